What follows belongs to an exercise in optimizing a design on an open flow for small area; a production flow would make more cautious choices.
At most, simulation tests tie the RTL to the original design; equivalence was not proved.
The runs stand in the order in which they began. Some may have run side by side, so a run need not build on the results above it, and the first need not be the original design.
The series may have gaps, and a smaller design here may also do less where the tests do not look.
The RTL of runs 6 to 10 was laid out without a check of its function.
The clock cells of runs 8 to 19 come from the design's own scripts or RTL, not from TritonCTS.
The clock input has no modelled driver; a real chip could not lean on it and would need a root buffer or a full tree.

==> flow/design.v <==
module perceptron (
	input wire rst_n,
	input wire clk,
	input wire signed [fp_width-1:0] IN1,
	input wire signed [fp_width-1:0] IN2,
	input wire signed [fp_width-1:0] weight1_new,
	input wire signed [fp_width-1:0] weight2_new,
	input wire weight1_ld,
	input wire weight2_ld,
	output reg signed [fp_width-1:0] weight1,
	output reg signed [fp_width-1:0] weight2,
	output wire [fp_width-1:0] result
);
    parameter fp_integer_width = 4;
    parameter fp_fract_width = 12;
    localparam fp_width = fp_integer_width + fp_fract_width;
	wire signed [fp_width*2-1:0] weighted_in1;
	wire signed [fp_width*2-1:0] weighted_in2;
	wire signed [fp_width-1:0] weighted_sum;
	always @(posedge clk, negedge rst_n) begin
		if (!rst_n) begin
			weight1 <= 0;
			weight2 <= 0;
		end else begin
			if (weight1_ld) begin
				weight1 <= weight1_new;
			end 
			if (weight2_ld) begin
				weight2 <= weight2_new;
			end
		end
	end
	assign weighted_in1 = (IN1 * weight1 ) >> fp_fract_width;
	assign weighted_in2 = (IN2 * weight2 ) >> fp_fract_width;
	assign weighted_sum = (weighted_in1[fp_width-1:0]) + (weighted_in2[fp_width-1:0]);
    assign result = weighted_sum;
endmodule
module comm_controller (
    input wire rst_n,
    input wire clk,
	input wire [7:0] rx_byte,
	input wire byte_ready,
	input wire uart_busy,
	input wire [15:0] weight1,
	input wire [15:0] weight2,
	input wire [15:0] result,
	output reg [7:0]  uart_byte,
	output wire [15:0] weight1_new,
	output wire [15:0] weight2_new,
	output wire [15:0] data_in1,
	output wire [15:0] data_in2,
    output wire [4:0] controller_state,
	output reg uart_send,
	output reg uart_clear,
	output reg weight_write,
	output reg input_write
);
    parameter clock_frequency	= 12000000;
    parameter uart_baud_rate	= 9600;
    localparam integer 
        OP_READ 				= 5,
        OP_WRITE_WEIGHTS		= 50,
        OP_WRITE_INPUTS			= 51,
        OP_READ_RESPONSE		= 100,
        OP_WRITE_RESPONSE_OK 	= 101,
        OP_WRITE_RESPONSE_ERR	= 102;
    localparam integer
        WAIT_COMM_st	= 0,
        INIT_RECV_st	= 1,
        INIT_SEND_st	= 2,
        WAIT_BYTE_st	= 3,
        REG_BYTE_st		= 4,
        SEND_OK_W_st	= 5,
        SEND_OK_IN_st	= 6,
        KEEP_OK_st		= 7,
        SEND_BYTE_st	= 8,
        NEXT_VALUE_st	= 9,
        WAIT_UART_st	= 10;
    reg [4:0] state, next_state;
    reg [4:0] byte_cnt, byte_cnt_val;
    reg byte_cnt_ld;
    reg byte_cnt_en;
    reg [7:0] operation;
    reg operation_ld;
    reg [7:0] data_buffer[3:0];
    reg data_buffer_ld;
    wire [7:0] curr_data[6:0];
    assign controller_state = state; 
    assign curr_data[6] = OP_READ_RESPONSE;
    assign curr_data[5] = weight1[15:8];
    assign curr_data[4] = weight1[7:0];
    assign curr_data[3] = weight2[15:8];
    assign curr_data[2] = weight2[7:0];
    assign curr_data[1] = result[15:8];
    assign curr_data[0] = result[7:0];
    assign weight1_new = {data_buffer[3], data_buffer[2]};
    assign weight2_new = {data_buffer[1], data_buffer[0]};
    assign data_in1 = {data_buffer[3], data_buffer[2]};
    assign data_in2 = {data_buffer[1], data_buffer[0]};
    always @(posedge clk, negedge rst_n) begin
        if (!rst_n) begin
            state <= WAIT_COMM_st;
        end else begin
            state <= next_state;
        end
    end
    always @(posedge clk, negedge rst_n) begin
        if (!rst_n) begin
            byte_cnt <= 0;
        end else if (byte_cnt_ld) begin
            byte_cnt <= byte_cnt_val;
        end else if (byte_cnt_en) begin
            byte_cnt <= byte_cnt - 1;
        end
    end
    always @(posedge clk, negedge rst_n) begin
        if (!rst_n) begin
            operation <= 0;
        end else if (operation_ld) begin
            operation <= rx_byte;
        end
    end
    always @(posedge clk, negedge rst_n) begin
        if (!rst_n) begin
            data_buffer[0] <= 0;
            data_buffer[1] <= 0;
            data_buffer[2] <= 0;
            data_buffer[3] <= 0;
        end else if (data_buffer_ld) begin
            data_buffer[byte_cnt] <= rx_byte;
        end
    end
    always @(*) begin
        next_state = state;
        case (state)
            WAIT_COMM_st:
                if (byte_ready) begin
                    if (rx_byte == OP_WRITE_WEIGHTS || rx_byte == OP_WRITE_INPUTS) begin
                        next_state = INIT_RECV_st;
                    end else if (rx_byte == OP_READ) begin
                        next_state = INIT_SEND_st;
                    end
                end
            INIT_RECV_st:
                next_state = WAIT_BYTE_st;
            INIT_SEND_st:
                next_state = SEND_BYTE_st;
            WAIT_BYTE_st:
                if (byte_ready) begin
                    next_state = REG_BYTE_st;
                end
            REG_BYTE_st:
                if (byte_cnt > 0) begin
                    next_state = WAIT_BYTE_st;
                end else if (byte_cnt == 0) begin
                    if (operation == OP_WRITE_INPUTS) begin
                        next_state = SEND_OK_IN_st;
                    end else begin
                        next_state = SEND_OK_W_st;
                    end
                end
            SEND_OK_W_st:
                next_state = KEEP_OK_st;
            SEND_OK_IN_st:
                next_state = KEEP_OK_st;
            KEEP_OK_st:
                next_state = WAIT_COMM_st;
            SEND_BYTE_st:
                next_state = NEXT_VALUE_st;
            NEXT_VALUE_st:
                if (byte_cnt > 0) begin
                    next_state = WAIT_UART_st;
                end else if (byte_cnt == 0) begin
                    next_state = WAIT_COMM_st;
                end
            WAIT_UART_st:
                if (!uart_busy) begin
                    next_state = SEND_BYTE_st;
                end
        endcase
    end
    always @(*) begin
        byte_cnt_val = 0;
        byte_cnt_ld = 0;
        byte_cnt_en = 0;
        data_buffer_ld = 0;
        operation_ld = 0;
        uart_byte = 0;
        uart_send = 0;
        uart_clear = 0;
        weight_write = 0;
        input_write = 0;
        case (state)
            INIT_RECV_st: begin
                uart_clear = 1;
                operation_ld = 1;
                byte_cnt_val = 3;
                byte_cnt_ld = 1;
            end
            INIT_SEND_st: begin
                uart_clear = 1;
                operation_ld = 1;
                byte_cnt_val = 6;
                byte_cnt_ld = 1;
            end
            REG_BYTE_st: begin
                uart_clear = 1;
                byte_cnt_en = 1;
                data_buffer_ld = 1;
            end
            SEND_OK_W_st: begin
                weight_write = 1;
                uart_byte = OP_WRITE_RESPONSE_OK;
                uart_send = 1;
            end
            SEND_OK_IN_st: begin
                input_write = 1;
                uart_byte = OP_WRITE_RESPONSE_OK;
                uart_send = 1;
            end
            KEEP_OK_st: begin
                uart_byte = OP_WRITE_RESPONSE_OK;
                uart_send = 1;
            end
            SEND_BYTE_st: begin
                uart_byte = curr_data[byte_cnt]; 
                uart_send = 1;
            end
            NEXT_VALUE_st: begin
                byte_cnt_en = 1;
                uart_byte = curr_data[byte_cnt]; 
                uart_send = 1;
            end
        endcase
end
endmodule
module uart_rx (
    input wire rst_n,
    input wire clk,
    input wire rx,
    input wire clear,
    output reg [7:0] data,   
    output reg busy,
    output reg error,
    output reg new_value
);
parameter  clock_frequency        = 12000000;
parameter  baud_rate              = 9600;
localparam clock_cycles_per_pulse = clock_frequency / baud_rate;
localparam integer 
    WAIT_START_st   = 3'd0,
    INIT_SYNC_START_st  = 3'd1,
    WAIT_SYNC_START_st  = 3'd2,
    INIT_SYNC_st      = 3'd3,
    WAIT_SYNC_st    = 3'd4,
    FETCH_BIT_st    = 3'd5,
    ERROR_st        = 3'd6,
    SUCCESS_st      = 3'd7;
reg [3:0] state, next_state;
reg data_ld;
reg rx_1, rx_synced;
reg [7:0] data_int, data_int_val;
reg data_int_ld;
reg error_set;
reg new_value_set;
reg [3:0] bit_cnt;
reg bit_cnt_ld, bit_cnt_en;
reg [15:0] sync_cnt, sync_cnt_val;
reg sync_cnt_ld, sync_cnt_en;
always @(posedge clk, negedge rst_n) begin
    if (!rst_n) begin
        state <= WAIT_START_st;
    end else begin
        state <= next_state;
    end
end
always @(posedge clk, negedge rst_n) begin
    if (!rst_n) begin
        rx_1 <= 1;
        rx_synced <= 1;
    end else begin
        rx_1 <= rx;
        rx_synced <= rx_1;
    end
end
always @(posedge clk, negedge rst_n) begin
    if (!rst_n) begin
        data <= 0;
        data_int <= 0;
    end else begin
        if (data_ld) begin
            data <= data_int;
        end
        if (data_int_ld) begin
            data_int[bit_cnt] <= rx_synced;
        end
    end
end
always @(posedge clk, negedge rst_n) begin
    if (!rst_n) begin
        error <= 0;
        new_value <= 0;
    end else begin
        if (clear) begin
            error <= 0;
            new_value <= 0;
        end
        if (new_value_set) begin 
            new_value <= 1;
        end
        if (error_set) begin 
            error <= 1;
        end
    end
end
always @(posedge clk, negedge rst_n) begin
    if (!rst_n) begin
        sync_cnt <= 0;
    end else if (sync_cnt_ld) begin
        sync_cnt <= sync_cnt_val;
    end else if (sync_cnt_en) begin
        sync_cnt <= sync_cnt - 1;
    end
end
always @(posedge clk, negedge rst_n) begin
    if (!rst_n) begin
        bit_cnt <= 0;
    end else if (bit_cnt_ld) begin
        bit_cnt <= 0;
    end else if (bit_cnt_en) begin
        bit_cnt <= bit_cnt + 1;
    end
end
always @(*) begin
    next_state = state;
    case (state)
        WAIT_START_st:
            if (!rx_synced) begin
                next_state = INIT_SYNC_START_st;
            end
        INIT_SYNC_START_st:
            next_state = WAIT_SYNC_START_st;
        WAIT_SYNC_START_st:
            if (sync_cnt == 0) begin
                if (rx_synced) begin
                    next_state = WAIT_START_st;
                end else begin
                    next_state = INIT_SYNC_st;
                end
            end
        INIT_SYNC_st:
            next_state = WAIT_SYNC_st;
        WAIT_SYNC_st:
            if (sync_cnt == 0) begin
                if (bit_cnt < 8) begin
                    next_state = FETCH_BIT_st;
                end else if (bit_cnt == 8 & !rx_synced) begin
                    next_state = ERROR_st;
                end else if (bit_cnt == 8 & rx_synced) begin
                    next_state = SUCCESS_st;
                end
            end
        FETCH_BIT_st:
            next_state = INIT_SYNC_st;
        ERROR_st:
            next_state = WAIT_START_st;
        SUCCESS_st:
            next_state = WAIT_START_st;
    endcase 
end
always @(*) begin
    busy = 1;
    data_ld = 0;
    data_int_ld = 0;
    error_set = 0;
    new_value_set = 0;
    bit_cnt_ld = 0;
    bit_cnt_en = 0;
    sync_cnt_val = 0;
    sync_cnt_ld = 0;
    sync_cnt_en = 0;
    case (state)
        WAIT_START_st: begin
            busy = 0;
        end
        INIT_SYNC_START_st: begin
            sync_cnt_val = clock_cycles_per_pulse/2;  
            sync_cnt_ld = 1;
            bit_cnt_ld = 1;
        end
        WAIT_SYNC_START_st: begin
            sync_cnt_en = 1;
        end
        INIT_SYNC_st: begin
            sync_cnt_val = clock_cycles_per_pulse;   
            sync_cnt_ld = 1;
        end
        WAIT_SYNC_st: begin
            sync_cnt_en = 1;
        end
        FETCH_BIT_st: begin
            bit_cnt_en = 1;
            data_int_ld = 1;
        end
        ERROR_st: begin
            error_set = 1;
        end
        SUCCESS_st: begin
            new_value_set = 1;
            data_ld = 1;
        end
    endcase 
end
endmodule
module uart_tx (
    input wire rst_n,
    input wire clk,
    input wire start,
    input wire [7:0] data,   
    output reg tx,
    output reg busy
);
parameter  clock_frequency        = 12000000;
parameter  baud_rate              = 9600;
localparam clock_cycles_per_pulse = clock_frequency / baud_rate;
localparam integer 
    IDLE_st         	= 3'd0,
	INIT_SEND_START_st 	= 3'd1,
	WAIT_SEND_START_st 	= 3'd2,
	INIT_SEND_BIT_st 	= 3'd3,
	WAIT_SEND_BIT_st 	= 3'd4,
	NEXT_BIT_st			= 3'd5,
	INIT_SEND_STOP_st	= 3'd6,
	WAIT_SEND_STOP_st	= 3'd7;
reg [2:0] state, next_state;
reg [15:0] sync_cnt;
reg sync_cnt_ld, sync_cnt_en;
reg [2:0] bit_cnt;
reg bit_cnt_ld, bit_cnt_en;
reg [7:0] input_data;
reg input_data_ld;
always @(posedge clk, negedge rst_n) begin
    if (!rst_n) begin
        state <= IDLE_st;
    end else begin
        state <= next_state;
    end
end
always @(posedge clk, negedge rst_n) begin
	if (!rst_n) begin
		input_data <= 0;
	end else if (input_data_ld) begin
		input_data <= data;
	end
end
always @(posedge clk, negedge rst_n) begin
    if (!rst_n) begin
        bit_cnt <= 0;
    end else if (bit_cnt_ld) begin
        bit_cnt <= 0;
    end else if (bit_cnt_en) begin
        bit_cnt <= bit_cnt + 1;
    end
end
always @(posedge clk, negedge rst_n) begin
    if (!rst_n) begin
        sync_cnt <= 0;
    end else if (sync_cnt_ld) begin
        sync_cnt <= clock_cycles_per_pulse;
    end else if (sync_cnt_en) begin
        sync_cnt <= sync_cnt - 1;
    end
end
always @(*) begin
    next_state = state;
    case (state)
	 	IDLE_st:
			if (start) begin
				next_state = INIT_SEND_START_st;
			end
		INIT_SEND_START_st:
			next_state = WAIT_SEND_START_st;
		WAIT_SEND_START_st:
			if (sync_cnt == 0) begin
				next_state = INIT_SEND_BIT_st;
			end
		INIT_SEND_BIT_st:
			next_state = WAIT_SEND_BIT_st;
		WAIT_SEND_BIT_st:
			if (sync_cnt == 0) begin
				if (bit_cnt < 7) begin
					next_state = NEXT_BIT_st;
				end else if (bit_cnt == 7) begin
					next_state = INIT_SEND_STOP_st;
				end
			end
		NEXT_BIT_st:
			next_state = INIT_SEND_BIT_st;
		INIT_SEND_STOP_st:
			next_state = WAIT_SEND_STOP_st;
		WAIT_SEND_STOP_st:
			if (sync_cnt == 0) begin
				next_state = IDLE_st;
			end
    endcase 
end
always @(*) begin
	tx = 1;
	busy = 1;
	sync_cnt_ld = 0;
	sync_cnt_en = 0;
	bit_cnt_ld = 0; 
	bit_cnt_en = 0;
	input_data_ld = 0;
    case (state)
	 	IDLE_st: begin
			busy = 0;
		end
		INIT_SEND_START_st: begin
			tx = 0;
			input_data_ld = 1;
			bit_cnt_ld = 1;
			sync_cnt_ld = 1;
		end
		WAIT_SEND_START_st: begin
			tx = 0;
			sync_cnt_en = 1;
		end
		INIT_SEND_BIT_st: begin
			tx = input_data[bit_cnt];
			sync_cnt_ld = 1;
		end
		WAIT_SEND_BIT_st: begin
			tx = input_data[bit_cnt];
			sync_cnt_en = 1;
		end
		INIT_SEND_STOP_st: begin
			tx = 1;
			sync_cnt_ld = 1;
		end
		WAIT_SEND_STOP_st: begin
			tx = 1;
			sync_cnt_en = 1;
		end
		NEXT_BIT_st: begin
            tx = input_data[bit_cnt];
			bit_cnt_en = 1;
		end
    endcase 
end
endmodule
module uart (
    input wire rst_n,
    input wire clk,
    input wire rx,
	output wire tx,
    input wire clear,
	input wire start_transmit,
    output wire tx_busy,
	output wire rx_busy,
    output wire error,
    output wire new_value,
	input wire [7:0] data_to_send,
    output wire [7:0] recvd_data
);
parameter  clock_frequency        = 12000000;
parameter  baud_rate              = 9600;
localparam clock_cycles_per_pulse = clock_frequency / baud_rate;
uart_rx #(
	.clock_frequency(clock_frequency),
	.baud_rate(baud_rate) 
) uart_rx(
	.rst_n(rst_n),
	.clk(clk),
	.rx(rx),
	.clear(clear),
	.data(recvd_data),
	.busy(rx_busy),
    .error(error),
    .new_value(new_value)
);
uart_tx #(
	.clock_frequency(clock_frequency),
	.baud_rate(baud_rate) 
) uart_tx(
	.rst_n(rst_n),
	.clk(clk),
	.start(start_transmit),
	.data(data_to_send),
	.tx(tx),
	.busy(tx_busy)
);
endmodule
module perceptron_top (
    input wire rst_n,
    input wire clk,
    output wire [4:0] cont_state,
    input wire rx,
	output wire tx
);
parameter fp_integer_width = 4;
parameter fp_fract_width = 12;
parameter clock_frequency	= 12000000;
parameter uart_baud_rate	= 9600;
localparam fp_width = fp_integer_width + fp_fract_width;
wire uart_clear;
wire uart_transmit;
wire [7:0] uart_data_to_send;
wire uart_tx_busy, uart_rx_busy, uart_error, uart_new_value;
wire [7:0] uart_received_data;
wire neur_IN_ld;
reg [fp_width-1:0] neur_IN1, neur_IN2;
wire [fp_width-1:0] neur_IN1_new, neur_IN2_new;
wire [fp_width-1:0] neur_weight1_new, neur_weight2_new;
wire neur_weight1_ld, neur_weight2_ld;
wire neur_weight_ld;
wire [fp_width-1:0] neur_weight1_curr, neur_weight2_curr;
wire [fp_width-1:0] neur_result;
wire [15:0] cont_IN1, cont_IN2_int;
wire [15:0] cont_IN1_new, cont_IN2_new;
wire [15:0] cont_weight1_new, cont_weight2_new;
wire [15:0] cont_weight1_curr, cont_weight2_curr;
wire [15:0] cont_result;
always @(posedge clk, negedge rst_n) begin
	if (!rst_n) begin
		neur_IN1 <= 0;
		neur_IN2 <= 0;
	end else if (neur_IN_ld) begin
		neur_IN1 <= neur_IN1_new;
		neur_IN2 <= neur_IN2_new;		
	end
end
perceptron #(
    .fp_integer_width(fp_integer_width),
    .fp_fract_width(fp_fract_width)
    ) perceptron (
	.rst_n(rst_n),
	.clk(clk),
	.IN1(neur_IN1),
	.IN2(neur_IN2),
	.weight1_new(neur_weight1_new),
	.weight2_new(neur_weight2_new),
	.weight1_ld(neur_weight1_ld),
	.weight2_ld(neur_weight2_ld),
	.weight1(neur_weight1_curr),
	.weight2(neur_weight2_curr),
    .result(neur_result)
);
uart #(
	.clock_frequency(clock_frequency),
	.baud_rate(uart_baud_rate)
) uart (
    .rst_n(rst_n),
    .clk(clk),
    .rx(rx),
	.tx(tx),
    .clear(uart_clear),
	.start_transmit(uart_transmit),
    .tx_busy(uart_tx_busy),
	.rx_busy(uart_rx_busy),
    .error(uart_error),
    .new_value(uart_new_value),
	.data_to_send(uart_data_to_send),
    .recvd_data(uart_received_data)
);
assign cont_weight1_curr = {{(16-fp_width){1'b0}}, neur_weight1_curr};
assign cont_weight2_curr = {{(16-fp_width){1'b0}}, neur_weight2_curr};
assign cont_result = {{(16-fp_width){1'b0}}, neur_result};
comm_controller comm_controller (
    .rst_n(rst_n),
    .clk(clk),
	.rx_byte(uart_received_data),
	.byte_ready(uart_new_value),
	.uart_busy(uart_rx_busy | uart_tx_busy),
	.weight1(cont_weight1_curr),
	.weight2(cont_weight2_curr),
	.result(cont_result),
	.uart_byte(uart_data_to_send),
	.weight1_new(cont_weight1_new),
	.weight2_new(cont_weight2_new),
	.data_in1(cont_IN1_new),
	.data_in2(cont_IN2_new),
    .controller_state(cont_state),
	.uart_send(uart_transmit),
	.uart_clear(uart_clear),
	.weight_write(neur_weight_ld),
	.input_write(neur_IN_ld)
);
assign neur_IN1_new = cont_IN1_new[fp_width-1:0];
assign neur_IN2_new = cont_IN2_new[fp_width-1:0];
assign neur_weight1_new = cont_weight1_new[fp_width-1:0];
assign neur_weight2_new = cont_weight2_new[fp_width-1:0];
assign neur_weight1_ld = neur_weight_ld;
assign neur_weight2_ld = neur_weight_ld;
endmodule
module perceptron_uart (
    input  wire rst_n,
    input  wire clk,
    input  wire rx,
    output wire tx
);
perceptron_top #(
    .fp_integer_width(4),
    .fp_fract_width(12),
    .clock_frequency(12000000),
    .uart_baud_rate(9600)
) perceptron_top (
    .rst_n(rst_n),
    .clk(clk),
    .cont_state(),
    .rx(rx),
    .tx(tx)
);
endmodule
==> flow/run.sh <==
#!/bin/bash
# synth_recipe.tcl (not shown) runs the flow's synth.tcl, then flattens the netlist and writes it again
# the make line also repeats each setting of config.mk as NAME=value (left out here)
make -C /OpenROAD-flow-scripts/flow DESIGN_CONFIG=/design/flow/config.mk WORK_HOME=/design/flow/orfs CLKGATE_MAP_FILE= SYNTH_SCRIPT=/design/flow/synth_recipe.tcl finish
==> flow/config.mk <==
export PLATFORM = sky130hd
export DESIGN_NAME = perceptron_uart
export DESIGN_NICKNAME = perceptron_uart
export VERILOG_FILES = /design/flow/design.v
export SDC_FILE = /design/flow/constraint.sdc
export NUM_CORES = 4
export LEC_CHECK = 0
export CAP_MARGIN = 20
export CORE_MARGIN = 2
export CORE_UTILIZATION = 40
export SLEW_MARGIN = 20
==> flow/constraint.sdc <==
create_clock -name core_clock -period 12.0 [get_ports {clk}]
set_input_delay 2.4000 -clock core_clock [delete_from_list [all_inputs] [get_ports {clk}]]
set_output_delay 2.4000 -clock core_clock [all_outputs]
set_load 0.01 [all_outputs]
==> flow_summary.json, run 1 <==
{
  "grt_max_degree": 78,
  "cts_made_buffers": 17,
  "rows": 94,
  "drc": 0,
  "crit_path_end": "perceptron_top.uart.uart_tx.input_data[7]$_DFFE_PN0P_",
  "hold_path_class": "reg2reg",
  "r2r_end": "perceptron_top.uart.uart_tx.input_data[7]$_DFFE_PN0P_",
  "syn2layout_area_growth_pct": 5.254,
  "crit_slowest_cell": "dfrtp_1",
  "netlist_instances": 2772,
  "cts_buffer_depth": 2,
  "fmax_mhz": 116.8,
  "die_h_um": 260.8,
  "synth-edff-count": 0,
  "finClkSkew_ps": 12.63,
  "grt_overflow_total": 0,
  "setup_viol": 0,
  "initial_utilization_pct": 40.27,
  "place_congestion": 0.8725,
  "routed_wirelength_um": 64290,
  "post_cts.repair.setup_buffers": 0,
  "placed_area_um2": 27170,
  "grt_pass1_vias": 19900,
  "cts_tree": "done",
  "stdcell_area_um2": 27770,
  "nNetsFinal": 3327,
  "ctsResizeCount": 0,
  "clock_sinks": 185,
  "dr_wl_met3_um": 3114,
  "grt.total_usage_pct": 20.05,
  "wire_per_inst_um": 18.02,
  "worst_pin_slew_ps": 1025,
  "reg2reg_depth": 28,
  "first_pass_iters": 5,
  "diodes": 0,
  "met2_length_um": 31010,
  "final_util_pct": 42.39,
  "synth_seq_cells": 185,
  "drive_gt1_share_pct": 6.992,
  "required_ps": 12380,
  "syn_area_um2": 26380,
  "cts_root_buffer": "clkbuf_16",
  "period_share_pct": 71.34,
  "startpoint": "perceptron_top.perceptron.weight2[1]$_DFFE_PN0N_",
  "ys_warn_count": 6,
  "ant_nets": 0,
  "die-width_um": 260.8,
  "rsz0062_at_grt": "no",
  "antenna_found_initial": 0,
  "dp_hpwl_um": 50990,
  "period_minus_slack_ps": 8561,
  "end_kind": "register",
  "clock_latency_ps": 460,
  "drt-initial-drc-count": 1219,
  "r2r_slack_ps": 3440,
  "port_buffers": 3,
  "vias_per_cell": 5.173,
  "postCtsHoldBufs": 0,
  "crit_path_start_kind": "register",
  "hold_violations": 0,
  "relSlewSlack_pct": 31.68,
  "dp_slack_ps": 3426,
  "wl_met1_um": 28320,
  "synth-main-ff-cell": "dfrtp_1",
  "die_area_um2": 68030,
  "htreeDepth": 4,
  "drv_slew": 0,
  "highest_layer": "met4",
  "async_flop_share_pct": 100.0,
  "io_pins": 4,
  "synthDistinctLibCells": 76,
  "criticalPathCategory": "reg2reg",
  "cp_max_fo": 18,
  "cpMostUsedCell": "fa_1",
  "fill_cells": 6323,
  "cp_slowest_stage_delay_ps": 830,
  "path_clk_slew_ps": 70,
  "status": "timing/DRC/antenna clean",
  "reg2reg_from": "perceptron_top.perceptron.weight2[1]$_DFFE_PN0N_",
  "tns_ps": 0,
  "core_um2": 65510,
  "dr_total_vias": 18450,
  "max_cap_violations": 0,
  "grt_pass1_wl_um": 107100,
  "worst_slack_ps": 3439,
  "seq_area_frac_synth_pct": 17.56,
  "synth_nets": 3409,
  "crit_arrival_ps": 8940,
  "synth_area_per_cell_um2": 9.518
}
## critical path, delay by kind of cell, from the launching register on
family                   cells  cell delay (ps)
adder cells (fa/ha/maj)      8             3690
AO/OA/AOI/OAI               12             2500
XOR/XNOR                     2              500
AND/OR/NAND/NOR              3              800
buffers and inverters        3              140
flip-flops                   1              830
## per-layer routing
| metal | global-route usage, % | vias to the layer above |
|---|---|---|
| met1 | 27.49 | 9535 |
| met5 | 0 | - |
| met4 | 6.524 | 0 |
| met3 | 2.137 | 90 |
| met2 | 33.30 | 465 |
| li1 | - | 8362 |
## logic make-up after synthesis
logic type | count (synthesis) | synth area share (%)
xor+xnor | 96 | 3.239
mux | 120 | 5.212
compound gates | 247 | 5.904
simple gates | 825 | 15.53
buf+inv | 665 | 9.489
fa+ha+maj | 634 | 43.07
flops | 185 | 17.56
## state kept, by name, indices dropped and copies added (netlist names), 5 cells and up
signal	flops
perceptron_top.comm_controller.byte_cnt	5
perceptron_top.comm_controller.data_buffer	32
perceptron_top.comm_controller.operation	8
perceptron_top.neur_IN1	16
perceptron_top.neur_IN2	16
perceptron_top.perceptron.weight1	16
perceptron_top.perceptron.weight2	16
perceptron_top.uart.uart_rx.data	8
perceptron_top.uart.uart_rx.data_int	8
perceptron_top.uart.uart_rx.sync_cnt	16
perceptron_top.uart.uart_tx.input_data	8
perceptron_top.uart.uart_tx.sync_cnt	16
## placed cells by master (no fill, tap or decap), types with 7 or more instances in the layout
cell type,instances
nor2b_1,20
nor3_1,37
buf_4,16
dfrtp_1,183
clkbuf_16,17
nand4_1,12
nand2_1,315
xor2_1,18
ha_1,177
o21a_1,14
mux2_2,115
fa_1,457
inv_1,543
and2_1,234
a21o_1,13
o21ai_0,84
a21oi_1,58
or3_1,8
nand3_1,26
nor4_1,9
nor2_1,100
a31oi_1,7
nand2b_1,30
xnor2_1,77
## cell type report
type	count	area, um^2	share of cell area (%)
well taps	864	1081	3.893
multi-input cells	1922	19260	69.35
flip-flops and latches	185	4632	16.68
clock inverters	12	155.1	0.5587
clock buffers	20	446.7	1.608
repair buffers	19	151.4	0.5452
inverters	545	2046	7.367
## synthesized netlist by cell type (26+ instances only)
| master | n | share of area [%] |
|---|---|---|
| and2_1 | 234 | 5.5 |
| dfrtp_1 | 183 | 17 |
| a21oi_1 | 58 | 1.1 |
| fa_1 | 457 | 35 |
| nand3_1 | 26 | 0.49 |
| nand2b_1 | 30 | 0.71 |
| nor3_1 | 37 | 0.70 |
| mux2_2 | 115 | 4.9 |
| xnor2_1 | 77 | 2.6 |
| ha_1 | 177 | 8.4 |
| o21ai_0 | 84 | 1.6 |
| inv_1 | 543 | 7.7 |
| clkbuf_1 | 111 | 1.6 |
| nand2_1 | 315 | 4.5 |
| nor2_1 | 102 | 1.5 |
## stage by stage
stage	instances	hold WS [ps]
floorplan	2772	345.2
global placement	3535	346.0
detailed placement	3535	353.7
CTS	3567	363.9
global route	3567	367.2
finish	3567	363.0
## how the worst min path moves through the flow
stage / to / slack [ps] / start / depth (start not counted)
detailed placement: perceptron_top.uart.uart_rx.rx_synced$_DFF_PN1_ / 350 / perceptron_top.uart.uart_rx.rx_1$_DFF_PN1_ / 0
CTS: perceptron_top.uart.uart_rx.rx_synced$_DFF_PN1_ / 360 / perceptron_top.uart.uart_rx.rx_1$_DFF_PN1_ / 0
global placement: perceptron_top.uart.uart_rx.rx_synced$_DFF_PN1_ / 350 / perceptron_top.uart.uart_rx.rx_1$_DFF_PN1_ / 0
global route: perceptron_top.uart.uart_rx.rx_synced$_DFF_PN1_ / 370 / perceptron_top.uart.uart_rx.rx_1$_DFF_PN1_ / 0
finish: perceptron_top.uart.uart_rx.rx_synced$_DFF_PN1_ / 360 / perceptron_top.uart.uart_rx.rx_1$_DFF_PN1_ / 0
floorplan: perceptron_top.uart.uart_rx.rx_synced$_DFF_PN1_ / 350 / perceptron_top.uart.uart_rx.rx_1$_DFF_PN1_ / 0
Power of run 1 is not shown: the default activity estimate is doubtful for this run.
==> run 2, diff against run 1 <==
==> flow/design.v (replaced) <==
module perceptron_uart (
    input  wire rst_n,
    input  wire clk,
    input  wire rx,
    output wire tx
);
    reg [4:0] p;                  
    reg [5:0] m;                  
    wire rev_end = (p == 5'd31);
    always @(posedge clk) begin
        p <= p + 5'd1;
        if (rev_end) m <= m[5] ? 6'd0 : m + 6'd1;
    end
    reg rxs;                      
    reg rxm, txm;                 
    reg clr;                      
    reg txq;                      
    reg [2:0] bc;                 
    reg [5:0] q;                  
    reg [3:0] k;                  
    reg [1:0] op;                 
    reg bb;                       
    assign tx = txq;
    wire tick = rev_end && (q == 6'd38);
    wire idle = !rxm && !txm;
    wire start = idle && !rxs;
    reg [31:0] wr;
    reg [32:0] ir;
    wire wt = wr[0];
    wire it = ir[32];
    wire [3:0] a = p[3:0];
    wire [5:0] d = m - {2'b00, a};
    wire valid = (d[5:4] == 2'b00);           
    wire [3:0] tgt = {~bc[0], k[2:0]};
    wire sel_in = op[1] & op[0];
    wire [3:0] cmpv = sel_in ? d[3:0] : a;
    wire hit = (p[4] == bc[1]) && (cmpv == tgt) && (!sel_in || valid);
    wire dwin = !k[3] && !bc[2];              
    wire ins = rxm && dwin && hit;
    wire w_in = !clr && ((ins && !op[0]) ? bb : wt);
    wire i_in = !clr && ((ins &&  op[0]) ? bb : it);
    always @(posedge clk) begin
        wr <= {w_in, wr[31:1]};
        ir <= {ir[31:0], i_in};
    end
    reg [4:0] ca, cb;             
    reg cr;                       
    wire a15 = (a == 4'd15);
    wire b15 = (d[3:0] == 4'd15);
    wire pp = (wt & it) ^ (a15 ^ b15);
    wire cst = (m == 6'd16) && (a == 4'd0);   
    wire inc = valid ? pp : cst;
    wire [4:0] an = ca + {4'd0, inc & !p[4]};
    wire [4:0] bn = cb + {4'd0, inc &  p[4]};
    wire sbit = an[0] ^ bn[0] ^ cr;
    wire cout = (an[0] & bn[0]) | (cr & (an[0] ^ bn[0]));
    always @(posedge clk) begin
        if (rev_end) begin
            if (m[5]) begin
                ca <= 5'd0;
                cb <= 5'd0;
            end else begin
                ca <= {1'b0, an[4:1]};
                cb <= {1'b0, bn[4:1]};
            end
            cr <= (m >= 6'd12) ? cout : 1'b0;
        end else begin
            ca <= an;
            cb <= bn;
        end
    end
    wire [5:0] rcol = 6'd12 + {2'b00, ~bc[0], k[2:0]};
    wire [2:0] e = k[2:0];
    wire cbit = (e == 3'd0) ? op[1] :
                (e == 3'd2) || (e == 3'd5) || (e == 3'd6);
    wire expb = op[1] ? (k == 4'd3 || k == 4'd4) : (k == 4'd1);
    always @(posedge clk) begin
        if (start) q <= 6'd19;
        else if (rev_end) q <= (q == 6'd38) ? 6'd0 : q + 6'd1;
        if (start) k <= 4'd14;
        else if (tick) begin
            if ((rxm && k == 4'd7) || (txm && k == 4'd9)) k <= 4'd0;
            else k <= k + 4'd1;
        end
        if (rxm && tick && bc == 3'd7) begin
            if (k == 4'd15) op[0] <= rxs;
            else if (k == 4'd0) op[1] <= rxs;
            else if (k <= 4'd6 && rxs != expb) op <= 2'b00;
        end
        if (rxm) begin
            if (tick) bb <= rxs;
        end else if (txm && !k[3]) begin
            if (bc == 3'd7) bb <= cbit;
            else if (!bc[2]) begin
                if (hit) bb <= wt;
            end else if (rev_end && m == rcol) bb <= sbit;
        end
    end
    always @(posedge clk or negedge rst_n) begin
        if (!rst_n) begin
            rxs <= 1'b1;
            rxm <= 1'b0;
            txm <= 1'b0;
            clr <= 1'b1;
            txq <= 1'b1;
            bc  <= 3'd7;
        end else begin
            rxs <= rx;
            if (tick && rxm) clr <= 1'b0;
            if (start) rxm <= 1'b1;
            if (rxm && tick && k == 4'd7) begin
                rxm <= 1'b0;
                if (bc == 3'd7) begin
                    if (op == 2'b01) begin
                        txm <= 1'b1;
                        txq <= 1'b0;
                    end else if (op[1]) begin
                        bc <= 3'd0;
                    end
                end else if (bc == 3'd3) begin
                    txm <= 1'b1;
                    txq <= 1'b0;
                    bc  <= 3'd7;
                end else begin
                    bc <= bc + 3'd1;
                end
            end
            if (txm && tick) begin
                if (!k[3]) txq <= bb;
                else if (k == 4'd8) txq <= 1'b1;
                else if ((bc == 3'd7 && op[1]) || bc == 3'd5) begin
                    txm <= 1'b0;
                    bc  <= 3'd7;
                end else begin
                    txq <= 1'b0;
                    bc  <= bc + 3'd1;
                end
            end
        end
    end
endmodule
==> run 2 against run 1 <==
  * Still clean
  * Die area decreased by 84%
  * Highest routed layer unchanged
  * Register-to-register slack improved by 4800 ps
  * Clock skew about the same
==> flow_summary.json, run 2 <==
{
  "status": "timing/DRC/antenna clean",
  "period_share_pct": 31.89,
  "io_pins": 4,
  "dp_hpwl_um": 4925,
  "stdcell_area_um2": 4458,
  "netlist_instances": 367,
  "rows": 36,
  "relSlewSlack_pct": 51.60,
  "nNetsFinal": 400,
  "synthTopCellsByCount": "90 x dfxtp_1, 24 x ha_1, 23 x nor2_1",
  "ys_top_cells_by_area": "dfxtp_1 44%, edfxtp_1 7.3%, ha_1 7.3%",
  "final_common_cell": "dfxtp_1",
  "async_flop_share_pct": 7.407,
  "ys_warn_count": 1,
  "synthDistinctLibCells": 57,
  "dr_total_vias": 2549,
  "grt.total_usage_pct": 13.79,
  "drt-initial-drc-count": 86,
  "die_area_um2": 11090,
  "end_kind": "output pin",
  "synth_top_cell_area_share_pct": 43.90,
  "routed_wirelength_um": 6940,
  "cts_root_buffer": "clkbuf_8",
  "worst_pin_slew_ps": 720.4,
  "initial_utilization_pct": 41.60,
  "cts_made_buffers": 9,
  "hold_violations": 0,
  "grt_pass1_wl_um": 12380,
  "antenna_found_initial": 0,
  "path_clk_slew_ps": 110,
  "grt_max_degree": 22,
  "yosysMostFrequentCell": "dfxtp_1",
  "htreeDepth": 3,
  "diodes": 0,
  "synth_largest_area_cell": "dfxtp_1",
  "first_pass_iters": 4,
  "port_buffers": 3,
  "synth-main-ff-cell": "dfxtp_1",
  "period_minus_slack_ps": 3827,
  "ctsResizeCount": 0,
  "grt_overflow_total": 0,
  "drv_slew": 0,
  "critPathTopFamily": "flip-flops",
  "syn_area_um2": 4104,
  "tns_ps": 0,
  "placed_area_um2": 4255,
  "fmax_mhz": 261.3,
  "crit_buf_inv": 1,
  "largest_register_ffs": 33,
  "cts_buffer_depth": 2,
  "cts_tree": "done",
  "highest_layer": "met4",
  "met2_length_um": 3101,
  "layout_common_cells": "90 x dfxtp_1, 24 x ha_1, 23 x nor2_1",
  "wire_per_inst_um": 13.63,
  "dr_wl_met3_um": 236,
  "drive_gt1_share_pct": 7.713,
  "crit_slowest_cell": "dfstp_2",
  "max_cap_violations": 0,
  "synth_nets": 396,
  "crit_path_start_kind": "register",
  "finClkSkew_ps": 12.42,
  "post_cts.repair.setup_buffers": 0,
  "synth_seq_cells": 108,
  "syn2layout_area_growth_pct": 8.628,
  "synth-edff-count": 10,
  "vias_per_cell": 5.008,
  "die_h_um": 105.3,
  "die-width_um": 105.3,
  "largest-register": "ir",
  "criticalPathCategory": "reg2out",
  "crit_arrival_ps": 1430,
  "seq_area_frac_synth_pct": 56.28,
  "core_um2": 9864,
  "postCtsHoldBufs": 0,
  "cp_max_fo": 2,
  "ant_nets": 0,
  "required_ps": 9600,
  "setup_viol": 0,
  "drc": 0,
  "wl_met1_um": 3498,
  "synth_area_per_cell_um2": 11.18,
  "clock_latency_ps": 360,
  "rsz0062_at_grt": "no",
  "place_congestion": 0.8539,
  "hold_path_class": "reg2reg",
  "cp_slowest_stage_delay_ps": 540,
  "reg_top3": "ir: 33 flops, wr: 32 flops",
  "grt_pass1_vias": 2580,
  "fill_cells": 912,
  "path_cells": "clkdlybuf4s50_1",
  "clock_sinks": 108
}
## run 2: final timing paths
path                               startpoint              end  slack [ps]  cells past startpoint
max reg2reg                m[0]$_SDFFCE_PP0P_     bb$_DFFE_PP_        8240                     14
max                             txq$_DFF_PN1_               tx        8170                      1
min reg2reg                     ir[9]$_DFF_P_   ir[10]$_DFF_P_         330                      0
max in group asynchronous               rst_n  bc[1]$_DFF_PN1_        9400                      1
min in group asynchronous               rst_n    txm$_DFF_PN0_        2300                      1
min                             ir[9]$_DFF_P_   ir[10]$_DFF_P_         330                      0
## run 2: cell type report
cell class | count | area, um^2 | area share, %
Sequential cell | 108 | 2310 | 51.81
Multi-Input combinational cell | 225 | 1655 | 37.13
Tap cell | 133 | 166.4 | 3.733
Clock buffer | 10 | 137.6 | 3.087
Inverter | 23 | 86.33 | 1.937
Clock inverter | 6 | 65.06 | 1.459
Timing Repair Buffer | 4 | 37.54 | 0.8420
## run 2: cells by family after synthesis
logic type	Yosys count	share of synthesized area, %
xor gates and xnor gates	28	5.976
DFF	108	56.28
adders and majority gates	26	8.293
muxes	7	1.707
buffers and inverters	34	3.384
and+or+nand+nor	103	13.69
AOI/OAI and AO/OA	61	10.67
## run 2: stage by stage
stage	cells	hold slack (ps)	setup WS [ps]	util [%]
floorplan	367	309.6	8595	-
global placement	493	312.1	8424	43.14
detailed placement	493	312.1	8293	43.14
CTS	509	328.8	8151	45.19
global route	509	332.4	7853	45.19
finish	509	326.5	8173	45.19
## run 2: metal layers
layer / vias up / global-route usage [%]
met5: - / 0
met3: 11 / 2.597
met4: 0 / 5.429
met1: 1211 / 18.97
met2: 29 / 21.43
li1: 1298 / -
Power of run 2 is not shown: the default activity estimate is doubtful for this run.
==> run 3, diff against run 2 <==
--- a/flow/config.mk
+++ b/flow/config.mk
@@ -7,2 +7,3 @@
 export LEC_CHECK = 0
+export ABC_AREA = 1
 export CAP_MARGIN = 20
==> run 3 against run 2 <==
  * Non-clock buffer count unchanged
  * Via count increased by 8.6%
  * Cell count up 16%
  * Still clean on timing, DRC and antenna
  * Synthesized cell count rose by 19%
  * Global-route usage down 0.12 points
  * Critical path depth unchanged
  * First-iteration DRC count rose by 2.3%
  * Largest cell class unchanged
  * Critical path type unchanged
==> flow_summary.json, run 3 <==
{
  "status": "timing/DRC/antenna clean",
  "drive_gt1_share_pct": 8.168,
  "synthTopCellsByCount": "90 x dfxtp_1, 72 x nand2_1, 62 x inv_1",
  "register_area_um2": 2310,
  "fill_cells": 1023,
  "crit_arrival_ps": 1440,
  "first_pass_iters": 4,
  "initial_utilization_pct": 40.60,
  "routed_wirelength_um": 6934,
  "largest_register_ffs": 33,
  "grt_overflow_total": 0,
  "grt.total_usage_pct": 13.67,
  "period_share_pct": 31.97,
  "worst_pin_slew_ps": 470.4,
  "ys_top_cells_by_area": "dfxtp_1 44%, edfxtp_1 7.3%, ha_1 7.3%",
  "multiInputGateArea_um2": 1563,
  "cts_tree": "done",
  "dp_slack_ps": 8570,
  "synth_top_cell_area_share_pct": 43.57,
  "drv_slew": 0,
  "worst_slack_ps": 8164,
  "rows": 37,
  "antenna_found_initial": 0,
  "ys_warn_count": 1,
  "rsz0062_at_grt": "no",
  "cp_max_fo": 2,
  "relSlewSlack_pct": 68.40,
  "nNetsFinal": 477,
  "drt-initial-drc-count": 88,
  "vias_per_cell": 4.699,
  "period_minus_slack_ps": 3836,
  "die_area_um2": 11170,
  "cts_made_buffers": 9,
  "synth_seq_cells": 108,
  "finClkSkew_ps": 7.145,
  "syn2layout_area_growth_pct": 9.743,
  "cts_buffer_depth": 2,
  "synth-main-ff-cell": "dfxtp_1",
  "grt_max_degree": 25,
  "reg_top3": "ir: 33 flops, wr: 32 flops",
  "htreeDepth": 3,
  "end_kind": "output pin",
  "postCtsHoldBufs": 0,
  "final_common_cell": "dfxtp_1",
  "hold_violations": 0,
  "syn_area_um2": 4135,
  "clock_sinks": 108,
  "crit_slowest_cell": "dfstp_2",
  "netlist_instances": 437,
  "synth_largest_area_cell": "dfxtp_1",
  "crit_buf_inv": 1,
  "place_congestion": 0.8733,
  "critPathTopFamily": "flip-flops",
  "synth_area_per_cell_um2": 9.463,
  "ant_nets": 0,
  "criticalPathCategory": "reg2out",
  "seq_area_frac_synth_pct": 55.85,
  "synth_nets": 466,
  "port_buffers": 3,
  "fmax_mhz": 260.7,
  "synthDistinctLibCells": 39,
  "required_ps": 9600,
  "async_flop_share_pct": 7.407,
  "largest-register": "ir",
  "die-width_um": 105.7,
  "layout_common_cells": "90 x dfxtp_1, 72 x nand2_1, 62 x inv_1",
  "wire_per_inst_um": 11.77,
  "die_h_um": 105.7,
  "core_um2": 10180,
  "drc": 0,
  "path_clk_slew_ps": 110,
  "ctsResizeCount": 0,
  "post_cts.repair.setup_buffers": 0,
  "grt_pass1_wl_um": 12390,
  "cts_root_buffer": "clkbuf_8",
  "cp_slowest_stage_delay_ps": 550,
  "setup_viol": 0,
  "synth-edff-count": 10,
  "tns_ps": 0,
  "path_cells": "clkdlybuf4s50_1",
  "clock_latency_ps": 360,
  "max_cap_violations": 0,
  "yosysMostFrequentCell": "dfxtp_1",
  "hold_path_class": "reg2reg",
  "dp_hpwl_um": 5065,
  "dr_total_vias": 2768,
  "io_pins": 4,
  "grt_pass1_vias": 2767,
  "crit_path_start_kind": "register",
  "diodes": 0
}
## run 3: cell count changes in the layout (fill, tap and decap cells not counted), sizes merged, moves of 7 or more
| cell | previous run | this run |
|---|---|---|
| o21ai | 7 | 15 |
| nand3 | 14 | 35 |
| mux2i | 7 | 0 |
| nor2 | 23 | 37 |
| nand2 | 14 | 74 |
| xnor2 | 14 | 5 |
| inv | 25 | 68 |
| a21oi | 8 | 18 |
| nand2b | 12 | 0 |
## run 3: cell type report
cell class	count	area share (%)
tap	136	3.750
sequential	108	50.90
timing repair buffer	4	0.8271
multi-input combinational	261	34.44
inverter	64	5.404
clock buffer	9	2.730
clock inverter	7	1.958
## run 3: final timing paths
path / slack (ps) / depth (start not counted) / end / startpoint
worst max register to register: 8610 / 15 / bb$_DFFE_PP_ / m[0]$_SDFFCE_PP0P_
min in group asynchronous: 2300 / 1 / txm$_DFF_PN0_ / rst_n
worst min register to register: 330 / 0 / wr[11]$_DFF_P_ / wr[12]$_DFF_P_
max in group asynchronous: 9390 / 1 / clr$_DFFE_PN1P_ / rst_n
worst max-delay path: 8160 / 1 / tx / txq$_DFF_PN1_
worst min-delay path: 330 / 0 / wr[11]$_DFF_P_ / wr[12]$_DFF_P_
## run 3: cells by family (layout without fill, tap and decap cells)
| kind of cell | count (synthesis) | count (layout) | share of synthesized area (%) |
|---|---|---|---|
| and+or+nand+nor | 166 | 166 | 18.70 |
| DFF | 108 | 108 | 55.85 |
| buffers and inverters | 68 | 84 | 6.354 |
| AOI/OAI and AO/OA | 55 | 55 | 7.897 |
| adders and majority gates | 26 | 26 | 8.230 |
| xor gates and xnor gates | 14 | 14 | 2.965 |
## run 3: layer usage
| layer | GRT usage (%) | share of wire (%) | up-vias |
|---|---|---|---|
| met4 | 5.451 | 1.9 | 0 |
| met2 | 21.52 | 45 | 34 |
| met1 | 18.03 | 50 | 1271 |
| li1 | - | - | 1449 |
| met5 | 0 | 0 | - |
| met3 | 3.401 | 3.0 | 14 |
## run 3: per-stage QoR
| step | hold WS [ps] | utilization (%) | std cells | instance area [um^2] |
|---|---|---|---|---|
| 3_5_place_dp | 312.1 | 42.47 | 573 | 4325 |
| 2_1_floorplan | 309.6 | - | 437 | 4135 |
| 6_report | 333.4 | 44.56 | 589 | 4538 |
| 5_1_grt | 340.5 | 44.56 | 589 | 4538 |
| 4_1_cts | 336.2 | 44.56 | 589 | 4538 |
| 3_3_place_gp | 312.1 | 42.47 | 573 | 4325 |
Power of run 3 is not shown: the default activity estimate is doubtful for this run.
==> run 4, diff against run 3 <==
--- a/flow/config.mk
+++ b/flow/config.mk
@@ -7,6 +7,8 @@
 export LEC_CHECK = 0
-export ABC_AREA = 1
 export CAP_MARGIN = 20
 export CORE_MARGIN = 2
-export CORE_UTILIZATION = 40
+export CORE_UTILIZATION = 60
+export CTS_BUF_LIST = sky130_fd_sc_hd__clkbuf_16
+export CTS_CLUSTER_DIAMETER = 500
+export CTS_CLUSTER_SIZE = 100
 export SLEW_MARGIN = 20
==> run 4 against run 3 <==
  * Register-to-register slack worse by 350 ps
  * Synthesized cell count is 16% lower
  * Cell count is 23% lower
  * Core utilization is 22 points higher
  * Via count is 8.2% lower
  * Die area is 33% lower
  * Maximum frequency is 0.81% higher
  * Critical path type unchanged
  * Highest routed layer unchanged
==> flow_summary.json, run 4 <==
{
  "status": "timing/DRC/antenna clean",
  "criticalPathCategory": "reg2out",
  "htreeDepth": 3,
  "yosysMostFrequentCell": "dfxtp_1",
  "cts_buffer_depth": 2,
  "routed_wirelength_um": 7120,
  "initial_utilization_pct": 61.08,
  "reg_top3": "ir: 33 flops, wr: 32 flops",
  "postCtsHoldBufs": 0,
  "netlist_instances": 367,
  "seq_area_frac_synth_pct": 56.28,
  "synth_area_per_cell_um2": 11.18,
  "finClkSkew_ps": 7.763,
  "place_congestion": 0.8244,
  "dr_total_vias": 2540,
  "period_share_pct": 31.71,
  "cts_tree": "done",
  "synth-main-ff-cell": "dfxtp_1",
  "grtUsageMet2_pct": 30.35,
  "drc": 0,
  "largest_register_ffs": 33,
  "synthDistinctLibCells": 57,
  "max_cap_violations": 0,
  "first_pass_iters": 4,
  "dp_hpwl_um": 5066,
  "grt.busiest_layer": "met2",
  "nNetsFinal": 400,
  "crit_buf_inv": 1,
  "port_buffers": 3,
  "hold_path_class": "reg2reg",
  "largest-register": "ir",
  "die_area_um2": 7518,
  "synth_nets": 396,
  "relSlewSlack_pct": 52.26,
  "grt.total_usage_pct": 20.53,
  "die-width_um": 86.71,
  "cp_max_fo": 2,
  "drive_gt1_share_pct": 7.181,
  "cp_slowest_stage_delay_ps": 530,
  "wire_per_inst_um": 15.61,
  "grt_pass1_vias": 2356,
  "ant_nets": 0,
  "hold_violations": 0,
  "met3_usage_pct": 4.286,
  "ctsResizeCount": 0,
  "ys_top_cells_by_area": "dfxtp_1 44%, edfxtp_1 7.3%, ha_1 7.3%",
  "async_flop_share_pct": 7.407,
  "critPathTopFamily": "flip-flops",
  "drt-initial-drc-count": 92,
  "rsz0062_at_grt": "no",
  "drv_slew": 0,
  "ys_warn_count": 1,
  "synth_seq_cells": 108,
  "path_cells": "clkdlybuf4s50_1",
  "crit_arrival_ps": 1400,
  "antenna_found_initial": 0,
  "end_kind": "output pin",
  "vias_per_cell": 5.570,
  "synthTopCellsByCount": "90 x dfxtp_1, 24 x ha_1, 23 x nor2_1",
  "grt_util_met1_pct": 29.70,
  "core_um2": 6719,
  "synth_largest_area_cell": "dfxtp_1",
  "tns_ps": 0,
  "fmax_mhz": 262.8,
  "grt_max_degree": 21,
  "post_cts.repair.setup_buffers": 0,
  "io_pins": 4,
  "syn_area_um2": 4104,
  "synth-edff-count": 10,
  "final_common_cell": "dfxtp_1",
  "clock_sinks": 108,
  "period_minus_slack_ps": 3805,
  "setup_viol": 0,
  "diodes": 0,
  "grt_overflow_total": 0,
  "clock_latency_ps": 340,
  "rows": 30,
  "worst_pin_slew_ps": 710.6,
  "cts_made_buffers": 9,
  "required_ps": 9600,
  "path_clk_slew_ps": 70,
  "syn2layout_area_growth_pct": 9.268,
  "cts_root_buffer": "clkbuf_16",
  "grt_pass1_wl_um": 11680,
  "crit_slowest_cell": "dfstp_2",
  "layout_common_cells": "90 x dfxtp_1, 24 x inv_1, 24 x ha_1",
  "synth_top_cell_area_share_pct": 43.90,
  "die_h_um": 86.71,
  "crit_path_start_kind": "register"
}
run 4: changes by cell type after synthesis, sizes merged, moves of 5 or more:
cell / before / now
nor2b: 0 / 5
nand2: 74 / 14
o21ai: 15 / 7
nand3: 35 / 14
mux2i: 0 / 7
a21oi: 18 / 8
nor2: 37 / 23
inv: 64 / 22
xor2: 9 / 14
nand2b: 0 / 12
xnor2: 5 / 14
run 4: logic make-up after synthesis:
family,Yosys count,share of synthesized area [%]
xor+xnor,28,5.976
flops,108,56.28
compound gates,61,10.67
mux,7,1.707
buf+inv,34,3.384
simple gates,103,13.69
fa+ha+maj,26,8.293
run 4: final timing paths:
| check | slack, ps | cells past startpoint | start | end |
|---|---|---|---|---|
| max in group asynchronous | 9400 | 1 | rst_n | bc[1]$_DFF_PN1_ |
| max | 8200 | 1 | txq$_DFF_PN1_ | tx |
| min reg2reg | 320 | 0 | wr[17]$_DFF_P_ | wr[16]$_DFF_P_ |
| min | 320 | 0 | wr[17]$_DFF_P_ | wr[16]$_DFF_P_ |
| max reg2reg | 8260 | 14 | m[0]$_SDFFCE_PP0P_ | bb$_DFFE_PP_ |
| min in group asynchronous | 2310 | 1 | rst_n | rxm$_DFFE_PN0P_ |
run 4: metrics by stage:
stage / worst slack [ps] / cells / cell area, um^2 / utilization, % / hold slack, ps
global placement: 8350 / 440 / 4189 / 62.35 / 310.5
global route: 8021 / 456 / 4484 / 66.74 / 326.0
detailed placement: 8335 / 440 / 4189 / 62.35 / 312.1
CTS: 8182 / 456 / 4484 / 66.74 / 324.4
finish: 8195 / 456 / 4484 / 66.74 / 323.1
floorplan: 8595 / 367 / 4104 / - / 309.6
run 4: per-layer routing:
| metal | vias to the layer above | share of wire [%] |
|---|---|---|
| met1 | 1203 | 52 |
| met2 | 30 | 44 |
| met3 | 9 | 2.7 |
| met4 | 0 | 1.6 |
| met5 | - | 0 |
| li1 | 1298 | - |
run 4: cell type report:
class / count / area [um^2]
inverters: 23 / 86.33
well taps: 80 / 100.1
clock buffers: 10 / 250.2
flip-flops and latches: 108 / 2310
clock inverters: 6 / 45.04
fillers: 516 / 2235
multi-input cells: 225 / 1655
repair buffers: 4 / 37.54
Power of run 4 is not shown: the default activity estimate is doubtful for this run.
==> run 5, diff against run 4 <==
--- a/flow/design.v
+++ b/flow/design.v
@@ -7,3 +7,3 @@
     reg [4:0] p;                  
-    reg [5:0] m;                  
+    reg [5:0] j;                  
     wire rev_end = (p == 5'd31);
@@ -11,3 +11,3 @@
         p <= p + 5'd1;
-        if (rev_end) m <= m[5] ? 6'd0 : m + 6'd1;
+        j <= (j == 6'd0) ? 6'd32 : j - 6'd1;
     end
@@ -15,5 +15,5 @@
     reg rxm, txm;                 
-    reg clr;                      
     reg txq;                      
     reg [2:0] bc;                 
+    wire clr = (bc == 3'd6);
     reg [5:0] q;                  
@@ -31,8 +31,7 @@
     wire [3:0] a = p[3:0];
-    wire [5:0] d = m - {2'b00, a};
-    wire valid = (d[5:4] == 2'b00);           
+    wire valid = !j[5] && (j[4] != p[4]);      
     wire [3:0] tgt = {~bc[0], k[2:0]};
     wire sel_in = op[1] & op[0];
-    wire [3:0] cmpv = sel_in ? d[3:0] : a;
-    wire hit = (p[4] == bc[1]) && (cmpv == tgt) && (!sel_in || valid);
+    wire [4:0] cmpv = sel_in ? {~j[4], j[3:0]} : p;
+    wire hit = (cmpv == {bc[1], tgt}) && !(sel_in && j[5]);
     wire dwin = !k[3] && !bc[2];              
@@ -48,5 +47,5 @@
     wire a15 = (a == 4'd15);
-    wire b15 = (d[3:0] == 4'd15);
+    wire b15 = (j[3:0] == 4'd15);
     wire pp = (wt & it) ^ (a15 ^ b15);
-    wire cst = (m == 6'd16) && (a == 4'd0);   
+    wire cst = (p == 5'd0) && (j == 6'd0);    
     wire inc = valid ? pp : cst;
@@ -58,3 +57,3 @@
         if (rev_end) begin
-            if (m[5]) begin
+            if (j == 6'd17) begin             
                 ca <= 5'd0;
@@ -65,3 +64,3 @@
             end
-            cr <= (m >= 6'd12) ? cout : 1'b0;
+            cr <= (j == 6'd29) ? 1'b0 : cout;  
         end else begin
@@ -71,3 +70,4 @@
     end
-    wire [5:0] rcol = 6'd12 + {2'b00, ~bc[0], k[2:0]};
+    wire [5:0] rn = {2'b00, ~bc[0], k[2:0]};
+    wire [5:0] rcol = (rn < 6'd3) ? rn + 6'd30 : rn - 6'd3;
     wire [2:0] e = k[2:0];
@@ -95,3 +95,3 @@
                 if (hit) bb <= wt;
-            end else if (rev_end && m == rcol) bb <= sbit;
+            end else if (rev_end && j == rcol) bb <= sbit;
         end
@@ -103,8 +103,7 @@
             txm <= 1'b0;
-            clr <= 1'b1;
             txq <= 1'b1;
-            bc  <= 3'd7;
+            bc  <= 3'd6;
         end else begin
             rxs <= rx;
-            if (tick && rxm) clr <= 1'b0;
+            if (tick && rxm && clr) bc <= 3'd7;
             if (start) rxm <= 1'b1;
--- a/flow/config.mk
+++ b/flow/config.mk
@@ -9,6 +9,3 @@
 export CORE_MARGIN = 2
-export CORE_UTILIZATION = 60
-export CTS_BUF_LIST = sky130_fd_sc_hd__clkbuf_16
-export CTS_CLUSTER_DIAMETER = 500
-export CTS_CLUSTER_SIZE = 100
+export CORE_UTILIZATION = 40
 export SLEW_MARGIN = 20
==> run 5 against run 4 <==
  * Critical path depth stayed put
  * Cell count is 16% higher
  * Synthesized area is 0.73% lower
  * Critical endpoint unchanged
  * Synthesized cell count is 6.0% higher
  * Worst setup slack worse by 22 ps
  * Still clean on timing, DRC and antenna
  * Via count is 5.2% higher
  * First-iteration DRC count is 36% higher
  * Largest cell class unchanged
==> flow_summary.json, run 5 <==
{
  "crit_arrival_ps": 1430,
  "seq_area_frac_synth_pct": 54.55,
  "grt_max_degree": 21,
  "finClkSkew_ps": 15.53,
  "grt_pass1_wl_um": 12510,
  "fmax_mhz": 261.3,
  "die_h_um": 104.9,
  "synth_largest_area_cell": "dfxtp_1",
  "period_share_pct": 31.89,
  "nNetsFinal": 419,
  "relSlewSlack_pct": 43.17,
  "synthDistinctLibCells": 61,
  "port_buffers": 3,
  "synth-edff-count": 4,
  "place_congestion": 0.8009,
  "rsz0062_at_grt": "no",
  "path_cells": "clkdlybuf4s50_1",
  "crit_slowest_cell": "dfstp_2",
  "synth_area_per_cell_um2": 10.47,
  "die-width_um": 104.9,
  "setup_viol": 0,
  "syn_area_um2": 4074,
  "antenna_found_initial": 0,
  "die_area_um2": 11010,
  "crit_buf_inv": 1,
  "grt_pass1_vias": 2701,
  "drc": 0,
  "io_pins": 4,
  "layout_common_cells": "96 x dfxtp_1, 27 x nor2_1, 26 x nand2_1, 26 x ha_1, 21 x inv_1",
  "rows": 36,
  "worst_pin_slew_ps": 846.0,
  "syn2layout_area_growth_pct": 7.985,
  "crit_path_start_kind": "register",
  "drt-initial-drc-count": 125,
  "clock_sinks": 107,
  "critPathTopFamily": "flip-flops",
  "ant_nets": 0,
  "grt_overflow_total": 0,
  "dp_slack_ps": 8569,
  "dp_hpwl_um": 4910,
  "final_common_cell": "dfxtp_1",
  "cts_made_buffers": 9,
  "drv_slew": 0,
  "routed_wirelength_um": 7135,
  "end_kind": "output pin",
  "ys_warn_count": 1,
  "grt.total_usage_pct": 14.09,
  "synth-main-ff-cell": "dfxtp_1",
  "reg_top3": "ir: 33 flops, wr: 32 flops",
  "async_flop_share_pct": 6.542,
  "first_pass_iters": 4,
  "post_cts.repair.setup_buffers": 0,
  "status": "timing/DRC/antenna clean",
  "criticalPathCategory": "reg2out",
  "synth_top_cell_area_share_pct": 47.17,
  "cp_slowest_stage_delay_ps": 540,
  "ys_top_cells_by_area": "dfxtp_1 47%, ha_1 8.0%, xor2_1 3.0%",
  "drive_gt1_share_pct": 8.122,
  "vias_per_cell": 5.070,
  "hold_violations": 0,
  "largest-register": "ir",
  "cp_max_fo": 2,
  "ctsResizeCount": 0,
  "initial_utilization_pct": 41.49,
  "hold_path_class": "reg2reg",
  "netlist_instances": 389,
  "period_minus_slack_ps": 3827,
  "largest_register_ffs": 33,
  "core_um2": 9819,
  "clock_latency_ps": 360,
  "postCtsHoldBufs": 0,
  "cts_buffer_depth": 2,
  "max_cap_violations": 0,
  "cts_tree": "done",
  "diodes": 0,
  "synthTopCellsByCount": "96 x dfxtp_1, 27 x nor2_1, 26 x ha_1, 26 x nand2_1, 21 x inv_1",
  "yosysMostFrequentCell": "dfxtp_1",
  "dr_total_vias": 2672,
  "path_clk_slew_ps": 100,
  "cts_root_buffer": "clkbuf_8",
  "tns_ps": 0,
  "wire_per_inst_um": 13.54,
  "required_ps": 9600,
  "worst_slack_ps": 8173,
  "synth_nets": 419,
  "htreeDepth": 3,
  "synth_seq_cells": 107
}
run 5: cell count changes after synthesis, moves of 4 or more:
cell / previous run / this run
a21oi_1: 8 / 18
nand2b_1: 12 / 4
nand2_1: 14 / 26
o21ai_0: 5 / 14
dfxtp_1: 90 / 96
nor2_1: 23 / 27
clkbuf_1: 5 / 12
a31oi_1: 5 / 1
edfxtp_1: 10 / 4
run 5: per-stage QoR:
| stage | area [um^2] | hold WS, ps | util (%) | std cells |
|---|---|---|---|---|
| 2_1_floorplan | 4074 | 309.6 | - | 389 |
| 3_3_place_gp | 4215 | 311.8 | 42.93 | 511 |
| 3_5_place_dp | 4215 | 312.1 | 42.93 | 511 |
| 4_1_cts | 4399 | 328.2 | 44.80 | 527 |
| 5_1_grt | 4399 | 335.0 | 44.80 | 527 |
| 6_report | 4399 | 327.9 | 44.80 | 527 |
run 5: logic make-up (layout without fill, tap and decap cells):
logic type	after synthesis	in the layout	share of synthesized area [%]
DFF	107	107	54.55
muxes	6	6	1.536
and+or+nand+nor	113	113	14.40
AOI/OAI and AO/OA	74	74	12.10
xor gates and xnor gates	25	25	5.375
adders and majority gates	27	27	8.477
buffers and inverters	37	42	3.563
run 5: worst paths after layout:
check,startpoint,to,slack (ps),cells past startpoint
max in group asynchronous,rst_n,txq$_DFF_PN1_,9450,1
hold / removal,wr[21]$_DFF_P_,wr[20]$_DFF_P_,330,0
min in group asynchronous,rst_n,bc[0]$_DFF_PN0_,2270,1
setup / recovery,txq$_DFF_PN1_,tx,8170,1
hold reg to reg,wr[21]$_DFF_P_,wr[20]$_DFF_P_,330,0
setup reg to reg,k[2]$_SDFFE_PP1N_,bb$_DFFE_PP_,8960,8
run 5: per-layer routing:
layer / share of wire (%) / vias up / track usage, %
met5: 0 / - / 0
met4: 1.5 / 0 / 5.905
met3: 2.6 / 9 / 3.244
met2: 46 / 34 / 22.31
met1: 50 / 1285 / 18.49
li1: - / 1344 / -
run 5: area by class of cell:
class	instances	area (um^2)
Clock buffer	10	127.6
Inverter	22	82.58
Sequential cell	107	2222
Clock inverter	6	56.30
Multi-Input combinational cell	245	1707
Tap cell	133	166.4
Fill cell	967	5420
Timing Repair Buffer	4	37.54
Power of run 5 is not shown: the default activity estimate is doubtful for this run.
==> run 6, diff against run 5 <==
--- a/flow/design.v
+++ b/flow/design.v
@@ -49,3 +49,3 @@
     wire pp = (wt & it) ^ (a15 ^ b15);
-    wire cst = (p == 5'd0) && (j == 6'd0);    
+    wire cst = (p == 5'd1) && j[5];           
     wire inc = valid ? pp : cst;
@@ -71,3 +71,5 @@
     wire [5:0] rn = {2'b00, ~bc[0], k[2:0]};
-    wire [5:0] rcol = (rn < 6'd3) ? rn + 6'd30 : rn - 6'd3;
+    wire [5:0] jp3 = j + 6'd3;
+    wire rmatch = (jp3[5:4] == 2'b00 && jp3[3:0] == rn[3:0]) ||
+                  (jp3[5:2] == 4'b1000 && rn[3:2] == 2'b00 && rn[1:0] != 2'd3 && jp3[1:0] == rn[1:0] + 2'd1);
     wire [2:0] e = k[2:0];
@@ -95,3 +97,3 @@
                 if (hit) bb <= wt;
-            end else if (rev_end && j == rcol) bb <= sbit;
+            end else if (rev_end && rmatch) bb <= sbit;
         end
==> flow/flow/run.sh (new file) <==
#!/bin/bash
# Own layout flow: the standard ORFS flow, with an area-oriented ABC script
# for the combinational logic, adders left to ABC, and a leaner clock tree.
# Registers come out of synthesis exactly as in the standard flow (same
# dfflibmap step); only the combinational mapping and CTS settings differ.
set -euo pipefail
W=$(pwd)
rm -rf "$W/scripts_mod"
cp -r "$FLOW_HOME/scripts" "$W/scripts_mod"
cp "$W/flow/abc_area.script" "$W/scripts_mod/abc_area.script"
CTS="${CTS_OVERRIDE:-$(cat "$W/flow/cts_args.txt")}"
bash "$W/standard.sh" SCRIPTS_DIR="$W/scripts_mod" ABC_AREA=1 ADDER_MAP_FILE= \
    "CTS_ARGS=$CTS" finish > "$W/standard.log" 2>&1
==> flow/flow/abc_area.script (new file) <==
strash
dch -f
map -a
mfs2
strash
dch -f
map -a
topo
==> flow/flow/cts_args.txt (new file) <==
-sink_clustering_enable -repair_clock_nets -dont_use_dummy_load -buf_list sky130_fd_sc_hd__clkbuf_16 -sink_clustering_size 60 -sink_clustering_max_diameter 200
==> flow/standard.sh (new file) <==
#!/bin/bash
# synth_recipe.tcl (not shown) runs the flow's synth.tcl, then flattens the netlist and writes it again
# the make line also repeats each setting of config.mk as NAME=value (left out here)
make -C /OpenROAD-flow-scripts/flow DESIGN_CONFIG=/design/flow/config.mk WORK_HOME=/design/flow/orfs CLKGATE_MAP_FILE= SYNTH_SCRIPT=/design/flow/synth_recipe.tcl "${@:-finish}"
--- a/flow/config.mk
+++ b/flow/config.mk
@@ -9,3 +9,3 @@
 export CORE_MARGIN = 2
-export CORE_UTILIZATION = 40
+export CORE_UTILIZATION = 60
 export SLEW_MARGIN = 20
removed: flow/run.sh
==> run 6 against run 5 <==
  * Final area fell by 11%
  * Critical path type unchanged
  * Cell count fell by 9.1%
  * Still clean
  * Via count fell by 5.1%
  * Critical path depth did not move
  * Critical endpoint unchanged
==> flow_summary.json, run 6 <==
{
  "status": "timing/DRC/antenna clean",
  "cts_root_buffer": "clkbuf_16",
  "netlist_instances": 391,
  "fmax_mhz": 264.1,
  "diodes": 0,
  "grt.busiest_layer": "met2",
  "post_cts.repair.setup_buffers": 0,
  "grt_overflow_total": 0,
  "cts_made_buffers": 9,
  "initial_utilization_pct": 60.99,
  "die_h_um": 81.12,
  "drv_slew": 0,
  "rows": 28,
  "hold_violations": 0,
  "dp_hpwl_um": 4301,
  "clock_sinks": 107,
  "synth_mux_area_share_pct": 0,
  "ys_warn_count": 1,
  "place_congestion": 0.9186,
  "worst_pin_slew_ps": 561.9,
  "path_clk_slew_ps": 70,
  "dp_slack_ps": 8569,
  "vias_per_cell": 5.292,
  "seq_area_frac_synth_pct": 62.27,
  "cp_slowest_stage_delay_ps": 530,
  "grt_pass1_wl_um": 10080,
  "syn_area_um2": 3568,
  "postCtsHoldBufs": 0,
  "wire_per_inst_um": 12.92,
  "htreeDepth": 3,
  "synth-simple-area-share_pct": 16.27,
  "hold_ws_ps": 310.2,
  "cts_buffer_depth": 2,
  "max_cap_violations": 0,
  "met3_usage_pct": 7.000,
  "antenna_found_initial": 0,
  "crit_buf_inv": 1,
  "routed_wirelength_um": 6190,
  "grt.total_usage_pct": 20.63,
  "hold_path_class": "reg2reg",
  "synth-edff-count": 4,
  "synth-main-ff-cell": "dfxtp_1",
  "syn2layout_area_growth_pct": 9.993,
  "die_area_um2": 6580,
  "synthDistinctLibCells": 28,
  "end_kind": "output pin",
  "drc": 0,
  "clock_latency_ps": 340,
  "rsz0062_at_grt": "no",
  "required_ps": 9600,
  "async_flop_share_pct": 6.542,
  "grt_max_degree": 22,
  "synth-xor-area-share_pct": 3.191,
  "port_buffers": 3,
  "largest_register_ffs": 33,
  "core_um2": 5851,
  "final_util_pct": 67.09,
  "nNetsFinal": 409,
  "synth_compound_area_share_pct": 12.06,
  "drive_gt1_share_pct": 4.455,
  "ys_top_cells_by_area": "dfxtp_1 54%, nor2_1 6.7%, clkinv_1 6.2%",
  "grt_pass1_vias": 2290,
  "critPathTopFamily": "flip-flops",
  "io_pins": 4,
  "first_pass_iters": 4,
  "synthTopCellsByCount": "96 x dfxtp_1, 64 x nor2_1, 59 x clkinv_1",
  "synth_area_per_cell_um2": 9.126,
  "finClkSkew_ps": 19.64,
  "crit_slowest_cell": "dfstp_2",
  "synthAdderAreaFrac_pct": 0,
  "relSlewSlack_pct": 61.57,
  "path_cells": "clkdlybuf4s50_1",
  "drt-initial-drc-count": 119,
  "synth_top_cell_area_share_pct": 53.86,
  "criticalPathCategory": "reg2out",
  "synth_nets": 394,
  "largest-register": "ir",
  "tns_ps": 0,
  "period_minus_slack_ps": 3786,
  "yosysMostFrequentCell": "dfxtp_1",
  "grt_util_met1_pct": 27.20,
  "synth_top_family_by_area": "simple AND/OR/NAND/NOR gates",
  "cts_tree": "done",
  "synth_largest_area_cell": "dfxtp_1",
  "period_share_pct": 31.55,
  "crit_path_start_kind": "register",
  "synth_seq_cells": 107,
  "final_common_cell": "dfxtp_1",
  "crit_arrival_ps": 1390,
  "setup_viol": 0,
  "ant_nets": 0,
  "worst_slack_ps": 8214,
  "die-width_um": 81.12,
  "dr_total_vias": 2535,
  "reg_top3": "ir: 33 flops, wr: 32 flops",
  "grtUsageMet2_pct": 31.07,
  "layout_common_cells": "96 x dfxtp_1, 64 x nor2_1, 59 x clkinv_1",
  "cp_max_fo": 2,
  "ctsResizeCount": 0
}
-- run 6: final cells by class --
class	instances	area [um^2]
well taps	75	93.84
multi-input cells	225	1125
inverters	59	221.5
flip-flops and latches	107	2222
clock buffers	9	225.2
repair buffers	4	37.54
fillers	454	1926
-- run 6: layer usage --
metal	share of wire (%)	routed length, um	vias up
li1	-	-	1312
met1	50	3113	1173
met2	44	2748	48
met3	4.7	288	2
met4	0.65	40	0
met5	0	0	-
-- run 6: logic make-up after synthesis --
kind of cell           count (synthesis)
AO/OA/AOI/OAI                         71
XOR/XNOR                              13
buffers and inverters                 59
flip-flops                           107
AND/OR/NAND/NOR                      141
-- run 6: final timing paths --
| kind | start | endpoint | slack (ps) | depth (start not counted) |
|---|---|---|---|---|
| worst min register to register | ir[31]$_DFF_P_ | ir[32]$_DFF_P_ | 310 | 0 |
| worst min-delay path | ir[31]$_DFF_P_ | ir[32]$_DFF_P_ | 310 | 0 |
| worst max register to register | p[1]$_DFF_P_ | txq$_DFF_PN1_ | 9030 | 13 |
| max in group asynchronous | rst_n | bc[2]$_DFF_PN1_ | 9390 | 1 |
| worst max-delay path | txq$_DFF_PN1_ | tx | 8210 | 1 |
| min in group asynchronous | rst_n | rxm$_DFFE_PN0P_ | 2320 | 1 |
-- run 6: per-stage QoR --
stage | cells | cell area (um^2)
final | 479 | 3925
after global routing | 479 | 3925
after CTS | 479 | 3925
after detailed placement | 470 | 3700
after global placement | 470 | 3700
after floorplan | 391 | 3568
Power of run 6 is not shown: the default activity estimate is doubtful for this run.
==> run 7, diff against run 6 <==
==> flow/flow/cts_args.txt (replaced) <==
-sink_clustering_enable -repair_clock_nets -dont_use_dummy_load -buf_list sky130_fd_sc_hd__clkbuf_8 -sink_clustering_size 30 -sink_clustering_max_diameter 100
==> run 7 against run 6 <==
  * Synthesized area unchanged
  * Register-to-register slack about the same
  * Routed wire length decreased by 3.6%
  * Highest routed layer unchanged
==> flow_summary.json, run 7 <==
{
  "path_clk_slew_ps": 100,
  "grt_max_degree": 22,
  "worst_pin_slew_ps": 575.0,
  "synth_nets": 394,
  "synth-main-ff-cell": "dfxtp_1",
  "tns_ps": 0,
  "layout_common_cells": "96 x dfxtp_1, 64 x nor2_1, 59 x clkinv_1",
  "synth_top_family_by_area": "simple AND/OR/NAND/NOR gates",
  "postCtsHoldBufs": 0,
  "drv_slew": 0,
  "grt_pass1_vias": 2248,
  "setup_viol": 0,
  "drc": 0,
  "reg2reg_depth": 13,
  "hold_path_class": "reg2reg",
  "yosysMostFrequentCell": "dfxtp_1",
  "met3_usage_pct": 6.111,
  "synth_area_per_cell_um2": 9.126,
  "clock_latency_ps": 350,
  "async_flop_share_pct": 6.542,
  "ys_top_cells_by_area": "dfxtp_1 54%, nor2_1 6.7%, clkinv_1 6.2%",
  "post_cts.repair.setup_buffers": 0,
  "synth_compound_area_share_pct": 12.06,
  "cts_root_buffer": "clkbuf_8",
  "hold_start": "ir[16]$_DFF_P_",
  "core_um2": 5851,
  "syn2layout_area_growth_pct": 7.153,
  "cts_buffer_depth": 2,
  "grt_util_met1_pct": 26.91,
  "grtUsageMet2_pct": 29.59,
  "required_ps": 9600,
  "ctsResizeCount": 0,
  "nNetsFinal": 409,
  "synth-edff-count": 4,
  "cp_max_fo": 2,
  "grt_overflow_total": 0,
  "seq_area_frac_synth_pct": 62.27,
  "fill_cells": 477,
  "port_buffers": 3,
  "routed_wirelength_um": 5966,
  "period_share_pct": 31.74,
  "max_cap_violations": 0,
  "grt.total_usage_pct": 19.68,
  "synthTopCellsByCount": "96 x dfxtp_1, 64 x nor2_1, 59 x clkinv_1",
  "drive_gt1_share_pct": 4.455,
  "antenna_found_initial": 0,
  "synth_mux_area_share_pct": 0,
  "diodes": 0,
  "cts_tree": "done",
  "place_congestion": 0.9186,
  "cp_slowest_stage_delay_ps": 540,
  "finClkSkew_ps": 30.46,
  "crit_arrival_ps": 1410,
  "synth-simple-area-share_pct": 16.27,
  "drt-initial-drc-count": 115,
  "crit_buf_inv": 1,
  "rsz0062_at_grt": "no",
  "reg2reg_from": "p[1]$_DFF_P_",
  "cts_made_buffers": 9,
  "hold_ws_ps": 305.7,
  "clock_sinks": 107,
  "htreeDepth": 3,
  "first_pass_iters": 4,
  "netlist_instances": 391,
  "largest-register": "ir",
  "reg_top3": "ir: 33 flops, wr: 32 flops",
  "synthDistinctLibCells": 28,
  "rows": 28,
  "die-width_um": 81.12,
  "synthAdderAreaFrac_pct": 0,
  "wire_per_inst_um": 12.46,
  "dr_total_vias": 2539,
  "path_cells": "clkdlybuf4s50_1",
  "initial_utilization_pct": 60.99,
  "end_kind": "output pin",
  "io_pins": 4,
  "relSlewSlack_pct": 60.68,
  "r2r_end": "txq$_DFF_PN1_",
  "syn_area_um2": 3568,
  "status": "timing/DRC/antenna clean",
  "synth_seq_cells": 107,
  "critPathTopFamily": "flip-flops",
  "die_h_um": 81.12,
  "ant_nets": 0,
  "grt.busiest_layer": "met2",
  "min_path_cells": 0,
  "criticalPathCategory": "reg2out",
  "ys_warn_count": 1,
  "crit_path_start_kind": "register",
  "final_common_cell": "dfxtp_1",
  "hold_end": "ir[17]$_DFF_P_",
  "crit_slowest_cell": "dfstp_2",
  "synth_largest_area_cell": "dfxtp_1",
  "hold_violations": 0,
  "dp_hpwl_um": 4301,
  "synth_top_cell_area_share_pct": 53.86,
  "r2r_slack_ps": 9030,
  "die_area_um2": 6580,
  "synth-xor-area-share_pct": 3.191,
  "period_minus_slack_ps": 3809,
  "grt_pass1_wl_um": 9798,
  "fmax_mhz": 262.5,
  "vias_per_cell": 5.301,
  "largest_register_ffs": 33
}
[run 7: cell counts after synthesis]
No cell type changed its count.
[run 7: stage by stage]
| stage | area (um^2) | utilization, % | std cells | setup slack [ps] |
|---|---|---|---|---|
| floorplan | 3568 | - | 391 | 9071 |
| global placement | 3700 | 63.24 | 470 | 8570 |
| detailed placement | 3700 | 63.24 | 470 | 8569 |
| CTS | 3824 | 65.35 | 479 | 8179 |
| global route | 3824 | 65.35 | 479 | 8142 |
| finish | 3824 | 65.35 | 479 | 8191 |
[run 7: cell families after synthesis]
kind of cell    after synthesis
xor+xnor                     13
buf+inv                      59
compound gates               71
simple gates                141
flops                       107
[run 7: how the worst max path moves through the flow]
stage | start | endpoint | slack, ps | cells after the start
6_report | txq$_DFF_PN1_ | tx | 8190 | 1
5_1_grt | txq$_DFF_PN1_ | tx | 8140 | 1
4_1_cts | txq$_DFF_PN1_ | tx | 8180 | 1
3_5_place_dp | txq$_DFF_PN1_ | tx | 8570 | 1
3_3_place_gp | txq$_DFF_PN1_ | tx | 8570 | 1
2_1_floorplan | txq$_DFF_PN1_ | tx | 9070 | 0
[run 7: area by class of cell]
type / count / area, um^2 / area share, %
tap: 75 / 93.84 / 2.454
clock buffer: 9 / 123.9 / 3.240
sequential: 107 / 2222 / 58.12
inverter: 59 / 221.5 / 5.792
timing repair buffer: 4 / 37.54 / 0.9817
multi-input combinational: 225 / 1125 / 29.42
[run 7: per-layer routing]
layer	vias to the layer above	wire length [um]
met5	-	0
met4	0	78
met3	10	255
met2	54	2584
met1	1165	3047
li1	1310	-
Power of run 7 is not shown: the default activity estimate is doubtful for this run.
==> run 8, diff against run 7 <==
--- a/flow/design.v
+++ b/flow/design.v
@@ -13,3 +13,3 @@
     end
-    reg rxs;                      
+    wire rxs = rx;                
     reg rxm, txm;                 
@@ -23,3 +23,3 @@
     assign tx = txq;
-    wire tick = rev_end && (q == 6'd38);
+    wire tick = rev_end && (q == 6'd63);
     wire idle = !rxm && !txm;
@@ -79,4 +79,4 @@
     always @(posedge clk) begin
-        if (start) q <= 6'd19;
-        else if (rev_end) q <= (q == 6'd38) ? 6'd0 : q + 6'd1;
+        if (start) q <= 6'd44;
+        else if (rev_end) q <= (q == 6'd63) ? 6'd25 : q + 6'd1;
         if (start) k <= 4'd14;
@@ -102,3 +102,2 @@
         if (!rst_n) begin
-            rxs <= 1'b1;
             rxm <= 1'b0;
@@ -108,3 +107,2 @@
         end else begin
-            rxs <= rx;
             if (tick && rxm && clr) bc <= 3'd7;
==> flow/flow/run.sh (replaced) <==
#!/bin/bash
# Own layout flow: the standard ORFS flow (standard.sh) with three changes:
#  - an area-oriented ABC script for the combinational logic, and adders left
#    to ABC instead of the half/full-adder map (registers are mapped exactly as
#    in the standard synthesis: the dfflibmap step is untouched);
#  - plain buf_1 cells as the port buffers;
#  - a flat clock distribution (mycts.tcl) in place of clock_tree_synthesis:
#    a few clock buffers, all fed straight from the clk port, each driving one
#    group of registers, so every register sees the same buffer delay.
# Every tool's output stays in the ORFS logs under orfs/logs; make's own output
# goes to standard.log.
set -euo pipefail
W=$(pwd)
rm -rf "$W/scripts_mod"
cp -r "$FLOW_HOME/scripts" "$W/scripts_mod"
cp "$W/flow/abc_area.script" "$W/scripts_mod/abc_area.script"
# swap the clock_tree_synthesis call for the flat distribution
sed -i "s|^log_cmd clock_tree_synthesis {\*}\$cts_args|source $W/flow/mycts.tcl|" "$W/scripts_mod/cts.tcl"
grep -q "mycts.tcl" "$W/scripts_mod/cts.tcl"
bash "$W/standard.sh" SCRIPTS_DIR="$W/scripts_mod" ABC_AREA=1 ADDER_MAP_FILE= \
    "BUFFER_PORTS_ARGS=-buffer_cell sky130_fd_sc_hd__buf_1" \
    "MY_CLK_BUF=$(cat "$W/flow/clkbuf.txt")" finish > "$W/standard.log" 2>&1
==> flow/flow/abc_area.script (replaced) <==
&get -n
&st
&dch -f
&nf -p -R 1000 -F 10 -A 10 -C 32
&put
mfs2
strash
&get -n
&st
&dch -f
&nf -p -R 1000 -F 10 -A 10 -C 32
&put
topo
==> flow/flow/clkbuf.txt (new file) <==
sky130_fd_sc_hd__clkbuf_16 4
==> flow/flow/mycts.tcl (new file) <==
# Flat clock distribution, run in ORFS's CTS step instead of clock_tree_synthesis.
# MY_CLK_BUF is "<cell> <count>": count buffers of that cell, each fed from the
# clk port net and driving one group of registers. The groups come from k-means
# on the register positions; each buffer is placed at its group's centroid.
set cfg $::env(MY_CLK_BUF)
set bufcell [lindex $cfg 0]
set nbuf [lindex $cfg 1]
set db [ord::get_db]
set block [ord::get_db_block]
set clknet [$block findNet clk]
set master [$db findMaster $bufcell]
set pts {}
foreach it [$clknet getITerms] {
  set box [[$it getInst] getBBox]
  lappend pts [list [expr {([$box xMin] + [$box xMax]) / 2.0}] [expr {([$box yMin] + [$box yMax]) / 2.0}] $it]
}
set n [llength $pts]
puts "mycts: $n clock sinks, $nbuf x $bufcell"
# seeds: spread along the sorted-by-x list, then Lloyd iterations
set sorted [lsort -real -index 0 $pts]
set cents {}
for {set g 0} {$g < $nbuf} {incr g} {
  set p [lindex $sorted [expr {int(($g + 0.5) * $n / $nbuf)}]]
  lappend cents [list [lindex $p 0] [lindex $p 1]]
}
for {set iter 0} {$iter < 50} {incr iter} {
  set groups {}
  for {set g 0} {$g < $nbuf} {incr g} { lappend groups {} }
  foreach p $pts {
    set best 0
    set bd 1e30
    for {set g 0} {$g < $nbuf} {incr g} {
      set c [lindex $cents $g]
      set d [expr {abs([lindex $p 0] - [lindex $c 0]) + abs([lindex $p 1] - [lindex $c 1])}]
      if {$d < $bd} { set bd $d; set best $g }
    }
    lset groups $best [concat [lindex $groups $best] [list $p]]
  }
  set newc {}
  for {set g 0} {$g < $nbuf} {incr g} {
    set grp [lindex $groups $g]
    if {[llength $grp] == 0} { lappend newc [lindex $cents $g]; continue }
    set sx 0.0
    set sy 0.0
    foreach p $grp { set sx [expr {$sx + [lindex $p 0]}]; set sy [expr {$sy + [lindex $p 1]}] }
    lappend newc [list [expr {$sx / [llength $grp]}] [expr {$sy / [llength $grp]}]]
  }
  set cents $newc
}
for {set g 0} {$g < $nbuf} {incr g} {
  set grp [lindex $groups $g]
  if {[llength $grp] == 0} { continue }
  set c [lindex $cents $g]
  set inst [odb::dbInst_create $block $master "clkbuf_flat_$g"]
  set net [odb::dbNet_create $block "clknet_flat_$g"]
  $net setSigType CLOCK
  foreach p $grp {
    set it [lindex $p 2]
    $it disconnect
    $it connect $net
  }
  [$inst findITerm A] connect $clknet
  [$inst findITerm X] connect $net
  $inst setLocation [expr {int([lindex $c 0])}] [expr {int([lindex $c 1])}]
  $inst setPlacementStatus PLACED
  puts "mycts: clkbuf_flat_$g drives [llength $grp] sinks at $c"
}
set_propagated_clock [all_clocks]
removed: flow/flow/cts_args.txt
==> run 8 against run 7 <==
  * Global-route usage decreased by 0.28 points
  * Maximum frequency rose by 14%
  * Worst hold slack better by 5.7 ps
  * Flip-flop and latch count is 1 lower
  * Worst setup slack gained 470 ps
  * Highest routed layer unchanged
==> flow_summary.json, run 8 <==
{
  "path_cells": "buf_1 > nor3_1 > nor3b_1",
  "grt_pass1_wl_um": 10230,
  "synth_compound_area_share_pct": 12.60,
  "grt_max_degree": 37,
  "place_congestion": 0.8542,
  "port_buffers": 3,
  "multiInputGateArea_um2": 1286,
  "tns_ps": 0,
  "first_pass_iters": 4,
  "period_share_pct": 27.85,
  "die_area_um2": 6468,
  "post_cts.repair.setup_buffers": 0,
  "diodes": 0,
  "end_kind": "register",
  "fill_cells": 443,
  "period_minus_slack_ps": 3343,
  "drive_gt1_share_pct": 2.374,
  "ys_top_cells_by_area": "dfxtp_1 55%, xnor2_1 3.7%, xor2_1 3.7%",
  "ctsResizeCount": 0,
  "critPathTopFamily": "simple AND/OR/NAND/NOR gates",
  "initial_utilization_pct": 62.87,
  "ys_warn_count": 1,
  "postCtsHoldBufs": 0,
  "syn2layout_area_growth_pct": 5.962,
  "core_um2": 5574,
  "dr_total_vias": 2372,
  "ant_nets": 0,
  "path_clk_slew_ps": 90,
  "nNetsFinal": 342,
  "max_cap_violations": 0,
  "reg_top3": "ir: 33 flops, wr: 32 flops",
  "crit_slowest_cell": "nor3_1",
  "yosysMostFrequentCell": "dfxtp_1",
  "drv_slew": 0,
  "crit_path_start_kind": "input pin",
  "worst_pin_slew_ps": 888.1,
  "dp_hpwl_um": 4170,
  "synth-simple-area-share_pct": 15.17,
  "setup_viol": 0,
  "required_ps": 12010,
  "async_flop_share_pct": 5.660,
  "die_h_um": 80.43,
  "finClkSkew_ps": 36.15,
  "synth-edff-count": 4,
  "hold_violations": 0,
  "register_area_um2": 2196,
  "fmax_mhz": 299.2,
  "rsz0062_at_grt": "no",
  "synthTopCellsByCount": "96 x dfxtp_1, 29 x nand2_1, 23 x nor2_1",
  "synthDistinctLibCells": 40,
  "cp_slowest_stage_delay_ps": 680,
  "final_common_cell": "dfxtp_1",
  "crit_arrival_ps": 3350,
  "die-width_um": 80.43,
  "rows": 27,
  "synth_top_family_by_area": "simple AND/OR/NAND/NOR gates",
  "netlist_instances": 329,
  "criticalPathCategory": "in2reg",
  "io_pins": 4,
  "drt-initial-drc-count": 140,
  "synth-xor-area-share_pct": 7.497,
  "cp_max_fo": 8,
  "synth_seq_cells": 106,
  "routed_wirelength_um": 6001,
  "synthAdderAreaFrac_pct": 0,
  "wire_per_inst_um": 14.67,
  "hold_path_class": "reg2reg",
  "largest-register": "ir",
  "crit_buf_inv": 1,
  "grt_pass1_vias": 2183,
  "synth_mux_area_share_pct": 1.428,
  "synth_area_per_cell_um2": 10.65,
  "grt.total_usage_pct": 19.40,
  "vias_per_cell": 5.800,
  "synth_largest_area_cell": "dfxtp_1",
  "synth_nets": 332,
  "drc": 0,
  "synth_top_cell_area_share_pct": 54.84,
  "status": "timing/DRC/antenna clean",
  "grt_overflow_total": 0,
  "synth-main-ff-cell": "dfxtp_1",
  "seq_area_frac_synth_pct": 62.66,
  "syn_area_um2": 3505,
  "largest_register_ffs": 33,
  "antenna_found_initial": 0,
  "layout_common_cells": "96 x dfxtp_1, 29 x nand2_1, 23 x nor2_1",
  "relSlewSlack_pct": 40.17,
  "clock_latency_ps": 170
}
==> run 8: cell types whose count changed after synthesis, moves of 4 or more <==
cell | before | now
nor2_1 | 64 | 23
mux2i_1 | 0 | 5
nand2_1 | 47 | 29
nand2b_1 | 0 | 4
xnor2_1 | 2 | 15
o211ai_1 | 5 | 1
and3_1 | 0 | 8
clkinv_1 | 59 | 6
nor3_1 | 12 | 6
xor2_1 | 11 | 15
a21o_1 | 0 | 4
nor2b_1 | 0 | 6
nand3_1 | 10 | 17
==> run 8: final timing paths <==
kind,to,depth (start not counted),from,slack (ps)
max reg2reg,txq$_DFF_PN1_,10,p[0]$_DFF_P_,9210
min,wr[18]$_DFF_P_,0,wr[19]$_DFF_P_,310
max in group asynchronous,txq$_DFF_PN1_,1,rst_n,9610
max,q[1]$_SDFFE_PP0N_,3,rx,8660
min in group asynchronous,bc[0]$_DFF_PN0_,1,rst_n,2110
min reg2reg,wr[18]$_DFF_P_,0,wr[19]$_DFF_P_,310
==> run 8: cells by family after synthesis <==
group                  Yosys count
AO/OA/AOI/OAI                   73
XOR/XNOR                        30
buffers and inverters            6
flip-flops                     106
multiplexers                     5
AND/OR/NAND/NOR                109
==> run 8: cell type report <==
type,count,area share (%)
plain buffers,4,2.695
inverters,6,0.6065
multi-input cells,217,34.64
flip-flops and latches,106,59.13
well taps,72,2.426
repair buffers,4,0.5054
==> run 8: per-layer routing <==
layer	GRT usage [%]	vias to the layer above	wire, um
li1	-	1190	-
met5	0	-	0
met1	28.56	1121	2929
met2	31.75	52	2701
met3	1.461	9	266
met4	3.729	0	104
==> run 8: worst register-to-register path: cells and delay by family (launching register included) <==
family | cells | cell delay [ps]
compound gates | 3 | 390
buf+inv | 1 | 270
flops | 1 | 490
simple gates | 6 | 1530
==> run 8: through the flow <==
stage | setup WS [ps] | cells | instance area (um^2) | util (%) | hold slack [ps]
final | 8657 | 409 | 3714 | 66.62 | 311.4
after global routing | 8444 | 409 | 3714 | 66.62 | 311.7
after CTS | 8673 | 409 | 3714 | 66.62 | 313.2
after detailed placement | 8499 | 405 | 3613 | 64.83 | 312.1
after global placement | 8541 | 405 | 3613 | 64.83 | 311.3
after floorplan | 8833 | 329 | 3505 | - | 309.6
Power of run 8 is not shown: the default activity estimate is doubtful for this run.
==> run 9, diff against run 8 <==
==> flow/flow/clkbuf.txt (replaced) <==
sky130_fd_sc_hd__clkbuf_4 10 sky130_fd_sc_hd__clkbuf_8
--- a/flow/flow/mycts.tcl
+++ b/flow/flow/mycts.tcl
@@ -1,5 +1,8 @@
 # Flat clock distribution, run in ORFS's CTS step instead of clock_tree_synthesis.
-# MY_CLK_BUF is "<cell> <count>": count buffers of that cell, each fed from the
-# clk port net and driving one group of registers. The groups come from k-means
-# on the register positions; each buffer is placed at its group's centroid.
+# MY_CLK_BUF is "<cell> <count> [<root cell>]": count leaf buffers of that cell,
+# each driving one group of registers. The groups come from k-means on the
+# register positions (balanced: equal group sizes); each leaf buffer is placed
+# at its group's centroid. The
+# leaves are fed from the clk port net, or, with a root cell, from one root
+# buffer (fed from the port) placed at the leaves' centroid.
 set cfg $::env(MY_CLK_BUF)
@@ -7,2 +10,3 @@
 set nbuf [lindex $cfg 1]
+set rootcell [lindex $cfg 2]
 set db [ord::get_db]
@@ -25,14 +29,25 @@
 }
-for {set iter 0} {$iter < 50} {incr iter} {
-  set groups {}
-  for {set g 0} {$g < $nbuf} {incr g} { lappend groups {} }
-  foreach p $pts {
-    set best 0
-    set bd 1e30
+# Lloyd iterations with balanced groups: each group takes at most
+# ceil(n / nbuf) registers, assigned nearest-first.
+set cap [expr {($n + $nbuf - 1) / $nbuf}]
+for {set iter 0} {$iter < 30} {incr iter} {
+  set cand {}
+  for {set i 0} {$i < $n} {incr i} {
+    set p [lindex $pts $i]
     for {set g 0} {$g < $nbuf} {incr g} {
       set c [lindex $cents $g]
-      set d [expr {abs([lindex $p 0] - [lindex $c 0]) + abs([lindex $p 1] - [lindex $c 1])}]
-      if {$d < $bd} { set bd $d; set best $g }
+      lappend cand [list [expr {abs([lindex $p 0] - [lindex $c 0]) + abs([lindex $p 1] - [lindex $c 1])}] $i $g]
     }
-    lset groups $best [concat [lindex $groups $best] [list $p]]
+  }
+  set cand [lsort -real -index 0 $cand]
+  set taken {}
+  set fill {}
+  set groups {}
+  for {set g 0} {$g < $nbuf} {incr g} { lappend fill 0; lappend groups {} }
+  foreach c $cand {
+    lassign $c d i g
+    if {[dict exists $taken $i] || [lindex $fill $g] >= $cap} { continue }
+    dict set taken $i 1
+    lset fill $g [expr {[lindex $fill $g] + 1}]
+    lset groups $g [concat [lindex $groups $g] [list [lindex $pts $i]]]
   }
@@ -48,2 +63,16 @@
   set cents $newc
+}
+set feed $clknet
+if {$rootcell ne ""} {
+  set rx 0.0
+  set ry 0.0
+  foreach c $cents { set rx [expr {$rx + [lindex $c 0]}]; set ry [expr {$ry + [lindex $c 1]}] }
+  set rinst [odb::dbInst_create $block [$db findMaster $rootcell] "clkbuf_flat_root"]
+  set feed [odb::dbNet_create $block "clknet_flat_root"]
+  $feed setSigType CLOCK
+  [$rinst findITerm A] connect $clknet
+  [$rinst findITerm X] connect $feed
+  $rinst setLocation [expr {int($rx / $nbuf)}] [expr {int($ry / $nbuf)}]
+  $rinst setPlacementStatus PLACED
+  puts "mycts: root clkbuf_flat_root ($rootcell)"
 }
@@ -61,3 +90,3 @@
   }
-  [$inst findITerm A] connect $clknet
+  [$inst findITerm A] connect $feed
   [$inst findITerm X] connect $net
==> run 9 against run 8 <==
  * Core utilization down 0.20 points
  * Die area unchanged
  * Routed wire length up 2.2%
  * Global-route usage up 0.47 points
  * Worst setup slack worse by 120 ps
  * Clock skew down 19 ps
  * Critical endpoint is now tx
  * Sequential share of layout area up 0.18 points
  * Via count up 2.4%
  * First-iteration DRC count up 9.3%
  * Critical path depth down 2
==> flow_summary.json, run 9 <==
{
  "drv_slew": 0,
  "synth_seq_cells": 106,
  "rows": 27,
  "max_cap_violations": 0,
  "post_cts.repair.setup_buffers": 0,
  "async_flop_share_pct": 5.660,
  "port_buffers": 3,
  "grt.total_usage_pct": 19.87,
  "synth-edff-count": 4,
  "cp_slowest_stage_delay_ps": 540,
  "routed_wirelength_um": 6136,
  "path_clk_slew_ps": 110,
  "postCtsHoldBufs": 0,
  "reg2reg_depth": 10,
  "hold_path_class": "reg2reg",
  "layout_common_cells": "96 x dfxtp_1, 29 x nand2_1, 23 x nor2_1",
  "register_area_um2": 2196,
  "netlist_instances": 329,
  "ys_warn_count": 1,
  "syn2layout_area_growth_pct": 5.641,
  "core_um2": 5574,
  "initial_utilization_pct": 62.87,
  "first_pass_iters": 4,
  "largest-register": "ir",
  "relSlewSlack_pct": 39.33,
  "synth_area_per_cell_um2": 10.65,
  "crit_slowest_cell": "dfstp_2",
  "multiInputGateArea_um2": 1286,
  "fill_cells": 450,
  "critPathTopFamily": "flip-flops",
  "largest_register_ffs": 33,
  "wire_per_inst_um": 14.75,
  "criticalPathCategory": "reg2out",
  "end_kind": "output pin",
  "fmax_mhz": 288.5,
  "hold_violations": 0,
  "path_cells": "buf_1",
  "reg_top3": "ir: 33 flops, wr: 32 flops",
  "status": "timing/DRC/antenna clean",
  "crit_arrival_ps": 1070,
  "dp_hpwl_um": 4170,
  "worst_pin_slew_ps": 900.5,
  "synth_nets": 332,
  "die-width_um": 80.43,
  "synthDistinctLibCells": 40,
  "stdcell_count": 416,
  "antenna_found_initial": 0,
  "synthTopCellsByCount": "96 x dfxtp_1, 29 x nand2_1, 23 x nor2_1",
  "synth_compound_area_share_pct": 12.60,
  "finClkSkew_ps": 16.85,
  "crit_path_start_kind": "register",
  "drive_gt1_share_pct": 4.360,
  "synth-main-ff-cell": "dfxtp_1",
  "startpoint": "txq$_DFF_PN1_",
  "worst-path-stages": 1,
  "period_share_pct": 28.88,
  "r2r_slack_ps": 9270,
  "yosysMostFrequentCell": "dfxtp_1",
  "period_minus_slack_ps": 3466,
  "grt_pass1_vias": 2245,
  "synth_top_cell_area_share_pct": 54.84,
  "rsz0062_at_grt": "no",
  "clock_latency_ps": 370,
  "grt_overflow_total": 0,
  "synth-xor-area-share_pct": 7.497,
  "ant_nets": 0,
  "synthAdderAreaFrac_pct": 0,
  "crit_buf_inv": 1,
  "synth-simple-area-share_pct": 15.17,
  "die_area_um2": 6468,
  "final_common_cell": "dfxtp_1",
  "nNetsFinal": 349,
  "crit_path_end": "tx",
  "required_ps": 9600,
  "grt_max_degree": 25,
  "tns_ps": 0,
  "grt_pass1_wl_um": 10400,
  "ctsResizeCount": 0,
  "syn_area_um2": 3505,
  "io_pins": 4,
  "synth_top_family_by_area": "simple AND/OR/NAND/NOR gates",
  "drc": 0,
  "seq_area_frac_synth_pct": 62.66,
  "vias_per_cell": 5.839,
  "dp_cells": 405,
  "setup_viol": 0,
  "drt-initial-drc-count": 153,
  "cp_max_fo": 2,
  "diodes": 0,
  "place_congestion": 0.8542,
  "synth_largest_area_cell": "dfxtp_1",
  "r2r_end": "txq$_DFF_PN1_",
  "synth_mux_area_share_pct": 1.428,
  "ys_top_cells_by_area": "dfxtp_1 55%, xnor2_1 3.7%, xor2_1 3.7%",
  "die_h_um": 80.43,
  "dr_total_vias": 2429,
  "reg2reg_from": "p[0]$_DFF_P_"
}
-- run 9: cell families (layout without fill, tap and decap cells) --
| logic type | after synthesis | count (layout) |
|---|---|---|
| and+or+nand+nor | 109 | 109 |
| xor gates and xnor gates | 30 | 30 |
| buffers and inverters | 6 | 21 |
| muxes | 5 | 5 |
| DFF | 106 | 106 |
| AOI/OAI and AO/OA | 73 | 73 |
-- run 9: layer usage --
metal,wire (um),GRT usage (%)
met1,2936,27.51
met2,2807,32.83
met3,279,2.921
met4,112,5.085
met5,0,0
-- run 9: layout make-up --
cell class	count	share of cell area (%)
tap	72	2.433
inverter	6	0.6083
sequential	106	59.31
buffer	11	2.399
multi-input combinational	217	34.74
timing repair buffer	4	0.5069
-- run 9: how the worst min path moves through the flow --
| stage | to | startpoint | cells past startpoint | slack, ps |
|---|---|---|---|---|
| final | wr[18]$_DFF_P_ | wr[19]$_DFF_P_ | 0 | 310 |
| after global routing | wr[18]$_DFF_P_ | wr[19]$_DFF_P_ | 0 | 310 |
| after CTS | wr[18]$_DFF_P_ | wr[19]$_DFF_P_ | 0 | 310 |
| after detailed placement | wr[18]$_DFF_P_ | wr[19]$_DFF_P_ | 0 | 310 |
| after global placement | wr[7]$_DFF_P_ | wr[8]$_DFF_P_ | 0 | 310 |
| after floorplan | ir[10]$_DFF_P_ | ir[9]$_DFF_P_ | 0 | 310 |
-- run 9: metrics by stage --
stage / hold slack (ps) / utilization [%] / instance area, um^2 / setup WS, ps
after floorplan: 309.6 / - / 3505 / 8833
after global placement: 311.3 / 64.83 / 3613 / 8541
after detailed placement: 312.1 / 64.83 / 3613 / 8499
after CTS: 311.3 / 66.42 / 3702 / 8497
after global routing: 313.6 / 66.42 / 3702 / 8482
final: 313.8 / 66.42 / 3702 / 8534
Power of run 9 is not shown: the default activity estimate is doubtful for this run.
==> run 10, diff against run 9 <==
==> flow/flow/clkbuf.txt (replaced) <==
sky130_fd_sc_hd__clkbuf_16 4
==> run 10 against run 9 <==
  * Critical path type is now in2reg
  * Cell count shrank 1.7%
  * First-iteration DRC count shrank 22%
  * Flip-flop and latch count is the same
==> flow_summary.json, run 10 <==
{
  "routed_wirelength_um": 6110,
  "synth_nets": 332,
  "fill_cells": 445,
  "register_area_um2": 2196,
  "r2r_end": "txq$_DFF_PN1_",
  "initial_utilization_pct": 62.87,
  "hold_violations": 0,
  "syn_area_um2": 3505,
  "worst_slack_ps": 8677,
  "met2_length_um": 2845,
  "dp_slack_ps": 8499,
  "synthTopCellsByCount": "96 x dfxtp_1, 29 x nand2_1, 23 x nor2_1",
  "wl_met1_um": 2906,
  "largest_register_ffs": 33,
  "rows": 27,
  "worst_pin_slew_ps": 877.2,
  "core_um2": 5574,
  "port_buffers": 3,
  "end_kind": "register",
  "grt_max_degree": 28,
  "netlist_instances": 329,
  "ctsResizeCount": 0,
  "die_area_um2": 6468,
  "relSlewSlack_pct": 40.90,
  "period_share_pct": 27.69,
  "die-width_um": 80.43,
  "synth-edff-count": 4,
  "ant_nets": 0,
  "place_congestion": 0.8542,
  "reg_top3": "ir: 33 flops, wr: 32 flops",
  "status": "timing/DRC/antenna clean",
  "antenna_found_initial": 0,
  "multiInputGateArea_um2": 1286,
  "ys_top_cells_by_area": "dfxtp_1 55%, xnor2_1 3.7%, xor2_1 3.7%",
  "synth_seq_cells": 106,
  "seq_area_frac_synth_pct": 62.66,
  "vias_per_cell": 5.748,
  "synth_area_per_cell_um2": 10.65,
  "first_pass_iters": 4,
  "crit_path_end": "q[1]$_SDFFE_PP0N_",
  "largest-register": "ir",
  "grt_pass1_wl_um": 10340,
  "criticalPathCategory": "in2reg",
  "clock_latency_ps": 160,
  "layout_common_cells": "96 x dfxtp_1, 29 x nand2_1, 23 x nor2_1",
  "wire_per_inst_um": 14.94,
  "die_h_um": 80.43,
  "highest_layer": "met4",
  "postCtsHoldBufs": 0,
  "rsz0062_at_grt": "no",
  "crit_arrival_ps": 3340,
  "reg2reg_depth": 10,
  "synth-main-ff-cell": "dfxtp_1",
  "synthDistinctLibCells": 40,
  "max_cap_violations": 0,
  "reg2reg_from": "p[0]$_DFF_P_",
  "yosysMostFrequentCell": "dfxtp_1",
  "final_util_pct": 66.62,
  "drive_gt1_share_pct": 2.374,
  "dr_total_vias": 2351,
  "startpoint": "rx",
  "crit_path_start_kind": "input pin",
  "ys_warn_count": 1,
  "dp_cells": 405,
  "r2r_slack_ps": 9250,
  "path_clk_slew_ps": 100,
  "dp_hpwl_um": 4170,
  "required_ps": 12020,
  "final_common_cell": "dfxtp_1",
  "setup_viol": 0,
  "cp_max_fo": 8,
  "synth_top_cell_area_share_pct": 54.84,
  "drc": 0,
  "grt.total_usage_pct": 19.72,
  "hold_path_class": "reg2reg",
  "drv_slew": 0,
  "drt-initial-drc-count": 119,
  "dr_wl_met3_um": 264,
  "diodes": 0,
  "syn2layout_area_growth_pct": 5.962,
  "finClkSkew_ps": 10.72,
  "period_minus_slack_ps": 3323,
  "io_pins": 4,
  "nNetsFinal": 342,
  "synth_largest_area_cell": "dfxtp_1",
  "stdcell_count": 409,
  "tns_ps": 0,
  "async_flop_share_pct": 5.660,
  "fmax_mhz": 301.0,
  "grt_overflow_total": 0,
  "grt_pass1_vias": 2220,
  "post_cts.repair.setup_buffers": 0
}
run 10: cell count changes in the layout (fill, tap and decap cells not counted), sizes merged:
cell    change
clkbuf      -7
run 10: logic make-up (layout without fill, tap and decap cells):
group           Yosys count  in the layout  synth area share (%)
compound gates           73             73                 12.60
xor+xnor                 30             30                 7.498
buf+inv                   6             14                0.6426
flops                   106            106                 62.66
mux                       5              5                 1.428
simple gates            109            109                 15.17
run 10: area by class of cell:
type | instances | area share [%]
sequential | 106 | 59.13
multi-input combinational | 217 | 34.64
buffer | 4 | 2.695
tap | 72 | 2.426
inverter | 6 | 0.6065
timing repair buffer | 4 | 0.5054
run 10: worst min path at each step:
stage               depth (start not counted)           start  slack (ps)              to
finish                                      0   ir[8]$_DFF_P_         330   ir[9]$_DFF_P_
CTS                                         0  ir[27]$_DFF_P_         320  ir[28]$_DFF_P_
floorplan                                   0   ir[9]$_DFF_P_         310  ir[10]$_DFF_P_
detailed placement                          0  wr[19]$_DFF_P_         310  wr[18]$_DFF_P_
global route                                0  ir[27]$_DFF_P_         330  ir[28]$_DFF_P_
global placement                            0   wr[8]$_DFF_P_         310   wr[7]$_DFF_P_
run 10: metal layers:
| metal | vias up | global-route usage, % |
|---|---|---|
| met4 | 0 | 4.237 |
| met5 | - | 0 |
| li1 | 1185 | - |
| met3 | 10 | 1.461 |
| met2 | 50 | 33.50 |
| met1 | 1106 | 27.76 |
run 10: through the flow:
| stage | hold slack, ps | area [um^2] |
|---|---|---|
| finish | 328.1 | 3714 |
| global route | 331.2 | 3714 |
| CTS | 322.2 | 3714 |
| detailed placement | 312.1 | 3613 |
| global placement | 311.3 | 3613 |
| floorplan | 309.6 | 3505 |
run 10: worst max-delay path: stages:
cell and delay (ps):
buf_1 150, nor3_1 680, nor3b_1 120
Power of run 10 is not shown: the default activity estimate is doubtful for this run.
==> run 11, diff against run 10 <==
--- a/flow/design.v
+++ b/flow/design.v
@@ -53,13 +53,8 @@
     wire [4:0] bn = cb + {4'd0, inc &  p[4]};
-    wire sbit = an[0] ^ bn[0] ^ cr;
-    wire cout = (an[0] & bn[0]) | (cr & (an[0] ^ bn[0]));
+    wire sbit = ca[0] ^ bn[0] ^ cr;           
+    wire cout = (ca[0] & bn[0]) | (cr & (ca[0] ^ bn[0]));
     always @(posedge clk) begin
         if (rev_end) begin
-            if (j == 6'd17) begin             
-                ca <= 5'd0;
-                cb <= 5'd0;
-            end else begin
-                ca <= {1'b0, an[4:1]};
-                cb <= {1'b0, bn[4:1]};
-            end
+            ca <= {1'b0, an[4:1]};
+            cb <= {1'b0, bn[4:1]};
             cr <= (j == 6'd29) ? 1'b0 : cout;  
@@ -70,6 +65,4 @@
     end
-    wire [5:0] rn = {2'b00, ~bc[0], k[2:0]};
-    wire [5:0] jp3 = j + 6'd3;
-    wire rmatch = (jp3[5:4] == 2'b00 && jp3[3:0] == rn[3:0]) ||
-                  (jp3[5:2] == 4'b1000 && rn[3:2] == 2'b00 && rn[1:0] != 2'd3 && jp3[1:0] == rn[1:0] + 2'd1);
+    reg sb;
+    always @(posedge clk) if (rev_end) sb <= sbit;
     wire [2:0] e = k[2:0];
@@ -97,3 +90,3 @@
                 if (hit) bb <= wt;
-            end else if (rev_end && rmatch) bb <= sbit;
+            end else if (hit && j == 6'd29) bb <= sb;
         end
==> flow/flow/clkbuf.txt (replaced) <==
sky130_fd_sc_hd__clkbuf_4 10 sky130_fd_sc_hd__clkbuf_8
==> run 11 against run 10 <==
  * Core utilization shrank 0.86 points
  * Via count down 7.3%
  * Synthesized area down 2.1%
  * Die area shrank 2.0%
  * Critical path depth is 2 lower
  * Global-route usage shrank 1.3 points
  * Register-to-register slack got worse by 370 ps
  * Maximum frequency fell by 3.7%
  * Highest routed layer unchanged
==> flow_summary.json, run 11 <==
{
  "yosysMostFrequentCell": "dfxtp_1",
  "nNetsFinal": 340,
  "hold_violations": 0,
  "critPathTopFamily": "flip-flops",
  "rsz0062_at_grt": "no",
  "ys_top_cells_by_area": "dfxtp_1 56%, edfxtp_1 4.4%, a21oi_1 4.2%",
  "vias_per_cell": 5.354,
  "routed_wirelength_um": 5534,
  "synth_top_cell_area_share_pct": 56.02,
  "setup_viol": 0,
  "relSlewSlack_pct": 58.29,
  "wire_per_inst_um": 13.60,
  "crit_path_start_kind": "register",
  "clock_latency_ps": 370,
  "ctsResizeCount": 0,
  "reg2reg_from": "p[0]$_DFF_P_",
  "reg_top3": "ir: 33 flops, wr: 32 flops",
  "end_kind": "output pin",
  "period_minus_slack_ps": 3451,
  "grt_pass1_wl_um": 9701,
  "r2r_end": "op[0]$_SDFFCE_PN0P_",
  "async_flop_share_pct": 5.607,
  "first_pass_iters": 4,
  "hold_path_class": "reg2reg",
  "fmax_mhz": 289.8,
  "path_clk_slew_ps": 110,
  "dr_total_vias": 2179,
  "ys_warn_count": 1,
  "grt_max_degree": 21,
  "r2r_slack_ps": 8880,
  "layout_common_cells": "96 x dfxtp_1, 31 x nor2_1, 30 x nand2_1",
  "hold_start": "wr[29]$_DFF_P_",
  "synth_seq_cells": 107,
  "tns_ps": 0,
  "largest_register_ffs": 33,
  "cp_max_fo": 2,
  "synth_largest_area_cell": "dfxtp_1",
  "reg2reg_depth": 10,
  "drt-initial-drc-count": 83,
  "cp_slowest_stage_delay_ps": 540,
  "synth-edff-count": 5,
  "post_cts.repair.setup_buffers": 0,
  "synth_nets": 324,
  "initial_utilization_pct": 62.30,
  "dp_hpwl_um": 3770,
  "min_path_cells": 0,
  "die-width_um": 79.62,
  "core_um2": 5507,
  "grt.total_usage_pct": 18.44,
  "crit_slowest_cell": "dfstp_2",
  "required_ps": 9600,
  "drc": 0,
  "place_congestion": 0.8955,
  "drv_slew": 0,
  "syn_area_um2": 3431,
  "worst_pin_slew_ps": 620.9,
  "synth_area_per_cell_um2": 10.69,
  "largest-register": "ir",
  "port_buffers": 3,
  "seq_area_frac_synth_pct": 64.88,
  "rows": 27,
  "crit_buf_inv": 1,
  "criticalPathCategory": "reg2out",
  "synthDistinctLibCells": 37,
  "grt_overflow_total": 0,
  "io_pins": 4,
  "ant_nets": 0,
  "antenna_found_initial": 0,
  "max_cap_violations": 0,
  "crit_arrival_ps": 1050,
  "status": "timing/DRC/antenna clean",
  "hold_end": "wr[28]$_DFF_P_",
  "synthTopCellsByCount": "96 x dfxtp_1, 31 x nor2_1, 30 x nand2_1",
  "synth-main-ff-cell": "dfxtp_1",
  "die_area_um2": 6339,
  "postCtsHoldBufs": 0,
  "final_common_cell": "dfxtp_1",
  "syn2layout_area_growth_pct": 5.543,
  "path_cells": "buf_1",
  "period_share_pct": 28.76,
  "die_h_um": 79.62,
  "drive_gt1_share_pct": 4.179,
  "diodes": 0,
  "grt_pass1_vias": 2060,
  "finClkSkew_ps": 15.38,
  "netlist_instances": 321
}
[run 11: how the worst max path moves through the flow]
stage,startpoint,endpoint,slack (ps),cells past startpoint
after detailed placement,rx,op[0]$_SDFFCE_PN0P_,8530,4
after global placement,rx,op[0]$_SDFFCE_PN0P_,8580,4
final,txq$_DFF_PN1_,tx,8550,1
after CTS,txq$_DFF_PN1_,tx,8540,1
after floorplan,rx,op[0]$_SDFFCE_PN0P_,8810,3
after global routing,txq$_DFF_PN1_,tx,8500,1
[run 11: cell families after synthesis]
group	share of synthesized area (%)
and+or+nand+nor	16.34
DFF	64.88
AOI/OAI and AO/OA	10.91
xor gates and xnor gates	5.872
muxes	1.459
buffers and inverters	0.5471
[run 11: final cells by class]
type                       count  area (um^2)
multi-input combinational    209         1186
tap                           72        90.09
fill                         455         1886
inverter                       5        18.77
buffer                        11        88.84
timing repair buffer           3        11.26
sequential                   107         2226
[run 11: per-layer routing]
layer,track usage [%],routed length (um),share of wire [%],vias up
li1,-,-,-,1142
met4,3.103,59,1.1,0
met2,27.48,2366,43,24
met3,1.810,155,2.8,8
met1,29.44,2953,53,1005
met5,0,0,0,-
[run 11: through the flow]
step                instances  hold WS (ps)  setup WS, ps  util [%]  cell area (um^2)
global placement          396         311.6          8576     64.14              3532
floorplan                 321         309.6          8808         -              3431
detailed placement        396         312.1          8534     64.14              3532
finish                    407         325.4          8549     65.76              3621
CTS                       407         324.7          8536     65.76              3621
global route              407         334.9          8496     65.76              3621
Power of run 11 is not shown: the default activity estimate is doubtful for this run.
==> run 12, diff against run 11 <==
--- a/flow/design.v
+++ b/flow/design.v
@@ -87,6 +87,4 @@
         end else if (txm && !k[3]) begin
-            if (bc == 3'd7) bb <= cbit;
-            else if (!bc[2]) begin
-                if (hit) bb <= wt;
-            end else if (hit && j == 6'd29) bb <= sb;
+            if (bc == 3'd7 || (bc == 3'd4 && op[1])) bb <= cbit;
+            else if (hit && (!bc[2] || j == 6'd29)) bb <= bc[2] ? sb : wt;
         end
@@ -104,16 +102,7 @@
                 rxm <= 1'b0;
-                if (bc == 3'd7) begin
-                    if (op == 2'b01) begin
-                        txm <= 1'b1;
-                        txq <= 1'b0;
-                    end else if (op[1]) begin
-                        bc <= 3'd0;
-                    end
-                end else if (bc == 3'd3) begin
+                if (bc == 3'd3 || (bc == 3'd7 && op == 2'b01)) begin
                     txm <= 1'b1;
                     txq <= 1'b0;
-                    bc  <= 3'd7;
-                end else begin
-                    bc <= bc + 3'd1;
                 end
+                if (bc != 3'd7 || op[1]) bc <= bc + 3'd1;
             end
@@ -122,3 +111,3 @@
                 else if (k == 4'd8) txq <= 1'b1;
-                else if ((bc == 3'd7 && op[1]) || bc == 3'd5) begin
+                else if ((bc == 3'd4 && op[1]) || bc == 3'd5) begin
                     txm <= 1'b0;
==> run 12 against run 11 <==
  * Synthesized area down 2.1%
  * Routed wire length down 3.7%
  * Final area decreased by 2.0%
  * Maximum frequency fell by 0.61%
  * Synthesized cell count down 4.4%
  * Critical endpoint unchanged
  * Highest routed layer unchanged
==> flow_summary.json, run 12 <==
{
  "status": "timing/DRC/antenna clean",
  "largest_register_ffs": 33,
  "synth_top_family_by_area": "simple AND/OR/NAND/NOR gates",
  "routed_wirelength_um": 5331,
  "startpoint": "txq$_DFF_PN1_",
  "dp_hpwl_um": 3561,
  "synth-edff-count": 5,
  "crit_path_end": "tx",
  "ys_warn_count": 1,
  "die_h_um": 78.83,
  "nNetsFinal": 326,
  "initial_utilization_pct": 61.39,
  "rsz0062_at_grt": "no",
  "reg2reg_depth": 10,
  "drc": 0,
  "path_clk_slew_ps": 120,
  "netlist_instances": 307,
  "antenna_found_initial": 0,
  "grt_pass1_vias": 1973,
  "wire_per_inst_um": 13.56,
  "syn_area_um2": 3359,
  "syn2layout_area_growth_pct": 5.661,
  "synth-xor-area-share_pct": 6.518,
  "required_ps": 9600,
  "final_common_cell": "dfxtp_1",
  "grt_overflow_total": 0,
  "synth_compound_area_share_pct": 9.758,
  "synth_mux_area_share_pct": 1.862,
  "port_buffers": 3,
  "relSlewSlack_pct": 45.03,
  "dr_total_vias": 2070,
  "hold_path_class": "reg2reg",
  "path_cells": "buf_1",
  "r2r_end": "bc[1]$_DFF_PN1_",
  "min_path_cells": 0,
  "grt_max_degree": 18,
  "cp_max_fo": 2,
  "ant_nets": 0,
  "worst-path-stages": 1,
  "ys_top_cells_by_area": "dfxtp_1 57%, edfxtp_1 4.5%, nor2_1 4.1%",
  "crit_path_start_kind": "register",
  "postCtsHoldBufs": 0,
  "grt.total_usage_pct": 17.77,
  "synth_area_per_cell_um2": 10.94,
  "synthDistinctLibCells": 37,
  "die-width_um": 78.83,
  "async_flop_share_pct": 5.607,
  "crit_buf_inv": 1,
  "die_area_um2": 6213,
  "seq_area_frac_synth_pct": 66.26,
  "yosysMostFrequentCell": "dfxtp_1",
  "synth_nets": 310,
  "period_share_pct": 28.93,
  "drive_gt1_share_pct": 4.361,
  "diodes": 0,
  "clock_latency_ps": 380,
  "r2r_slack_ps": 8960,
  "reg2reg_from": "p[0]$_DFF_P_",
  "max_cap_violations": 0,
  "drv_slew": 0,
  "setup_viol": 0,
  "hold_violations": 0,
  "synth-simple-area-share_pct": 14.93,
  "core_um2": 5473,
  "synthAdderAreaFrac_pct": 0,
  "worst_pin_slew_ps": 818.3,
  "first_pass_iters": 4,
  "crit_slowest_cell": "dfstp_2",
  "criticalPathCategory": "reg2out",
  "tns_ps": 0,
  "cp_slowest_stage_delay_ps": 550,
  "post_cts.repair.setup_buffers": 0,
  "synth_largest_area_cell": "dfxtp_1",
  "synthTopCellsByCount": "96 x dfxtp_1, 37 x nor2_1, 26 x a21oi_1",
  "end_kind": "output pin",
  "critPathTopFamily": "flip-flops",
  "reg_top3": "ir: 33 flops, wr: 32 flops",
  "grt_pass1_wl_um": 9066,
  "io_pins": 4,
  "drt-initial-drc-count": 92,
  "vias_per_cell": 5.267,
  "fmax_mhz": 288.0,
  "layout_common_cells": "96 x dfxtp_1, 37 x nor2_1, 26 x a21oi_1",
  "finClkSkew_ps": 18.77,
  "synth_seq_cells": 107,
  "synth_top_cell_area_share_pct": 57.21,
  "crit_arrival_ps": 1070,
  "ctsResizeCount": 0,
  "period_minus_slack_ps": 3472,
  "largest-register": "ir",
  "place_congestion": 0.8156,
  "rows": 27,
  "synth-main-ff-cell": "dfxtp_1"
}
[run 12: per-layer routing]
layer | global-route usage (%) | vias to the layer above | share of wire [%] | wire (um)
li1 | - | 1095 | - | -
met1 | 26.28 | 940 | 51 | 2732
met2 | 28.38 | 27 | 44 | 2327
met3 | 2.159 | 8 | 3.7 | 196
met4 | 3.966 | 0 | 1.4 | 74
met5 | 0 | - | 0 | 0
[run 12: final cells by class]
type / instances / area, um^2
Sequential cell: 107 / 2226
Fill cell: 453 / 1923
Multi-Input combinational cell: 194 / 1111
Tap cell: 72 / 90.09
Buffer: 11 / 88.84
Inverter: 6 / 22.52
Timing Repair Buffer: 3 / 11.26
[run 12: kinds of logic (layout without fill, tap and decap cells)]
family / count (synthesis) / after routing
compound gates: 58 / 58
xor+xnor: 25 / 25
simple gates: 105 / 105
flops: 107 / 107
buf+inv: 6 / 20
mux: 6 / 6
[run 12: metrics by stage]
stage                     utilization [%]  setup WS, ps  hold slack, ps  std cells  area, um^2
final                               64.86          8528           315.6        393        3550
after global routing                64.86          8482           326.8        393        3550
after CTS                           64.86          8503           318.3        393        3550
after detailed placement            63.24          8561           312.1        382        3461
after global placement              63.24          8566           310.0        382        3461
after floorplan                         -          8771           309.6        307        3359
[run 12: how the worst min path moves through the flow]
stage                    from             end
2_1_floorplan   ir[9]$_DFF_P_  ir[10]$_DFF_P_
6_report       wr[15]$_DFF_P_  wr[14]$_DFF_P_
5_1_grt         wr[4]$_DFF_P_   wr[3]$_DFF_P_
3_5_place_dp    ir[8]$_DFF_P_   ir[9]$_DFF_P_
3_3_place_gp   ir[14]$_DFF_P_  ir[15]$_DFF_P_
4_1_cts        wr[15]$_DFF_P_  wr[14]$_DFF_P_
Power of run 12 is not shown: the default activity estimate is doubtful for this run.
==> run 13, diff against run 12 <==
--- a/flow/flow/abc_area.script
+++ b/flow/flow/abc_area.script
@@ -1 +1,8 @@
+&get -n
+&st
+&dch -f
+&nf -p -R 1000 -F 10 -A 10 -C 32
+&put
+mfs2
+strash
 &get -n
--- a/flow/config.mk
+++ b/flow/config.mk
@@ -9,3 +9,3 @@
 export CORE_MARGIN = 2
-export CORE_UTILIZATION = 60
+export CORE_UTILIZATION = 75
 export SLEW_MARGIN = 20
==> run 13 against run 12 <==
  * Global-route usage grew 6.0 points
  * Core utilization grew 16 points
  * Critical endpoint unchanged
  * Routed wire length is 8.9% higher
  * Register-to-register slack worse by 240 ps
  * Flip-flop and latch count unchanged
  * Worst hold slack better by 20 ps
==> flow_summary.json, run 13 <==
{
  "core_um2": 4324,
  "netlist_instances": 305,
  "grt.total_usage_pct": 23.76,
  "diodes": 0,
  "relSlewSlack_pct": 60.12,
  "r2r_end": "bc[1]$_DFF_PN1_",
  "worst_pin_slew_ps": 593.7,
  "grt_pass1_wl_um": 9756,
  "fmax_mhz": 290.9,
  "grt_max_degree": 19,
  "required_ps": 9600,
  "reg2reg_depth": 11,
  "criticalPathCategory": "reg2out",
  "reg_top3": "ir: 33 flops, wr: 32 flops",
  "wire_per_inst_um": 15.64,
  "die_h_um": 70.69,
  "crit_path_start_kind": "register",
  "max_cap_violations": 0,
  "postCtsHoldBufs": 0,
  "nNetsFinal": 324,
  "status": "timing/DRC/antenna clean",
  "place_congestion": 0.8742,
  "end_kind": "output pin",
  "async_flop_share_pct": 5.607,
  "ys_top_cells_by_area": "dfxtp_1 58%, edfxtp_1 4.5%, xnor2_1 3.7%",
  "port_buffers": 3,
  "post_cts.repair.setup_buffers": 0,
  "critPathTopFamily": "flip-flops",
  "reg2reg_from": "p[0]$_DFF_P_",
  "rows": 24,
  "dr_total_vias": 2195,
  "die_area_um2": 4997,
  "synth_top_cell_area_share_pct": 57.61,
  "syn2layout_area_growth_pct": 4.951,
  "synth_area_per_cell_um2": 10.94,
  "min_path_cells": 0,
  "crit_arrival_ps": 1040,
  "setup_viol": 0,
  "grt_pass1_vias": 2114,
  "rsz0062_at_grt": "no",
  "final_common_cell": "dfxtp_1",
  "grt_overflow_total": 0,
  "period_share_pct": 28.64,
  "clock_latency_ps": 370,
  "hold_path_class": "reg2reg",
  "r2r_slack_ps": 8720,
  "finClkSkew_ps": 17.77,
  "synth_largest_area_cell": "dfxtp_1",
  "largest_register_ffs": 33,
  "ctsResizeCount": 0,
  "seq_area_frac_synth_pct": 66.73,
  "synthDistinctLibCells": 36,
  "synth-edff-count": 5,
  "io_pins": 4,
  "path_clk_slew_ps": 100,
  "first_pass_iters": 4,
  "drive_gt1_share_pct": 4.389,
  "hold_violations": 0,
  "die-width_um": 70.69,
  "drv_slew": 0,
  "synthTopCellsByCount": "96 x dfxtp_1, 29 x nor2_1, 25 x nand2_1",
  "vias_per_cell": 5.916,
  "ant_nets": 0,
  "layout_common_cells": "96 x dfxtp_1, 29 x nor2_1, 25 x nand2_1",
  "cp_max_fo": 2,
  "initial_utilization_pct": 77.14,
  "yosysMostFrequentCell": "dfxtp_1",
  "hold_start": "wr[9]$_DFF_P_",
  "synth-main-ff-cell": "dfxtp_1",
  "crit_buf_inv": 1,
  "syn_area_um2": 3336,
  "antenna_found_initial": 0,
  "cp_slowest_stage_delay_ps": 540,
  "hold_end": "wr[8]$_DFF_P_",
  "routed_wirelength_um": 5803,
  "path_cells": "buf_1",
  "largest-register": "ir",
  "period_minus_slack_ps": 3437,
  "dp_hpwl_um": 3939,
  "drt-initial-drc-count": 163,
  "crit_slowest_cell": "dfstp_2",
  "ys_warn_count": 1,
  "synth_nets": 308,
  "tns_ps": 0,
  "drc": 0,
  "fill_cells": 275,
  "synth_seq_cells": 107
}
run 13: stage by stage:
step	instances	hold slack, ps	utilization [%]	area (um^2)	setup WS, ps
after floorplan	305	309.6	-	3336	8914
after global placement	360	311.2	78.91	3412	8713
after detailed placement	360	312.1	78.91	3412	8699
after CTS	371	335.7	80.96	3501	8540
after global routing	371	340.0	80.96	3501	8331
final	371	335.4	80.96	3501	8563
run 13: final cells by class:
type	count	area, um^2	share of cell area, %
multi-input combinational	192	1087	31.06
tap	52	65.06	1.858
timing repair buffer	3	11.26	0.3217
inverter	6	22.52	0.6433
buffer	11	88.84	2.538
sequential	107	2226	63.58
run 13: worst max path at each step:
stage	startpoint	to	slack, ps	cells past startpoint
final	txq$_DFF_PN1_	tx	8560	1
after global routing	p[0]$_DFF_P_	bc[1]$_DFF_PN1_	8330	11
after CTS	txq$_DFF_PN1_	tx	8540	1
after detailed placement	rx	op[0]$_SDFFCE_PN0P_	8700	4
after global placement	rx	op[0]$_SDFFCE_PN0P_	8710	4
after floorplan	rx	op[0]$_SDFFCE_PN0P_	8910	3
run 13: routing by layer:
metal | part of all wire [%] | vias to the layer above | track usage, %
met4 | 1.9 | 0 | 6.289
li1 | - | 1088 | -
met2 | 49 | 53 | 41.12
met3 | 4.7 | 12 | 2.991
met1 | 45 | 1042 | 31.93
met5 | 0 | - | 0
run 13: cell families after synthesis:
group           after synthesis  synth area share (%)
buf+inv                       6                0.6751
compound gates               62                 10.58
mux                           5                 1.500
simple gates                102                 14.48
xor+xnor                     23                 6.039
flops                       107                 66.73
Power of run 13 is not shown: the default activity estimate is doubtful for this run.
==> run 14, diff against run 13 <==
--- a/flow/flow/abc_area.script
+++ b/flow/flow/abc_area.script
@@ -1 +1,15 @@
+&get -n
+&st
+&dch -f
+&nf -p -R 1000 -F 10 -A 10 -C 32
+&put
+mfs2
+strash
+&get -n
+&st
+&dch -f
+&nf -p -R 1000 -F 10 -A 10 -C 32
+&put
+mfs2
+strash
 &get -n
==> run 14 against run 13 <==
  * Still clean
  * Worst setup slack got worse by 91 ps
  * Via count fell by 1.3%
  * Worst hold slack worse by 17 ps
  * First-iteration DRC count shrank 13%
  * Maximum frequency shrank 2.6%
  * Global-route usage decreased by 1.7 points
  * Sequential share of layout area grew 0.48 points
  * Cell count fell by 1.9%
  * Critical path depth is 12 higher
  * Flip-flop and latch count is the same
  * Highest routed layer unchanged
==> flow_summary.json, run 14 <==
{
  "yosysMostFrequentCell": "dfxtp_1",
  "tns_ps": 0,
  "synthTopCellsByCount": "96 x dfxtp_1, 24 x nor2_1, 23 x o21ai_0",
  "grt.total_usage_pct": 22.11,
  "ant_nets": 0,
  "initial_utilization_pct": 77.07,
  "antenna_found_initial": 0,
  "synth_top_family_by_area": "simple AND/OR/NAND/NOR gates",
  "drv_slew": 0,
  "ctsResizeCount": 0,
  "rsz0062_at_grt": "no",
  "io_pins": 4,
  "path_clk_slew_ps": 100,
  "dr_total_vias": 2167,
  "drc": 0,
  "synth_nets": 301,
  "grt_pass1_wl_um": 9170,
  "relSlewSlack_pct": 53.16,
  "setup_viol": 0,
  "crit_path_start_kind": "register",
  "hold_path_class": "reg2reg",
  "synth_compound_area_share_pct": 10.06,
  "synthAdderAreaFrac_pct": 0,
  "status": "timing/DRC/antenna clean",
  "post_cts.repair.setup_buffers": 0,
  "required_ps": 12290,
  "cp_max_fo": 15,
  "synth-xor-area-share_pct": 6.352,
  "final_common_cell": "dfxtp_1",
  "placed_area_um2": 3386,
  "syn2layout_area_growth_pct": 4.990,
  "drive_gt1_share_pct": 4.487,
  "synth_seq_cells": 107,
  "place_congestion": 0.9173,
  "ys_warn_count": 1,
  "synth_largest_area_cell": "dfxtp_1",
  "crit_arrival_ps": 3820,
  "grt_overflow_total": 0,
  "synth-simple-area-share_pct": 13.91,
  "diodes": 0,
  "seq_area_frac_synth_pct": 67.26,
  "routed_wirelength_um": 5314,
  "dp_hpwl_um": 3749,
  "die_area_um2": 4960,
  "end_kind": "register",
  "async_flop_share_pct": 5.607,
  "worst_pin_slew_ps": 697.3,
  "stdcell_area_um2": 3475,
  "vias_per_cell": 5.953,
  "first_pass_iters": 5,
  "period_share_pct": 29.40,
  "netlist_instances": 298,
  "synth_top_cell_area_share_pct": 58.07,
  "grt_pass1_vias": 2019,
  "finClkSkew_ps": 17.69,
  "fmax_mhz": 283.4,
  "clock_latency_ps": 360,
  "syn_area_um2": 3309,
  "synth-main-ff-cell": "dfxtp_1",
  "dp_slack_ps": 8529,
  "ys_top_cells_by_area": "dfxtp_1 58%, edfxtp_1 4.5%, xnor2_1 4.2%",
  "synth_mux_area_share_pct": 1.512,
  "period_minus_slack_ps": 3528,
  "criticalPathCategory": "reg2reg",
  "core_um2": 4294,
  "layout_common_cells": "96 x dfxtp_1, 24 x nor2_1, 23 x o21ai_0",
  "synth_area_per_cell_um2": 11.11,
  "synth-edff-count": 5,
  "worst_slack_ps": 8472,
  "die_h_um": 70.43,
  "die-width_um": 70.43,
  "reg_top3": "ir: 33 flops, wr: 32 flops",
  "wire_per_inst_um": 14.60,
  "largest-register": "ir",
  "hold_violations": 0,
  "synthDistinctLibCells": 33,
  "nNetsFinal": 317,
  "postCtsHoldBufs": 0,
  "grt_max_degree": 16,
  "drt-initial-drc-count": 141,
  "port_buffers": 3,
  "rows": 24,
  "largest_register_ffs": 33,
  "max_cap_violations": 0
}
-- run 14: metal layers --
layer  GRT usage [%]  wire, um
met3           3.030       333
met1           31.72      2420
met5               0         0
met2           37.11      2521
met4           2.778        39
-- run 14: worst paths after layout --
kind	start	end	slack (ps)	depth (start not counted)
worst max-delay path	p[0]$_DFF_P_	bc[1]$_DFF_PN1_	8470	13
worst min-delay path	wr[28]$_DFF_P_	wr[27]$_DFF_P_	320	0
worst min register to register	wr[28]$_DFF_P_	wr[27]$_DFF_P_	320	0
worst max register to register	p[0]$_DFF_P_	bc[1]$_DFF_PN1_	8470	13
max in group asynchronous	rst_n	bc[2]$_DFF_PN1_	9840	1
min in group asynchronous	rst_n	txm$_DFF_PN0_	1880	1
-- run 14: layout make-up --
cell class	count	area, um^2
tap	52	65.06
multi-input combinational	183	1054
sequential	107	2226
inverter	8	30.03
fill	285	819.5
buffer	11	88.84
timing repair buffer	3	11.26
-- run 14: logic make-up after synthesis --
kind of cell           count (synthesis)
AO/OA/AOI/OAI                         58
flip-flops                           107
XOR/XNOR                              24
buffers and inverters                  8
multiplexers                           5
AND/OR/NAND/NOR                       96
-- run 14: stage by stage --
step / std cells / utilization, % / hold WS (ps)
floorplan: 298 / - / 309.6
global placement: 353 / 78.85 / 310.8
detailed placement: 353 / 78.85 / 312.8
CTS: 364 / 80.91 / 322.4
global route: 364 / 80.91 / 337.7
finish: 364 / 80.91 / 318.4
-- run 14: critical path, cell delays in order (launching register included) --
cell and delay, ps:
dfxtp_1 450, nand3_1 170, nor2b_1 250, nand2_1 250
clkinv_1 320, and3_1 260, and2_0 270, nand4_1 360
nor3_1 480, o21ai_0 220, nor2_1 180, nand2_1 100
o21ai_0 80, nand2_1 60
Power of run 14 is not shown: the default activity estimate is doubtful for this run.
==> run 15, diff against run 14 <==
==> flow/flow/clkbuf.txt (replaced) <==
sky130_fd_sc_hd__clkbuf_4 10 sky130_fd_sc_hd__clkbuf_8 1
--- a/flow/flow/mycts.tcl
+++ b/flow/flow/mycts.tcl
@@ -1,3 +1,3 @@
 # Flat clock distribution, run in ORFS's CTS step instead of clock_tree_synthesis.
-# MY_CLK_BUF is "<cell> <count> [<root cell>]": count leaf buffers of that cell,
+# MY_CLK_BUF is "<cell> <count> [<root cell> [<root count>]]": count leaf cells,
 # each driving one group of registers. The groups come from k-means on the
@@ -5,4 +5,5 @@
 # at its group's centroid. The
-# leaves are fed from the clk port net, or, with a root cell, from one root
-# buffer (fed from the port) placed at the leaves' centroid.
+# leaves are fed from the clk port net, or, with a root cell, from root cells
+# (fed from the port) placed at the centroid of the leaves each one feeds. With
+# inverters as both root and leaf cells the registers still see clk's polarity.
 set cfg $::env(MY_CLK_BUF)
@@ -64,15 +65,38 @@
 }
-set feed $clknet
+proc pin_of {inst dir} {
+  foreach it [$inst getITerms] {
+    if {[$it getSigType] eq "POWER" || [$it getSigType] eq "GROUND"} { continue }
+    if {[$it getIoType] eq $dir} { return $it }
+  }
+  error "mycts: no $dir pin on [$inst getName]"
+}
+# roots: nroot cells fed from the port, each feeding the leaves nearest it
+# (leaves split into equal runs along x)
+set nroot 1
+if {[llength $cfg] > 3} { set nroot [lindex $cfg 3] }
+set leafroot {}
+for {set g 0} {$g < $nbuf} {incr g} { lappend leafroot $clknet }
 if {$rootcell ne ""} {
-  set rx 0.0
-  set ry 0.0
-  foreach c $cents { set rx [expr {$rx + [lindex $c 0]}]; set ry [expr {$ry + [lindex $c 1]}] }
-  set rinst [odb::dbInst_create $block [$db findMaster $rootcell] "clkbuf_flat_root"]
-  set feed [odb::dbNet_create $block "clknet_flat_root"]
-  $feed setSigType CLOCK
-  [$rinst findITerm A] connect $clknet
-  [$rinst findITerm X] connect $feed
-  $rinst setLocation [expr {int($rx / $nbuf)}] [expr {int($ry / $nbuf)}]
-  $rinst setPlacementStatus PLACED
-  puts "mycts: root clkbuf_flat_root ($rootcell)"
+  set order {}
+  for {set g 0} {$g < $nbuf} {incr g} { lappend order [list [lindex [lindex $cents $g] 0] $g] }
+  set order [lsort -real -index 0 $order]
+  for {set r 0} {$r < $nroot} {incr r} {
+    set mine [lrange $order [expr {$r * $nbuf / $nroot}] [expr {($r + 1) * $nbuf / $nroot - 1}]]
+    set rx 0.0
+    set ry 0.0
+    foreach o $mine {
+      set c [lindex $cents [lindex $o 1]]
+      set rx [expr {$rx + [lindex $c 0]}]
+      set ry [expr {$ry + [lindex $c 1]}]
+    }
+    set rinst [odb::dbInst_create $block [$db findMaster $rootcell] "clkbuf_flat_root$r"]
+    set rnet [odb::dbNet_create $block "clknet_flat_root$r"]
+    $rnet setSigType CLOCK
+    [pin_of $rinst INPUT] connect $clknet
+    [pin_of $rinst OUTPUT] connect $rnet
+    $rinst setLocation [expr {int($rx / [llength $mine])}] [expr {int($ry / [llength $mine])}]
+    $rinst setPlacementStatus PLACED
+    foreach o $mine { lset leafroot [lindex $o 1] $rnet }
+    puts "mycts: root clkbuf_flat_root$r ($rootcell) feeds [llength $mine] leaves"
+  }
 }
@@ -90,4 +114,4 @@
   }
-  [$inst findITerm A] connect $feed
-  [$inst findITerm X] connect $net
+  [pin_of $inst INPUT] connect [lindex $leafroot $g]
+  [pin_of $inst OUTPUT] connect $net
   $inst setLocation [expr {int([lindex $c 0])}] [expr {int([lindex $c 1])}]
==> run 15 against run 14 <==
  * Final area unchanged
  * Routed wire length unchanged
  * Critical path depth unchanged
  * Maximum frequency unchanged
  * Largest cell class unchanged
  * Still clean on timing, DRC and antenna
  * Worst hold slack unchanged
  * First-iteration DRC count unchanged
  * Register-to-register slack about the same
  * Die area unchanged
  * Global-route usage unchanged
  * Via count unchanged
  * Cell count unchanged
==> flow_summary.json, run 15 <==
{
  "stdcell_count": 364,
  "dp_hpwl_um": 3749,
  "port_buffers": 3,
  "rows": 24,
  "relSlewSlack_pct": 53.16,
  "finClkSkew_ps": 17.69,
  "synth_largest_area_cell": "dfxtp_1",
  "netlist_instances": 298,
  "ant_nets": 0,
  "wire_per_inst_um": 14.60,
  "die-width_um": 70.43,
  "core_um2": 4294,
  "post_cts.repair.setup_buffers": 0,
  "async_flop_share_pct": 5.607,
  "crit_arrival_ps": 3820,
  "max_cap_violations": 0,
  "diodes": 0,
  "dr_total_vias": 2167,
  "status": "timing/DRC/antenna clean",
  "drv_slew": 0,
  "period_share_pct": 29.40,
  "antenna_found_initial": 0,
  "dp_cells": 353,
  "vias_per_cell": 5.953,
  "place_congestion": 0.9173,
  "worst_pin_slew_ps": 697.3,
  "yosysMostFrequentCell": "dfxtp_1",
  "clock_latency_ps": 360,
  "setup_viol": 0,
  "seq_area_frac_synth_pct": 67.26,
  "syn_area_um2": 3309,
  "grt_max_degree": 16,
  "criticalPathCategory": "reg2reg",
  "grt.total_usage_pct": 22.11,
  "synth-edff-count": 5,
  "die_h_um": 70.43,
  "layout_common_cells": "96 x dfxtp_1, 24 x nor2_1, 23 x o21ai_0",
  "final_common_cell": "dfxtp_1",
  "r2r_slack_ps": 8470,
  "hold_violations": 0,
  "drt-initial-drc-count": 141,
  "ys_warn_count": 1,
  "hold_end": "wr[27]$_DFF_P_",
  "drive_gt1_share_pct": 4.487,
  "synthDistinctLibCells": 33,
  "tns_ps": 0,
  "initial_utilization_pct": 77.07,
  "synth_nets": 301,
  "synthTopCellsByCount": "96 x dfxtp_1, 24 x nor2_1, 23 x o21ai_0",
  "crit_path_start_kind": "register",
  "die_area_um2": 4960,
  "r2r_end": "bc[1]$_DFF_PN1_",
  "grt_overflow_total": 0,
  "nNetsFinal": 317,
  "drc": 0,
  "reg2reg_from": "p[0]$_DFF_P_",
  "postCtsHoldBufs": 0,
  "fill_cells": 285,
  "grt_pass1_vias": 2019,
  "grt_pass1_wl_um": 9170,
  "synth_top_cell_area_share_pct": 58.07,
  "end_kind": "register",
  "routed_wirelength_um": 5314,
  "reg_top3": "ir: 33 flops, wr: 32 flops",
  "path_clk_slew_ps": 100,
  "ctsResizeCount": 0,
  "synth_seq_cells": 107,
  "hold_start": "wr[28]$_DFF_P_",
  "rsz0062_at_grt": "no",
  "min_path_cells": 0,
  "reg2reg_depth": 13,
  "ys_top_cells_by_area": "dfxtp_1 58%, edfxtp_1 4.5%, xnor2_1 4.2%",
  "synth-main-ff-cell": "dfxtp_1",
  "synth_area_per_cell_um2": 11.11,
  "fmax_mhz": 283.4,
  "required_ps": 12290,
  "period_minus_slack_ps": 3528,
  "largest_register_ffs": 33,
  "cp_max_fo": 15,
  "first_pass_iters": 5,
  "io_pins": 4,
  "hold_path_class": "reg2reg",
  "syn2layout_area_growth_pct": 4.990,
  "largest-register": "ir"
}
==> run 15: cell counts in the layout (fill, tap and decap cells not counted) <==
No cell type changed its count.
==> run 15: worst max-delay path: stages (launching register included) <==
cell and delay [ps]:
dfxtp_1 450, nand3_1 170, nor2b_1 250, nand2_1 250, clkinv_1 320, and3_1 260, and2_0 270, nand4_1 360
nor3_1 480, o21ai_0 220, nor2_1 180, nand2_1 100, o21ai_0 80, nand2_1 60
==> run 15: kinds of logic (layout without fill, tap and decap cells) <==
kind of cell / Yosys count / after routing / share of synthesized area, %
flip-flops: 107 / 107 / 67.26
AO/OA/AOI/OAI: 58 / 58 / 10.06
AND/OR/NAND/NOR: 96 / 96 / 13.91
multiplexers: 5 / 5 / 1.512
buffers and inverters: 8 / 22 / 0.9074
XOR/XNOR: 24 / 24 / 6.352
==> run 15: metal layers <==
metal / track usage (%) / vias up / share of wire (%)
met1: 31.72 / 1022 / 46
met5: 0 / - / 0
met2: 37.11 / 84 / 47
li1: - / 1057 / -
met3: 3.030 / 4 / 6.3
met4: 2.778 / 0 / 0.73
==> run 15: how the worst max path moves through the flow <==
stage / from / to / slack, ps / depth (start not counted)
after CTS: p[0]$_DFF_P_ / bc[1]$_DFF_PN1_ / 8510 / 13
after detailed placement: p[0]$_DFF_P_ / bc[1]$_DFF_PN1_ / 8530 / 13
after global routing: p[0]$_DFF_P_ / bc[1]$_DFF_PN1_ / 7970 / 13
after floorplan: rx / op[0]$_SDFFCE_PN0P_ / 8910 / 3
final: p[0]$_DFF_P_ / bc[1]$_DFF_PN1_ / 8470 / 13
after global placement: rx / rxm$_DFFE_PN0P_ / 8600 / 4
==> run 15: stage by stage <==
stage          instance area, um^2  setup slack, ps  hold slack (ps)  util, %
2_1_floorplan                 3309             8914            309.6        -
6_report                      3475             8472            318.4    80.91
3_5_place_dp                  3386             8529            312.8    78.85
3_3_place_gp                  3386             8600            310.8    78.85
4_1_cts                       3475             8505            322.4    80.91
5_1_grt                       3475             7975            337.7    80.91
==> run 15: cell type report <==
class | instances | area (um^2) | share of cell area (%)
Sequential cell | 107 | 2226 | 64.06
Inverter | 8 | 30.03 | 0.8642
Timing Repair Buffer | 3 | 11.26 | 0.3241
Multi-Input combinational cell | 183 | 1054 | 30.32
Tap cell | 52 | 65.06 | 1.873
Buffer | 11 | 88.84 | 2.557
Power of run 15 is not shown: the default activity estimate is doubtful for this run.
==> run 16, diff against run 15 <==
==> flow/flow/clkbuf.txt (replaced) <==
sky130_fd_sc_hd__inv_4 9 sky130_fd_sc_hd__inv_6 2
==> run 16 against run 15 <==
  * Synthesized cell count is the same
  * Final area shrank 0.43%
  * Worst setup slack lost 9.6 ps
  * Register-to-register slack is essentially flat
  * Clock skew grew 7.1 ps
  * Die area is the same
  * First-iteration DRC count grew 18%
  * Flip-flop and latch count is the same
  * Via count shrank 1.3%
  * Routed wire length grew 3.3%
  * Cell count is the same
  * Critical path type unchanged
  * Largest cell class unchanged
==> flow_summary.json, run 16 <==
{
  "die-width_um": 70.43,
  "hold_path_class": "reg2reg",
  "reg_top3": "ir: 33 flops, wr: 32 flops",
  "fmax_mhz": 282.7,
  "synth_largest_area_cell": "dfxtp_1",
  "io_pins": 4,
  "yosysMostFrequentCell": "dfxtp_1",
  "finClkSkew_ps": 24.83,
  "drive_gt1_share_pct": 4.487,
  "grt_pass1_vias": 2037,
  "criticalPathCategory": "reg2reg",
  "largest_register_ffs": 33,
  "status": "timing/DRC/antenna clean",
  "synthDistinctLibCells": 33,
  "place_congestion": 0.9173,
  "required_ps": 12090,
  "port_buffers": 3,
  "vias_per_cell": 5.874,
  "initial_utilization_pct": 77.07,
  "post_cts.repair.setup_buffers": 0,
  "first_pass_iters": 6,
  "rows": 24,
  "synth_seq_cells": 107,
  "ys_warn_count": 1,
  "setup_viol": 0,
  "tns_ps": 0,
  "fill_cells": 277,
  "grt_pass1_wl_um": 9377,
  "relSlewSlack_pct": 51.07,
  "synth_area_per_cell_um2": 11.11,
  "die_area_um2": 4960,
  "synth-edff-count": 5,
  "drv_slew": 0,
  "clock_latency_ps": 150,
  "grt_max_degree": 16,
  "nNetsFinal": 317,
  "path_clk_slew_ps": 120,
  "drt-initial-drc-count": 166,
  "syn_area_um2": 3309,
  "crit_arrival_ps": 3630,
  "period_minus_slack_ps": 3538,
  "dp_hpwl_um": 3749,
  "antenna_found_initial": 0,
  "crit_path_start_kind": "register",
  "grt_overflow_total": 0,
  "synth-main-ff-cell": "dfxtp_1",
  "end_kind": "register",
  "cp_max_fo": 15,
  "synth_nets": 301,
  "rsz0062_at_grt": "no",
  "layout_common_cells": "96 x dfxtp_1, 24 x nor2_1, 23 x o21ai_0",
  "r2r_slack_ps": 8460,
  "grt.total_usage_pct": 22.91,
  "async_flop_share_pct": 5.607,
  "synthTopCellsByCount": "96 x dfxtp_1, 24 x nor2_1, 23 x o21ai_0",
  "largest-register": "ir",
  "worst_pin_slew_ps": 728.3,
  "wire_per_inst_um": 15.08,
  "seq_area_frac_synth_pct": 67.26,
  "synth_top_cell_area_share_pct": 58.07,
  "drc": 0,
  "stdcell_area_um2": 3460,
  "diodes": 0,
  "placed_area_um2": 3386,
  "die_h_um": 70.43,
  "syn2layout_area_growth_pct": 4.537,
  "routed_wirelength_um": 5488,
  "max_cap_violations": 0,
  "ys_top_cells_by_area": "dfxtp_1 58%, edfxtp_1 4.5%, xnor2_1 4.2%",
  "period_share_pct": 29.48,
  "netlist_instances": 298,
  "postCtsHoldBufs": 0,
  "ctsResizeCount": 0,
  "ant_nets": 0,
  "hold_violations": 0,
  "final_common_cell": "dfxtp_1",
  "core_um2": 4294,
  "dr_total_vias": 2138
}
run 16: changes by cell type in the layout (fill, tap and decap cells not counted):
cell / previous run / this run
inv_6: 0 / 2
clkbuf_4: 10 / 0
inv_4: 0 / 9
clkbuf_8: 1 / 0
run 16: logic make-up (layout without fill, tap and decap cells):
group                     count (synthesis)  in the layout  share of synthesized area [%]
muxes                                     5              5                          1.512
AOI/OAI and AO/OA                        58             58                          10.06
buffers and inverters                     8             22                         0.9074
and+or+nand+nor                          96             96                          13.91
DFF                                     107            107                          67.26
xor gates and xnor gates                 24             24                          6.352
run 16: layout make-up:
cell class | instances | area (um^2) | area share, %
Sequential cell | 107 | 2226 | 64.34
Inverter | 19 | 103.9 | 3.002
Multi-Input combinational cell | 183 | 1054 | 30.45
Tap cell | 52 | 65.06 | 1.881
Timing Repair Buffer | 3 | 11.26 | 0.3255
run 16: stage by stage:
step	hold WS (ps)	setup WS [ps]	instances	util, %
6_report	311.8	8462	364	80.57
5_1_grt	327.8	7953	364	80.57
4_1_cts	314.3	8504	364	80.57
3_5_place_dp	312.8	8529	353	78.85
3_3_place_gp	310.8	8600	353	78.85
2_1_floorplan	309.6	8914	298	-
run 16: layer usage:
metal / GRT usage (%) / up-vias / share of wire, %
met1: 33.17 / 996 / 45
met3: 2.309 / 12 / 5.9
met2: 37.84 / 74 / 46
met4: 4.701 / 0 / 2.3
li1: - / 1056 / -
met5: 0 / - / 0
run 16: path summary, 6_finish.rpt:
| check | from | to | depth (start not counted) |
|---|---|---|---|
| hold reg to reg | ir[14]$_DFF_P_ | ir[15]$_DFF_P_ | 0 |
| max in group asynchronous | rst_n | bc[2]$_DFF_PN1_ | 1 |
| setup / recovery | p[0]$_DFF_P_ | bc[1]$_DFF_PN1_ | 13 |
| hold / removal | ir[14]$_DFF_P_ | ir[15]$_DFF_P_ | 0 |
| min in group asynchronous | rst_n | txm$_DFF_PN0_ | 1 |
| setup reg to reg | p[0]$_DFF_P_ | bc[1]$_DFF_PN1_ | 13 |
run 16: worst max-delay path, cell delays in order (launching register included):
cell	delay (ps)
dfxtp_1	450
nand3_1	170
nor2b_1	260
nand2_1	250
clkinv_1	320
and3_1	270
and2_0	280
nand4_1	360
nor3_1	480
o21ai_0	220
nor2_1	180
nand2_1	100
o21ai_0	80
nand2_1	60
Power of run 16 is not shown: the default activity estimate is doubtful for this run.
==> run 17, diff against run 16 <==
==> flow/flow/clkbuf.txt (replaced) <==
sky130_fd_sc_hd__inv_4 8 sky130_fd_sc_hd__inv_6 2
==> run 17 against run 16 <==
  * Final area down 0.18%
  * Via count increased by 1.2%
  * First-iteration DRC count down 22%
  * Cell count shrank 0.27%
  * Die area unchanged
  * Core utilization shrank 0.15 points
  * Register-to-register slack got worse by 40 ps
  * Worst hold slack better by 16 ps
  * Synthesized cell count unchanged
  * Synthesized area stayed put
  * Highest routed layer unchanged
==> flow_summary.json, run 17 <==
{
  "status": "timing/DRC/antenna clean",
  "hold_path_class": "reg2reg",
  "fill_cells": 281,
  "synth-main-ff-cell": "dfxtp_1",
  "reg_top3": "ir: 33 flops, wr: 32 flops",
  "drv_slew": 0,
  "rows": 24,
  "reg2reg_depth": 13,
  "path_clk_slew_ps": 110,
  "synth-edff-count": 5,
  "ys_warn_count": 1,
  "period_minus_slack_ps": 3581,
  "diodes": 0,
  "fmax_mhz": 279.3,
  "min_path_cells": 0,
  "die-width_um": 70.43,
  "nNetsFinal": 316,
  "crit_path_start_kind": "register",
  "rsz0062_at_grt": "no",
  "tns_ps": 0,
  "grt_max_degree": 16,
  "antenna_found_initial": 0,
  "drive_gt1_share_pct": 4.180,
  "critPathTopFamily": "simple AND/OR/NAND/NOR gates",
  "final_common_cell": "dfxtp_1",
  "synth_seq_cells": 107,
  "place_congestion": 0.9173,
  "routed_wirelength_um": 5416,
  "synth_top_cell_area_share_pct": 58.07,
  "setup_viol": 0,
  "synth_largest_area_cell": "dfxtp_1",
  "grt_pass1_wl_um": 9149,
  "hold_violations": 0,
  "max_cap_violations": 0,
  "r2r_end": "bc[1]$_DFF_PN1_",
  "first_pass_iters": 4,
  "ant_nets": 0,
  "syn_area_um2": 3309,
  "netlist_instances": 298,
  "core_um2": 4294,
  "largest-register": "ir",
  "required_ps": 12070,
  "cpMostUsedCell": "nand2_1",
  "post_cts.repair.setup_buffers": 0,
  "grt.total_usage_pct": 22.17,
  "crit_path_end": "bc[1]$_DFF_PN1_",
  "end_kind": "register",
  "drc": 0,
  "clock_latency_ps": 150,
  "dr_total_vias": 2164,
  "io_pins": 4,
  "layout_common_cells": "96 x dfxtp_1, 24 x nor2_1, 23 x o21ai_0",
  "seq_area_frac_synth_pct": 67.26,
  "synth_area_per_cell_um2": 11.11,
  "drt-initial-drc-count": 129,
  "worst-path-stages": 13,
  "r2r_slack_ps": 8420,
  "wire_per_inst_um": 14.92,
  "vias_per_cell": 5.961,
  "port_buffers": 3,
  "ys_top_cells_by_area": "dfxtp_1 58%, edfxtp_1 4.5%, xnor2_1 4.2%",
  "crit_arrival_ps": 3650,
  "ctsResizeCount": 0,
  "syn2layout_area_growth_pct": 4.348,
  "period_share_pct": 29.84,
  "crit_slowest_cell": "nor3_1",
  "largest_register_ffs": 33,
  "startpoint": "p[0]$_DFF_P_",
  "dp_hpwl_um": 3749,
  "cp_max_fo": 15,
  "worst_pin_slew_ps": 695.4,
  "path_cells": "nand3_1 > nor2b_1 > nand2_1 > clkinv_1 > and3_1 > and2_0 > nand4_1 > nor3_1 > o21ai_0 > nor2_1 > nand2_1 > o21ai_0 > nand2_1",
  "grt_pass1_vias": 2019,
  "synth_nets": 301,
  "reg2reg_from": "p[0]$_DFF_P_",
  "grt_overflow_total": 0,
  "die_area_um2": 4960,
  "finClkSkew_ps": 18.01,
  "yosysMostFrequentCell": "dfxtp_1",
  "criticalPathCategory": "reg2reg",
  "postCtsHoldBufs": 0,
  "initial_utilization_pct": 77.07,
  "synthTopCellsByCount": "96 x dfxtp_1, 24 x nor2_1, 23 x o21ai_0",
  "synthDistinctLibCells": 33,
  "crit_buf_inv": 1,
  "die_h_um": 70.43,
  "relSlewSlack_pct": 53.28,
  "async_flop_share_pct": 5.607,
  "cp_slowest_stage_delay_ps": 500
}
==> run 17: cell count changes in the layout (fill, tap and decap cells not counted), sizes merged <==
cell  change
inv       -1
==> run 17: worst register-to-register path: stages (launching register included) <==
cell,delay [ps]
dfxtp_1,460
nand3_1,170
nor2b_1,260
nand2_1,260
clkinv_1,310
and3_1,260
and2_0,280
nand4_1,370
nor3_1,500
o21ai_0,220
nor2_1,180
nand2_1,100
o21ai_0,80
nand2_1,60
==> run 17: how the worst min path moves through the flow <==
stage                   startpoint        endpoint  slack, ps
finish               ir[5]$_DFF_P_   ir[6]$_DFF_P_        330
global route         ir[3]$_DFF_P_   ir[4]$_DFF_P_        340
CTS                  ir[5]$_DFF_P_   ir[6]$_DFF_P_        330
detailed placement   wr[1]$_DFF_P_   wr[0]$_DFF_P_        310
global placement    wr[16]$_DFF_P_  wr[15]$_DFF_P_        310
floorplan            ir[9]$_DFF_P_  ir[10]$_DFF_P_        310
==> run 17: cells by family (layout without fill, tap and decap cells) <==
| group | Yosys count | after routing | share of synthesized area [%] |
|---|---|---|---|
| flops | 107 | 107 | 67.26 |
| simple gates | 96 | 96 | 13.91 |
| compound gates | 58 | 58 | 10.06 |
| xor+xnor | 24 | 24 | 6.352 |
| buf+inv | 8 | 21 | 0.9074 |
| mux | 5 | 5 | 1.512 |
==> run 17: stage by stage <==
step	std cells	area, um^2	hold WS [ps]	setup slack (ps)	utilization [%]
5_1_grt	363	3453	342.7	7933	80.42
4_1_cts	363	3453	332.5	8485	80.42
2_1_floorplan	298	3309	309.6	8914	-
3_3_place_gp	353	3386	310.8	8600	78.85
3_5_place_dp	353	3386	312.8	8529	78.85
6_report	363	3453	327.7	8419	80.42
==> run 17: cell type report <==
class	count	area, um^2	area share, %
sequential	107	2226	64.46
timing repair buffer	3	11.26	0.3261
inverter	18	97.59	2.826
multi-input combinational	183	1054	30.51
tap	52	65.06	1.884
==> run 17: per-layer routing <==
metal / vias to the layer above / GRT usage, % / wire length (um)
li1: 1057 / - / -
met1: 1008 / 31.91 / 2483
met2: 86 / 37.00 / 2523
met3: 13 / 2.020 / 289
met4: 0 / 4.487 / 119
met5: - / 0 / 0
Power of run 17 is not shown: the default activity estimate is doubtful for this run.
==> run 18, diff against run 17 <==
==> flow/flow/clkbuf.txt (replaced) <==
sky130_fd_sc_hd__inv_4 8 sky130_fd_sc_hd__clkinv_8 1
==> run 18 against run 17 <==
  * Still clean on timing, DRC and antenna
  * Die area unchanged
  * Synthesized cell count did not move
  * Via count decreased by 1.8%
  * Critical path depth unchanged
  * Final area hardly changed
  * Synthesized area did not move
  * Sequential share of layout area is essentially flat
  * First-iteration DRC count is 3.9% higher
  * Register-to-register slack barely moved
  * Worst setup slack worse by 0.57 ps
  * Maximum frequency about the same
  * Flip-flop and latch count stayed put
  * Critical endpoint unchanged
  * Largest cell class unchanged
==> flow_summary.json, run 18 <==
{
  "ys_top_cells_by_area": "dfxtp_1 58%, edfxtp_1 4.5%, xnor2_1 4.2%",
  "grt_pass1_vias": 1988,
  "relSlewSlack_pct": 53.55,
  "rsz0062_at_grt": "no",
  "die-width_um": 70.43,
  "grt_max_degree": 16,
  "stdcell_area_um2": 3452,
  "layout_common_cells": "96 x dfxtp_1, 24 x nor2_1, 23 x o21ai_0",
  "crit_arrival_ps": 3730,
  "setup_viol": 0,
  "path_clk_slew_ps": 110,
  "die_h_um": 70.43,
  "drive_gt1_share_pct": 3.871,
  "ys_warn_count": 1,
  "syn2layout_area_growth_pct": 4.310,
  "synth_nets": 301,
  "drv_slew": 0,
  "required_ps": 12150,
  "largest_register_ffs": 33,
  "synth_area_per_cell_um2": 11.11,
  "ctsResizeCount": 0,
  "core_um2": 4294,
  "end_kind": "register",
  "period_minus_slack_ps": 3582,
  "final_common_cell": "dfxtp_1",
  "synthTopCellsByCount": "96 x dfxtp_1, 24 x nor2_1, 23 x o21ai_0",
  "rows": 24,
  "period_share_pct": 29.85,
  "synth_top_cell_area_share_pct": 58.07,
  "drt-initial-drc-count": 134,
  "drc": 0,
  "grt.total_usage_pct": 21.92,
  "finClkSkew_ps": 16.73,
  "seq_area_frac_synth_pct": 67.26,
  "cp_max_fo": 15,
  "synthDistinctLibCells": 33,
  "placed_area_um2": 3386,
  "final_util_pct": 80.39,
  "diodes": 0,
  "criticalPathCategory": "reg2reg",
  "place_congestion": 0.9173,
  "syn_area_um2": 3309,
  "vias_per_cell": 5.870,
  "max_cap_violations": 0,
  "port_buffers": 3,
  "antenna_found_initial": 0,
  "routed_wirelength_um": 5328,
  "dr_total_vias": 2125,
  "status": "timing/DRC/antenna clean",
  "yosysMostFrequentCell": "dfxtp_1",
  "netlist_instances": 298,
  "initial_utilization_pct": 77.07,
  "fmax_mhz": 279.2,
  "synth-edff-count": 5,
  "clock_latency_ps": 230,
  "synth_largest_area_cell": "dfxtp_1",
  "die_area_um2": 4960,
  "postCtsHoldBufs": 0,
  "crit_path_start_kind": "register",
  "post_cts.repair.setup_buffers": 0,
  "largest-register": "ir",
  "hold_path_class": "reg2reg",
  "first_pass_iters": 4,
  "worst_pin_slew_ps": 691.5,
  "async_flop_share_pct": 5.607,
  "reg_top3": "ir: 33 flops, wr: 32 flops",
  "synth-main-ff-cell": "dfxtp_1",
  "nNetsFinal": 315,
  "grt_pass1_wl_um": 9066,
  "tns_ps": 0,
  "wire_per_inst_um": 14.72,
  "hold_violations": 0,
  "ant_nets": 0,
  "dp_hpwl_um": 3749,
  "io_pins": 4,
  "synth_seq_cells": 107,
  "grt_overflow_total": 0
}
run 18: cell counts after synthesis:
Identical to the previous run, type by type.
run 18: kinds of logic (layout without fill, tap and decap cells):
logic type	after synthesis	count (layout)	synth area share, %
XOR/XNOR	24	24	6.352
AO/OA/AOI/OAI	58	58	10.06
AND/OR/NAND/NOR	96	96	13.91
multiplexers	5	5	1.512
flip-flops	107	107	67.26
buffers and inverters	8	20	0.9074
run 18: path summary, 6_finish.rpt:
kind | slack [ps] | end | from | cells after the start
min in group asynchronous | 2030 | txm$_DFF_PN0_ | rst_n | 1
min reg2reg | 330 | ir[6]$_DFF_P_ | ir[5]$_DFF_P_ | 0
max | 8420 | bc[1]$_DFF_PN1_ | p[0]$_DFF_P_ | 13
max in group asynchronous | 9700 | bc[2]$_DFF_PN1_ | rst_n | 1
min | 330 | ir[6]$_DFF_P_ | ir[5]$_DFF_P_ | 0
max reg2reg | 8420 | bc[1]$_DFF_PN1_ | p[0]$_DFF_P_ | 13
run 18: critical path: stages, from the launching register on:
cell and delay, ps:
dfxtp_1 460, nand3_1 170, nor2b_1 260, nand2_1 260, clkinv_1 320, and3_1 260
and2_0 270, nand4_1 370, nor3_1 500, o21ai_0 220, nor2_1 180, nand2_1 100
o21ai_0 80, nand2_1 60
run 18: routing by layer:
metal	share of wire (%)	routed length (um)	track usage, %	vias up
met1	46	2471	31.62	990
met5	0	0	0	-
met3	5.7	304	2.742	7
met4	1.1	59	2.564	0
met2	47	2493	36.90	77
li1	-	-	-	1051
run 18: per-stage QoR:
step	setup WS (ps)	hold slack, ps	cells
floorplan	8914	309.6	298
global placement	8600	310.8	353
detailed placement	8529	312.8	353
CTS	8494	333.3	362
global route	7953	343.2	362
finish	8418	327.2	362
run 18: layout make-up:
class | count | area (um^2)
fill | 285 | 842.1
inverter | 17 | 96.34
sequential | 107 | 2226
tap | 52 | 65.06
timing repair buffer | 3 | 11.26
multi-input combinational | 183 | 1054
Power of run 18 is not shown: the default activity estimate is doubtful for this run.
==> run 19, diff against run 18 <==
==> flow/flow/clkbuf.txt (replaced) <==
sky130_fd_sc_hd__inv_4 8 sky130_fd_sc_hd__inv_8 1
==> run 19 against run 18 <==
  * Routed wire length up 0.58%
  * Register-to-register slack improved by 20 ps
  * Final area decreased by 0.14%
  * Still clean on timing, DRC and antenna
  * Critical path depth unchanged
  * Synthesized cell count stayed put
  * Flip-flop and latch count unchanged
  * Sequential share of layout area up 0.094 points
  * Worst setup slack better by 25 ps
  * Worst hold slack worse by 0.54 ps
  * Global-route usage did not move
==> flow_summary.json, run 19 <==
{
  "initial_utilization_pct": 77.07,
  "syn_area_um2": 3309,
  "min_path_cells": 0,
  "crit_arrival_ps": 3650,
  "core_um2": 4294,
  "setup_viol": 0,
  "r2r_end": "bc[1]$_DFF_PN1_",
  "nNetsFinal": 315,
  "synth-main-ff-cell": "dfxtp_1",
  "grt_max_degree": 16,
  "hold_end": "ir[6]$_DFF_P_",
  "status": "timing/DRC/antenna clean",
  "period_share_pct": 29.64,
  "hold_path_class": "reg2reg",
  "final_common_cell": "dfxtp_1",
  "worst_slack_ps": 8443,
  "routed_wirelength_um": 5359,
  "synth_nets": 301,
  "grt_overflow_total": 0,
  "ctsResizeCount": 0,
  "synth_largest_area_cell": "dfxtp_1",
  "fmax_mhz": 281.2,
  "path_clk_slew_ps": 110,
  "port_buffers": 3,
  "hold_violations": 0,
  "synthDistinctLibCells": 33,
  "grt_pass1_vias": 1986,
  "drive_gt1_share_pct": 3.871,
  "ant_nets": 0,
  "largest_register_ffs": 33,
  "worst_pin_slew_ps": 690.8,
  "rsz0062_at_grt": "no",
  "clock_latency_ps": 170,
  "first_pass_iters": 5,
  "placed_area_um2": 3386,
  "layout_common_cells": "96 x dfxtp_1, 24 x nor2_1, 23 x o21ai_0",
  "hold_start": "ir[5]$_DFF_P_",
  "stdcell_area_um2": 3447,
  "rows": 24,
  "drt-initial-drc-count": 115,
  "netlist_instances": 298,
  "synth-edff-count": 5,
  "dp_slack_ps": 8529,
  "reg2reg_depth": 13,
  "finClkSkew_ps": 16.47,
  "synth_top_cell_area_share_pct": 58.07,
  "r2r_slack_ps": 8440,
  "postCtsHoldBufs": 0,
  "ys_top_cells_by_area": "dfxtp_1 58%, edfxtp_1 4.5%, xnor2_1 4.2%",
  "drv_slew": 0,
  "period_minus_slack_ps": 3557,
  "max_cap_violations": 0,
  "syn2layout_area_growth_pct": 4.159,
  "die_h_um": 70.43,
  "end_kind": "register",
  "tns_ps": 0,
  "dp_cells": 353,
  "dp_hpwl_um": 3749,
  "synthTopCellsByCount": "96 x dfxtp_1, 24 x nor2_1, 23 x o21ai_0",
  "place_congestion": 0.9173,
  "seq_area_frac_synth_pct": 67.26,
  "die-width_um": 70.43,
  "yosysMostFrequentCell": "dfxtp_1",
  "vias_per_cell": 5.878,
  "wire_per_inst_um": 14.80,
  "largest-register": "ir",
  "io_pins": 4,
  "async_flop_share_pct": 5.607,
  "drc": 0,
  "startpoint": "p[0]$_DFF_P_",
  "required_ps": 12090,
  "synth_seq_cells": 107,
  "criticalPathCategory": "reg2reg",
  "cp_max_fo": 15,
  "post_cts.repair.setup_buffers": 0,
  "reg_top3": "ir: 33 flops, wr: 32 flops",
  "dr_total_vias": 2128,
  "relSlewSlack_pct": 53.60,
  "die_area_um2": 4960,
  "reg2reg_from": "p[0]$_DFF_P_",
  "stdcell_count": 362,
  "synth_area_per_cell_um2": 11.11,
  "antenna_found_initial": 0,
  "grt_pass1_wl_um": 9059,
  "crit_path_start_kind": "register",
  "ys_warn_count": 1,
  "grt.total_usage_pct": 21.92,
  "diodes": 0
}
run 19: area by class of cell:
cell class	instances	area [um^2]
repair buffers	3	11.26
well taps	52	65.06
inverters	17	91.34
multi-input cells	183	1054
flip-flops and latches	107	2226
fillers	286	847.1
run 19: worst max-delay path by stage:
| stage | slack [ps] | end |
|---|---|---|
| floorplan | 8910 | op[0]$_SDFFCE_PN0P_ |
| CTS | 8490 | bc[1]$_DFF_PN1_ |
| finish | 8440 | bc[1]$_DFF_PN1_ |
| detailed placement | 8530 | bc[1]$_DFF_PN1_ |
| global route | 7950 | bc[1]$_DFF_PN1_ |
| global placement | 8600 | rxm$_DFFE_PN0P_ |
run 19: stage by stage:
stage | util [%] | hold WS (ps)
floorplan | - | 309.6
global placement | 78.85 | 310.8
detailed placement | 78.85 | 312.8
CTS | 80.27 | 332.7
global route | 80.27 | 342.8
finish | 80.27 | 326.7
run 19: cells by family (layout without fill, tap and decap cells):
group	Yosys count	after routing	share of synthesized area [%]
compound gates	58	58	10.06
simple gates	96	96	13.91
flops	107	107	67.26
xor+xnor	24	24	6.352
buf+inv	8	20	0.9074
mux	5	5	1.512
run 19: per-layer routing:
| layer | part of all wire, % | vias to the layer above | track usage [%] |
|---|---|---|---|
| li1 | - | 1055 | - |
| met1 | 46 | 986 | 31.62 |
| met2 | 47 | 78 | 36.90 |
| met3 | 5.7 | 9 | 2.453 |
| met4 | 1.3 | 0 | 2.991 |
| met5 | 0 | - | 0 |
run 19: worst max-delay path: stages (launching register included):
cell	delay [ps]
dfxtp_1	460
nand3_1	170
nor2b_1	260
nand2_1	250
clkinv_1	320
and3_1	260
and2_0	270
nand4_1	370
nor3_1	500
o21ai_0	200
nor2_1	180
nand2_1	100
o21ai_0	80
nand2_1	60
Power of run 19 is not shown: the default activity estimate is doubtful for this run.

[re-timing with driven ports]
The flow's constraints put no driver on any port. The routed layouts listed below were extracted and timed again, unchanged, in two steps.
Step 1: set_driving_cell puts a clkbuf_16 on clk and a buf_2 on each other input, an assumption about the parent block.
Step 2 also shifts input and output timing later by t, the mid clock arrival at the registers, as if the neighbouring blocks saw the same clock.
Three values: ideal ports, drivers, drivers and shift; two values: the first two.
| run | t (ns) | slack for setup (ns) | latest minus earliest clock arrival (ns) | worst data-port slew with drivers (ns) |
|---|---|---|---|---|
| run 1 | 0.500 | 3.439 / 3.439 / 3.439 | 0.012 / 0.013 | 0.04 |
| run 2 | 0.388 | 8.173 / 8.143 / 8.236 | 0.013 / 0.014 | 0.03 |
| run 3 | 0.392 | 8.164 / 8.133 / 8.524 | 0.012 / 0.011 | 0.03 |
| run 4 | 0.372 | 8.195 / 8.160 / 8.259 | 0.010 / 0.009 | 0.03 |
| run 5 | 0.388 | 8.173 / 8.141 / 8.529 | 0.018 / 0.017 | 0.03 |
| run 6 | 0.366 | 8.214 / 8.175 / 8.541 | 0.023 / 0.023 | 0.03 |
| run 7 | 0.368 | 8.191 / 8.159 / 8.527 | 0.036 / 0.036 | 0.03 |
| run 8 | 0.230 | 8.657 / 8.703 / 8.482 | 0.036 / 0.036 | 0.03 |
| run 9 | 0.390 | 8.534 / 8.505 / 8.507 | 0.017 / 0.017 | 0.03 |
| run 10 | 0.230 | 8.677 / 8.674 / 8.501 | 0.011 / 0.011 | 0.03 |
| run 11 | 0.384 | 8.549 / 8.524 / 8.524 | 0.016 / 0.016 | 0.03 |
| run 12 | 0.393 | 8.528 / 8.501 / 8.561 | 0.022 / 0.023 | 0.03 |
| run 13 | 0.386 | 8.563 / 8.537 / 8.700 | 0.019 / 0.018 | 0.03 |
| run 14 | 0.374 | 8.472 / 8.472 / 8.472 | 0.019 / 0.018 | 0.03 |
| run 15 | 0.374 | 8.472 / 8.472 / 8.472 | 0.019 / 0.018 | 0.03 |
| run 16 | 0.193 | 8.462 / 8.462 / 8.462 | 0.026 / 0.026 | 0.03 |
| run 17 | 0.196 | 8.419 / 8.419 / 8.419 | 0.018 / 0.018 | 0.03 |
| run 18 | 0.262 | 8.418 / 8.418 / 8.418 | 0.017 / 0.017 | 0.03 |
| run 19 | 0.202 | 8.443 / 8.443 / 8.443 | 0.017 / 0.016 | 0.03 |
After both steps every run listed still meets setup and hold. The setup slack of run 10, which loses most, moves by -0.003 ns with the drivers and by -0.176 ns with both steps.
